What follows belongs to an exercise in optimizing a design on an open flow for a short achievable clock period and few clock cycles; a production flow would make more cautious choices.
Only simulation tests tie the RTL to the original design; equivalence was not proved.
The runs stand in the order in which they began. Some may have run side by side, so a run need not build on the results above it, and the first need not be the original design.
The series may have gaps, and a smaller design here may also do less where the tests do not look.
No activity file was given, so power comes from the tool's default toggle rates.

<file path="design/flow/run.sh">
#!/bin/bash
# synth_recipe.tcl (not shown) runs the flow's synth.tcl, then flattens the netlist and writes it again
# the make line also repeats each setting of config.mk as NAME=value (left out here)
make -C /OpenROAD-flow-scripts/flow DESIGN_CONFIG=/design/flow/config.mk WORK_HOME=/design/flow/orfs CLKGATE_MAP_FILE= SYNTH_SCRIPT=/design/flow/synth_recipe.tcl finish
</file>
<file path="design/flow/design.v">
`timescale 1ns / 1ps
module Mux2to1(Output, Sel, Input_0, Input_1);
	input wire Input_0, Input_1, Sel; 	 
	output wire Output;						 
	wire Sel_bar, F1, F2;					 
	not NG(Sel_bar, Sel); 				 
	and AG1(F1, Sel_bar, Input_0);	 
	and AG2(F2, Sel, Input_1);			 
	or OG(Output, F1, F2);				 
endmodule
`timescale 1ns / 1ps
module Mux2to1Width32 ( out , in0 , in1 , sel ) ;
    input wire sel ;
    input wire [31:0] in0 ;
    input wire [31:0] in1 ;
    output reg [31:0] out ;
    always @ ( * ) begin
        case ( sel )     
            1'b0 : out = in0 ;
            1'b1 : out = in1 ;
            default : out = in0 ;    
        endcase
    end
endmodule
`timescale 1ns / 1ps
module Mux3to1Width32 ( out , in0 , in1 , in2 , sel ) ;
    input wire [1:0] sel ;
    input wire [31:0] in0 ;
    input wire [31:0] in1 ;
    input wire [31:0] in2 ;
    output reg signed [31:0] out ;
    always @ ( * ) begin
        case ( sel )     
            2'b00 : out = in0 ;
            2'b01 : out = in1 ;
            2'b10 : out = in2 ;
            default : out = in0 ;    
        endcase
    end
endmodule
`timescale 1ns / 1ps
module Mux3to1Width5 ( out , in0 , in1 , in2 , sel ) ;
    input wire [1:0] sel ;
    input wire [4:0] in0 ;
    input wire [4:0] in1 ;
    input wire [4:0] in2 ;
    output reg [4:0] out ;
    always @ ( * ) begin
        case ( sel )     
            2'b00 : out = in0 ;
            2'b01 : out = in1 ;
            2'b10 : out = in2 ;
            default : out = in0 ;    
        endcase
    end
endmodule
`timescale 1ns / 1ps
module Mux5to1Width32 ( out , in0 , in1 , in2 , in3 , in4 , sel ) ;
    input wire [2:0] sel ;
    input wire [31:0] in0 ;
    input wire [31:0] in1 ;
    input wire [31:0] in2 ;
    input wire [31:0] in3 ;
    input wire [31:0] in4 ;
    output reg [31:0] out ;
    always @ ( * ) begin
        case ( sel )     
            3'b000 : out = in0 ;
            3'b001 : out = in1 ;
            3'b010 : out = in2 ;
            3'b011 : out = in3 ;
            3'b100 : out = in4 ;
            default : out = in0 ;    
        endcase
    end
endmodule
`timescale 1ns / 1ps
module CLA_4_bit( PP , GG , s , a , b , c_in ) ;
	input [3:0] a, b ;		 
	input c_in ;			 
	output [3:0] s ;		 
	output PP, GG ;			 
	wire [3:0] P, G ;		 
	wire C1, C2, C3 ;		 
	assign P[0] = a[0] ^ b[0] ,	 
		   P[1] = a[1] ^ b[1] ,
		   P[2] = a[2] ^ b[2] ,
		   P[3] = a[3] ^ b[3] ;
	assign G[0] = a[0] & b[0] ,	 
		   G[1] = a[1] & b[1] ,
		   G[2] = a[2] & b[2] ,
		   G[3] = a[3] & b[3] ;
	assign PP = P[3] & P[2] & P[1] & P[0] ;  
	assign GG = G[3] | (P[3] & (G[2] | (P[2] & (G[1] | (P[1] & G[0]))))) ;	 
	assign C1 = G[0] | (P[0] & c_in) ;	 
	assign C2 = G[1] | (P[1] & C1) ;	 
	assign C3 = G[2] | (P[2] & (G[1] | (P[1] & C1))) ;	 
	assign s[0] = P[0] ^ c_in ;	 
	assign s[1] = P[1] ^ C1 ;	 
	assign s[2] = P[2] ^ C2 ;	 
	assign s[3] = P[3] ^ C3 ;	 
endmodule
`timescale 1ns / 1ps
module LookAhead_Carry_Unit_Level_1( C , BP , BG , P , G , c_in ) ;
	input [3:0] P, G ;	 
	input c_in ;		 
	output [3:0] C ;	 
	output BP, BG ;		 
	assign C[0] = G[0] | (P[0] & c_in) ;	 
	assign C[1] = G[1] | (P[1] & (G[0] | (P[0] & c_in))) ;	 
	assign C[2] = G[2] | (P[2] & (G[1] | (P[1] & (G[0] | (P[0] & c_in))))) ;	 
	assign C[3] = G[3] | (P[3] & (G[2] | (P[2] & (G[1] | (P[1] & (G[0] | (P[0] & c_in))))))) ;	 
	assign BP = P[0] & P[1] & P[2] & P[3] ;	 
	assign BG = G[3] | (P[3] & G[2]) | (P[3] & P[2] & G[1]) | (P[3] & P[2] & P[1] & G[0]) ;	 
endmodule
`timescale 1ns / 1ps
module LookAhead_Carry_Unit_Level_2 ( C , P , G , c_in ) ;
	input [1:0] P, G ;	 
	input c_in ;		 
	output [1:0] C ;	 
	assign C[0] = G[0] | (P[0] & c_in) ;	 
	assign C[1] = G[1] | (P[1] & (G[0] | (P[0] & c_in))) ;	 
endmodule
`timescale 1ns / 1ps
module CLA_16_bit ( s , BP , BG , a , b , c_in ) ;
	input [15:0] a, b ;		 
	input c_in ;			 
	output [15:0] s ;		 
	output BP, BG ;			 
	wire [3:0] P, G, C ;
	CLA_4_bit C0 (.PP(P[0]), .GG(G[0]), .s(s[3:0]), .a(a[3:0]), .b(b[3:0]), .c_in(c_in)) ;
	CLA_4_bit C1 (.PP(P[1]), .GG(G[1]), .s(s[7:4]), .a(a[7:4]), .b(b[7:4]), .c_in(C[0])) ;
	CLA_4_bit C2 (.PP(P[2]), .GG(G[2]), .s(s[11:8]), .a(a[11:8]), .b(b[11:8]), .c_in(C[1])) ;
	CLA_4_bit C3 (.PP(P[3]), .GG(G[3]), .s(s[15:12]), .a(a[15:12]), .b(b[15:12]), .c_in(C[2])) ;
	LookAhead_Carry_Unit_Level_1 LAC (.C(C), .BP(BP), .BG(BG), .P(P), .G(G), .c_in(c_in)) ;
endmodule
`timescale 1ns / 1ps
module CLA_32_bit ( s , c_out, a , b , c_in ) ;
	input [31:0] a, b ;		 
	input c_in ;			 
	output [31:0] s ;		 
	output c_out ;			 
	wire [1:0] P, G, C ;
	assign c_out = C[1] ;  
	CLA_16_bit C0 (.BP(P[0]), .BG(G[0]), .s(s[15:0]), .a(a[15:0]), .b(b[15:0]), .c_in(c_in)) ;
	CLA_16_bit C1 (.BP(P[1]), .BG(G[1]), .s(s[31:16]), .a(a[31:16]), .b(b[31:16]), .c_in(C[0])) ;
	LookAhead_Carry_Unit_Level_2 LAC (.C(C), .P(P), .G(G), .c_in(c_in)) ;
endmodule
`timescale 1ns / 1ps
module CLA32BitNoCarry ( s, a , b ) ;
	input [31:0] a, b ;		 
	output [31:0] s ;		 
	wire [1:0] P, G, C ;
	CLA_16_bit C0 (.BP(P[0]), .BG(G[0]), .s(s[15:0]), .a(a[15:0]), .b(b[15:0]), .c_in(1'b0)) ;	 
	CLA_16_bit C1 (.BP(P[1]), .BG(G[1]), .s(s[31:16]), .a(a[31:16]), .b(b[31:16]), .c_in(C[0])) ;
	LookAhead_Carry_Unit_Level_2 LAC (.C(C), .P(P), .G(G), .c_in(1'b0)) ;	 
endmodule
`timescale 1ns / 1ps
module Barrel_Shifter(in, shamt, fill_bit, dir, out);
	input wire signed [31:0] in;			 
	input wire [5:0] shamt;		 
	input wire dir;				 
	input wire fill_bit;			 
	output wire signed [31:0] out;		 
	wire [31:0] w0, w1, w2, w3, w4, w5, w6;  
	Mux2to1 dir_Level_0_Mux_0(.Output(w0[31]), .Sel(dir), .Input_0(in[31]), .Input_1(in[0]));
	Mux2to1 dir_Level_0_Mux_1(.Output(w0[30]), .Sel(dir), .Input_0(in[30]), .Input_1(in[1]));
	Mux2to1 dir_Level_0_Mux_2(.Output(w0[29]), .Sel(dir), .Input_0(in[29]), .Input_1(in[2]));
	Mux2to1 dir_Level_0_Mux_3(.Output(w0[28]), .Sel(dir), .Input_0(in[28]), .Input_1(in[3]));
	Mux2to1 dir_Level_0_Mux_4(.Output(w0[27]), .Sel(dir), .Input_0(in[27]), .Input_1(in[4]));
	Mux2to1 dir_Level_0_Mux_5(.Output(w0[26]), .Sel(dir), .Input_0(in[26]), .Input_1(in[5]));
	Mux2to1 dir_Level_0_Mux_6(.Output(w0[25]), .Sel(dir), .Input_0(in[25]), .Input_1(in[6]));
	Mux2to1 dir_Level_0_Mux_7(.Output(w0[24]), .Sel(dir), .Input_0(in[24]), .Input_1(in[7]));
	Mux2to1 dir_Level_0_Mux_8(.Output(w0[23]), .Sel(dir), .Input_0(in[23]), .Input_1(in[8]));
	Mux2to1 dir_Level_0_Mux_9(.Output(w0[22]), .Sel(dir), .Input_0(in[22]), .Input_1(in[9]));
	Mux2to1 dir_Level_0_Mux_10(.Output(w0[21]), .Sel(dir), .Input_0(in[21]), .Input_1(in[10]));
	Mux2to1 dir_Level_0_Mux_11(.Output(w0[20]), .Sel(dir), .Input_0(in[20]), .Input_1(in[11]));
	Mux2to1 dir_Level_0_Mux_12(.Output(w0[19]), .Sel(dir), .Input_0(in[19]), .Input_1(in[12]));
	Mux2to1 dir_Level_0_Mux_13(.Output(w0[18]), .Sel(dir), .Input_0(in[18]), .Input_1(in[13]));
	Mux2to1 dir_Level_0_Mux_14(.Output(w0[17]), .Sel(dir), .Input_0(in[17]), .Input_1(in[14]));
	Mux2to1 dir_Level_0_Mux_15(.Output(w0[16]), .Sel(dir), .Input_0(in[16]), .Input_1(in[15]));
	Mux2to1 dir_Level_0_Mux_16(.Output(w0[15]), .Sel(dir), .Input_0(in[15]), .Input_1(in[16]));
	Mux2to1 dir_Level_0_Mux_17(.Output(w0[14]), .Sel(dir), .Input_0(in[14]), .Input_1(in[17]));
	Mux2to1 dir_Level_0_Mux_18(.Output(w0[13]), .Sel(dir), .Input_0(in[13]), .Input_1(in[18]));
	Mux2to1 dir_Level_0_Mux_19(.Output(w0[12]), .Sel(dir), .Input_0(in[12]), .Input_1(in[19]));
	Mux2to1 dir_Level_0_Mux_20(.Output(w0[11]), .Sel(dir), .Input_0(in[11]), .Input_1(in[20]));
	Mux2to1 dir_Level_0_Mux_21(.Output(w0[10]), .Sel(dir), .Input_0(in[10]), .Input_1(in[21]));
	Mux2to1 dir_Level_0_Mux_22(.Output(w0[9]), .Sel(dir), .Input_0(in[9]), .Input_1(in[22]));
	Mux2to1 dir_Level_0_Mux_23(.Output(w0[8]), .Sel(dir), .Input_0(in[8]), .Input_1(in[23]));
	Mux2to1 dir_Level_0_Mux_24(.Output(w0[7]), .Sel(dir), .Input_0(in[7]), .Input_1(in[24]));
	Mux2to1 dir_Level_0_Mux_25(.Output(w0[6]), .Sel(dir), .Input_0(in[6]), .Input_1(in[25]));
	Mux2to1 dir_Level_0_Mux_26(.Output(w0[5]), .Sel(dir), .Input_0(in[5]), .Input_1(in[26]));
	Mux2to1 dir_Level_0_Mux_27(.Output(w0[4]), .Sel(dir), .Input_0(in[4]), .Input_1(in[27]));
	Mux2to1 dir_Level_0_Mux_28(.Output(w0[3]), .Sel(dir), .Input_0(in[3]), .Input_1(in[28]));
	Mux2to1 dir_Level_0_Mux_29(.Output(w0[2]), .Sel(dir), .Input_0(in[2]), .Input_1(in[29]));
	Mux2to1 dir_Level_0_Mux_30(.Output(w0[1]), .Sel(dir), .Input_0(in[1]), .Input_1(in[30]));
	Mux2to1 dir_Level_0_Mux_31(.Output(w0[0]), .Sel(dir), .Input_0(in[0]), .Input_1(in[31]));
	Mux2to1 shift_Level_1_Mux_0(.Output(w1[31]), .Sel(shamt[5]), .Input_0(w0[31]), .Input_1(fill_bit));
	Mux2to1 shift_Level_1_Mux_1(.Output(w1[30]), .Sel(shamt[5]), .Input_0(w0[30]), .Input_1(fill_bit));
	Mux2to1 shift_Level_1_Mux_2(.Output(w1[29]), .Sel(shamt[5]), .Input_0(w0[29]), .Input_1(fill_bit));
	Mux2to1 shift_Level_1_Mux_3(.Output(w1[28]), .Sel(shamt[5]), .Input_0(w0[28]), .Input_1(fill_bit));
	Mux2to1 shift_Level_1_Mux_4(.Output(w1[27]), .Sel(shamt[5]), .Input_0(w0[27]), .Input_1(fill_bit));
	Mux2to1 shift_Level_1_Mux_5(.Output(w1[26]), .Sel(shamt[5]), .Input_0(w0[26]), .Input_1(fill_bit));
	Mux2to1 shift_Level_1_Mux_6(.Output(w1[25]), .Sel(shamt[5]), .Input_0(w0[25]), .Input_1(fill_bit));
	Mux2to1 shift_Level_1_Mux_7(.Output(w1[24]), .Sel(shamt[5]), .Input_0(w0[24]), .Input_1(fill_bit));
	Mux2to1 shift_Level_1_Mux_8(.Output(w1[23]), .Sel(shamt[5]), .Input_0(w0[23]), .Input_1(fill_bit));
	Mux2to1 shift_Level_1_Mux_9(.Output(w1[22]), .Sel(shamt[5]), .Input_0(w0[22]), .Input_1(fill_bit));
	Mux2to1 shift_Level_1_Mux_10(.Output(w1[21]), .Sel(shamt[5]), .Input_0(w0[21]), .Input_1(fill_bit));
	Mux2to1 shift_Level_1_Mux_11(.Output(w1[20]), .Sel(shamt[5]), .Input_0(w0[20]), .Input_1(fill_bit));
	Mux2to1 shift_Level_1_Mux_12(.Output(w1[19]), .Sel(shamt[5]), .Input_0(w0[19]), .Input_1(fill_bit));
	Mux2to1 shift_Level_1_Mux_13(.Output(w1[18]), .Sel(shamt[5]), .Input_0(w0[18]), .Input_1(fill_bit));
	Mux2to1 shift_Level_1_Mux_14(.Output(w1[17]), .Sel(shamt[5]), .Input_0(w0[17]), .Input_1(fill_bit));
	Mux2to1 shift_Level_1_Mux_15(.Output(w1[16]), .Sel(shamt[5]), .Input_0(w0[16]), .Input_1(fill_bit));
	Mux2to1 shift_Level_1_Mux_16(.Output(w1[15]), .Sel(shamt[5]), .Input_0(w0[15]), .Input_1(fill_bit));
	Mux2to1 shift_Level_1_Mux_17(.Output(w1[14]), .Sel(shamt[5]), .Input_0(w0[14]), .Input_1(fill_bit));
	Mux2to1 shift_Level_1_Mux_18(.Output(w1[13]), .Sel(shamt[5]), .Input_0(w0[13]), .Input_1(fill_bit));
	Mux2to1 shift_Level_1_Mux_19(.Output(w1[12]), .Sel(shamt[5]), .Input_0(w0[12]), .Input_1(fill_bit));
	Mux2to1 shift_Level_1_Mux_20(.Output(w1[11]), .Sel(shamt[5]), .Input_0(w0[11]), .Input_1(fill_bit));
	Mux2to1 shift_Level_1_Mux_21(.Output(w1[10]), .Sel(shamt[5]), .Input_0(w0[10]), .Input_1(fill_bit));
	Mux2to1 shift_Level_1_Mux_22(.Output(w1[9]), .Sel(shamt[5]), .Input_0(w0[9]), .Input_1(fill_bit));
	Mux2to1 shift_Level_1_Mux_23(.Output(w1[8]), .Sel(shamt[5]), .Input_0(w0[8]), .Input_1(fill_bit));
	Mux2to1 shift_Level_1_Mux_24(.Output(w1[7]), .Sel(shamt[5]), .Input_0(w0[7]), .Input_1(fill_bit));
	Mux2to1 shift_Level_1_Mux_25(.Output(w1[6]), .Sel(shamt[5]), .Input_0(w0[6]), .Input_1(fill_bit));
	Mux2to1 shift_Level_1_Mux_26(.Output(w1[5]), .Sel(shamt[5]), .Input_0(w0[5]), .Input_1(fill_bit));
	Mux2to1 shift_Level_1_Mux_27(.Output(w1[4]), .Sel(shamt[5]), .Input_0(w0[4]), .Input_1(fill_bit));
	Mux2to1 shift_Level_1_Mux_28(.Output(w1[3]), .Sel(shamt[5]), .Input_0(w0[3]), .Input_1(fill_bit));
	Mux2to1 shift_Level_1_Mux_29(.Output(w1[2]), .Sel(shamt[5]), .Input_0(w0[2]), .Input_1(fill_bit));
	Mux2to1 shift_Level_1_Mux_30(.Output(w1[1]), .Sel(shamt[5]), .Input_0(w0[1]), .Input_1(fill_bit));
	Mux2to1 shift_Level_1_Mux_31(.Output(w1[0]), .Sel(shamt[5]), .Input_0(w0[0]), .Input_1(fill_bit));
	Mux2to1 shift_Level_2_Mux_0(.Output(w2[31]), .Sel(shamt[4]), .Input_0(w1[31]), .Input_1(fill_bit));
	Mux2to1 shift_Level_2_Mux_1(.Output(w2[30]), .Sel(shamt[4]), .Input_0(w1[30]), .Input_1(fill_bit));
	Mux2to1 shift_Level_2_Mux_2(.Output(w2[29]), .Sel(shamt[4]), .Input_0(w1[29]), .Input_1(fill_bit));
	Mux2to1 shift_Level_2_Mux_3(.Output(w2[28]), .Sel(shamt[4]), .Input_0(w1[28]), .Input_1(fill_bit));
	Mux2to1 shift_Level_2_Mux_4(.Output(w2[27]), .Sel(shamt[4]), .Input_0(w1[27]), .Input_1(fill_bit));
	Mux2to1 shift_Level_2_Mux_5(.Output(w2[26]), .Sel(shamt[4]), .Input_0(w1[26]), .Input_1(fill_bit));
	Mux2to1 shift_Level_2_Mux_6(.Output(w2[25]), .Sel(shamt[4]), .Input_0(w1[25]), .Input_1(fill_bit));
	Mux2to1 shift_Level_2_Mux_7(.Output(w2[24]), .Sel(shamt[4]), .Input_0(w1[24]), .Input_1(fill_bit));
	Mux2to1 shift_Level_2_Mux_8(.Output(w2[23]), .Sel(shamt[4]), .Input_0(w1[23]), .Input_1(fill_bit));
	Mux2to1 shift_Level_2_Mux_9(.Output(w2[22]), .Sel(shamt[4]), .Input_0(w1[22]), .Input_1(fill_bit));
	Mux2to1 shift_Level_2_Mux_10(.Output(w2[21]), .Sel(shamt[4]), .Input_0(w1[21]), .Input_1(fill_bit));
	Mux2to1 shift_Level_2_Mux_11(.Output(w2[20]), .Sel(shamt[4]), .Input_0(w1[20]), .Input_1(fill_bit));
	Mux2to1 shift_Level_2_Mux_12(.Output(w2[19]), .Sel(shamt[4]), .Input_0(w1[19]), .Input_1(fill_bit));
	Mux2to1 shift_Level_2_Mux_13(.Output(w2[18]), .Sel(shamt[4]), .Input_0(w1[18]), .Input_1(fill_bit));
	Mux2to1 shift_Level_2_Mux_14(.Output(w2[17]), .Sel(shamt[4]), .Input_0(w1[17]), .Input_1(fill_bit));
	Mux2to1 shift_Level_2_Mux_15(.Output(w2[16]), .Sel(shamt[4]), .Input_0(w1[16]), .Input_1(fill_bit));
	Mux2to1 shift_Level_2_Mux_16(.Output(w2[15]), .Sel(shamt[4]), .Input_0(w1[15]), .Input_1(w1[31]));
	Mux2to1 shift_Level_2_Mux_17(.Output(w2[14]), .Sel(shamt[4]), .Input_0(w1[14]), .Input_1(w1[30]));
	Mux2to1 shift_Level_2_Mux_18(.Output(w2[13]), .Sel(shamt[4]), .Input_0(w1[13]), .Input_1(w1[29]));
	Mux2to1 shift_Level_2_Mux_19(.Output(w2[12]), .Sel(shamt[4]), .Input_0(w1[12]), .Input_1(w1[28]));
	Mux2to1 shift_Level_2_Mux_20(.Output(w2[11]), .Sel(shamt[4]), .Input_0(w1[11]), .Input_1(w1[27]));
	Mux2to1 shift_Level_2_Mux_21(.Output(w2[10]), .Sel(shamt[4]), .Input_0(w1[10]), .Input_1(w1[26]));
	Mux2to1 shift_Level_2_Mux_22(.Output(w2[9]), .Sel(shamt[4]), .Input_0(w1[9]), .Input_1(w1[25]));
	Mux2to1 shift_Level_2_Mux_23(.Output(w2[8]), .Sel(shamt[4]), .Input_0(w1[8]), .Input_1(w1[24]));
	Mux2to1 shift_Level_2_Mux_24(.Output(w2[7]), .Sel(shamt[4]), .Input_0(w1[7]), .Input_1(w1[23]));
	Mux2to1 shift_Level_2_Mux_25(.Output(w2[6]), .Sel(shamt[4]), .Input_0(w1[6]), .Input_1(w1[22]));
	Mux2to1 shift_Level_2_Mux_26(.Output(w2[5]), .Sel(shamt[4]), .Input_0(w1[5]), .Input_1(w1[21]));
	Mux2to1 shift_Level_2_Mux_27(.Output(w2[4]), .Sel(shamt[4]), .Input_0(w1[4]), .Input_1(w1[20]));
	Mux2to1 shift_Level_2_Mux_28(.Output(w2[3]), .Sel(shamt[4]), .Input_0(w1[3]), .Input_1(w1[19]));
	Mux2to1 shift_Level_2_Mux_29(.Output(w2[2]), .Sel(shamt[4]), .Input_0(w1[2]), .Input_1(w1[18]));
	Mux2to1 shift_Level_2_Mux_30(.Output(w2[1]), .Sel(shamt[4]), .Input_0(w1[1]), .Input_1(w1[17]));
	Mux2to1 shift_Level_2_Mux_31(.Output(w2[0]), .Sel(shamt[4]), .Input_0(w1[0]), .Input_1(w1[16]));
	Mux2to1 shift_Level_3_Mux_0(.Output(w3[31]), .Sel(shamt[3]), .Input_0(w2[31]), .Input_1(fill_bit));
	Mux2to1 shift_Level_3_Mux_1(.Output(w3[30]), .Sel(shamt[3]), .Input_0(w2[30]), .Input_1(fill_bit));
	Mux2to1 shift_Level_3_Mux_2(.Output(w3[29]), .Sel(shamt[3]), .Input_0(w2[29]), .Input_1(fill_bit));
	Mux2to1 shift_Level_3_Mux_3(.Output(w3[28]), .Sel(shamt[3]), .Input_0(w2[28]), .Input_1(fill_bit));
	Mux2to1 shift_Level_3_Mux_4(.Output(w3[27]), .Sel(shamt[3]), .Input_0(w2[27]), .Input_1(fill_bit));
	Mux2to1 shift_Level_3_Mux_5(.Output(w3[26]), .Sel(shamt[3]), .Input_0(w2[26]), .Input_1(fill_bit));
	Mux2to1 shift_Level_3_Mux_6(.Output(w3[25]), .Sel(shamt[3]), .Input_0(w2[25]), .Input_1(fill_bit));
	Mux2to1 shift_Level_3_Mux_7(.Output(w3[24]), .Sel(shamt[3]), .Input_0(w2[24]), .Input_1(fill_bit));
	Mux2to1 shift_Level_3_Mux_8(.Output(w3[23]), .Sel(shamt[3]), .Input_0(w2[23]), .Input_1(w2[31]));
	Mux2to1 shift_Level_3_Mux_9(.Output(w3[22]), .Sel(shamt[3]), .Input_0(w2[22]), .Input_1(w2[30]));
	Mux2to1 shift_Level_3_Mux_10(.Output(w3[21]), .Sel(shamt[3]), .Input_0(w2[21]), .Input_1(w2[29]));
	Mux2to1 shift_Level_3_Mux_11(.Output(w3[20]), .Sel(shamt[3]), .Input_0(w2[20]), .Input_1(w2[28]));
	Mux2to1 shift_Level_3_Mux_12(.Output(w3[19]), .Sel(shamt[3]), .Input_0(w2[19]), .Input_1(w2[27]));
	Mux2to1 shift_Level_3_Mux_13(.Output(w3[18]), .Sel(shamt[3]), .Input_0(w2[18]), .Input_1(w2[26]));
	Mux2to1 shift_Level_3_Mux_14(.Output(w3[17]), .Sel(shamt[3]), .Input_0(w2[17]), .Input_1(w2[25]));
	Mux2to1 shift_Level_3_Mux_15(.Output(w3[16]), .Sel(shamt[3]), .Input_0(w2[16]), .Input_1(w2[24]));
	Mux2to1 shift_Level_3_Mux_16(.Output(w3[15]), .Sel(shamt[3]), .Input_0(w2[15]), .Input_1(w2[23]));
	Mux2to1 shift_Level_3_Mux_17(.Output(w3[14]), .Sel(shamt[3]), .Input_0(w2[14]), .Input_1(w2[22]));
	Mux2to1 shift_Level_3_Mux_18(.Output(w3[13]), .Sel(shamt[3]), .Input_0(w2[13]), .Input_1(w2[21]));
	Mux2to1 shift_Level_3_Mux_19(.Output(w3[12]), .Sel(shamt[3]), .Input_0(w2[12]), .Input_1(w2[20]));
	Mux2to1 shift_Level_3_Mux_20(.Output(w3[11]), .Sel(shamt[3]), .Input_0(w2[11]), .Input_1(w2[19]));
	Mux2to1 shift_Level_3_Mux_21(.Output(w3[10]), .Sel(shamt[3]), .Input_0(w2[10]), .Input_1(w2[18]));
	Mux2to1 shift_Level_3_Mux_22(.Output(w3[9]), .Sel(shamt[3]), .Input_0(w2[9]), .Input_1(w2[17]));
	Mux2to1 shift_Level_3_Mux_23(.Output(w3[8]), .Sel(shamt[3]), .Input_0(w2[8]), .Input_1(w2[16]));
	Mux2to1 shift_Level_3_Mux_24(.Output(w3[7]), .Sel(shamt[3]), .Input_0(w2[7]), .Input_1(w2[15]));
	Mux2to1 shift_Level_3_Mux_25(.Output(w3[6]), .Sel(shamt[3]), .Input_0(w2[6]), .Input_1(w2[14]));
	Mux2to1 shift_Level_3_Mux_26(.Output(w3[5]), .Sel(shamt[3]), .Input_0(w2[5]), .Input_1(w2[13]));
	Mux2to1 shift_Level_3_Mux_27(.Output(w3[4]), .Sel(shamt[3]), .Input_0(w2[4]), .Input_1(w2[12]));
	Mux2to1 shift_Level_3_Mux_28(.Output(w3[3]), .Sel(shamt[3]), .Input_0(w2[3]), .Input_1(w2[11]));
	Mux2to1 shift_Level_3_Mux_29(.Output(w3[2]), .Sel(shamt[3]), .Input_0(w2[2]), .Input_1(w2[10]));
	Mux2to1 shift_Level_3_Mux_30(.Output(w3[1]), .Sel(shamt[3]), .Input_0(w2[1]), .Input_1(w2[9]));
	Mux2to1 shift_Level_3_Mux_31(.Output(w3[0]), .Sel(shamt[3]), .Input_0(w2[0]), .Input_1(w2[8]));
	Mux2to1 shift_Level_4_Mux_0(.Output(w4[31]), .Sel(shamt[2]), .Input_0(w3[31]), .Input_1(fill_bit));
	Mux2to1 shift_Level_4_Mux_1(.Output(w4[30]), .Sel(shamt[2]), .Input_0(w3[30]), .Input_1(fill_bit));
	Mux2to1 shift_Level_4_Mux_2(.Output(w4[29]), .Sel(shamt[2]), .Input_0(w3[29]), .Input_1(fill_bit));
	Mux2to1 shift_Level_4_Mux_3(.Output(w4[28]), .Sel(shamt[2]), .Input_0(w3[28]), .Input_1(fill_bit));
	Mux2to1 shift_Level_4_Mux_4(.Output(w4[27]), .Sel(shamt[2]), .Input_0(w3[27]), .Input_1(w3[31]));
	Mux2to1 shift_Level_4_Mux_5(.Output(w4[26]), .Sel(shamt[2]), .Input_0(w3[26]), .Input_1(w3[30]));
	Mux2to1 shift_Level_4_Mux_6(.Output(w4[25]), .Sel(shamt[2]), .Input_0(w3[25]), .Input_1(w3[29]));
	Mux2to1 shift_Level_4_Mux_7(.Output(w4[24]), .Sel(shamt[2]), .Input_0(w3[24]), .Input_1(w3[28]));
	Mux2to1 shift_Level_4_Mux_8(.Output(w4[23]), .Sel(shamt[2]), .Input_0(w3[23]), .Input_1(w3[27]));
	Mux2to1 shift_Level_4_Mux_9(.Output(w4[22]), .Sel(shamt[2]), .Input_0(w3[22]), .Input_1(w3[26]));
	Mux2to1 shift_Level_4_Mux_10(.Output(w4[21]), .Sel(shamt[2]), .Input_0(w3[21]), .Input_1(w3[25]));
	Mux2to1 shift_Level_4_Mux_11(.Output(w4[20]), .Sel(shamt[2]), .Input_0(w3[20]), .Input_1(w3[24]));
	Mux2to1 shift_Level_4_Mux_12(.Output(w4[19]), .Sel(shamt[2]), .Input_0(w3[19]), .Input_1(w3[23]));
	Mux2to1 shift_Level_4_Mux_13(.Output(w4[18]), .Sel(shamt[2]), .Input_0(w3[18]), .Input_1(w3[22]));
	Mux2to1 shift_Level_4_Mux_14(.Output(w4[17]), .Sel(shamt[2]), .Input_0(w3[17]), .Input_1(w3[21]));
	Mux2to1 shift_Level_4_Mux_15(.Output(w4[16]), .Sel(shamt[2]), .Input_0(w3[16]), .Input_1(w3[20]));
	Mux2to1 shift_Level_4_Mux_16(.Output(w4[15]), .Sel(shamt[2]), .Input_0(w3[15]), .Input_1(w3[19]));
	Mux2to1 shift_Level_4_Mux_17(.Output(w4[14]), .Sel(shamt[2]), .Input_0(w3[14]), .Input_1(w3[18]));
	Mux2to1 shift_Level_4_Mux_18(.Output(w4[13]), .Sel(shamt[2]), .Input_0(w3[13]), .Input_1(w3[17]));
	Mux2to1 shift_Level_4_Mux_19(.Output(w4[12]), .Sel(shamt[2]), .Input_0(w3[12]), .Input_1(w3[16]));
	Mux2to1 shift_Level_4_Mux_20(.Output(w4[11]), .Sel(shamt[2]), .Input_0(w3[11]), .Input_1(w3[15]));
	Mux2to1 shift_Level_4_Mux_21(.Output(w4[10]), .Sel(shamt[2]), .Input_0(w3[10]), .Input_1(w3[14]));
	Mux2to1 shift_Level_4_Mux_22(.Output(w4[9]), .Sel(shamt[2]), .Input_0(w3[9]), .Input_1(w3[13]));
	Mux2to1 shift_Level_4_Mux_23(.Output(w4[8]), .Sel(shamt[2]), .Input_0(w3[8]), .Input_1(w3[12]));
	Mux2to1 shift_Level_4_Mux_24(.Output(w4[7]), .Sel(shamt[2]), .Input_0(w3[7]), .Input_1(w3[11]));
	Mux2to1 shift_Level_4_Mux_25(.Output(w4[6]), .Sel(shamt[2]), .Input_0(w3[6]), .Input_1(w3[10]));
	Mux2to1 shift_Level_4_Mux_26(.Output(w4[5]), .Sel(shamt[2]), .Input_0(w3[5]), .Input_1(w3[9]));
	Mux2to1 shift_Level_4_Mux_27(.Output(w4[4]), .Sel(shamt[2]), .Input_0(w3[4]), .Input_1(w3[8]));
	Mux2to1 shift_Level_4_Mux_28(.Output(w4[3]), .Sel(shamt[2]), .Input_0(w3[3]), .Input_1(w3[7]));
	Mux2to1 shift_Level_4_Mux_29(.Output(w4[2]), .Sel(shamt[2]), .Input_0(w3[2]), .Input_1(w3[6]));
	Mux2to1 shift_Level_4_Mux_30(.Output(w4[1]), .Sel(shamt[2]), .Input_0(w3[1]), .Input_1(w3[5]));
	Mux2to1 shift_Level_4_Mux_31(.Output(w4[0]), .Sel(shamt[2]), .Input_0(w3[0]), .Input_1(w3[4]));
	Mux2to1 shift_Level_5_Mux_0(.Output(w5[31]), .Sel(shamt[1]), .Input_0(w4[31]), .Input_1(fill_bit));
	Mux2to1 shift_Level_5_Mux_1(.Output(w5[30]), .Sel(shamt[1]), .Input_0(w4[30]), .Input_1(fill_bit));
	Mux2to1 shift_Level_5_Mux_2(.Output(w5[29]), .Sel(shamt[1]), .Input_0(w4[29]), .Input_1(w4[31]));
	Mux2to1 shift_Level_5_Mux_3(.Output(w5[28]), .Sel(shamt[1]), .Input_0(w4[28]), .Input_1(w4[30]));
	Mux2to1 shift_Level_5_Mux_4(.Output(w5[27]), .Sel(shamt[1]), .Input_0(w4[27]), .Input_1(w4[29]));
	Mux2to1 shift_Level_5_Mux_5(.Output(w5[26]), .Sel(shamt[1]), .Input_0(w4[26]), .Input_1(w4[28]));
	Mux2to1 shift_Level_5_Mux_6(.Output(w5[25]), .Sel(shamt[1]), .Input_0(w4[25]), .Input_1(w4[27]));
	Mux2to1 shift_Level_5_Mux_7(.Output(w5[24]), .Sel(shamt[1]), .Input_0(w4[24]), .Input_1(w4[26]));
	Mux2to1 shift_Level_5_Mux_8(.Output(w5[23]), .Sel(shamt[1]), .Input_0(w4[23]), .Input_1(w4[25]));
	Mux2to1 shift_Level_5_Mux_9(.Output(w5[22]), .Sel(shamt[1]), .Input_0(w4[22]), .Input_1(w4[24]));
	Mux2to1 shift_Level_5_Mux_10(.Output(w5[21]), .Sel(shamt[1]), .Input_0(w4[21]), .Input_1(w4[23]));
	Mux2to1 shift_Level_5_Mux_11(.Output(w5[20]), .Sel(shamt[1]), .Input_0(w4[20]), .Input_1(w4[22]));
	Mux2to1 shift_Level_5_Mux_12(.Output(w5[19]), .Sel(shamt[1]), .Input_0(w4[19]), .Input_1(w4[21]));
	Mux2to1 shift_Level_5_Mux_13(.Output(w5[18]), .Sel(shamt[1]), .Input_0(w4[18]), .Input_1(w4[20]));
	Mux2to1 shift_Level_5_Mux_14(.Output(w5[17]), .Sel(shamt[1]), .Input_0(w4[17]), .Input_1(w4[19]));
	Mux2to1 shift_Level_5_Mux_15(.Output(w5[16]), .Sel(shamt[1]), .Input_0(w4[16]), .Input_1(w4[18]));
	Mux2to1 shift_Level_5_Mux_16(.Output(w5[15]), .Sel(shamt[1]), .Input_0(w4[15]), .Input_1(w4[17]));
	Mux2to1 shift_Level_5_Mux_17(.Output(w5[14]), .Sel(shamt[1]), .Input_0(w4[14]), .Input_1(w4[16]));
	Mux2to1 shift_Level_5_Mux_18(.Output(w5[13]), .Sel(shamt[1]), .Input_0(w4[13]), .Input_1(w4[15]));
	Mux2to1 shift_Level_5_Mux_19(.Output(w5[12]), .Sel(shamt[1]), .Input_0(w4[12]), .Input_1(w4[14]));
	Mux2to1 shift_Level_5_Mux_20(.Output(w5[11]), .Sel(shamt[1]), .Input_0(w4[11]), .Input_1(w4[13]));
	Mux2to1 shift_Level_5_Mux_21(.Output(w5[10]), .Sel(shamt[1]), .Input_0(w4[10]), .Input_1(w4[12]));
	Mux2to1 shift_Level_5_Mux_22(.Output(w5[9]), .Sel(shamt[1]), .Input_0(w4[9]), .Input_1(w4[11]));
	Mux2to1 shift_Level_5_Mux_23(.Output(w5[8]), .Sel(shamt[1]), .Input_0(w4[8]), .Input_1(w4[10]));
	Mux2to1 shift_Level_5_Mux_24(.Output(w5[7]), .Sel(shamt[1]), .Input_0(w4[7]), .Input_1(w4[9]));
	Mux2to1 shift_Level_5_Mux_25(.Output(w5[6]), .Sel(shamt[1]), .Input_0(w4[6]), .Input_1(w4[8]));
	Mux2to1 shift_Level_5_Mux_26(.Output(w5[5]), .Sel(shamt[1]), .Input_0(w4[5]), .Input_1(w4[7]));
	Mux2to1 shift_Level_5_Mux_27(.Output(w5[4]), .Sel(shamt[1]), .Input_0(w4[4]), .Input_1(w4[6]));
	Mux2to1 shift_Level_5_Mux_28(.Output(w5[3]), .Sel(shamt[1]), .Input_0(w4[3]), .Input_1(w4[5]));
	Mux2to1 shift_Level_5_Mux_29(.Output(w5[2]), .Sel(shamt[1]), .Input_0(w4[2]), .Input_1(w4[4]));
	Mux2to1 shift_Level_5_Mux_30(.Output(w5[1]), .Sel(shamt[1]), .Input_0(w4[1]), .Input_1(w4[3]));
	Mux2to1 shift_Level_5_Mux_31(.Output(w5[0]), .Sel(shamt[1]), .Input_0(w4[0]), .Input_1(w4[2]));
	Mux2to1 shift_Level_6_Mux_0(.Output(w6[31]), .Sel(shamt[0]), .Input_0(w5[31]), .Input_1(fill_bit));
	Mux2to1 shift_Level_6_Mux_1(.Output(w6[30]), .Sel(shamt[0]), .Input_0(w5[30]), .Input_1(w5[31]));
	Mux2to1 shift_Level_6_Mux_2(.Output(w6[29]), .Sel(shamt[0]), .Input_0(w5[29]), .Input_1(w5[30]));
	Mux2to1 shift_Level_6_Mux_3(.Output(w6[28]), .Sel(shamt[0]), .Input_0(w5[28]), .Input_1(w5[29]));
	Mux2to1 shift_Level_6_Mux_4(.Output(w6[27]), .Sel(shamt[0]), .Input_0(w5[27]), .Input_1(w5[28]));
	Mux2to1 shift_Level_6_Mux_5(.Output(w6[26]), .Sel(shamt[0]), .Input_0(w5[26]), .Input_1(w5[27]));
	Mux2to1 shift_Level_6_Mux_6(.Output(w6[25]), .Sel(shamt[0]), .Input_0(w5[25]), .Input_1(w5[26]));
	Mux2to1 shift_Level_6_Mux_7(.Output(w6[24]), .Sel(shamt[0]), .Input_0(w5[24]), .Input_1(w5[25]));
	Mux2to1 shift_Level_6_Mux_8(.Output(w6[23]), .Sel(shamt[0]), .Input_0(w5[23]), .Input_1(w5[24]));
	Mux2to1 shift_Level_6_Mux_9(.Output(w6[22]), .Sel(shamt[0]), .Input_0(w5[22]), .Input_1(w5[23]));
	Mux2to1 shift_Level_6_Mux_10(.Output(w6[21]), .Sel(shamt[0]), .Input_0(w5[21]), .Input_1(w5[22]));
	Mux2to1 shift_Level_6_Mux_11(.Output(w6[20]), .Sel(shamt[0]), .Input_0(w5[20]), .Input_1(w5[21]));
	Mux2to1 shift_Level_6_Mux_12(.Output(w6[19]), .Sel(shamt[0]), .Input_0(w5[19]), .Input_1(w5[20]));
	Mux2to1 shift_Level_6_Mux_13(.Output(w6[18]), .Sel(shamt[0]), .Input_0(w5[18]), .Input_1(w5[19]));
	Mux2to1 shift_Level_6_Mux_14(.Output(w6[17]), .Sel(shamt[0]), .Input_0(w5[17]), .Input_1(w5[18]));
	Mux2to1 shift_Level_6_Mux_15(.Output(w6[16]), .Sel(shamt[0]), .Input_0(w5[16]), .Input_1(w5[17]));
	Mux2to1 shift_Level_6_Mux_16(.Output(w6[15]), .Sel(shamt[0]), .Input_0(w5[15]), .Input_1(w5[16]));
	Mux2to1 shift_Level_6_Mux_17(.Output(w6[14]), .Sel(shamt[0]), .Input_0(w5[14]), .Input_1(w5[15]));
	Mux2to1 shift_Level_6_Mux_18(.Output(w6[13]), .Sel(shamt[0]), .Input_0(w5[13]), .Input_1(w5[14]));
	Mux2to1 shift_Level_6_Mux_19(.Output(w6[12]), .Sel(shamt[0]), .Input_0(w5[12]), .Input_1(w5[13]));
	Mux2to1 shift_Level_6_Mux_20(.Output(w6[11]), .Sel(shamt[0]), .Input_0(w5[11]), .Input_1(w5[12]));
	Mux2to1 shift_Level_6_Mux_21(.Output(w6[10]), .Sel(shamt[0]), .Input_0(w5[10]), .Input_1(w5[11]));
	Mux2to1 shift_Level_6_Mux_22(.Output(w6[9]), .Sel(shamt[0]), .Input_0(w5[9]), .Input_1(w5[10]));
	Mux2to1 shift_Level_6_Mux_23(.Output(w6[8]), .Sel(shamt[0]), .Input_0(w5[8]), .Input_1(w5[9]));
	Mux2to1 shift_Level_6_Mux_24(.Output(w6[7]), .Sel(shamt[0]), .Input_0(w5[7]), .Input_1(w5[8]));
	Mux2to1 shift_Level_6_Mux_25(.Output(w6[6]), .Sel(shamt[0]), .Input_0(w5[6]), .Input_1(w5[7]));
	Mux2to1 shift_Level_6_Mux_26(.Output(w6[5]), .Sel(shamt[0]), .Input_0(w5[5]), .Input_1(w5[6]));
	Mux2to1 shift_Level_6_Mux_27(.Output(w6[4]), .Sel(shamt[0]), .Input_0(w5[4]), .Input_1(w5[5]));
	Mux2to1 shift_Level_6_Mux_28(.Output(w6[3]), .Sel(shamt[0]), .Input_0(w5[3]), .Input_1(w5[4]));
	Mux2to1 shift_Level_6_Mux_29(.Output(w6[2]), .Sel(shamt[0]), .Input_0(w5[2]), .Input_1(w5[3]));
	Mux2to1 shift_Level_6_Mux_30(.Output(w6[1]), .Sel(shamt[0]), .Input_0(w5[1]), .Input_1(w5[2]));
	Mux2to1 shift_Level_6_Mux_31(.Output(w6[0]), .Sel(shamt[0]), .Input_0(w5[0]), .Input_1(w5[1]));
	Mux2to1 dir_Level_7_Mux_0(.Output(out[31]), .Sel(dir), .Input_0(w6[31]), .Input_1(w6[0]));
	Mux2to1 dir_Level_7_Mux_1(.Output(out[30]), .Sel(dir), .Input_0(w6[30]), .Input_1(w6[1]));
	Mux2to1 dir_Level_7_Mux_2(.Output(out[29]), .Sel(dir), .Input_0(w6[29]), .Input_1(w6[2]));
	Mux2to1 dir_Level_7_Mux_3(.Output(out[28]), .Sel(dir), .Input_0(w6[28]), .Input_1(w6[3]));
	Mux2to1 dir_Level_7_Mux_4(.Output(out[27]), .Sel(dir), .Input_0(w6[27]), .Input_1(w6[4]));
	Mux2to1 dir_Level_7_Mux_5(.Output(out[26]), .Sel(dir), .Input_0(w6[26]), .Input_1(w6[5]));
	Mux2to1 dir_Level_7_Mux_6(.Output(out[25]), .Sel(dir), .Input_0(w6[25]), .Input_1(w6[6]));
	Mux2to1 dir_Level_7_Mux_7(.Output(out[24]), .Sel(dir), .Input_0(w6[24]), .Input_1(w6[7]));
	Mux2to1 dir_Level_7_Mux_8(.Output(out[23]), .Sel(dir), .Input_0(w6[23]), .Input_1(w6[8]));
	Mux2to1 dir_Level_7_Mux_9(.Output(out[22]), .Sel(dir), .Input_0(w6[22]), .Input_1(w6[9]));
	Mux2to1 dir_Level_7_Mux_10(.Output(out[21]), .Sel(dir), .Input_0(w6[21]), .Input_1(w6[10]));
	Mux2to1 dir_Level_7_Mux_11(.Output(out[20]), .Sel(dir), .Input_0(w6[20]), .Input_1(w6[11]));
	Mux2to1 dir_Level_7_Mux_12(.Output(out[19]), .Sel(dir), .Input_0(w6[19]), .Input_1(w6[12]));
	Mux2to1 dir_Level_7_Mux_13(.Output(out[18]), .Sel(dir), .Input_0(w6[18]), .Input_1(w6[13]));
	Mux2to1 dir_Level_7_Mux_14(.Output(out[17]), .Sel(dir), .Input_0(w6[17]), .Input_1(w6[14]));
	Mux2to1 dir_Level_7_Mux_15(.Output(out[16]), .Sel(dir), .Input_0(w6[16]), .Input_1(w6[15]));
	Mux2to1 dir_Level_7_Mux_16(.Output(out[15]), .Sel(dir), .Input_0(w6[15]), .Input_1(w6[16]));
	Mux2to1 dir_Level_7_Mux_17(.Output(out[14]), .Sel(dir), .Input_0(w6[14]), .Input_1(w6[17]));
	Mux2to1 dir_Level_7_Mux_18(.Output(out[13]), .Sel(dir), .Input_0(w6[13]), .Input_1(w6[18]));
	Mux2to1 dir_Level_7_Mux_19(.Output(out[12]), .Sel(dir), .Input_0(w6[12]), .Input_1(w6[19]));
	Mux2to1 dir_Level_7_Mux_20(.Output(out[11]), .Sel(dir), .Input_0(w6[11]), .Input_1(w6[20]));
	Mux2to1 dir_Level_7_Mux_21(.Output(out[10]), .Sel(dir), .Input_0(w6[10]), .Input_1(w6[21]));
	Mux2to1 dir_Level_7_Mux_22(.Output(out[9]), .Sel(dir), .Input_0(w6[9]), .Input_1(w6[22]));
	Mux2to1 dir_Level_7_Mux_23(.Output(out[8]), .Sel(dir), .Input_0(w6[8]), .Input_1(w6[23]));
	Mux2to1 dir_Level_7_Mux_24(.Output(out[7]), .Sel(dir), .Input_0(w6[7]), .Input_1(w6[24]));
	Mux2to1 dir_Level_7_Mux_25(.Output(out[6]), .Sel(dir), .Input_0(w6[6]), .Input_1(w6[25]));
	Mux2to1 dir_Level_7_Mux_26(.Output(out[5]), .Sel(dir), .Input_0(w6[5]), .Input_1(w6[26]));
	Mux2to1 dir_Level_7_Mux_27(.Output(out[4]), .Sel(dir), .Input_0(w6[4]), .Input_1(w6[27]));
	Mux2to1 dir_Level_7_Mux_28(.Output(out[3]), .Sel(dir), .Input_0(w6[3]), .Input_1(w6[28]));
	Mux2to1 dir_Level_7_Mux_29(.Output(out[2]), .Sel(dir), .Input_0(w6[2]), .Input_1(w6[29]));
	Mux2to1 dir_Level_7_Mux_30(.Output(out[1]), .Sel(dir), .Input_0(w6[1]), .Input_1(w6[30]));
	Mux2to1 dir_Level_7_Mux_31(.Output(out[0]), .Sel(dir), .Input_0(w6[0]), .Input_1(w6[31]));
endmodule
`timescale 1ns / 1ps
module D_Flip_Flop(clk, rst, D, Q);
	input wire clk, rst, D;  
	output reg Q; 	 
	always @(posedge clk)	 
	begin
		if(rst)
			begin
				Q <= 1'b0;
			end
		else
			begin
				Q <= D;
			end
	end
endmodule
`timescale 1ns / 1ps
module ALU(clk, rst, a, b, control_signal, result, carry_out, zero);
	input clk, rst;					 
	input signed [31:0] a, b; 				 
	input [6:0] control_signal;	 
	output reg signed [31:0] result;		 
	output carry_out;					 
	output zero;						 
	reg [31:0] adder_input1, adder_input2;		 
	reg fill_bit;						 
	wire c_in, c_out, direction;	 
	wire [31:0] adder_result, shift_result;	 
	assign direction = control_signal[4];	 
	assign c_in = control_signal[3];			 
	assign zero = ~(|result);					 
	Mux2to1 Carry_Out(.Output(new_c_out), .Sel(control_signal[6]), .Input_0(carry_out), .Input_1(c_out));	
	CLA_32_bit Adder(.s(adder_result) , .c_out(c_out), .a(adder_input1) , .b(adder_input2) , .c_in(c_in));
	Barrel_Shifter BS(.in(a), .shamt(b[5:0]), .fill_bit(fill_bit), .dir(direction), .out(shift_result));
	D_Flip_Flop DFF_(.clk(clk), .rst(rst), .D(new_c_out), .Q(carry_out));
	always @(*)
	begin
		case(control_signal[3])
			1'b0:			 
				begin
					adder_input1 = a;
					adder_input2 = b;
				end
			1'b1:			 
				begin
					adder_input1 = 0;
					adder_input2 = ~b;
				end
		endcase
		case(control_signal[5])
			1'b0: 		 
				begin
					fill_bit = 1'b0;
				end
			1'b1:			 
				begin
					fill_bit = a[31];
				end
		endcase
		case(control_signal[2:0])
			3'b000:	 	 
				begin
					result = adder_result;
				end
			3'b001: 		 
				begin
					result = a & b;
				end
			3'b010: 		 
				begin
					result = a ^ b;
				end
			3'b011: 		 
				begin
					result = shift_result;
				end
			default:		 
				begin
					result = 32'b0;
				end
		endcase
	end
endmodule
`timescale 1ns / 1ps
module ALU_Control(control_signal, ALUOp, function_code);
	input [2:0] ALUOp;				 
	input [9:0] function_code;		 
	output reg [6:0] control_signal;	 
	always @(*)
		begin
			case(ALUOp)
				3'b001:								 
					begin
						case(function_code)
							10'b0000000000:		 
								begin
									control_signal = 7'b1000000;
								end
							10'b0000000001:		 
								begin
									control_signal = 7'b0000001;
								end
							10'b0000000010:		 
								begin
									control_signal = 7'b0000010;
								end
							10'b0000000011:		 
								begin
									control_signal = 7'b0001000;
								end
							default:					 
								begin
									control_signal = 7'b0111111;
								end
						endcase
					end
				3'b010:								 
					begin
						case(function_code)
							10'b0000000000:		 
								begin
									control_signal = 7'b0010011;
								end
							10'b0000000001:		 
								begin
									control_signal = 7'b0000011;
								end
							10'b0000000010:		 
								begin
									control_signal = 7'b0100011;
								end
							default:					 
								begin
									control_signal = 7'b0111111;
								end
						endcase
					end
				3'b011:								 
					begin
						case(function_code)
							10'b0000000000:		 
								begin
									control_signal = 7'b0010011;
								end
							10'b0000000001:		 
								begin
									control_signal = 7'b0000011;
								end
							10'b0000000010:		 
								begin
									control_signal = 7'b0100011;
								end
							default:					 
								begin
									control_signal = 7'b0111111;
								end
						endcase
					end
				3'b100:		 
					begin
						control_signal = 7'b1000000;
					end
				3'b101:		 
					begin
						control_signal = 7'b0001000;
					end
				3'b110:		 
					begin
						control_signal = 7'b0000000;
					end
				3'b000:		 
					begin
						control_signal = 7'b0111111;
					end
				default:		 
					begin
						control_signal = 7'b0111111;
					end
			endcase
		end
endmodule
`timescale 1ns / 1ps
module Controller ( opcode , aluOp , memWrite , aluSrc , regWrite , branchCompType , 
                    regDest , branchReg , branchCarryType , branchCarryDep , 
                    branchNoRegNoCond , branchComp , mem2RegData ) ;
    output wire memWrite, regWrite, branchReg, branchCarryType, 
                branchCarryDep, branchNoRegNoCond, branchComp ;
    output wire [2:0] aluOp, aluSrc ;
    output wire [1:0] branchCompType, regDest, mem2RegData ;
    input wire [5:0] opcode ;
    wire [5:0] neg_opcode ;    
    not NOT0 (neg_opcode[0], opcode[0]) ;
    not NOT1 (neg_opcode[1], opcode[1]) ;
    not NOT2 (neg_opcode[2], opcode[2]) ;
    not NOT3 (neg_opcode[3], opcode[3]) ;
    not NOT4 (neg_opcode[4], opcode[4]) ;
    not NOT5 (neg_opcode[5], opcode[5]) ;
    and AND0 (memWrite, neg_opcode[5], neg_opcode[4], neg_opcode[3], opcode[2], opcode[1], neg_opcode[0]) ;
    wire wire0, wire1, wire2, wire3, wire4, wire5, wire6, wire7, wire8, wire9,
         wire13, wire15, wire16, wire19, wire20, wire21,
         wire23, wire24, wire25, wire26, wire27 ;
    and AND1 (wire0, opcode[2], neg_opcode[1]) ;
    or OR0 (wire1, wire0, neg_opcode[2]) ;
    and AND2 (wire2, neg_opcode[3], wire1) ;
    and AND3 (wire3, opcode[3], neg_opcode[2], neg_opcode[1], neg_opcode[0]) ;
    or OR1 (wire4, wire2, wire3) ;
    and AND4 (regWrite, neg_opcode[5], neg_opcode[4], wire4) ;
    and AND5 (branchReg, neg_opcode[5], neg_opcode[4], opcode[3], neg_opcode[2], opcode[1], opcode[0]) ;
    and AND6 (branchCarryType, neg_opcode[5], neg_opcode[4], opcode[3], neg_opcode[2], neg_opcode[1], opcode[0]) ;
    xor XOR0 (wire5, opcode[1], opcode[0]) ;
    and AND7 (branchCarryDep, neg_opcode[5], neg_opcode[4], opcode[3], neg_opcode[2], wire5) ;
    and AND8 (wire6, neg_opcode[3], opcode[2], opcode[1], opcode[0]) ;
    and AND9 (wire7, opcode[3], neg_opcode[2], neg_opcode[1], neg_opcode[0]) ;
    or OR2 (wire8, wire6, wire7) ;
    and AND10 (branchNoRegNoCond, neg_opcode[5], neg_opcode[4], wire8) ;
    nand NAND0 (wire9, opcode[1], opcode[0]) ;
    and AND11 (branchComp, neg_opcode[5], neg_opcode[4], opcode[3], opcode[2], wire9) ;
    nand NAND1 (wire13, opcode[1], opcode[2]) ;
    and AND26 (wire23, neg_opcode[2], opcode[1], opcode[0]) ;
    and AND27 (wire24, opcode[2], wire9) ;
    or OR8 (wire25, wire23, wire24) ;
    and AND28 (wire26, neg_opcode[5], neg_opcode[4], neg_opcode[3], wire25) ;
    or OR9 (aluOp[2], wire26, branchComp) ;
    and AND29 (wire27, neg_opcode[5], neg_opcode[4], neg_opcode[3], wire5) ;
    or OR10 (aluOp[1], wire27, branchComp) ;
    and AND20 (aluOp[0], neg_opcode[5], neg_opcode[4], neg_opcode[3], neg_opcode[0], wire13) ;
    xnor XNOR0 (wire15, opcode[1], opcode[0]) ;
    xor XOR1 (wire16, opcode[2], opcode[1]) ;
    and AND18 (aluSrc[2], neg_opcode[5], neg_opcode[4], neg_opcode[3], wire15, wire16) ;
    and AND19 (wire19, neg_opcode[5], neg_opcode[4], neg_opcode[3], neg_opcode[2], neg_opcode[1], opcode[0]) ;
    or OR5 (aluSrc[1], wire19, branchComp) ;
    and AND30 (wire20, neg_opcode[5], neg_opcode[4], neg_opcode[3], opcode[2], wire5) ;
    or OR6 (aluSrc[0], wire20, branchComp) ;
    and AND21 (wire21, neg_opcode[5], neg_opcode[4], opcode[3], opcode[2], neg_opcode[0]) ;
    and AND22 (branchCompType[1], wire21, opcode[1]) ;
    and AND23 (branchCompType[0], wire21, neg_opcode[1]) ;
    and AND24 (regDest[1], neg_opcode[5], neg_opcode[4], neg_opcode[3], opcode[2], neg_opcode[1], opcode[0]) ;
    and AND25 (regDest[0], neg_opcode[5], neg_opcode[4], opcode[3], neg_opcode[2], neg_opcode[1], neg_opcode[0]) ;
    assign mem2RegData[1] = regDest[0] ;
    assign mem2RegData[0] = regDest[1] ;
endmodule
`timescale 1ns / 1ps
module BranchComparisonSuccess ( zero , leadBitResult , ctrl , isSuccess ) ;
    input wire zero ;
    input wire [1:0] ctrl ;
    input wire leadBitResult ;
    output reg isSuccess ;
    always @ ( * ) begin     
        case ({ctrl, zero, leadBitResult})
            4'b00_1_0 : isSuccess = 1'b1 ;
            4'b00_1_1 : isSuccess = 1'b1 ;
            4'b00_0_0 : isSuccess = 1'b0 ;
            4'b00_0_1 : isSuccess = 1'b0 ;
            4'b01_1_0 : isSuccess = 1'b0 ;
            4'b01_0_0 : isSuccess = 1'b0 ;
            4'b01_1_1 : isSuccess = 1'b1 ;
            4'b01_0_1 : isSuccess = 1'b1 ;
            4'b10_1_0 : isSuccess = 1'b0 ;
            4'b10_1_1 : isSuccess = 1'b0 ;
            4'b10_0_0 : isSuccess = 1'b1 ;
            4'b10_0_1 : isSuccess = 1'b1 ;
            default : isSuccess = 1'b0 ;     
        endcase
    end
endmodule
`timescale 1ns / 1ps
module DFF ( writeEnable , writeData , data , clk , rst ) ;
    input wire writeEnable, writeData, clk , rst ;
    output reg data ;
    always @ ( posedge clk ) begin   
        if ( rst )  data <= 1'b0 ;   
        else if ( writeEnable )	data <= writeData ;  
    end
endmodule
`timescale 1ns / 1ps
module Register ( writeEnable , writeData , data , clk , rst ) ;
    input wire writeEnable, clk, rst ;
    input wire [31:0] writeData ;
    output wire [31:0] data ;
    DFF F00 (writeEnable, writeData[0], data[0], clk, rst) ;
    DFF F01 (writeEnable, writeData[1], data[1], clk, rst) ;
    DFF F02 (writeEnable, writeData[2], data[2], clk, rst) ;
    DFF F03 (writeEnable, writeData[3], data[3], clk, rst) ;
    DFF F04 (writeEnable, writeData[4], data[4], clk, rst) ;
    DFF F05 (writeEnable, writeData[5], data[5], clk, rst) ;
    DFF F06 (writeEnable, writeData[6], data[6], clk, rst) ;
    DFF F07 (writeEnable, writeData[7], data[7], clk, rst) ;
    DFF F08 (writeEnable, writeData[8], data[8], clk, rst) ;
    DFF F09 (writeEnable, writeData[9], data[9], clk, rst) ;
    DFF F10 (writeEnable, writeData[10], data[10], clk, rst) ;
    DFF F11 (writeEnable, writeData[11], data[11], clk, rst) ;
    DFF F12 (writeEnable, writeData[12], data[12], clk, rst) ;
    DFF F13 (writeEnable, writeData[13], data[13], clk, rst) ;
    DFF F14 (writeEnable, writeData[14], data[14], clk, rst) ;
    DFF F15 (writeEnable, writeData[15], data[15], clk, rst) ;
    DFF F16 (writeEnable, writeData[16], data[16], clk, rst) ;
    DFF F17 (writeEnable, writeData[17], data[17], clk, rst) ;
    DFF F18 (writeEnable, writeData[18], data[18], clk, rst) ;
    DFF F19 (writeEnable, writeData[19], data[19], clk, rst) ;
    DFF F20 (writeEnable, writeData[20], data[20], clk, rst) ;
    DFF F21 (writeEnable, writeData[21], data[21], clk, rst) ;
    DFF F22 (writeEnable, writeData[22], data[22], clk, rst) ;
    DFF F23 (writeEnable, writeData[23], data[23], clk, rst) ;
    DFF F24 (writeEnable, writeData[24], data[24], clk, rst) ;
    DFF F25 (writeEnable, writeData[25], data[25], clk, rst) ;
    DFF F26 (writeEnable, writeData[26], data[26], clk, rst) ;
    DFF F27 (writeEnable, writeData[27], data[27], clk, rst) ;
    DFF F28 (writeEnable, writeData[28], data[28], clk, rst) ;
    DFF F29 (writeEnable, writeData[29], data[29], clk, rst) ;
    DFF F30 (writeEnable, writeData[30], data[30], clk, rst) ;
    DFF F31 (writeEnable, writeData[31], data[31], clk, rst) ;
endmodule
`timescale 1ns / 1ps
module RegisterFile ( rs, rt , rd , regWrite , writeData , rsReadData , rtReadData , clk , rst ) ;
    input wire [4:0] rs, rt, rd ;    
    input wire regWrite, clk, rst ;  
    input wire signed [31:0] writeData ;     
    output reg signed [31:0] rsReadData, rtReadData ;    
    wire signed [1023:32] data ;     
    reg [31:1] writeEnable ;     
    Register R01 (writeEnable[1], writeData, data[63:32], clk, rst) ;
    Register R02 (writeEnable[2], writeData, data[95:64], clk, rst) ;
    Register R03 (writeEnable[3], writeData, data[127:96], clk, rst) ;
    Register R04 (writeEnable[4], writeData, data[159:128], clk, rst) ;
    Register R05 (writeEnable[5], writeData, data[191:160], clk, rst) ;
    Register R06 (writeEnable[6], writeData, data[223:192], clk, rst) ;
    Register R07 (writeEnable[7], writeData, data[255:224], clk, rst) ;
    Register R08 (writeEnable[8], writeData, data[287:256], clk, rst) ;
    Register R09 (writeEnable[9], writeData, data[319:288], clk, rst) ;
    Register R10 (writeEnable[10], writeData, data[351:320], clk, rst) ;
    Register R11 (writeEnable[11], writeData, data[383:352], clk, rst) ;
    Register R12 (writeEnable[12], writeData, data[415:384], clk, rst) ;
    Register R13 (writeEnable[13], writeData, data[447:416], clk, rst) ;
    Register R14 (writeEnable[14], writeData, data[479:448], clk, rst) ;
    Register R15 (writeEnable[15], writeData, data[511:480], clk, rst) ;
    Register R16 (writeEnable[16], writeData, data[543:512], clk, rst) ;
    Register R17 (writeEnable[17], writeData, data[575:544], clk, rst) ;
    Register R18 (writeEnable[18], writeData, data[607:576], clk, rst) ;
    Register R19 (writeEnable[19], writeData, data[639:608], clk, rst) ;
    Register R20 (writeEnable[20], writeData, data[671:640], clk, rst) ;
    Register R21 (writeEnable[21], writeData, data[703:672], clk, rst) ;
    Register R22 (writeEnable[22], writeData, data[735:704], clk, rst) ;
    Register R23 (writeEnable[23], writeData, data[767:736], clk, rst) ;
    Register R24 (writeEnable[24], writeData, data[799:768], clk, rst) ;
    Register R25 (writeEnable[25], writeData, data[831:800], clk, rst) ;
    Register R26 (writeEnable[26], writeData, data[863:832], clk, rst) ;
    Register R27 (writeEnable[27], writeData, data[895:864], clk, rst) ;
    Register R28 (writeEnable[28], writeData, data[927:896], clk, rst) ;
    Register R29 (writeEnable[29], writeData, data[959:928], clk, rst) ;
    Register R30 (writeEnable[30], writeData, data[991:960], clk, rst) ;
    Register R31 (writeEnable[31], writeData, data[1023:992], clk, rst) ;
    always @ ( * ) begin
        if ( ~ regWrite )
            writeEnable = 32'b0 ;
        else begin   
            writeEnable = 32'b0 ;
            case ( rd )  
                5'b00001: writeEnable[1] = 1'b1 ;
                5'b00010: writeEnable[2] = 1'b1 ;
                5'b00011: writeEnable[3] = 1'b1 ;
                5'b00100: writeEnable[4] = 1'b1 ;
                5'b00101: writeEnable[5] = 1'b1 ;
                5'b00110: writeEnable[6] = 1'b1 ;
                5'b00111: writeEnable[7] = 1'b1 ;
                5'b01000: writeEnable[8] = 1'b1 ;
                5'b01001: writeEnable[9] = 1'b1 ;
                5'b01010: writeEnable[10] = 1'b1 ;
                5'b01011: writeEnable[11] = 1'b1 ;
                5'b01100: writeEnable[12] = 1'b1 ;
                5'b01101: writeEnable[13] = 1'b1 ;
                5'b01110: writeEnable[14] = 1'b1 ;
                5'b01111: writeEnable[15] = 1'b1 ;
                5'b10000: writeEnable[16] = 1'b1 ;
                5'b10001: writeEnable[17] = 1'b1 ;
                5'b10010: writeEnable[18] = 1'b1 ;
                5'b10011: writeEnable[19] = 1'b1 ;
                5'b10100: writeEnable[20] = 1'b1 ;
                5'b10101: writeEnable[21] = 1'b1 ;
                5'b10110: writeEnable[22] = 1'b1 ;
                5'b10111: writeEnable[23] = 1'b1 ;
                5'b11000: writeEnable[24] = 1'b1 ;
                5'b11001: writeEnable[25] = 1'b1 ;
                5'b11010: writeEnable[26] = 1'b1 ;
                5'b11011: writeEnable[27] = 1'b1 ;
                5'b11100: writeEnable[28] = 1'b1 ;
                5'b11101: writeEnable[29] = 1'b1 ;
                5'b11110: writeEnable[30] = 1'b1 ;
                5'b11111: writeEnable[31] = 1'b1 ;
                default: ;   
            endcase
        end
        case ( rs )  
            5'b00000: rsReadData = 32'd0 ;      
            5'b00001: rsReadData = data[63:32] ;
            5'b00010: rsReadData = data[95:64] ;
            5'b00011: rsReadData = data[127:96] ;
            5'b00100: rsReadData = data[159:128] ;
            5'b00101: rsReadData = data[191:160] ;
            5'b00110: rsReadData = data[223:192] ;
            5'b00111: rsReadData = data[255:224] ;
            5'b01000: rsReadData = data[287:256] ;
            5'b01001: rsReadData = data[319:288] ;
            5'b01010: rsReadData = data[351:320] ;
            5'b01011: rsReadData = data[383:352] ;
            5'b01100: rsReadData = data[415:384] ;
            5'b01101: rsReadData = data[447:416] ;
            5'b01110: rsReadData = data[479:448] ;
            5'b01111: rsReadData = data[511:480] ;
            5'b10000: rsReadData = data[543:512] ;
            5'b10001: rsReadData = data[575:544] ;
            5'b10010: rsReadData = data[607:576] ;
            5'b10011: rsReadData = data[639:608] ;
            5'b10100: rsReadData = data[671:640] ;
            5'b10101: rsReadData = data[703:672] ;
            5'b10110: rsReadData = data[735:704] ;
            5'b10111: rsReadData = data[767:736] ;
            5'b11000: rsReadData = data[799:768] ;
            5'b11001: rsReadData = data[831:800] ;
            5'b11010: rsReadData = data[863:832] ;
            5'b11011: rsReadData = data[895:864] ;
            5'b11100: rsReadData = data[927:896] ;
            5'b11101: rsReadData = data[959:928] ;
            5'b11110: rsReadData = data[991:960] ;
            default: rsReadData = data[1023:992] ;   
        endcase
        case ( rt )  
            5'b00000: rtReadData = 32'd0 ;      
            5'b00001: rtReadData = data[63:32] ;
            5'b00010: rtReadData = data[95:64] ;
            5'b00011: rtReadData = data[127:96] ;
            5'b00100: rtReadData = data[159:128] ;
            5'b00101: rtReadData = data[191:160] ;
            5'b00110: rtReadData = data[223:192] ;
            5'b00111: rtReadData = data[255:224] ;
            5'b01000: rtReadData = data[287:256] ;
            5'b01001: rtReadData = data[319:288] ;
            5'b01010: rtReadData = data[351:320] ;
            5'b01011: rtReadData = data[383:352] ;
            5'b01100: rtReadData = data[415:384] ;
            5'b01101: rtReadData = data[447:416] ;
            5'b01110: rtReadData = data[479:448] ;
            5'b01111: rtReadData = data[511:480] ;
            5'b10000: rtReadData = data[543:512] ;
            5'b10001: rtReadData = data[575:544] ;
            5'b10010: rtReadData = data[607:576] ;
            5'b10011: rtReadData = data[639:608] ;
            5'b10100: rtReadData = data[671:640] ;
            5'b10101: rtReadData = data[703:672] ;
            5'b10110: rtReadData = data[735:704] ;
            5'b10111: rtReadData = data[767:736] ;
            5'b11000: rtReadData = data[799:768] ;
            5'b11001: rtReadData = data[831:800] ;
            5'b11010: rtReadData = data[863:832] ;
            5'b11011: rtReadData = data[895:864] ;
            5'b11100: rtReadData = data[927:896] ;
            5'b11101: rtReadData = data[959:928] ;
            5'b11110: rtReadData = data[991:960] ;
            default: rtReadData = data[1023:992] ;   
        endcase
    end
endmodule
`timescale 1ns / 1ps
module ProgramCounter ( clk , rst , next , add ) ;
	input wire clk, rst ;
	input wire [31:0] next ;
	output reg [31:0] add ;
	always @ ( posedge clk ) begin	 
		if ( rst )	add <= 32'b0 ;	 
		else			add <= next ;
	end
endmodule
`timescale 1ns / 1ps
module SignExtension16to32 ( in , out ) ;
    input wire [15:0] in ;
    output reg signed [31:0] out ;
    always @ ( * ) begin
        case ( in[15] )
            1'b0 : out = {16'b0, in} ;    
            1'b1 : out = {16'b1111111111111111, in} ;    
            default : out = {16'b0, in} ;    
        endcase
    end
endmodule
`timescale 1ns / 1ps
module SignExtension21to32 ( in , out ) ;
    input wire [20:0] in ;
    output reg signed [31:0] out ;
    always @ ( * ) begin
        case ( in[20] )
            1'b0 : out = {11'b0, in} ;    
            1'b1 : out = {11'b11111111111, in} ;    
            default : out = {11'b0, in} ;    
        endcase
    end
endmodule
`timescale 1ns / 1ps
module SignExtension23to32 ( in , out ) ;
    input wire [22:0] in ;
    output reg signed [31:0] out ;
    always @ ( * ) begin
        case ( in[22] )
            1'b0 : out = {9'b0, in} ;    
            1'b1 : out = {9'b111111111, in} ;    
            default : out = {9'b0, in} ;    
        endcase
    end
endmodule
`timescale 1ns / 1ps
module PadLeadingZeros6to32 ( in , out ) ;
    input wire [5:0] in ;
    output wire [31:0] out ;
    assign out = {26'b0, in} ;   
endmodule
`timescale 1ns / 1ps
module LeftShiftTwoPlacesWidth21 ( in , out ) ;
    input wire [20:0] in ;
    output wire [22:0] out ;
    assign out = {in, 2'b0} ;    
endmodule
`timescale 1ns / 1ps
module LeftShiftTwoPlacesWidth26 ( in , out ) ;
    input wire [25:0] in ;
    output wire [27:0] out ;
    assign out = {in, 2'b0} ;    
endmodule
`timescale 1ns / 1ps
module ConcatenateHigh4Low28 ( high , low , out ) ;
    input wire [3:0] high ;
    input wire [27:0] low ;
    output wire [31:0] out ;
    assign out = {high, low} ;   
endmodule
`timescale 1ns / 1ps
module Datapath ( clk , rst , imem_addr , imem_rdata , dmem_addr , dmem_wdata , dmem_we , dmem_rdata ) ;
    input wire clk, rst ;
    output wire [31:0] imem_addr ;       
    input wire [31:0] imem_rdata ;       
    output wire [31:0] dmem_addr ;       
    output wire [31:0] dmem_wdata ;      
    output wire dmem_we ;                
    input wire [31:0] dmem_rdata ;       
    wire [2:0] aluOp;
	wire memWrite;
	wire [2:0] aluSrc;
	wire regWrite;
	wire [1:0] branchCompType;
	wire [1:0] regDest;
	wire branchReg;
	wire branchCarryType;
	wire branchCarryDep;
	wire branchNoRegNoCond;
	wire branchComp;
	wire [1:0] mem2RegData;
    wire [31:0] nextInstrAdd ;
    wire [31:0] instrAdd ;
    wire [31:0] instr ;
    wire [4:0] destReg ;
	wire signed [31:0] rsReadData;
	wire signed [31:0] rtReadData;
    wire signed [31:0] writeData ;
    Controller CNT (
		.opcode(instr[31:26]),
		.aluOp(aluOp), 
		.memWrite(memWrite), 
		.aluSrc(aluSrc), 
		.regWrite(regWrite), 
		.branchCompType(branchCompType), 
		.regDest(regDest), 
		.branchReg(branchReg), 
		.branchCarryType(branchCarryType), 
		.branchCarryDep(branchCarryDep), 
		.branchNoRegNoCond(branchNoRegNoCond), 
		.branchComp(branchComp),
		.mem2RegData(mem2RegData)
	);
    ProgramCounter PC (.clk(clk), .rst(rst), .next(nextInstrAdd), .add(instrAdd)) ;
    assign imem_addr = instrAdd ;
    assign instr = imem_rdata ;
    RegisterFile RF (
		.rs(instr[25:21]), 
		.rt(instr[20:16]), 
		.rd(destReg), 
		.regWrite(regWrite), 
		.writeData(writeData), 
		.rsReadData(rsReadData), 
		.rtReadData(rtReadData), 
		.clk(clk), 
		.rst(rst)
	) ;
    Mux3to1Width5 DESTREG (.out(destReg), .in0(instr[25:21]), .in1(5'b11111), .in2(instr[20:16]), .sel(regDest)) ;
    wire signed [31:0] immedExt ;
    wire signed [31:0] offsetExt ;
    wire [31:0] shamtPadded ;
    SignExtension16to32 SIGNEXTD16 (.in(instr[15:0]), .out(immedExt)) ;
    SignExtension21to32 SIGNEXTD21 (.in(instr[20:0]), .out(offsetExt)) ;
    PadLeadingZeros6to32 ZEROPADDER (.in(instr[15:10]), .out(shamtPadded)) ;
    wire signed [31:0] aluSecOperand ;
    Mux5to1Width32 ALUSECOP (.out(aluSecOperand), .in0(rtReadData), .in1(immedExt), 
                             .in2(shamtPadded), .in3(32'b0), .in4(offsetExt), .sel(aluSrc)) ;
    wire [6:0] aluControlSig ;
    ALU_Control ALUCNT (.control_signal(aluControlSig), .ALUOp(aluOp), .function_code(instr[9:0])) ;
    wire [31:0] aluResult ;
    wire aluCarryOut ;
    wire aluZero ;
    ALU ALU32BIT (.clk(clk), .rst(rst), .a(rsReadData), .b(aluSecOperand), .control_signal(aluControlSig),
                  .result(aluResult), .carry_out(aluCarryOut), .zero(aluZero)) ;
    wire signed [31:0] memReadData ;
    assign dmem_addr = aluResult ;
    assign dmem_wdata = rtReadData ;
    assign dmem_we = memWrite ;
    assign memReadData = dmem_rdata ;
    wire [31:0] pcPlus4 ;
    Mux3to1Width32 REGWRITEDATA (.out(writeData), .in0(aluResult), .in1(memReadData), .in2(pcPlus4), .sel(mem2RegData)) ;
    CLA32BitNoCarry ADDER1 (.a(instrAdd), .b(32'b100), .s(pcPlus4)) ;
    wire [27:0] addrShifted ;
    wire [31:0] pseudoDirAdd ;
    LeftShiftTwoPlacesWidth26 LSH1 (.in(instr[25:0]), .out(addrShifted)) ;
    ConcatenateHigh4Low28 CONCAT (.high(pcPlus4[31:28]), .low(addrShifted), .out(pseudoDirAdd)) ;
    wire [22:0] offsetShifted ;
    wire [31:0] pcRelAdd ;
	 wire signed [31:0] offsetShiftedExtd ; 
    LeftShiftTwoPlacesWidth21 LSH2 (.in(instr[20:0]), .out(offsetShifted)) ;
	 SignExtension23to32 SIGNEXTD23 (.in(offsetShifted), .out(offsetShiftedExtd)) ;
    CLA32BitNoCarry ADDER2 (.a(offsetShiftedExtd), .b(pcPlus4), .s(pcRelAdd)) ;
    wire branchSuccess, branchPermit ;
    BranchComparisonSuccess BCS (.zero(aluZero), .leadBitResult(aluResult[31]), .ctrl(branchCompType), .isSuccess(branchSuccess)) ;
    and BP1 (branchPermit, branchSuccess, branchComp) ;
    wire [31:0] nextInstrAdd1 ;
    wire [31:0] nextInstrAdd2 ;
    wire [31:0] nextInstrAdd3 ;
    Mux2to1Width32 CHK1 (.out(nextInstrAdd1), .in0(pcPlus4), .in1(pcRelAdd), .sel(branchPermit)) ;
    Mux2to1Width32 CHK2 (.out(nextInstrAdd2), .in0(nextInstrAdd1), .in1(pseudoDirAdd), .sel(branchNoRegNoCond)) ;
    wire carryBrPermit ;
    wire carryBrPossible ;
    xnor CARRYBRSUC (carryBrPossible, aluCarryOut, branchCarryType) ;
    and BP2 (carryBrPermit, carryBrPossible, branchCarryDep) ;
    Mux2to1Width32 CHK3 (.out(nextInstrAdd3), .in0(nextInstrAdd2), .in1(pseudoDirAdd), .sel(carryBrPermit)) ;
    Mux2to1Width32 CHK4 (.out(nextInstrAdd), .in0(nextInstrAdd3), .in1(rsReadData), .sel(branchReg)) ;
endmodule
`timescale 1ns / 1ps
module KGPRISC(clk, rst, imem_addr, imem_rdata, dmem_addr, dmem_wdata, dmem_we, dmem_rdata);
	input wire clk, rst; 		 
	output wire [31:0] imem_addr;
	input wire [31:0] imem_rdata;
	output wire [31:0] dmem_addr;
	output wire [31:0] dmem_wdata;
	output wire dmem_we;
	input wire [31:0] dmem_rdata;
	Datapath DP( .clk(clk) , .rst(rst) , .imem_addr(imem_addr) , .imem_rdata(imem_rdata) ,
	             .dmem_addr(dmem_addr) , .dmem_wdata(dmem_wdata) , .dmem_we(dmem_we) ,
	             .dmem_rdata(dmem_rdata) ) ; 	 
endmodule
</file>
<file path="design/flow/constraint.sdc">
create_clock -name core_clock -period 14.0 [get_ports {clk}]
set_input_delay 2.8000 -clock core_clock [delete_from_list [all_inputs] [get_ports {clk}]]
set_output_delay 2.8000 -clock core_clock [all_outputs]
set_load 0.01 [all_outputs]
</file>
<file path="design/flow/config.mk">
export PLATFORM = sky130hd
export DESIGN_NAME = KGPRISC
export DESIGN_NICKNAME = KGPRISC
export VERILOG_FILES = /design/flow/design.v
export SDC_FILE = /design/flow/constraint.sdc
export NUM_CORES = 4
export LEC_CHECK = 0
export CAP_MARGIN = 20
export CORE_MARGIN = 2
export CORE_UTILIZATION = 40
export SLEW_MARGIN = 20
</file>
==> run summary, run 1 <==
Placed design
The count of buffers added on input and output ports is 162. At the end of routability-driven placement, the weighted congestion stood at 1.026. The HPWL reported at the end of detailed placement is 235300 um. In this run, placement finished with an instance count of 8848.

STA
After layout, the minimum clock period comes to 13.75 ns. The worst clock skew on the final layout is 0.05605 ns. The transition time at the pin with the least slew margin is 1.322 ns.

The total count of hold-check failures in the final report is 0. For this run, the top clock speed supported by timing is 72.71 MHz. In this run the tightest slew margin relative to its limit is 0.1188. Setup repair after global routing left no endpoint under its margin. The final sum of negative setup slack is 0 ns.

In the finished design, the share of the clock period the worst path needs comes to 0.9824. The final-report setup violation count is 0. The hold slack is 0.5052 ns.

The number of max-slew violations in the final report came to 0.

Final layout
After the last flow step, the layout net total stands at 7288. The area growth from synthesis to layout is 16.11%. The area occupied by multi-input gates is 34600 um^2. Leaving out fill and tap cells, the most frequent cells in the layout are 1213 x sky130_fd_sc_hd__nor2_1, 1025 x sky130_fd_sc_hd__dfxtp_1, 1022 x sky130_fd_sc_hd__a211oi_1. The combined flip-flop and latch cell area is 20520 um^2. The fraction of the core area covered by cells at the end of the flow is 0.4663. After filler insertion, the fill cell instance count of the layout stands at 14140. The share of final-layout standard cells stronger than drive strength 1 is 0.1167. The count of cells in the finished layout, fillers not included, comes to 9075. Ranked by flip-flop count, first place goes to DP.PC.add. The library cell used most frequently in the layout, excluding fill and tap cells, is sky130_fd_sc_hd__nor2_1.

The number of flip-flops under the largest register name is 32.

GRT
The first global-routing pass estimated 486700 um of wire. Entering global routing, the biggest net connects 206 pins. The remaining global-route overflow is 0. For this run, the total global-route usage over all layers was measured as 0.4687.

The number of global-route vias before repair was 59150. The initial antenna violation count is 30.

Setup path
Among all stages on the critical path, the largest delay is contributed by sky130_fd_sc_hd__or3b_2. The nature of the critical path startpoint is a primary input. The capturing element type of the critical path is a primary output. The largest fanout on the critical path is 27. The critical path ends at dmem_addr[31]. The worst reg-to-reg path cell count is 37.

The arrival time at the worst endpoint is 10.95 ns. The startpoint identified for the worst register-to-register timing path is DP.RF.R21.F03.data. The critical path is of the primary input to primary output type. The worst setup slack for register-to-register paths is 4.60 ns. The required arrival time at the worst endpoint is 11.20 ns.

On the worst path, the slowest cell contributes a delay of 0.65 ns. In this run the worst setup path begins at imem_rdata[23]. The reg-to-reg critical path endpoint is DP.PC.add[24].

Min path
The path class of the tightest hold or removal check is flop to flop. Counting instances, the worst hold path has a depth of 2.

Detailed routing
The first routing iteration left 12540 violations. The total iterations of the first detailed-routing run is 12. The detailed router placed 65940 vias in this run.

In this run the remaining antenna-violating nets after routing total 0. The routed wire length per instance is 39.52 um. For this run, design rule violations remaining after detail routing come to 0. The routed wire length is 358600 um. Using the TritonRoute via totals, the vias-per-cell ratio works out to 7.266.

Logic synthesis
The cell area that synthesis handed to floorplanning was 57490 um^2. sky130_fd_sc_hd__dfxtp_1 takes more of the synthesized area than any other cell. Of the synthesized area, sequential elements account for 0.3569. In this run, synthesis produced a sequential element count of 1025. The post-synthesis cell count is 7140. After synthesis, the cell types taking the most area are sky130_fd_sc_hd__dfxtp_1 36%, sky130_fd_sc_hd__a211oi_1 13%, sky130_fd_sc_hd__nor2_1 8.6%. The number of nets in the synthesized netlist is 7365. A synthesized cell averages 8.052 um^2.

In this run, synthesis inferred 0 flip-flops with an integrated enable. Of all flip-flops after synthesis, the portion carrying an async set or reset was 0. The netlist uses 102 different library cells. The most instantiated flip-flop cell in the synthesis netlist is sky130_fd_sc_hd__dfxtp_1.

The synthesis warning total is 16. The share of synthesized area in the top cell type comes to 0.3569.

Die
The core region is 143100 um^2. The die width is 383.1 um. The die is 383.1 um tall. The number of primary I/O pins is 163. The floorplan step defined a die boundary enclosing 146800 um^2.

The floorplan row count is 139. For this configuration, the core starts out at a cell density of 0.4017.

Clock tree
The number of buffers between clock root and the deepest sink is 3. The clock edge transition at the registers on the reported setup and hold paths is 0.07 ns. The tree is rooted in a sky130_fd_sc_hd__clkbuf_16. Clock tree synthesis inserted a total of 110 buffers. Hold repair after CTS inserted 0 buffers. In this run the number of H-tree levels came out at 3. The CTS tree is done. The clock net sink count is 1025.

The clock latency on the worst-skew pair is 0.80 ns.

Power and ir drop
Summing internal, switching and leakage power gives 0.006865 W. The cell leakage power is 23.62 nW. The power per cell area is 102.8 nW/um^2. IR analysis of the VDD net gives a maximum drop of 106.6 uV.

Job
The number of max-capacitance violations reported is 0.

Run status
The flow ran to the end and the layout has no timing, DRC or antenna violations.
-- Yosys cell counts, types with 19 or more instances --
master,number
sky130_fd_sc_hd__nand3_1,230
sky130_fd_sc_hd__inv_1,142
sky130_fd_sc_hd__xnor2_1,40
sky130_fd_sc_hd__a2bb2oi_1,23
sky130_fd_sc_hd__a2111oi_0,75
sky130_fd_sc_hd__and3_1,317
sky130_fd_sc_hd__nand4_1,140
sky130_fd_sc_hd__nor4_1,39
sky130_fd_sc_hd__a22oi_1,609
sky130_fd_sc_hd__buf_2,47
sky130_fd_sc_hd__ha_1,114
sky130_fd_sc_hd__o21a_1,19
sky130_fd_sc_hd__nand2_1,209
sky130_fd_sc_hd__a2111o_1,28
sky130_fd_sc_hd__nand3b_1,21
sky130_fd_sc_hd__or4_1,20
sky130_fd_sc_hd__a221oi_1,72
sky130_fd_sc_hd__a211oi_1,1023
sky130_fd_sc_hd__a21oi_1,146
sky130_fd_sc_hd__o211ai_1,22
sky130_fd_sc_hd__nor2_1,1313
sky130_fd_sc_hd__dfxtp_1,1025
sky130_fd_sc_hd__fa_1,45
sky130_fd_sc_hd__clkbuf_1,687
sky130_fd_sc_hd__a31oi_1,35
sky130_fd_sc_hd__a22o_1,42
sky130_fd_sc_hd__and2_1,32
sky130_fd_sc_hd__nand2b_1,19
sky130_fd_sc_hd__mux2i_1,48
sky130_fd_sc_hd__o22ai_1,23
sky130_fd_sc_hd__a32oi_1,22
sky130_fd_sc_hd__nor3_1,63
sky130_fd_sc_hd__nor2b_1,19
sky130_fd_sc_hd__o21ai_0,107
sky130_fd_sc_hd__a21o_1,20
-- per-layer routing --
metal | GRT usage | wire length [um]
met1 | 0.5858 | 131100
met5 | 0.01422 | 529
met3 | 0.1922 | 54930
met2 | 0.6497 | 139000
met4 | 0.3211 | 33080
-- stage by stage --
step                      area (um^2)  setup slack (ns)
after global placement          62770           0.08683
after detailed placement        62810            0.1650
final                           66750            0.2463
after CTS                       66530            0.1012
after global routing            66710           0.01279
after floorplan                 57490             1.515
-- worst min-delay path by stage --
stage,from,end,slack (ns)
floorplan,DP.RF.R26.F02.data,DP.RF.R26.F02.data,0.48
global placement,DP.PC.add[1],DP.PC.add[1],0.48
detailed placement,DP.PC.add[1],DP.PC.add[1],0.49
CTS,DP.PC.add[1],DP.PC.add[1],0.50
global route,DP.RF.R26.F02.data,DP.RF.R26.F02.data,0.52
finish,DP.RF.R26.F02.data,DP.RF.R26.F02.data,0.51
-- timing repair --
item,in CTS,in global routing
setup buffers,0,4
endpoints found under the setup margin,0,3
gates resized for setup,0,19
-- where the power goes --
group          leakage (nW)  switching [W]  internal [W]  total, W
Sequential             8.26      0.0000181       0.00293   0.00295
Clock                  1.85        0.00135       0.00171   0.00307
Combinational          13.5       0.000614      0.000231  0.000846
-- layout make-up --
cell class                 instances  area share
antenna                           17   0.0006373
clock buffer                     152     0.04735
clock inverter                    52    0.008398
inverter                         144    0.008098
multi-input combinational       5208      0.5183
sequential                      1025      0.3074
tap                             1903     0.03567
timing repair buffer             574     0.07412
-- critical path: cells and delay by family --
| kind | cells | cell delay (ns) |
|---|---|---|
| and+or+nand+nor | 9 | 2.82 |
| AOI/OAI and AO/OA | 13 | 2.36 |
| adders and majority gates | 4 | 1.41 |
| buffers and inverters | 5 | 1.35 |
| xor gates and xnor gates | 1 | 0.15 |
-- logic make-up after synthesis --
logic type,synth area share
flops,0.3569
simple gates,0.2083
fa+ha+maj,0.04048
mux,0.009728
buf+inv,0.06103
compound gates,0.3150
xor+xnor,0.008531
Testbench counts, summed over its fixed seeds: cycles 26,791.
==> run 2: changes to the inputs <==
==> design/flow/design.v (replaced) <==
`timescale 1ns / 1ps
module KGPRISC(clk, rst, imem_addr, imem_rdata, dmem_addr, dmem_wdata, dmem_we, dmem_rdata);
	input wire clk, rst;
	output wire [31:0] imem_addr;
	input wire [31:0] imem_rdata;
	output wire [31:0] dmem_addr;
	output wire [31:0] dmem_wdata;
	output wire dmem_we;
	input wire [31:0] dmem_rdata;
	reg  [31:0] pc_f;
	reg         v_d, ptk_d;
	reg  [31:0] ir_d, pc4_d;
	reg         v_e, we_e, ld_e, st_e, setc_e, useimm_e;
	reg  [4:0]  rd_e;
	reg  [31:0] a_e, t_e, imm_e, pv_e;
	reg         fa_m, fa_w, ft_m, ft_w;
	reg         r_add, r_and, r_xor, r_neg, r_shl, r_shr, r_sra, r_pass;
	reg         we_m, st_m;
	reg         ld_m;
	reg  [4:0]  rd_m;
	reg  [31:0] res_m, sd_m;
	reg         we_w;
	reg  [4:0]  rd_w;
	reg  [31:0] wv_w;
	reg         carry;
	reg         rst_q;    
	reg  [31:1] wsel_w;
	reg         wz_w;
	reg  [31:1] rs_oh, rt_oh;
	reg         se_a, sm_a, sw_a, se_t, sm_t, sw_t;
	wire [31:0] rfq [1:31];
	wire [31:1] rfz;
	genvar g;
	generate for (g = 1; g < 32; g = g + 1) begin : RF
		reg [31:0] q;
		reg        z;
		always @(posedge clk)
			if (rst_q) begin
				q <= 32'd0;
				z <= 1'b1;
			end else if (wsel_w[g]) begin
				q <= wv_w;
				z <= wz_w;
			end
		assign rfq[g] = q;
		assign rfz[g] = z;
	end endgenerate
	reg  [31:0] ra, rb;
	integer k;
	always @(*) begin
		ra = 32'd0;
		rb = 32'd0;
		for (k = 1; k < 32; k = k + 1) begin
			ra = ra | ({32{rs_oh[k]}} & rfq[k]);
			rb = rb | ({32{rt_oh[k]}} & rfq[k]);
		end
	end
	wire ra_z = ~|(rs_oh & ~rfz);
	wire [31:0] a_fw = fa_m ? res_m : (fa_w ? wv_w : a_e);
	wire [31:0] t_fw = ft_m ? res_m : (ft_w ? wv_w : t_e);
	wire [31:0] b_op = useimm_e ? imm_e : t_fw;
	wire [32:0] sum  = {1'b0, a_fw} + {1'b0, b_op};
	wire [31:0] neg  = 32'd0 - t_fw;
	wire [5:0]  amt  = b_op[5:0];
	wire [63:0] sra_x = {{32{a_fw[31]}}, a_fw} >> amt[4:0];
	wire [31:0] shl  = amt[5] ? 32'd0 : (a_fw << amt[4:0]);
	wire [31:0] shr  = amt[5] ? 32'd0 : (a_fw >> amt[4:0]);
	wire [31:0] sra  = amt[5] ? {32{a_fw[31]}} : sra_x[31:0];
	wire [31:0] res_e = ({32{r_add}} & sum[31:0]) | ({32{r_and}} & (a_fw & b_op)) |
	                    ({32{r_xor}} & (a_fw ^ b_op)) | ({32{r_neg}} & neg) |
	                    ({32{r_shl}} & shl) | ({32{r_shr}} & shr) | ({32{r_sra}} & sra) |
	                    ({32{r_pass}} & pv_e);
	wire [31:0] s_p = a_fw ^ b_op;
	wire [31:0] s_g = a_fw | b_op;
	wire sum_zero = &(s_p ~^ {s_g[30:0], 1'b0});    
	wire [5:0] op = ir_d[31:26];
	wire [4:0] rs = ir_d[25:21];
	wire [4:0] rt = ir_d[20:16];
	wire [9:0] fn = ir_d[9:0];
	wire fn0 = (fn == 10'd0), fn1 = (fn == 10'd1), fn2 = (fn == 10'd2), fn3 = (fn == 10'd3);
	wire o_alu = (op == 6'd0), o_shi = (op == 6'd1), o_shv = (op == 6'd2), o_addi = (op == 6'd3);
	wire o_compi = (op == 6'd4), o_lw = (op == 6'd5), o_sw = (op == 6'd6), o_b = (op == 6'd7);
	wire o_bl = (op == 6'd8), o_bcy = (op == 6'd9), o_bncy = (op == 6'd10), o_br = (op == 6'd11);
	wire o_bltz = (op == 6'd12), o_bz = (op == 6'd13), o_bnz = (op == 6'd14);
	wire o_sh = o_shi | o_shv;
	wire sh_ok = fn0 | fn1 | fn2;
	wire o_rel = o_bltz | o_bz | o_bnz;
	wire o_pd = o_b | o_bl | o_bcy | o_bncy;
	wire [31:0] imm21 = {{11{ir_d[20]}}, ir_d[20:0]};
	wire [31:0] imm16 = {{16{ir_d[15]}}, ir_d[15:0]};
	wire [31:0] rel_tgt = pc4_d + {imm21[29:0], 2'b00};
	wire [31:0] pd_tgt  = {pc4_d[31:28], ir_d[25:0], 2'b00};
	wire seq_d = (o_pd & (ir_d[25:0] == pc4_d[27:2])) | (o_rel & (ir_d[20:0] == 21'd0));
	wire uses_a = (o_alu & (fn0 | fn1 | fn2)) | o_shi | o_shv | o_addi | o_lw | o_sw | o_br | o_rel;
	wire uses_t = (o_alu & (fn0 | fn1 | fn2 | fn3)) | o_shv | o_sw;
	wire writes = o_alu | o_sh | o_addi | o_compi;    
	wire [4:0] rd_d = o_lw ? rt : (o_bl ? 5'd31 : rs);
	wire we_d = ((writes | o_lw) & (rd_d != 5'd0)) | o_bl;
	wire [31:0] a_d = sw_a ? wv_w : ra;
	wire [31:0] t_d = sw_t ? wv_w : rb;
	wire a_d_z = sw_a ? wz_w : ra_z;
	wire m_z = (res_m == 32'd0);
	wire hit_e = se_a;
	wire hit_m = sm_a;
	wire hitt_e = se_t;
	wire hitt_m = sm_t;
	wire o_regbr = o_rel | o_br;
	wire [31:0] bv = hit_e ? sum[31:0] : (hit_m ? res_m : a_d);
	wire b_zero = hit_e ? sum_zero : (hit_m ? m_z : a_d_z);
	wire cy = setc_e ? sum[32] : carry;
	wire stall_d = v_d & ((ld_e & ((uses_a & hit_e) | (uses_t & hitt_e))) |
	                      (o_regbr & ((hit_e & ~setc_e) | (hit_m & ld_m))));
	wire adv_d = v_d & ~stall_d;
	wire taken_d = (o_bz & b_zero) | (o_bnz & ~b_zero) | (o_bltz & bv[31]) | o_br |
	               o_b | o_bl | (o_bcy & cy) | (o_bncy & ~cy);
	wire redir_d = adv_d & (taken_d ^ ptk_d) & ~seq_d;
	wire [31:0] rtgt_d = taken_d ? (o_br ? bv : (o_rel ? rel_tgt : pd_tgt)) : pc4_d;
	wire [31:0] fi = imem_rdata;
	wire [5:0] f_op = fi[31:26];
	wire f_pd = (f_op == 6'd7) | (f_op == 6'd8);
	wire f_rel = (f_op == 6'd12) | (f_op == 6'd13) | (f_op == 6'd14);
	wire [31:0] pc4_f = pc_f + 32'd4;
	wire [31:0] f_rel_tgt = pc4_f + {{9{fi[20]}}, fi[20:0], 2'b00};
	wire [31:0] f_pd_tgt = {pc4_f[31:28], fi[25:0], 2'b00};
	wire f_bcy = (f_op == 6'd9), f_bncy = (f_op == 6'd10);
	wire f_cknow = ~(v_d & ((o_alu & fn0) | o_addi)) & ~setc_e;
	wire f_ctk = f_cknow & ((f_bcy & carry) | (f_bncy & ~carry));
	wire f_ptk = f_pd | f_ctk | (f_rel & fi[20]);
	wire [31:0] f_npc = f_ptk ? (f_rel ? f_rel_tgt : f_pd_tgt) : pc4_f;
	wire [31:0] npc = redir_d ? rtgt_d : (stall_d ? pc_f : f_npc);
	wire [4:0] rs_n = stall_d ? rs : fi[25:21];
	wire [4:0] rt_n = stall_d ? rt : fi[20:16];
	assign imem_addr  = pc_f;
	assign dmem_addr  = res_m;
	assign dmem_wdata = sd_m;
	assign dmem_we    = st_m;
	always @(posedge clk) begin
		rst_q <= rst;
		if (rst) begin
			pc_f <= 32'd0;
			carry <= 1'b0;
			v_d <= 1'b0;
			v_e <= 1'b0; we_e <= 1'b0; ld_e <= 1'b0; st_e <= 1'b0; setc_e <= 1'b0;
			we_m <= 1'b0; st_m <= 1'b0; ld_m <= 1'b0;
			we_w <= 1'b0;
			wsel_w <= 31'd0;
		end else begin
			pc_f <= npc;
			if (v_e & setc_e) carry <= sum[32];
			v_d <= ~redir_d;
			if (!stall_d) begin
				ir_d <= fi;
				pc4_d <= pc4_f;
				ptk_d <= f_ptk;
				for (k = 1; k < 32; k = k + 1) begin
					rs_oh[k] <= (fi[25:21] == k);
					rt_oh[k] <= (fi[20:16] == k);
				end
			end
			v_e    <= adv_d;
			we_e   <= adv_d & we_d;
			ld_e   <= adv_d & o_lw;
			st_e   <= adv_d & o_sw;
			setc_e <= adv_d & ((o_alu & fn0) | o_addi);
			we_m  <= we_e;
			ld_m  <= ld_e;
			st_m  <= st_e;
			we_w <= we_m;
			for (k = 1; k < 32; k = k + 1) wsel_w[k] <= we_m & (rd_m == k);
		end
	end
	always @(posedge clk) begin
		rd_e   <= rd_d;
		a_e    <= a_d;
		t_e    <= t_d;
		fa_m   <= hit_e;
		fa_w   <= hit_m;
		ft_m   <= hitt_e;
		ft_w   <= hitt_m;
		se_a   <= adv_d & we_d & (rd_d == rs_n);
		sm_a   <= we_e & (rd_e == rs_n);
		sw_a   <= we_m & (rd_m == rs_n);
		se_t   <= adv_d & we_d & (rd_d == rt_n);
		sm_t   <= we_e & (rd_e == rt_n);
		sw_t   <= we_m & (rd_m == rt_n);
		useimm_e <= o_addi | o_lw | o_sw | o_shi;
		imm_e  <= o_shi ? {26'd0, ir_d[15:10]} : (o_addi ? imm21 : imm16);
		pv_e   <= o_compi ? (32'd0 - imm21) : (o_bl ? pc4_d : 32'd0);
		r_add  <= (o_alu & fn0) | o_addi | o_lw | o_sw;
		r_and  <= o_alu & fn1;
		r_xor  <= o_alu & fn2;
		r_neg  <= o_alu & fn3;
		r_shl  <= o_sh & fn0;
		r_shr  <= o_sh & fn1;
		r_sra  <= o_sh & fn2;
		r_pass <= o_compi | o_bl | (o_alu & ~(fn0 | fn1 | fn2 | fn3)) | (o_sh & ~sh_ok);
		rd_m  <= rd_e;
		res_m <= res_e;
		sd_m  <= t_fw;
		rd_w <= rd_m;
		wv_w <= ld_m ? dmem_rdata : res_m;
		wz_w <= ld_m ? (dmem_rdata == 32'd0) : m_z;
	end
endmodule
==> design/flow/flow/run.sh (new file) <==
#!/bin/bash
# Own layout flow: the standard ORFS flow (standard.sh, unchanged synthesis), with
# - the port buffers made buf_4 cells (buffer_ports otherwise picks a slow delay cell);
# - gate sizing not limited to the same footprint.
set -euo pipefail
MARGIN=${MARGIN:-9.8}
sed "s|\"\${@:-finish}\"|SETUP_SLACK_MARGIN=$MARGIN MATCH_CELL_FOOTPRINT=0 'BUFFER_PORTS_ARGS=-buffer_cell sky130_fd_sc_hd__buf_4' \"\${@:-finish}\"|" standard.sh > standard_margin.sh
grep -q "SETUP_SLACK_MARGIN=$MARGIN" standard_margin.sh
bash standard_margin.sh > standard_margin.log 2>&1
==> design/flow/standard.sh (new file) <==
#!/bin/bash
# synth_recipe.tcl (not shown) runs the flow's synth.tcl, then flattens the netlist and writes it again
# the make line also repeats each setting of config.mk as NAME=value (left out here)
make -C /OpenROAD-flow-scripts/flow DESIGN_CONFIG=/design/flow/config.mk WORK_HOME=/design/flow/orfs CLKGATE_MAP_FILE= SYNTH_SCRIPT=/design/flow/synth_recipe.tcl "${@:-finish}"
removed: design/flow/run.sh
==> run 2 against run 1 <==
Against the previous run:
- hold slack lost 0.12 ns
- core utilization is 0.34 points higher
- clock power up about 50%
- still clean on timing, DRC and antenna
- largest cell class unchanged
==> run summary, run 2 <==
Logic synthesis
The async set or reset register ratio after synthesis is 0 (unchanged). The cell taking the most area after synthesis is sky130_fd_sc_hd__dfxtp_1. sky130_fd_sc_hd__dfxtp_1 is the most common cell in the netlist.

The register area share after synthesis is 0.4014 (+0.04445). The post-synthesis cell count was 8465 (+19%). The flop and latch count out of synthesis came to 1467 (+43%).

The mean post-synth cell area was 9.018 um^2 (+12%). The post-synth net total was 8662 (+18%). The number of distinct library cell variants in the gate-level netlist after synthesis is 93 (-8.8%). Ranked by total cell area, the synthesized netlist is headed by sky130_fd_sc_hd__dfxtp_1 35%, sky130_fd_sc_hd__mux2i_1 16%, sky130_fd_sc_hd__nor2_1 6.3%. The summed instance area of the synthesized netlist was 76340 um^2 (+33%). The number of enable flip-flop cells after synthesis is 127 (+127). The most instantiated flip-flop cell in the synthesis netlist is sky130_fd_sc_hd__dfxtp_1. The synthesis warning total came to 1 (-15). By count the netlist is led by 1340 x sky130_fd_sc_hd__dfxtp_1, 1285 x sky130_fd_sc_hd__nor2_1, 1196 x sky130_fd_sc_hd__mux2i_1. The top-area cell type share of the netlist area is 0.3514 (-0.005507).

STA
The headroom to the max-slew limit is 0.1279 (+0.009061). The minimum period implied by the final worst setup slack is 5.407 ns (-8.346 ns). The hold slack was 0.3864 ns (-0.1188 ns). The total count of hold-check failures in the final report was 0 (unchanged). The highest clock frequency the design can meet is 184.9 MHz (+150%). The final-report setup violation count was 0 (unchanged).

The share of the clock period used by the worst path was 0.3862 (-0.5962). The number of max-slew violations in the final report is 0 (unchanged). Setup repair after global routing could not meet its margin everywhere. The worst clock skew on the final layout is 0.05228 ns (-0.003764 ns).

The transition time at the pin with the least slew margin came to 1.295 ns (-0.02727 ns). The final sum of negative setup slack is 0 ns (unchanged).

Clock tree
The number of buffers between clock root and the deepest sink is 3 (unchanged). The clock edge transition at the registers on the reported setup and hold paths was 0.06 ns (about the same). The clock net sink count was 1467 (+43%). The total number of H-tree levels is 4 (+1). The clock latency on the worst-skew pair is 0.89 ns (+0.09 ns). The number of buffers created by CTS is 165 (+50%).

The root buffer cell chosen for the clock tree is sky130_fd_sc_hd__clkbuf_16. The CTS tree is done.

Final layout
The library cells used most frequently in the layout, excluding fill and tap cells, are 1276 x sky130_fd_sc_hd__nor2_1, 1218 x sky130_fd_sc_hd__dfxtp_1, 1172 x sky130_fd_sc_hd__mux2i_1. The final-stage net count is 8599 (+18%). The register containing the most flip-flops in the final layout is RF.q.

The share of final-layout standard cells stronger than drive strength 1 is 0.1565 (+0.03979). The post-route non-filler standard cell count is 11070 (+22%). The fraction of the core area covered by cells at the end of the flow is 0.4698 (+0.003443). The number of fillers in the final layout is 18060 (+28%). The library cell used most frequently in the layout, excluding fill and tap cells, is sky130_fd_sc_hd__nor2_1. The number of flip-flops under the largest register name is 992 (+3000%). Relative to the synthesized area, the layout overhead comes to 16.92%.

Placed design
The number of placed instances with taps included is 10630 (+20%). The quantity of I/O buffers inserted on ports came to 162 (unchanged). The HPWL reported at the end of detailed placement is 278800 um (+18%). The placer's final routability congestion estimate is 1.017 (-0.93%).

Job
The number of max-capacitance violations reported is 0 (unchanged).

Detailed routing
The total via count after detailed routing is 77110 (+17%). The routed wire length came to 437300 um (+22%). The total iterations of the first detailed-routing run is 9 (-3). The per-cell via count in the routed design is 6.968 (-4.1%).

The routed wire length per instance was 39.52 um (about the same). The count of nets left with antenna violations after detail routing came to 0 (unchanged). The DRC violations left was 0 (unchanged). The detailed router's first-iteration violation count is 13750 (+9.7%).

GRT
The global-route wire length before repair is 589200 um (+21%). The initial antenna violation count is 32 (+6.7%). The remaining global-route overflow is 0 (unchanged). The number of global-route vias before repair is 71090 (+20%). The overall global routing resource usage is 0.4319 (-0.03689). The pin count of the biggest net entering global routing is 218 (+5.8%).

Min path
The depth of the worst hold-timing path is 0 (-2). The worst hold path belongs to the class flop to flop.

Die
The die width came to 440.9 um (+15%). The height of the chip is 440.9 um (+15%). The number of primary I/O pins is 163 (unchanged).

The area inside the core boundary is 190000 um^2 (+33%). The total die area came to 194300 um^2 (+32%). The floorplan row count was 160 (+15%). The initial standard-cell utilization of the core came to 0.4018 (about the same).

Setup path
The capturing element type of the critical path is a flop. The worst setup path is launched from a flop. The type of the setup path with the least slack is flop to flop. The arrival time at the worst endpoint is 6.20 ns (-4.75 ns).

The largest fanout on the critical path is 26 (-3.7%). The worst setup slack for register-to-register paths is 8.59 ns (+3.99 ns). The required arrival time at the worst endpoint is 14.79 ns (+3.59 ns). The worst reg-to-reg path cell count is 10 (-73%).

Power and ir drop
The cell leakage power is 31.91 nW (+35%). The worst vdd rail ir drop came to 138.6 uV (+30%). The power per cell area is 106.3 nW/um^2 (+3.4%).

Run status
The run finished with no timing, DRC or antenna violations.
## run 2: changes by cell type after synthesis, moves of 259 or more
| cell | before | now |
|---|---|---|
| sky130_fd_sc_hd__mux2i_1 | 48 | 1196 |
| sky130_fd_sc_hd__a211oi_1 | 1023 | 55 |
| sky130_fd_sc_hd__and3_1 | 317 | 30 |
| sky130_fd_sc_hd__dfxtp_1 | 1025 | 1340 |
| sky130_fd_sc_hd__a22o_1 | 42 | 326 |
| sky130_fd_sc_hd__a22oi_1 | 609 | 345 |
| sky130_fd_sc_hd__a221oi_1 | 72 | 331 |
## run 2: through the flow
stage / power, W / setup WS [ns] / cell area, um^2
2_1_floorplan: 0.004699 / 8.783 / 76780
4_1_cts: 0.009446 / 9.074 / 88300
3_5_place_dp: 0.004917 / 6.917 / 80240
5_1_grt: 0.009662 / 9.014 / 89210
6_report: 0.009489 / 8.593 / 89250
3_3_place_gp: 0.004919 / 7.073 / 80200
## run 2: kinds of logic after synthesis
group | Yosys count | share of synthesized area
muxes | 1295 | 0.1719
DFF | 1467 | 0.4014
buffers and inverters | 970 | 0.04901
xor gates and xnor gates | 201 | 0.02306
AOI/OAI and AO/OA | 2010 | 0.1950
adders and majority gates | 131 | 0.02177
and+or+nand+nor | 2391 | 0.1379
## run 2: repair_timing
action,CTS,global route
setup buffers,79,25
hold buffers,0,0
endpoints found under the setup margin,272,185
pin swaps,25,36
gates cloned,11,2
resized for setup,439,138
## run 2: where the power goes
part | switching [W] | total, W | internal [W]
Clock | 0.00197 | 0.00461 | 0.00264
Sequential | 0.0000601 | 0.00431 | 0.00425
Combinational | 0.000393 | 0.000571 | 0.000178
## run 2: cell type report
class / count / area (um^2) / share of cell area
Antenna cell: 18 / 45.04 / 0.0005047
Clock buffer: 233 / 4790 / 0.05366
Clock inverter: 69 / 869.6 / 0.009743
Inverter: 181 / 706.9 / 0.007921
Multi-Input combinational cell: 6029 / 43740 / 0.4900
Sequential cell: 1467 / 31050 / 0.3479
Tap cell: 2511 / 3142 / 0.03520
Timing Repair Buffer: 558 / 4915 / 0.05507
## run 2: routing by layer
layer,up-vias,GRT usage,share of wire
li1,31040,-,-
met1,37570,0.5771,0.39
met2,6593,0.5838,0.39
met3,1891,0.1524,0.14
met4,22,0.2748,0.081
met5,-,0.0007444,0.00047
## run 2: worst max-delay path, stage by stage (launching register included)
cell and delay [ns]:
sky130_fd_sc_hd__edfxtp_1 0.90, sky130_fd_sc_hd__buf_4 0.84, sky130_fd_sc_hd__a22oi_1 0.22, sky130_fd_sc_hd__nand3_1 0.14
sky130_fd_sc_hd__nor3_1 0.08, sky130_fd_sc_hd__a21oi_1 0.65, sky130_fd_sc_hd__mux2i_1 0.43, sky130_fd_sc_hd__o21ai_0 1.00
sky130_fd_sc_hd__o21ai_0 0.48, sky130_fd_sc_hd__a31oi_1 0.31, sky130_fd_sc_hd__a32o_1 0.20
## run 2: final timing paths
path,startpoint,endpoint
hold reg to reg,sm_t,ft_w
setup / recovery,rs_oh[22],pc_f[4]
hold / removal,sm_t,ft_w
setup reg to reg,rs_oh[22],pc_f[4]
Testbench counts for the RTL of run 2, summed over its fixed seeds: cycles 28,386.
==> run 3: changes to the inputs <==
--- a/design/flow/design.v
+++ b/design/flow/design.v
@@ -20,3 +20,3 @@
 	reg  [4:0]  rd_m;
-	reg  [31:0] res_m, sd_m;
+	reg  [31:0] res_m, sd_m, da_m;    
 	reg         we_w;
@@ -27,3 +27,3 @@
 	reg  [31:1] wsel_w;
-	reg         wz_w;
+	reg         wz_w, wo_w;
 	reg  [31:1] rs_oh, rt_oh;
@@ -31,3 +31,3 @@
 	wire [31:0] rfq [1:31];
-	wire [31:1] rfz;
+	wire [31:1] rfz, rfo;
 	genvar g;
@@ -35,3 +35,3 @@
 		reg [31:0] q;
-		reg        z;
+		reg        z, o;
 		always @(posedge clk)
@@ -40,2 +40,3 @@
 				z <= 1'b1;
+				o <= 1'b0;
 			end else if (wsel_w[g]) begin
@@ -43,2 +44,3 @@
 				z <= wz_w;
+				o <= wo_w;
 			end
@@ -46,2 +48,3 @@
 		assign rfz[g] = z;
+		assign rfo[g] = o;
 	end endgenerate
@@ -58,2 +61,3 @@
 	wire ra_z = ~|(rs_oh & ~rfz);
+	wire ra_o = |(rs_oh & rfo);
 	wire [31:0] a_fw = fa_m ? res_m : (fa_w ? wv_w : a_e);
@@ -102,2 +106,3 @@
 	wire m_z = (res_m == 32'd0);
+	wire m_o = (res_m == 32'd1);
 	wire hit_e = se_a;
@@ -115,4 +120,11 @@
 	               o_b | o_bl | (o_bcy & cy) | (o_bncy & ~cy);
-	wire redir_d = adv_d & (taken_d ^ ptk_d) & ~seq_d;
-	wire [31:0] rtgt_d = taken_d ? (o_br ? bv : (o_rel ? rel_tgt : pd_tgt)) : pc4_d;
+	wire c_t = adv_d & ~seq_d & ~ptk_d;
+	wire c_n = adv_d & ~seq_d & ptk_d;
+	wire s_bv = c_t & o_br;
+	wire s_tg = c_t & ~o_br & taken_d;
+	wire s_p4 = c_n & ~taken_d;
+	wire redir_d = s_bv | s_tg | s_p4;
+	wire [31:0] tgt_d = o_rel ? rel_tgt : pd_tgt;
+	wire d_dec = v_d & o_addi & (ir_d[20:0] == 21'h1FFFFF) & ~hit_e & ~(hit_m & ld_m);
+	wire d_one = hit_m ? m_o : (sw_a ? wo_w : ra_o);
 	wire [31:0] fi = imem_rdata;
@@ -120,5 +132,13 @@
 	wire f_pd = (f_op == 6'd7) | (f_op == 6'd8);
-	wire f_rel = (f_op == 6'd12) | (f_op == 6'd13) | (f_op == 6'd14);
+	wire f_bz = (f_op == 6'd13), f_bnz = (f_op == 6'd14);
+	wire f_rel = (f_op == 6'd12) | f_bz | f_bnz;
+	wire f_know = d_dec & (f_bz | f_bnz) & (fi[25:21] == rs);
 	wire [31:0] pc4_f = pc_f + 32'd4;
-	wire [31:0] f_rel_tgt = pc4_f + {{9{fi[20]}}, fi[20:0], 2'b00};
+	wire f_short = (fi[20:9] == 12'd0) | (fi[20:9] == 12'hFFF);
+	wire [9:0]  f_lo = {1'b0, pc4_f[10:2]} + {1'b0, fi[8:0]};
+	wire [20:0] f_hi = pc4_f[31:11];
+	wire [20:0] f_hi_p1 = f_hi + 21'd1;
+	wire [20:0] f_hi_m1 = f_hi - 21'd1;
+	wire [20:0] f_hi_t = fi[20] ? (f_lo[9] ? f_hi : f_hi_m1) : (f_lo[9] ? f_hi_p1 : f_hi);
+	wire [31:0] f_rel_tgt = {f_hi_t, f_lo[8:0], pc4_f[1:0]};
 	wire [31:0] f_pd_tgt = {pc4_f[31:28], fi[25:0], 2'b00};
@@ -127,5 +147,9 @@
 	wire f_ctk = f_cknow & ((f_bcy & carry) | (f_bncy & ~carry));
-	wire f_ptk = f_pd | f_ctk | (f_rel & fi[20]);
-	wire [31:0] f_npc = f_ptk ? (f_rel ? f_rel_tgt : f_pd_tgt) : pc4_f;
-	wire [31:0] npc = redir_d ? rtgt_d : (stall_d ? pc_f : f_npc);
+	wire f_ptk = f_pd | f_ctk | (f_rel & f_short & (f_know ? (f_bnz ^ d_one) : fi[20]));
+	wire [31:0] f_tgt = f_rel ? f_rel_tgt : f_pd_tgt;
+	wire s_keep = ~redir_d & stall_d;
+	wire s_ft = ~redir_d & ~stall_d & f_ptk;
+	wire s_f4 = ~redir_d & ~stall_d & ~f_ptk;
+	wire [31:0] npc = ({32{s_bv}} & bv) | ({32{s_tg}} & tgt_d) | ({32{s_p4}} & pc4_d) |
+	                  ({32{s_keep}} & pc_f) | ({32{s_ft}} & f_tgt) | ({32{s_f4}} & pc4_f);
 	wire [4:0] rs_n = stall_d ? rs : fi[25:21];
@@ -133,3 +157,3 @@
 	assign imem_addr  = pc_f;
-	assign dmem_addr  = res_m;
+	assign dmem_addr  = da_m;
 	assign dmem_wdata = sd_m;
@@ -198,2 +222,3 @@
 		res_m <= res_e;
+		da_m  <= sum[31:0];
 		sd_m  <= t_fw;
@@ -202,2 +227,3 @@
 		wz_w <= ld_m ? (dmem_rdata == 32'd0) : m_z;
+		wo_w <= ld_m ? (dmem_rdata == 32'd1) : m_o;
 	end
==> run 3 against run 2 <==
Against the previous run:
- largest power group unchanged
- design area is 0.94% higher
- highest routed layer unchanged
- via count up 0.79%
- fmax rose by 9.8%
- die area rose by 2.4%
- first-iteration DRC count grew 0.73%
- critical endpoint is now pc_f[20]
- sequential power grew 4.9%
- non-clock buffer count shrank 30
==> run summary, run 3 <==
Run status
The run finished with no timing, DRC or antenna violations.

Final layout
The most common cell after layout, fill and taps aside is sky130_fd_sc_hd__nor2_1. The area growth from synthesis to layout is 15.21%. The share of final-layout standard cells stronger than drive strength 1 is 0.1335 (-0.02297). The register containing the most flip-flops in the final layout is RF.q. The post-route standard cell area excluding fillers is 90090 um^2 (+0.94%).

The post-route non-filler standard cell count is 11240 (+1.6%). In the layout the commonest cells are 1351 x sky130_fd_sc_hd__nor2_1, 1314 x sky130_fd_sc_hd__dfxtp_1, 1256 x sky130_fd_sc_hd__mux2i_1. The final-stage net count came to 8717 (+1.4%).

The number of flip-flops under the largest register name is 992 (unchanged). The fraction of the core area covered by cells at the end of the flow came to 0.4630 (-0.006808).

Die
The floorplan row count is 162 (+1.3%). The height of the chip was 446.2 um (+1.2%). The number of primary I/O pins is 163 (unchanged). The area inside the core boundary is 194600 um^2 (+2.4%). The initial standard-cell utilization of the core is 0.4019 (about the same). The total die area was 199100 um^2 (+2.4%). The die width is 446.2 um (+1.2%).

Detailed routing
The total via count after detailed routing is 77720 (+0.79%). The DRC violations left is 0 (unchanged). The detailed router's first-iteration violation count is 13850 (+0.73%). The count of nets left with antenna violations after detail routing was 0 (unchanged).

The total iterations of the first detailed-routing run is 10 (+1). The routed wire length came to 418700 um (-4.2%). The routed wire length per instance came to 37.24 um (-5.8%). The per-cell via count in the routed design is 6.913 (-0.80%).

Setup path
The largest delay contributor family on the critical path is buffers and inverters. The peak per-stage delay on the critical path is 0.51 ns (-0.49 ns). The number of cells on the critical path was 22 (+12). The capturing element type of the critical path is a flop.

The largest fanout on the critical path is 34 (+31%). The worst reg-to-reg path cell count is 22 (+12). The combined buffer and inverter count along the critical path was 7 (+6). The arrival time at the worst endpoint is 5.61 ns (-0.59 ns). The setup path with the least slack is of type flop to flop. The largest individual stage delay along the critical path comes from the cell sky130_fd_sc_hd__ha_1. By instance count, the cell type seen most on the critical path is sky130_fd_sc_hd__buf_4.

The worst setup path is launched from a flop. The critical path goes through buf_4, mux2i_1, o21ai_0, buf_4, mux2i_1, ha_1, xor2_1, nand4_1, nor4_1, a32o_2, a21oi_1, mux2_2, nand4b_1, buf_4, nor4_4, clkbuf_16, nor4_4, buf_6, buf_12, buf_6, o221ai_2, a41oi_2. The required arrival time at the worst endpoint was 14.69 ns (-0.10 ns).

Placed design
The HPWL reported at the end of detailed placement came to 256500 um (-8.0%). The placer's final routability congestion estimate is 1.055 (+3.8%). The post-detailed-placement cell area is 81750 um^2 (+1.9%). The number of placed instances with taps included was 10800 (+1.6%).

The quantity of I/O buffers inserted on ports is 162 (unchanged).

Power and ir drop
The relative contribution of combinational cells to total power was 0.078 (+0.018). The cell leakage power came to 32.17 nW (+0.80%). The clock share of power is 0.477 (-0.009). The worst vdd rail ir drop is 117.3 uV (-15%). The switching power summed over all nets is 0.002692 W (+11%).

The power per cell area is 112.6 nW/um^2 (+5.9%). The fraction of power spent switching nets was 0.2654 (+0.009499). The internal power consumption was 0.007451 W (+5.5%). The sequential group share of total power is 0.445 (-0.009).

Clock tree
The number of buffers created by CTS is 169 (+2.4%). The number of buffers between clock root and the deepest sink is 3 (unchanged). The clock edge transition at the registers on the reported setup and hold paths is 0.06 ns (about the same).

The total number of H-tree levels came to 4 (unchanged). The hold-fix buffer count after cts was 0 (unchanged). The clock net sink count is 1531 (+4.4%). The tree is rooted in a sky130_fd_sc_hd__clkbuf_16.

The CTS tree is done. The clock latency on the worst-skew pair was 0.87 ns (-0.02 ns).

GRT
The remaining global-route overflow is 0 (unchanged). The met1 usage in global routing is 0.5360 (-0.04116). The global routing stage identified its most utilized layer as met2.

The number of global-route vias before repair was 71220 (+0.18%). The met2 global-route usage came to 0.5477 (-0.03611). The global routing usage on met3 is 0.1475 (-0.004852). The global-route wire length before repair is 569200 um (-3.4%). The pin count of the biggest net entering global routing came to 228 (+4.6%). The initial antenna violation count was 25 (-22%). The overall global routing resource usage was 0.4027 (-0.02913).

STA
The total count of hold-check failures in the final report came to 0 (unchanged). The highest clock frequency the design can meet is 203.0 MHz (+9.8%). The transition time at the pin with the least slew margin is 1.360 ns (+0.06578 ns). The share of the clock period used by the worst path was 0.3519 (-0.03431). The minimum period implied by the final worst setup slack was 4.927 ns (-0.4804 ns).

Setup repair after global routing could not meet its margin everywhere. The final sum of negative setup slack was 0 ns (unchanged). The number of max-slew violations in the final report came to 0 (unchanged). The headroom to the max-slew limit came to 0.09312 (-0.03473). The final-report setup violation count is 0 (unchanged). The worst clock skew on the final layout came to 0.06465 ns (+0.01237 ns). The hold slack came to 0.3456 ns (-0.04086 ns).

Min path
The depth of the worst hold-timing path is 0 (unchanged). The worst hold path class is flop to flop.

Logic synthesis
The flop and latch count out of synthesis was 1531 (+4.4%). The top-area cell type share of the netlist area is 0.3594 (+0.008012). The post-synth net total is 8871 (+2.4%). The most common cell in the synthesized netlist is sky130_fd_sc_hd__dfxtp_1.

The number of enable flip-flop cells after synthesis is 127 (unchanged). The post-synthesis cell count came to 8692 (+2.7%). After synthesis, the most frequently instantiated cells are 1404 x sky130_fd_sc_hd__dfxtp_1, 1357 x sky130_fd_sc_hd__nor2_1, 1265 x sky130_fd_sc_hd__mux2i_1.

Of all cell types, the one taking the most synthesized area is sky130_fd_sc_hd__dfxtp_1. The number of distinct library cell variants in the gate-level netlist after synthesis is 88 (-5.4%). After synthesis, the cell types taking the most area are sky130_fd_sc_hd__dfxtp_1 36%, sky130_fd_sc_hd__mux2i_1 16%, sky130_fd_sc_hd__nor2_1 6.5%. The register area share after synthesis was 0.4082 (+0.006822).

The synthesis warning total is 1 (unchanged). Among all flip-flop cells after synthesis, the most frequent one is sky130_fd_sc_hd__dfxtp_1. The mean post-synth cell area is 8.997 um^2 (-0.23%). The summed instance area of the synthesized netlist is 78200 um^2 (+2.4%). The async set or reset register ratio after synthesis is 0 (unchanged).

Job
The number of max-capacitance violations reported is 0 (unchanged).
==> run 3: changes by cell type after synthesis, sizes merged, moves of 29 or more <==
cell / previous run / this run
clkbuf: 640 / 734
nor2: 1287 / 1357
mux2i: 1198 / 1265
dfxtp: 1340 / 1404
o21ai: 225 / 185
mux2: 96 / 58
buf: 149 / 120
==> run 3: timing repair <==
item	CTS	global route
hold endpoints to repair	0	0
cloned	15	0
setup endpoints to repair	206	269
gates resized for setup	254	70
setup buffers	74	18
pin swaps	36	23
==> run 3: final timing paths <==
check | startpoint | slack, ns | end
worst max-delay path | wv_w[8] | 9.07 | pc_f[20]
worst max register to register | wv_w[8] | 9.07 | pc_f[20]
worst min register to register | sm_t | 0.35 | ft_w
worst min-delay path | sm_t | 0.35 | ft_w
==> run 3: per-stage QoR <==
stage               setup slack, ns  power (W)
floorplan                     8.680   0.004954
global placement              7.175   0.005300
detailed placement            7.151   0.005300
CTS                           9.306    0.01006
global route                  8.997    0.01030
finish                        9.073    0.01014
==> run 3: cells by family (layout without fill, tap and decap cells) <==
logic type / after synthesis / in the layout / share of synthesized area
xor gates and xnor gates: 207 / 207 / 0.02328
other: 0 / 21 / 0
adders and majority gates: 113 / 113 / 0.01837
and+or+nand+nor: 2455 / 2455 / 0.1385
buffers and inverters: 1050 / 1037 / 0.05114
DFF: 1531 / 1531 / 0.4082
muxes: 1323 / 1323 / 0.1703
AOI/OAI and AO/OA: 2013 / 2014 / 0.1903
==> run 3: routing by layer <==
metal	share of wire	up-vias
li1	-	31480
met3	0.15	1813
met5	0.00059	-
met2	0.39	6719
met4	0.080	26
met1	0.38	37690
==> run 3: layout make-up <==
| class | instances | area, um^2 |
|---|---|---|
| Sequential cell | 1531 | 32210 |
| Fill cell | 18560 | 104500 |
| Clock inverter | 71 | 1033 |
| Antenna cell | 21 | 52.55 |
| Tap cell | 2542 | 3181 |
| Clock buffer | 242 | 4943 |
| Timing Repair Buffer | 528 | 4544 |
| Inverter | 196 | 777.0 |
| Multi-Input combinational cell | 6112 | 43350 |
==> run 3: power by group through the flow <==
stage | Combinational (W) | Sequential [W] | Clock (W)
floorplan | 0.000374 | 0.00458 | 0
global placement | 0.000682 | 0.00462 | 0
detailed placement | 0.000682 | 0.00462 | 0
CTS | 0.000719 | 0.00451 | 0.00483
global route | 0.000776 | 0.00452 | 0.00501
finish | 0.000789 | 0.00452 | 0.00484
Testbench counts for the RTL of run 3, summed over its fixed seeds: cycles 27,624.
==> run 4: changes to the inputs <==
--- a/design/flow/design.v
+++ b/design/flow/design.v
@@ -76,5 +76,2 @@
 	                    ({32{r_pass}} & pv_e);
-	wire [31:0] s_p = a_fw ^ b_op;
-	wire [31:0] s_g = a_fw | b_op;
-	wire sum_zero = &(s_p ~^ {s_g[30:0], 1'b0});    
 	wire [5:0] op = ir_d[31:26];
@@ -112,12 +109,17 @@
 	wire o_regbr = o_rel | o_br;
-	wire [31:0] bv = hit_e ? sum[31:0] : (hit_m ? res_m : a_d);
-	wire b_zero = hit_e ? sum_zero : (hit_m ? m_z : a_d_z);
-	wire cy = setc_e ? sum[32] : carry;
+	reg         brw;
+	reg  [31:0] brv;
+	wire br_slow = o_br & ~hit_e & ~hit_m & ~brw;
+	reg         pex_d;    
+	wire [31:0] bv = hit_m ? res_m : brv;
+	wire b_neg = hit_m ? res_m[31] : a_d[31];
+	wire b_zero = hit_m ? m_z : a_d_z;
 	wire stall_d = v_d & ((ld_e & ((uses_a & hit_e) | (uses_t & hitt_e))) |
-	                      (o_regbr & ((hit_e & ~setc_e) | (hit_m & ld_m))));
+	                      (~pex_d & ((o_regbr & (hit_e | (hit_m & ld_m))) |
+	                                 ((o_bcy | o_bncy) & setc_e) | br_slow)));
 	wire adv_d = v_d & ~stall_d;
-	wire taken_d = (o_bz & b_zero) | (o_bnz & ~b_zero) | (o_bltz & bv[31]) | o_br |
-	               o_b | o_bl | (o_bcy & cy) | (o_bncy & ~cy);
-	wire c_t = adv_d & ~seq_d & ~ptk_d;
-	wire c_n = adv_d & ~seq_d & ptk_d;
+	wire taken_d = (o_bz & b_zero) | (o_bnz & ~b_zero) | (o_bltz & b_neg) | o_br |
+	               o_b | o_bl | (o_bcy & carry) | (o_bncy & ~carry);
+	wire c_t = adv_d & ~seq_d & ~pex_d & ~ptk_d;
+	wire c_n = adv_d & ~seq_d & ~pex_d & ptk_d;
 	wire s_bv = c_t & o_br;
@@ -127,4 +129,6 @@
 	wire [31:0] tgt_d = o_rel ? rel_tgt : pd_tgt;
-	wire d_dec = v_d & o_addi & (ir_d[20:0] == 21'h1FFFFF) & ~hit_e & ~(hit_m & ld_m);
+	wire d_dec = v_d & o_addi & (rs != 5'd0) & (ir_d[20:0] == 21'h1FFFFF) & ~hit_e & ~(hit_m & ld_m);
 	wire d_one = hit_m ? m_o : (sw_a ? wo_w : ra_o);
+	wire d_brk = v_d & o_addi & (rs != 5'd0) & ((hit_e & r_pass) | (~hit_e & hit_m & ~ld_m));
+	wire [31:0] d_bsum = (hit_e ? pv_e : res_m) + imm21;
 	wire [31:0] fi = imem_rdata;
@@ -135,2 +139,3 @@
 	wire f_know = d_dec & (f_bz | f_bnz) & (fi[25:21] == rs);
+	wire f_brk = d_brk & (f_op == 6'd11) & (fi[25:21] == rs);
 	wire [31:0] pc4_f = pc_f + 32'd4;
@@ -151,5 +156,7 @@
 	wire s_ft = ~redir_d & ~stall_d & f_ptk;
-	wire s_f4 = ~redir_d & ~stall_d & ~f_ptk;
+	wire s_fb = ~redir_d & ~stall_d & f_brk;
+	wire s_f4 = ~redir_d & ~stall_d & ~f_ptk & ~f_brk;
 	wire [31:0] npc = ({32{s_bv}} & bv) | ({32{s_tg}} & tgt_d) | ({32{s_p4}} & pc4_d) |
-	                  ({32{s_keep}} & pc_f) | ({32{s_ft}} & f_tgt) | ({32{s_f4}} & pc4_f);
+	                  ({32{s_keep}} & pc_f) | ({32{s_ft}} & f_tgt) | ({32{s_fb}} & d_bsum) |
+	                  ({32{s_f4}} & pc4_f);
 	wire [4:0] rs_n = stall_d ? rs : fi[25:21];
@@ -170,2 +177,3 @@
 			wsel_w <= 31'd0;
+			brw <= 1'b0;
 		end else begin
@@ -174,2 +182,3 @@
 			v_d <= ~redir_d;
+			brw <= v_d & br_slow;
 			if (!stall_d) begin
@@ -178,2 +187,3 @@
 				ptk_d <= f_ptk;
+				pex_d <= f_brk | (f_know & f_short);
 				for (k = 1; k < 32; k = k + 1) begin
@@ -196,2 +206,3 @@
 	always @(posedge clk) begin
+		brv <= a_d;
 		rd_e   <= rd_d;
--- a/design/flow/flow/run.sh
+++ b/design/flow/flow/run.sh
@@ -5,3 +5,3 @@
 set -euo pipefail
-MARGIN=${MARGIN:-9.8}
+MARGIN=${MARGIN:-9.5}
 sed "s|\"\${@:-finish}\"|SETUP_SLACK_MARGIN=$MARGIN MATCH_CELL_FOOTPRINT=0 'BUFFER_PORTS_ARGS=-buffer_cell sky130_fd_sc_hd__buf_4' \"\${@:-finish}\"|" standard.sh > standard_margin.sh
==> run 4 against run 3 <==
Against the previous run:
- core utilization down 0.43 points
- clock skew down 0.011 ns
- fmax up 4.0%
- non-clock buffer count down 69
- total power down 0.67%
- hold slack better by 0.045 ns
- sequential power about the same
- clock power about the same
- routed wire length up 0.68%
- combinational power down 8.7%
- first-iteration DRC count up 1.3%
- clock-buffer cell count up 1
- highest routed layer unchanged
==> run summary, run 4 <==
Final layout
The number of flip-flops under the largest register name came to 992 (unchanged). The area growth from synthesis to layout is 14.17%. The library cells used most frequently in the layout, excluding fill and tap cells, are 1379 x sky130_fd_sc_hd__nor2_1, 1353 x sky130_fd_sc_hd__dfxtp_1, 1222 x sky130_fd_sc_hd__mux2i_1. The post-route non-filler standard cell count is 11410 (+1.4%).

The fraction of the core area covered by cells at the end of the flow was 0.4586 (-0.004328). The share of final-layout standard cells stronger than drive strength 1 is 0.1224 (-0.01117). The library cell used most frequently in the layout, excluding fill and tap cells, is sky130_fd_sc_hd__nor2_1.

RF.q holds more flip-flops than any other register. The final-stage net count is 8777 (+0.69%).

Logic synthesis
Counting instances in the post-synthesis netlist gives the leading cell types as 1405 x sky130_fd_sc_hd__dfxtp_1, 1387 x sky130_fd_sc_hd__nor2_1, 1225 x sky130_fd_sc_hd__mux2i_1. The synthesis warning total was 1 (unchanged). The register area share after synthesis is 0.4044 (-0.003812).

The top-area cell type share of the netlist area came to 0.3558 (-0.003660). The post-synth net total came to 8975 (+1.2%). The async set or reset register ratio after synthesis came to 0 (unchanged). The mean post-synth cell area is 8.989 um^2 (about the same). The post-synthesis cell count was 8795 (+1.2%). The number of distinct library cell variants in the gate-level netlist after synthesis is 98 (+11%). The summed instance area of the synthesized netlist is 79060 um^2 (+1.1%). The most common cell in the synthesized netlist is sky130_fd_sc_hd__dfxtp_1. In the synthesized netlist the dominant register cell turns out to be sky130_fd_sc_hd__dfxtp_1. The cell taking the most area after synthesis is sky130_fd_sc_hd__dfxtp_1.

The flop and latch count out of synthesis came to 1533 (+0.13%). By area the synthesized netlist is led by sky130_fd_sc_hd__dfxtp_1 36%, sky130_fd_sc_hd__mux2i_1 16%, sky130_fd_sc_hd__nor2_1 6.6%. The number of enable flip-flop cells after synthesis is 128 (+0.79%).

STA
The minimum period implied by the final worst setup slack is 4.739 ns (-0.1880 ns). The total count of hold-check failures in the final report is 0 (unchanged). The final sum of negative setup slack is 0 ns (unchanged). The final-report setup violation count is 0 (unchanged). The transition time at the pin with the least slew margin is 1.373 ns (+0.01285 ns). The share of the clock period used by the worst path is 0.3385 (-0.01343).

The number of max-slew violations in the final report is 0 (unchanged). The hold slack came to 0.3901 ns (+0.04455 ns). The headroom to the max-slew limit is 0.08455 (-0.008570). Setup repair after global routing could not meet its margin everywhere. The highest clock frequency the design can meet is 211.0 MHz (+4.0%). The worst clock skew on the final layout is 0.05403 ns (-0.01062 ns).

Placed design
The placer's final routability congestion estimate is 1.019 (-3.5%). The HPWL reported at the end of detailed placement is 259900 um (+1.3%). The quantity of I/O buffers inserted on ports is 162 (unchanged).

The number of placed instances with taps included is 11000 (+1.9%).

GRT
The remaining global-route overflow is 0 (unchanged). The pin count of the biggest net entering global routing is 226 (-0.88%). The initial antenna violation count is 38 (+52%). The number of global-route vias before repair was 71990 (+1.1%). The overall global routing resource usage is 0.3971 (-0.005662).

The global-route wire length before repair came to 572900 um (+0.65%).

Die
The area inside the core boundary came to 196800 um^2 (+1.1%). The number of primary I/O pins was 163 (unchanged). The die width was 448.6 um (+0.54%). The floorplan row count was 163 (+0.62%). The height of the chip came to 448.6 um (+0.54%). The total die area is 201200 um^2 (+1.1%). The initial standard-cell utilization of the core is 0.4017 (about the same).

Power and ir drop
The relative contribution of combinational cells to total power is 0.071 (-0.007). The fraction of power spent switching nets is 0.2593 (-0.006070). The power after layout is 0.01007 W (-0.67%). The internal power consumption came to 0.007462 W (+0.15%).

The sequential group share of total power is 0.448 (+0.003). The switching power summed over all nets was 0.002612 W (-2.9%). The clock share of power was 0.481 (+0.004). The cell leakage power is 32.24 nW (+0.23%). The worst vdd rail ir drop came to 135.0 uV (+15%).

The power per cell area is 111.6 nW/um^2 (-0.87%).

Job
The number of max-capacitance violations reported was 0 (unchanged).

Setup path
STA classifies the critical path endpoint as a flop. The arrival time at the worst endpoint is 5.50 ns (-0.11 ns). The type of the setup path with the least slack is primary input to flop. The nature of the critical path startpoint is a primary input.

The largest fanout on the critical path is 8 (-76%). The required arrival time at the worst endpoint is 14.77 ns (+0.08 ns).

Run status
The flow ran to the end and the layout has no timing, DRC or antenna violations.

Clock tree
The number of buffers created by CTS is 170 (+0.59%). The hold-fix buffer count after cts came to 0 (unchanged). CTS placed an instance of sky130_fd_sc_hd__clkbuf_16 at the clock tree root. The clock edge transition at the registers on the reported setup and hold paths is 0.06 ns (about the same). The clock net sink count was 1533 (+0.13%). The clock latency on the worst-skew pair is 0.87 ns (about the same). The number of buffers between clock root and the deepest sink came to 3 (unchanged). TritonCTS built the clock tree. The total number of H-tree levels is 4 (unchanged).

Detailed routing
The total via count after detailed routing is 78550 (+1.1%). The routed wire length per instance is 36.96 um (-0.76%). The routed wire length is 421500 um (+0.68%). The DRC violations left is 0 (unchanged). The detailed router's first-iteration violation count is 14030 (+1.3%).

The count of nets left with antenna violations after detail routing is 0 (unchanged). The per-cell via count in the routed design is 6.887 (-0.38%). The total iterations of the first detailed-routing run came to 12 (+2).

Min path
The min-delay analysis places its worst path in the category flop to flop.
## run 4: cell count changes after synthesis, sizes merged, moves of 14 or more
cell / change
a21oi: +45
a222oi: +14
mux2: +65
mux2i: -40
nor2: +30
o21ai: +31
xnor2: +27
xor2: -21
## run 4: layout make-up
type	instances	area (um^2)
fill	18800	106500
multi-input combinational	6246	44110
sequential	1533	32140
clock buffer	243	4892
timing repair buffer	459	3973
tap	2640	3303
clock inverter	69	1028
inverter	186	738.2
antenna	29	72.57
timing repair inverter	1	11.26
## run 4: cell families after synthesis
logic type	synth area share
fa+ha+maj	0.01842
mux	0.1729
flops	0.4044
compound gates	0.1915
simple gates	0.1398
xor+xnor	0.02402
buf+inv	0.04898
## run 4: metrics by stage
stage	worst slack [ns]	area, um^2
2_1_floorplan	8.658	79320
3_3_place_gp	7.672	82510
3_5_place_dp	7.642	82550
4_1_cts	9.318	89490
5_1_grt	9.152	90190
6_report	9.261	90270
## run 4: path summary, 6_finish.rpt
path / from / slack, ns / end / depth (start not counted)
setup / recovery: imem_rdata[20] / 9.26 / pc_f[0] / 13
hold reg to reg: rd_e[4] / 0.39 / rd_m[4] / 0
setup reg to reg: ir_d[7] / 9.36 / pc_f[31] / 12
hold / removal: rd_e[4] / 0.39 / rd_m[4] / 0
## run 4: repair_timing
item | 4_1_cts | 5_1_grt
pin swaps | 31 | 29
gates resized for setup | 136 | 87
cloned | 7 | 5
setup endpoints to repair | 153 | 124
setup buffers | 29 | 23
## run 4: layer usage
metal | up-vias | share of wire | GRT usage
li1 | 31820 | - | -
met1 | 38010 | 0.39 | 0.5363
met2 | 6915 | 0.38 | 0.5333
met3 | 1787 | 0.15 | 0.1503
met4 | 26 | 0.073 | 0.2284
met5 | - | 0.00042 | 0.0007102
## run 4: worst max-delay path, stage by stage
cell and delay (ns):
sky130_fd_sc_hd__buf_16 0.11, sky130_fd_sc_hd__or3_4 0.41, sky130_fd_sc_hd__or4_4 0.44, sky130_fd_sc_hd__nor3_4 0.23, sky130_fd_sc_hd__o21ai_2 0.12, sky130_fd_sc_hd__nor2_2 0.18, sky130_fd_sc_hd__a221oi_4 0.10, sky130_fd_sc_hd__or3_4 0.45
sky130_fd_sc_hd__buf_12 0.18, sky130_fd_sc_hd__buf_12 0.12, sky130_fd_sc_hd__o221ai_4 0.16, sky130_fd_sc_hd__a221oi_2 0.08, sky130_fd_sc_hd__nor2_1 0.11
## run 4: power groups by stage
stage / sequential (W) / clock, W / combinational (W)
after floorplan: 0.00458 / 0 / 0.000357
after global placement: 0.00460 / 0 / 0.000633
after detailed placement: 0.00460 / 0 / 0.000631
after CTS: 0.00451 / 0.00484 / 0.000654
after global routing: 0.00451 / 0.00500 / 0.000718
final: 0.00451 / 0.00485 / 0.000720
Testbench counts for the RTL of run 4, summed over its fixed seeds: cycles 27,326.
==> run 5: changes to the inputs <==
==> design/flow/flow/run.sh (replaced) <==
#!/bin/bash
# Own layout flow: the standard ORFS flow (standard.sh, unchanged synthesis), with
# - the port buffers made buf_4 cells (buffer_ports otherwise picks a slow delay cell);
# - gate sizing not limited to the same footprint;
# - the repair after global routing sees wires 25% more resistive and capacitive than the
#   platform's estimate (flow/grt_rc.tcl), to leave room for the detailed route.
set -euo pipefail
MARGIN=${MARGIN:-9.5}
export PRE_GLOBAL_ROUTE_TCL=$PWD/flow/grt_rc.tcl
sed "s|\"\${@:-finish}\"|SETUP_SLACK_MARGIN=$MARGIN MATCH_CELL_FOOTPRINT=0 'BUFFER_PORTS_ARGS=-buffer_cell sky130_fd_sc_hd__buf_4' PRE_GLOBAL_ROUTE_TCL=$PRE_GLOBAL_ROUTE_TCL \"\${@:-finish}\"|" standard.sh > standard_margin.sh
grep -q "SETUP_SLACK_MARGIN=$MARGIN" standard_margin.sh
bash standard_margin.sh > standard_margin.log 2>&1
==> design/flow/flow/grt_rc.tcl (new file) <==
# Sourced before global routing: the platform's wire RC (platforms/sky130hd/setRC.tcl)
# scaled by 1.25 for the estimates the repair after global routing works from.
set k 1.25
foreach {layer c r} {
  li1  1.499e-04   7.176e-02
  met1 1.72375E-04 8.929e-04
  met2 1.36233E-04 8.929e-04
  met3 2.14962E-04 1.567e-04
  met4 1.48128E-04 1.567e-04
  met5 1.54087E-04 1.781e-05
} {
  set_layer_rc -layer $layer -capacitance [expr {$c * $k}] -resistance [expr {$r * $k}]
}
puts "grt_rc.tcl: wire RC scaled by $k"
==> run 5 against run 4 <==
Against the previous run:
- largest power group unchanged
- via count grew 0.45%
- critical path type unchanged
- critical path depth is the same
- first-iteration DRC count grew 2.2%
==> run summary, run 5 <==
Setup path
The peak per-stage delay on the critical path is 0.44 ns (about the same). The cell repeated most along the worst path is sky130_fd_sc_hd__or3_4. The combined buffer and inverter count along the critical path is 3 (unchanged). The launch instance of the worst register-to-register path is rs_oh[18]. The worst setup slack for register-to-register paths was 9.57 ns (+0.21 ns).

The capturing element type of the critical path is a flop. The nature of the critical path startpoint is a primary input. The largest fanout on the critical path is 8 (unchanged).

The type of the setup path with the least slack is primary input to flop. Walking the worst path, the cells encountered are buf_16, or3_4, or4_4, nor3_4, o21ai_4, nor2_4, a221oi_4, or3_4, buf_12, clkbuf_16, nor2_1, o21ai_0, a31oi_1. The library cell contributing the largest single delay on the critical path is sky130_fd_sc_hd__or4_4. The worst reg-to-reg path cell count is 14 (+2). The required arrival time at the worst endpoint came to 14.75 ns (-0.02 ns). The largest delay contributor family on the critical path is simple AND/OR/NAND/NOR gates. The arrival time at the worst endpoint is 5.51 ns (about the same). The reg-to-reg critical path endpoint is pc_f[31].

Clock tree
The clock edge transition at the registers on the reported setup and hold paths is 0.06 ns (about the same). The total number of H-tree levels is 4 (unchanged). The number of buffers created by CTS is 170 (unchanged). The number of buffers between clock root and the deepest sink was 3 (unchanged).

TritonCTS built the clock tree. The hold-fix buffer count after cts is 0 (unchanged). The buffer cell driving the clock tree root is sky130_fd_sc_hd__clkbuf_16. The clock latency on the worst-skew pair was 0.87 ns (about the same).

The clock net sink count was 1533 (unchanged).

STA
Setup repair after global routing could not meet its margin everywhere. The worst clock skew on the final layout came to 0.04872 ns (-0.005313 ns). The final-report setup violation count is 0 (unchanged).

The highest clock frequency the design can meet came to 210.0 MHz (-0.49%). The hold slack is 0.3908 ns (+0.0006300 ns). The number of max-slew violations in the final report is 0 (unchanged). The total count of hold-check failures in the final report was 0 (unchanged). The headroom to the max-slew limit is 0.1635 (+0.07893).

The share of the clock period used by the worst path came to 0.3402 (+0.001651). The final sum of negative setup slack came to 0 ns (unchanged). The transition time at the pin with the least slew margin came to 1.255 ns (-0.1184 ns). The minimum period implied by the final worst setup slack is 4.762 ns (+0.02311 ns).

Placed design
The HPWL reported at the end of detailed placement is 259900 um (unchanged). The post-detailed-placement cell area is 82550 um^2 (unchanged). The placer's final routability congestion estimate is 1.019 (unchanged). The number of placed instances with taps included was 11000 (unchanged). The quantity of I/O buffers inserted on ports is 162 (unchanged).

Die
The area inside the core boundary came to 196800 um^2 (unchanged). The number of primary I/O pins was 163 (unchanged). The height of the chip is 448.6 um (unchanged). The die width is 448.6 um (unchanged).

The floorplan row count came to 163 (unchanged). The total die area is 201200 um^2 (unchanged). The initial standard-cell utilization of the core is 0.4017 (unchanged).

Power and ir drop
The clock share of power was 0.480 (about the same). The cell leakage power is 32.66 nW (+1.3%). The relative contribution of combinational cells to total power came to 0.073 (+0.002). The power per cell area is 110.6 nW/um^2 (-0.92%). The sequential group share of total power came to 0.447 (about the same).

The power after layout was 0.01009 W (+0.20%). The internal power consumption is 0.007472 W (+0.15%). The worst vdd rail ir drop is 135.7 uV (+0.50%).

The fraction of power spent switching nets is 0.2597 (+0.0003970). The switching power summed over all nets is 0.002622 W (+0.35%).

Logic synthesis
The post-synthesis cell count is 8795 (unchanged). By area the synthesized netlist is led by sky130_fd_sc_hd__dfxtp_1 36%, sky130_fd_sc_hd__mux2i_1 16%, sky130_fd_sc_hd__nor2_1 6.6%. The async set or reset register ratio after synthesis is 0 (unchanged). The summed instance area of the synthesized netlist is 79060 um^2 (unchanged). The post-synth net total is 8975 (unchanged).

The number of distinct library cell variants in the gate-level netlist after synthesis is 98 (unchanged). The most common cell in the synthesized netlist is sky130_fd_sc_hd__dfxtp_1. The number of enable flip-flop cells after synthesis is 128 (unchanged). The synthesis warning total is 1 (unchanged).

The cell taking the most area after synthesis is sky130_fd_sc_hd__dfxtp_1. The mean post-synth cell area was 8.989 um^2 (unchanged). By count the netlist is led by 1405 x sky130_fd_sc_hd__dfxtp_1, 1387 x sky130_fd_sc_hd__nor2_1, 1225 x sky130_fd_sc_hd__mux2i_1. The top-area cell type share of the netlist area is 0.3558 (unchanged). The register area share after synthesis is 0.4044 (unchanged). For this run, the leading register cell type out of synthesis is sky130_fd_sc_hd__dfxtp_1. The flop and latch count out of synthesis is 1533 (unchanged).

GRT
The remaining global-route overflow is 0 (unchanged). The pin count of the biggest net entering global routing is 226 (unchanged). The number of global-route vias before repair is 71970 (-0.028%). The overall global routing resource usage is 0.3970 (about the same).

The initial antenna violation count is 32 (-16%). The global-route wire length before repair is 572900 um (about the same).

Detailed routing
The met1 layer wirelength in the final routing is 164900 um (about the same). The total iterations of the first detailed-routing run was 10 (-2). The uppermost layer routed is met5. The routed wire length is 423400 um (+0.44%). The detailed router's first-iteration violation count is 14340 (+2.2%). The total via count after detailed routing is 78910 (+0.45%). The DRC violations left was 0 (unchanged). The count of nets left with antenna violations after detail routing came to 0 (unchanged). The per-cell via count in the routed design is 6.882 (about the same). The met2 wire length is 162700 um (+0.68%). The routed wire length per instance is 36.93 um (about the same).

The total met3 wirelength after detailed routing is 65080 um (+1.2%).

Run status
The run finished with no timing, DRC or antenna violations.

Final layout
In the layout the commonest cells are 1377 x sky130_fd_sc_hd__nor2_1, 1332 x sky130_fd_sc_hd__dfxtp_1, 1214 x sky130_fd_sc_hd__mux2i_1. The final-stage net count is 8840 (+0.72%). The post-route standard cell area excluding fillers is 91290 um^2 (+1.1%).

The post-route non-filler standard cell count was 11470 (+0.52%). The number of flip-flops under the largest register name is 992 (unchanged). The area growth from synthesis to layout is 15.46%. The register containing the most flip-flops in the final layout is RF.q. The share of final-layout standard cells stronger than drive strength 1 is 0.1385 (+0.01617). Leaving out fill and tap cells, the most frequent cell in the layout is sky130_fd_sc_hd__nor2_1.

Min path
The depth of the worst hold-timing path is 0 (unchanged). The worst hold path belongs to the class flop to flop. For hold timing, the worst endpoint is rd_m[4]. The startpoint identified for the worst hold timing path is rd_e[4].

Job
The number of max-capacitance violations reported is 0 (unchanged).
## run 5: final cells by class
class                           instances  area (um^2)
Antenna cell                           25        62.56
Clock buffer                          243         4892
Clock inverter                         69         1028
Fill cell                           18720       105500
Inverter                              186        740.7
Multi-Input combinational cell       6249        44520
Sequential cell                      1533        32170
Tap cell                             2640         3303
Timing Repair Buffer                  519         4561
Timing Repair inverter                  1        11.26
## run 5: metrics by stage
step                utilization  setup slack (ns)
floorplan                     -             8.658
global placement         0.4192             7.672
detailed placement       0.4194             7.642
CTS                      0.4547             9.318
global route             0.4635             9.083
finish                   0.4638             9.238
## run 5: cell families after synthesis
group                    count (synthesis)  synth area share
adder cells (fa/ha/maj)                114           0.01842
flip-flops                            1533            0.4044
multiplexers                          1349            0.1729
XOR/XNOR                               213           0.02402
buffers and inverters                 1016           0.04898
AND/OR/NAND/NOR                       2500            0.1398
AO/OA/AOI/OAI                         2070            0.1915
## run 5: power groups by stage
stage               Sequential [W]  Combinational, W  Clock [W]
floorplan                  0.00458          0.000357          0
global placement           0.00460          0.000633          0
detailed placement         0.00460          0.000631          0
CTS                        0.00451          0.000654    0.00484
global route               0.00451          0.000815    0.00526
finish                     0.00451          0.000738    0.00485
## run 5: layer usage
| layer | up-vias | GRT usage |
|---|---|---|
| li1 | 31970 | - |
| met1 | 38270 | 0.5363 |
| met2 | 6892 | 0.5333 |
| met3 | 1756 | 0.1502 |
| met4 | 22 | 0.2283 |
| met5 | - | 0.0007102 |
## run 5: worst max path at each step
| stage | startpoint | to | depth (start not counted) |
|---|---|---|---|
| 2_1_floorplan | rst | ir_d[0] | 3 |
| 5_1_grt | imem_rdata[1] | pc_f[29] | 14 |
| 3_3_place_gp | imem_rdata[1] | pc_f[31] | 13 |
| 3_5_place_dp | imem_rdata[1] | pc_f[31] | 13 |
| 4_1_cts | imem_rdata[17] | pc_f[31] | 12 |
| 6_report | imem_rdata[20] | pc_f[25] | 13 |
## run 5: repair_timing
item / in CTS / in global routing
setup buffers: 29 / 77
cloned: 7 / 10
gates resized for setup: 136 / 204
pin swaps: 31 / 40
setup endpoints to repair: 153 / 163
==> run 6: changes to the inputs <==
--- a/design/flow/design.v
+++ b/design/flow/design.v
@@ -122,3 +122,4 @@
 	               o_b | o_bl | (o_bcy & carry) | (o_bncy & ~carry);
-	wire c_t = adv_d & ~seq_d & ~pex_d & ~ptk_d;
+	wire long_d = o_rel & ~((ir_d[20:9] == 12'd0) | (ir_d[20:9] == 12'hFFF));
+	wire c_t = adv_d & ~seq_d & ~pex_d & (~ptk_d | long_d);
 	wire c_n = adv_d & ~seq_d & ~pex_d & ptk_d;
@@ -152,3 +153,3 @@
 	wire f_ctk = f_cknow & ((f_bcy & carry) | (f_bncy & ~carry));
-	wire f_ptk = f_pd | f_ctk | (f_rel & f_short & (f_know ? (f_bnz ^ d_one) : fi[20]));
+	wire f_ptk = f_pd | f_ctk | (f_rel & (f_know ? (f_bnz ^ d_one) : fi[20]));
 	wire [31:0] f_tgt = f_rel ? f_rel_tgt : f_pd_tgt;
==> design/flow/flow/run.sh (replaced) <==
#!/bin/bash
# Own layout flow: the standard ORFS flow (standard.sh, unchanged synthesis), with
# - the port buffers made buf_4 cells (buffer_ports otherwise picks a slow delay cell);
# - gate sizing not limited to the same footprint.
set -euo pipefail
MARGIN=${MARGIN:-9.5}
sed "s|\"\${@:-finish}\"|SETUP_SLACK_MARGIN=$MARGIN MATCH_CELL_FOOTPRINT=0 'BUFFER_PORTS_ARGS=-buffer_cell sky130_fd_sc_hd__buf_4' \"\${@:-finish}\"|" standard.sh > standard_margin.sh
grep -q "SETUP_SLACK_MARGIN=$MARGIN" standard_margin.sh
bash standard_margin.sh > standard_margin.log 2>&1
removed: design/flow/flow/grt_rc.tcl
==> run 6 against run 5 <==
Against the previous run:
- sequential power about the same
- synthesized cell count down 0.28%
- area after synthesis decreased by 0.20%
- critical path type unchanged
- routed wire length shrank 1.6%
- final cell count is 0.72% lower
==> run summary, run 6 <==
Setup path
The required arrival time at the worst endpoint is 14.68 ns (-0.07 ns). The capturing element type of the critical path is a flop. Traced cell by cell, the critical path runs through buf_8, ha_4, o21ai_2, o21a_1, o311ai_4, buf_4, nand3_4, or4_4, o32a_1, nand3_2, a21oi_2, nor3_2, a31oi_1.

The library cell contributing the largest single delay on the critical path is sky130_fd_sc_hd__or4_4. The arrival time at the worst endpoint is 5.37 ns (-0.14 ns). The nature of the critical path startpoint is a primary input. The worst register-to-register path begins at rs_oh[7]. The peak per-stage delay on the critical path was 0.43 ns (about the same). The largest delay contributor family on the critical path is compound AO/OA/AOI/OAI gates. The most critical setup path has its startpoint at imem_rdata[2]. The largest fanout on the critical path was 5 (-3).

The setup path with the least slack is of type primary input to flop. The combined buffer and inverter count along the critical path was 2 (-1).

Logic synthesis
The cell taking the most area after synthesis is sky130_fd_sc_hd__dfxtp_1. The async set or reset register ratio after synthesis is 0 (unchanged). The mean post-synth cell area is 8.997 um^2 (about the same). The number of distinct library cell variants in the gate-level netlist after synthesis is 93 (-5.1%). The post-synth net total is 8950 (-0.28%). The number of enable flip-flop cells after synthesis is 128 (unchanged). The register area share after synthesis is 0.4052 (+0.0008080). Sorting the synthesized cells by area gives the leading types as sky130_fd_sc_hd__dfxtp_1 36%, sky130_fd_sc_hd__mux2i_1 16%, sky130_fd_sc_hd__nor2_1 6.5%. The flop and latch count out of synthesis is 1533 (unchanged). The most instantiated flip-flop cell in the synthesis netlist is sky130_fd_sc_hd__dfxtp_1.

Counting instances in the post-synthesis netlist gives the leading cell types as 1405 x sky130_fd_sc_hd__dfxtp_1, 1371 x sky130_fd_sc_hd__nor2_1, 1251 x sky130_fd_sc_hd__mux2i_1. The synthesis warning total is 1 (unchanged). The most common cell in the synthesized netlist is sky130_fd_sc_hd__dfxtp_1.

The summed instance area of the synthesized netlist is 78900 um^2 (-0.20%). The top-area cell type share of the netlist area is 0.3565 (+0.0007109). The post-synthesis cell count is 8770 (-0.28%).

Placed design
The quantity of I/O buffers inserted on ports was 162 (unchanged). The placer's final routability congestion estimate is 1.005 (-1.4%). The HPWL reported at the end of detailed placement was 255600 um (-1.6%).

Die
The initial standard-cell utilization of the core is 0.4013 (about the same). The die width is 448.1 um (about the same). The total die area is 200800 um^2 (-0.20%).

The area inside the core boundary is 196600 um^2 (-0.10%). The number of primary I/O pins was 163 (unchanged). The height of the chip is 448.1 um (about the same). The floorplan row count is 163 (unchanged).

Final layout
The combined flip-flop and latch cell area is 32130 um^2 (-0.10%). The number of flip-flops under the largest register name is 992 (unchanged). The number of fillers in the final layout is 18980 (+1.4%).

The share of final-layout standard cells stronger than drive strength 1 was 0.1227 (-0.01580). The fraction of the core area covered by cells at the end of the flow is 0.4587 (-0.005132). The top cell types in the final layout, fill and taps aside, are 1366 x sky130_fd_sc_hd__nor2_1, 1350 x sky130_fd_sc_hd__dfxtp_1, 1244 x sky130_fd_sc_hd__mux2i_1.

RF.q holds more flip-flops than any other register. The most common cell after layout, fill and taps aside is sky130_fd_sc_hd__nor2_1. The final-stage net count is 8756 (-0.95%). The area growth from synthesis to layout is 14.30%. The area occupied by multi-input gates is 44060 um^2 (-1.0%).

Clock tree
The hold-fix buffer count after cts is 0 (unchanged). The buffer cell driving the clock tree root is sky130_fd_sc_hd__clkbuf_16. The number of buffers created by CTS is 171 (+0.59%).

The clock latency on the worst-skew pair is 0.88 ns (about the same). The number of buffers between clock root and the deepest sink was 3 (unchanged). The clock edge transition at the registers on the reported setup and hold paths was 0.06 ns (about the same). TritonCTS built the clock tree. The total number of H-tree levels is 4 (unchanged).

The clock net sink count was 1533 (unchanged).

Detailed routing
The total via count after detailed routing came to 78220 (-0.87%). The count of nets left with antenna violations after detail routing was 0 (unchanged). The routed wire length per instance was 36.59 um (-0.92%). The DRC violations left was 0 (unchanged). The per-cell via count in the routed design was 6.872 (-0.16%). The total iterations of the first detailed-routing run came to 9 (-1). The detailed router's first-iteration violation count is 12850 (-10%). The routed wire length is 416500 um (-1.6%).

Min path
The launch point of the worst hold path is sm_t. The worst hold path class is flop to flop.

STA
The final sum of negative setup slack came to 0 ns (unchanged). The worst clock skew on the final layout is 0.05626 ns (+0.007536 ns). The minimum period implied by the final worst setup slack is 4.689 ns (-0.07341 ns). The headroom to the max-slew limit is 0.1379 (-0.02558). The highest clock frequency the design can meet came to 213.3 MHz (+1.6%). Setup repair after global routing could not meet its margin everywhere. The total count of hold-check failures in the final report was 0 (unchanged).

The final-report setup violation count is 0 (unchanged). The number of max-slew violations in the final report is 0 (unchanged). The share of the clock period used by the worst path is 0.3349 (-0.005244). The transition time at the pin with the least slew margin is 1.293 ns (+0.03837 ns).

GRT
The number of global-route vias before repair was 71570 (-0.57%). The global-route wire length before repair was 568500 um (-0.76%). The remaining global-route overflow is 0 (unchanged). The overall global routing resource usage is 0.3972 (about the same). The initial antenna violation count came to 33 (+3.1%). The pin count of the biggest net entering global routing is 227 (+0.44%).

Power and ir drop
The worst vdd rail ir drop was 135.8 uV (+0.13%). The power per cell area is 114.1 nW/um^2 (+3.2%). The cell leakage power came to 32.30 nW (-1.1%).

Job
The number of max-capacitance violations reported is 0 (unchanged).

Run status
The run finished with no timing, DRC or antenna violations.
-- run 6: changes by cell type after synthesis, moves of 21 or more --
cell                       change
sky130_fd_sc_hd__inv_1        -26
sky130_fd_sc_hd__a21oi_1      -21
sky130_fd_sc_hd__nand2_1      +32
sky130_fd_sc_hd__clkbuf_1     -38
sky130_fd_sc_hd__buf_1        +34
sky130_fd_sc_hd__mux2i_1      +26
sky130_fd_sc_hd__mux2_2       -26
-- run 6: worst paths after layout --
| kind | to | slack, ns | cells past startpoint |
|---|---|---|---|
| worst max-delay path | pc_f[28] | 9.31 | 13 |
| worst min-delay path | ft_w | 0.37 | 0 |
| worst max register to register | pc_f[31] | 9.49 | 14 |
| worst min register to register | ft_w | 0.37 | 0 |
-- run 6: routing by layer --
layer	vias to the layer above	wire length (um)	track usage
met3	2061	56820	0.1259
li1	31820	-	-
met2	6801	170700	0.5808
met4	20	40500	0.3049
met5	-	200	0.0007215
met1	37520	148300	0.4842
-- run 6: where the power goes --
group / switching, W / internal [W]
Clock: 0.00208 / 0.00291
Sequential: 0.0000765 / 0.00445
Combinational: 0.000583 / 0.000195
Total: 0.00274 / 0.00755
-- run 6: area by class of cell --
class | count | share of cell area
tap | 2640 | 0.03663
clock buffer | 231 | 0.05416
antenna | 24 | 0.0006660
timing repair buffer | 459 | 0.04225
sequential | 1533 | 0.3563
multi-input combinational | 6252 | 0.4886
clock inverter | 85 | 0.01473
inverter | 159 | 0.006660
-- run 6: kinds of logic (layout without fill, tap and decap cells) --
group | Yosys count | after routing | share of synthesized area
AOI/OAI and AO/OA | 2056 | 2057 | 0.1911
xor gates and xnor gates | 210 | 210 | 0.02331
adders and majority gates | 114 | 114 | 0.01846
buffers and inverters | 987 | 934 | 0.04764
DFF | 1533 | 1533 | 0.4052
muxes | 1348 | 1348 | 0.1727
other | 0 | 24 | 0
and+or+nand+nor | 2522 | 2523 | 0.1416
-- run 6: through the flow --
| stage | instances | total power [W] | area, um^2 | hold WS [ns] | setup slack [ns] |
|---|---|---|---|---|---|
| finish | 11380 | 0.01029 | 90180 | 0.3687 | 9.311 |
| global route | 11370 | 0.01047 | 90140 | 0.3696 | 9.228 |
| CTS | 11330 | 0.01023 | 89380 | 0.3775 | 9.323 |
| detailed placement | 10980 | 0.005307 | 82510 | 0.3724 | 8.000 |
| global placement | 10980 | 0.005307 | 82500 | 0.3794 | 7.926 |
| floorplan | 8770 | 0.004960 | 79260 | 0.3096 | 8.659 |
-- run 6: timing repair --
item	in CTS	in global routing
pin swaps	14	40
setup endpoints to repair	161	126
buffers inserted	28	28
cloned	5	5
gates resized for setup	86	81
Testbench counts for the RTL of run 6, summed over its fixed seeds: cycles 27,326.
==> run 7: changes to the inputs <==
--- a/design/flow/design.v
+++ b/design/flow/design.v
@@ -139,4 +139,5 @@
 	wire f_rel = (f_op == 6'd12) | f_bz | f_bnz;
-	wire f_know = d_dec & (f_bz | f_bnz) & (fi[25:21] == rs);
-	wire f_brk = d_brk & (f_op == 6'd11) & (fi[25:21] == rs);
+	wire f_rsm = (fi[25:21] == rs);
+	wire f_know = d_dec & (f_bz | f_bnz);
+	wire f_brk = d_brk & (f_op == 6'd11);
 	wire [31:0] pc4_f = pc_f + 32'd4;
@@ -188,3 +189,3 @@
 				ptk_d <= f_ptk;
-				pex_d <= f_brk | (f_know & f_short);
+				pex_d <= f_rsm & (f_brk | (f_know & f_short));
 				for (k = 1; k < 32; k = k + 1) begin
==> run 7 against run 6 <==
Against the previous run:
- routed wire length grew 0.51%
- fmax decreased by 2.4%
- sequential cell count is the same
- critical path depth down 1
- combinational power grew 0.5%
- sequential share of layout area grew 0.29 points
- total power fell by 2.0%
- register-to-register slack lost 0.04 ns
- synthesized cell count is 0.99% lower
- clock power decreased by 4.2%
- highest routed layer unchanged
==> run summary, run 7 <==
Logic synthesis
The most instantiated flip-flop cell in the synthesis netlist is sky130_fd_sc_hd__dfxtp_1. The post-synth net total is 8863 (-0.97%). The number of distinct library cell variants in the gate-level netlist after synthesis is 97 (+4.3%). The post-synthesis cell count is 8683 (-0.99%). The mean post-synth cell area is 9.073 um^2 (+0.85%). Summed over all instances, the cell type with the most area after synthesis is sky130_fd_sc_hd__dfxtp_1. After synthesis, the most frequently instantiated cells are 1405 x sky130_fd_sc_hd__dfxtp_1, 1331 x sky130_fd_sc_hd__nor2_1, 1207 x sky130_fd_sc_hd__mux2i_1. The top-area cell type share of the netlist area came to 0.3570 (+0.0005492). After synthesis, the cell types taking the most area are sky130_fd_sc_hd__dfxtp_1 36%, sky130_fd_sc_hd__mux2i_1 15%, sky130_fd_sc_hd__nor2_1 6.3%. The number of enable flip-flop cells after synthesis was 128 (unchanged). The most common cell in the synthesized netlist is sky130_fd_sc_hd__dfxtp_1.

The synthesis warning total is 1 (unchanged). The flop and latch count out of synthesis is 1533 (unchanged). The async set or reset register ratio after synthesis is 0 (unchanged).

The summed instance area of the synthesized netlist is 78780 um^2 (-0.15%). The register area share after synthesis is 0.4058 (+0.0006242).

Min path
The depth of the worst hold-timing path is 0 (unchanged). The worst hold path class is flop to flop. The startpoint identified for the worst hold timing path is sm_t. The worst-case hold path end point is ft_w.

Detailed routing
The per-cell via count in the routed design is 6.871 (about the same). The count of nets left with antenna violations after detail routing is 0 (unchanged). The routed wire length per instance is 37.21 um (+1.7%). The DRC violations left came to 0 (unchanged). The routed wire length is 418600 um (+0.51%).

The total iterations of the first detailed-routing run was 11 (+2). The total via count after detailed routing is 77300 (-1.2%). The detailed router's first-iteration violation count was 13600 (+5.9%).

STA
The final-report setup violation count is 0 (unchanged). The minimum period implied by the final worst setup slack is 4.804 ns (+0.1149 ns). The final sum of negative setup slack is 0 ns (unchanged). The headroom to the max-slew limit is 0.1227 (-0.01516). The transition time at the pin with the least slew margin is 1.279 ns (-0.01386 ns).

The worst path setup slack after routing is 9.196 ns (-0.1149 ns). The worst clock skew on the final layout is 0.06823 ns (+0.01197 ns). The number of max-slew violations in the final report is 0 (unchanged). The share of the clock period used by the worst path came to 0.3431 (+0.008209). The highest clock frequency the design can meet is 208.2 MHz (-2.4%). Setup repair after global routing could not meet its margin everywhere. The total count of hold-check failures in the final report is 0 (unchanged).

Final layout
The number of flip-flops under the largest register name is 992 (unchanged). The share of final-layout standard cells stronger than drive strength 1 was 0.1223 (-0.0004634). The fraction of the core area covered by cells at the end of the flow is 0.4579 (-0.0008120). The final-stage net count is 8654 (-1.2%). The post-route non-filler standard cell count is 11250 (-1.2%).

The register containing the most flip-flops in the final layout is RF.q. In the layout the commonest cells are 1350 x sky130_fd_sc_hd__dfxtp_1, 1323 x sky130_fd_sc_hd__nor2_1, 1199 x sky130_fd_sc_hd__mux2i_1. Compared with the post-synthesis result, the final layout area differs by 13.57%. The number of fillers in the final layout came to 18800 (-0.91%). The most common cell after layout, fill and taps aside is sky130_fd_sc_hd__dfxtp_1.

Setup path
The largest fanout on the critical path is 4 (-1). The type of the setup path with the least slack is primary input to flop. The launch instance of the worst register-to-register path is se_a.

The worst reg-to-reg path cell count is 14 (unchanged). The required arrival time at the worst endpoint is 14.71 ns (+0.03 ns). The arrival time at the worst endpoint is 5.51 ns (+0.14 ns). The worst setup path is launched from a primary input.

The reg-to-reg critical path endpoint is pc_f[29]. STA classifies the critical path endpoint as a flop. The worst setup slack for register-to-register paths is 9.45 ns (-0.04 ns).

GRT
The initial antenna violation count is 27 (-18%). The remaining global-route overflow was 0 (unchanged). The met1 usage in global routing is 0.5360 (+0.05178). The global routing usage on met3 is 0.1527 (+0.02678). The number of global-route vias before repair is 70700 (-1.2%). The met2 global-route usage is 0.5309 (-0.04986). The global-route wire length before repair is 566700 um (-0.33%). The overall global routing resource usage is 0.3993 (+0.002054). The global-route layer with the greatest usage is met1. The pin count of the biggest net entering global routing was 226 (-0.44%).

Die
The area inside the core boundary is 195400 um^2 (-0.61%). The floorplan row count is 162 (-0.61%). The die width is 447.8 um (about the same). The initial standard-cell utilization of the core was 0.4032 (+0.001856). The total die area is 200500 um^2 (-0.15%). The number of primary I/O pins is 163 (unchanged). The height of the chip came to 447.8 um (about the same).

Placed design
The HPWL reported at the end of detailed placement is 253700 um (-0.74%). The post-placement worst setup slack is 8.150 ns (+0.1495 ns). The quantity of I/O buffers inserted on ports is 162 (unchanged). The placer's final routability congestion estimate is 1.011 (+0.66%).

The number of placed instances with taps included is 10870 (-0.94%).

Clock tree
The number of buffers between clock root and the deepest sink is 3 (unchanged). The CTS tree is done. The clock net sink count is 1533 (unchanged). The number of buffers created by CTS is 169 (-1.2%). The total number of H-tree levels is 4 (unchanged). Clock tree synthesis selected as its root buffer the cell sky130_fd_sc_hd__clkbuf_16. The clock latency on the worst-skew pair is 0.88 ns (about the same). The clock edge transition at the registers on the reported setup and hold paths is 0.06 ns (about the same).

Power and ir drop
The power after layout is 0.01009 W (-2.0%). The worst vdd rail ir drop is 140.9 uV (+3.7%). The power per cell area is 112.8 nW/um^2 (-1.2%). The cell leakage power was 31.76 nW (-1.7%).

Run status
The flow ran to the end and the layout has no timing, DRC or antenna violations.

Job
The number of max-capacitance violations reported is 0 (unchanged).
## run 7: changes by cell type in the layout (fill, tap and decap cells not counted), sizes merged, moves of 14 or more
cell     change
o2111ai     +14
a221oi      +16
a21oi       -23
buf         -30
o21ai       +23
clkbuf      +18
nand2       -38
mux2i       -42
a211oi      -20
a21o        +20
a211o       +20
nor2        -39
o211ai      -14
nand2b      +29
## run 7: logic make-up after synthesis
| group | synth area share |
|---|---|
| muxes | 0.1694 |
| AOI/OAI and AO/OA | 0.1957 |
| and+or+nand+nor | 0.1382 |
| DFF | 0.4058 |
| xor gates and xnor gates | 0.02400 |
| adders and majority gates | 0.01874 |
| buffers and inverters | 0.04814 |
## run 7: cell type report
class                   count  area (um^2)  area share
diodes                     14        35.03   0.0003916
inverters                 163        629.4    0.007034
well taps                2624         3283     0.03670
clock buffers             246         5055     0.05650
multi-input cells        6174        43790      0.4894
clock inverters            64        887.1    0.009915
flip-flops and latches   1533        32140      0.3592
repair buffers            432         3650     0.04079
repair inverters            1        5.005  0.00005594
## run 7: worst max-delay path: stages
cell and delay [ns]:
sky130_fd_sc_hd__buf_4 0.13, sky130_fd_sc_hd__ha_4 0.28, sky130_fd_sc_hd__o21ai_2 0.06, sky130_fd_sc_hd__o21a_1 0.23, sky130_fd_sc_hd__o31ai_4 0.38, sky130_fd_sc_hd__nand4_1 0.22, sky130_fd_sc_hd__or3_4 0.43, sky130_fd_sc_hd__o21a_1 0.22
sky130_fd_sc_hd__xnor2_1 0.13, sky130_fd_sc_hd__mux2_4 0.28, sky130_fd_sc_hd__a221oi_2 0.23, sky130_fd_sc_hd__a21oi_1 0.11
## run 7: routing by layer
metal | routed length [um] | vias to the layer above
met5 | 466 | -
met1 | 162800 | 37510
met3 | 63750 | 1712
met2 | 159100 | 6566
met4 | 32520 | 32
li1 | - | 31490
## run 7: how the worst max path moves through the flow
stage,end,slack (ns),start,depth (start not counted)
final,pc_f[27],9.20,imem_rdata[2],12
after global routing,pc_f[27],9.06,imem_rdata[1],13
after global placement,res_m[28],8.11,ft_w,18
after detailed placement,carry,8.15,ft_w,19
after floorplan,ir_d[0],8.66,rst,3
after CTS,pc_f[27],9.26,imem_rdata[1],13
## run 7: metrics by stage
stage	hold WS [ns]	instance area, um^2
global route	0.3816	89440
finish	0.3662	89470
detailed placement	0.3816	82270
floorplan	0.3096	79110
CTS	0.3732	88860
global placement	0.3820	82260
## run 7: repair_timing
item / CTS / global route
cloned: 8 / 4
hold buffers: 0 / 0
buffers inserted: 18 / 24
endpoints found under the setup margin: 141 / 40
pin swaps: 25 / 16
gates resized for setup: 97 / 68
## run 7: report_power, final
group          switching (W)  internal, W
Sequential         0.0000746      0.00445
Clock                0.00202      0.00276
Combinational       0.000595     0.000188
Testbench counts for the RTL of run 7, summed over its fixed seeds: cycles 27,326.
==> run 8: changes to the inputs <==
--- a/design/flow/design.v
+++ b/design/flow/design.v
@@ -122,3 +122,3 @@
 	               o_b | o_bl | (o_bcy & carry) | (o_bncy & ~carry);
-	wire long_d = o_rel & ~((ir_d[20:9] == 12'd0) | (ir_d[20:9] == 12'hFFF));
+	wire long_d = o_rel & ~((ir_d[20:6] == 15'd0) | (ir_d[20:6] == 15'h7FFF));
 	wire c_t = adv_d & ~seq_d & ~pex_d & (~ptk_d | long_d);
@@ -139,13 +139,12 @@
 	wire f_rel = (f_op == 6'd12) | f_bz | f_bnz;
-	wire f_rsm = (fi[25:21] == rs);
-	wire f_know = d_dec & (f_bz | f_bnz);
-	wire f_brk = d_brk & (f_op == 6'd11);
+	wire f_know = d_dec & (f_bz | f_bnz) & (fi[25:21] == rs);
+	wire f_brk = d_brk & (f_op == 6'd11) & (fi[25:21] == rs);
 	wire [31:0] pc4_f = pc_f + 32'd4;
-	wire f_short = (fi[20:9] == 12'd0) | (fi[20:9] == 12'hFFF);
-	wire [9:0]  f_lo = {1'b0, pc4_f[10:2]} + {1'b0, fi[8:0]};
-	wire [20:0] f_hi = pc4_f[31:11];
-	wire [20:0] f_hi_p1 = f_hi + 21'd1;
-	wire [20:0] f_hi_m1 = f_hi - 21'd1;
-	wire [20:0] f_hi_t = fi[20] ? (f_lo[9] ? f_hi : f_hi_m1) : (f_lo[9] ? f_hi_p1 : f_hi);
-	wire [31:0] f_rel_tgt = {f_hi_t, f_lo[8:0], pc4_f[1:0]};
+	wire f_short = (fi[20:6] == 15'd0) | (fi[20:6] == 15'h7FFF);
+	wire [6:0]  f_lo = {1'b0, pc4_f[7:2]} + {1'b0, fi[5:0]};
+	wire [23:0] f_hi = pc4_f[31:8];
+	wire [23:0] f_hi_p1 = f_hi + 24'd1;
+	wire [23:0] f_hi_m1 = f_hi - 24'd1;
+	wire [23:0] f_hi_t = fi[20] ? (f_lo[6] ? f_hi : f_hi_m1) : (f_lo[6] ? f_hi_p1 : f_hi);
+	wire [31:0] f_rel_tgt = {f_hi_t, f_lo[5:0], pc4_f[1:0]};
 	wire [31:0] f_pd_tgt = {pc4_f[31:28], fi[25:0], 2'b00};
@@ -189,3 +188,3 @@
 				ptk_d <= f_ptk;
-				pex_d <= f_rsm & (f_brk | (f_know & f_short));
+				pex_d <= f_brk | (f_know & f_short);
 				for (k = 1; k < 32; k = k + 1) begin
==> run 8 against run 7 <==
Against the previous run:
- critical path type unchanged
- sequential share of layout area is 0.11 points lower
- combinational power is 6.9% lower
- first-iteration DRC count is 5.5% lower
- core utilization is 0.24 points lower
- die area is 0.52% higher
- design area is 0.31% higher
- clock power is 3% lower
- sequential cell count stayed put
- sequential power hardly changed
- still clean
- critical path depth is 4 higher
- via count is 1.2% higher
==> run summary, run 8 <==
Final layout
The share of final-layout standard cells stronger than drive strength 1 is 0.1183 (-0.003973). The number of flip-flops under the largest register name is 992 (unchanged). Leaving out fill and tap cells, the most frequent cell in the layout is sky130_fd_sc_hd__dfxtp_1. The area growth from synthesis to layout is 13.32%.

The library cells used most frequently in the layout, excluding fill and tap cells, are 1348 x sky130_fd_sc_hd__dfxtp_1, 1328 x sky130_fd_sc_hd__nor2_1, 1233 x sky130_fd_sc_hd__mux2i_1. Counting flops per register, the top entry is RF.q. The final-stage net count came to 8803 (+1.7%).

STA
The share of the clock period used by the worst path is 0.3544 (+0.01133). The minimum period implied by the final worst setup slack is 4.962 ns (+0.1586 ns). The headroom to the max-slew limit is 0.1176 (-0.005168). The final-report setup violation count is 0 (unchanged). The final sum of negative setup slack is 0 ns (unchanged).

Setup repair after global routing could not meet its margin everywhere. The highest clock frequency the design can meet came to 201.5 MHz (-3.2%). The hold slack is 0.3522 ns (-0.01401 ns). The worst clock skew on the final layout is 0.04500 ns (-0.02323 ns).

The total count of hold-check failures in the final report is 0 (unchanged). The number of max-slew violations in the final report is 0 (unchanged). The transition time at the pin with the least slew margin was 1.324 ns (+0.04435 ns).

Die
The initial standard-cell utilization of the core is 0.4020 (-0.001195). The total die area came to 201600 um^2 (+0.52%). The die width is 449.0 um (+0.26%).

The number of primary I/O pins came to 163 (unchanged). The height of the chip came to 449.0 um (+0.26%). The area inside the core boundary is 197000 um^2 (+0.83%).

The floorplan row count is 163 (+0.62%).

Detailed routing
The total via count after detailed routing came to 78200 (+1.2%). The per-cell via count in the routed design was 6.846 (-0.36%). The total met3 wirelength after detailed routing is 57790 um (-9.3%). The routed wire length is 420800 um (+0.52%).

The count of nets left with antenna violations after detail routing came to 0 (unchanged). The detailed router's first-iteration violation count came to 12840 (-5.5%). The met2 wire length was 172100 um (+8.1%). The total iterations of the first detailed-routing run is 9 (-2). The met1 layer wirelength in the final routing is 149800 um (-8.0%). Routed signal wires occupy layers up through met5. The DRC violations left is 0 (unchanged). The routed wire length per instance is 36.84 um (-1.0%).

Setup path
The required arrival time at the worst endpoint is 14.69 ns (-0.02 ns). The peak per-stage delay on the critical path is 0.48 ns (+0.05 ns). The largest fanout on the critical path is 4 (unchanged). The nature of the critical path startpoint is a primary input.

The capturing element type of the critical path is a flop. By startpoint and endpoint, the worst setup path is classified as primary input to flop. Traced cell by cell, the critical path runs through buf_8, ha_4, inv_2, fa_2, nor2b_4, o31ai_4, a211oi_4, nand2_2, buf_6, or4_4, nor3_4, a31oi_1, xnor2_1, a21oi_2, a221oi_2, a21oi_1. The arrival time at the worst endpoint came to 5.65 ns (+0.14 ns).

The launch instance of the worst register-to-register path is se_a. The start point of the critical path is imem_rdata[0]. The library cell contributing the largest single delay on the critical path is sky130_fd_sc_hd__or4_4.

Logic synthesis
The flop and latch count out of synthesis is 1533 (unchanged). The post-synthesis cell count is 8824 (+1.6%). The async set or reset register ratio after synthesis is 0 (unchanged). By count the netlist is led by 1405 x sky130_fd_sc_hd__dfxtp_1, 1334 x sky130_fd_sc_hd__nor2_1, 1237 x sky130_fd_sc_hd__mux2i_1. The number of enable flip-flop cells after synthesis is 128 (unchanged). The post-synth net total is 9001 (+1.6%). The mean post-synth cell area is 8.975 um^2 (-1.1%).

The cell taking the most area after synthesis is sky130_fd_sc_hd__dfxtp_1. In the synthesized netlist the dominant register cell turns out to be sky130_fd_sc_hd__dfxtp_1. The summed instance area of the synthesized netlist is 79200 um^2 (+0.53%). The synthesis warning total is 1 (unchanged). The top-area cell type share of the netlist area came to 0.3552 (-0.001873).

The most common cell in the synthesized netlist is sky130_fd_sc_hd__dfxtp_1. In the post-synthesis netlist, the biggest area contributors are sky130_fd_sc_hd__dfxtp_1 36%, sky130_fd_sc_hd__mux2i_1 16%, sky130_fd_sc_hd__nor2_1 6.3%. The number of distinct library cell variants in the gate-level netlist after synthesis is 100 (+3.1%).

The register area share after synthesis was 0.4037 (-0.002129).

Clock tree
The clock latency on the worst-skew pair is 0.86 ns (-0.02 ns). TritonCTS built the clock tree. The hold-fix buffer count after cts is 0 (unchanged).

The clock edge transition at the registers on the reported setup and hold paths is 0.06 ns (about the same). The total number of H-tree levels came to 4 (unchanged). The clock net sink count is 1533 (unchanged). The number of buffers created by CTS was 166 (-1.8%). The buffer cell driving the clock tree root is sky130_fd_sc_hd__clkbuf_16. The number of buffers between clock root and the deepest sink is 3 (unchanged).

Placed design
The placer's final routability congestion estimate is 1.050 (+3.9%). The HPWL reported at the end of detailed placement is 265900 um (+4.8%). The quantity of I/O buffers inserted on ports is 162 (unchanged).

GRT
The number of global-route vias before repair is 72010 (+1.8%). The initial antenna violation count is 35 (+30%). The pin count of the biggest net entering global routing is 241 (+6.6%). The global-route wire length before repair is 573700 um (+1.2%).

The overall global routing resource usage came to 0.3955 (-0.003788). The remaining global-route overflow was 0 (unchanged).

Job
The number of max-capacitance violations reported is 0 (unchanged).

Power and ir drop
The power per cell area is 110.3 nW/um^2 (-2.2%). The worst vdd rail ir drop is 138.2 uV (-1.9%). The cell leakage power came to 31.98 nW (+0.68%).

Run status
The flow ran to the end and the layout has no timing, DRC or antenna violations.

Min path
The worst hold path begins at sm_t. In this run the worst hold path is classified as flop to flop.
==> run 8: cell count changes in the layout (fill, tap and decap cells not counted), moves of 23 or more <==
cell	before	now
sky130_fd_sc_hd__buf_4	396	446
sky130_fd_sc_hd__o21ai_0	186	218
sky130_fd_sc_hd__nand2b_1	58	30
sky130_fd_sc_hd__nand2_1	362	424
sky130_fd_sc_hd__a21o_1	79	56
sky130_fd_sc_hd__mux2i_1	1199	1233
sky130_fd_sc_hd__a211o_1	34	6
==> run 8: power by group <==
group / switching (W) / internal, W / leakage, nW
sequential: 0.0000777 / 0.00445 / 12.7
combinational: 0.000538 / 0.000190 / 16.5
clock: 0.00199 / 0.00265 / 2.78
==> run 8: per-layer routing <==
layer	track usage	up-vias
met5	0.001184	-
met4	0.3061	30
met3	0.1352	2063
met2	0.5780	6481
met1	0.4750	37590
li1	-	32030
==> run 8: timing repair <==
action,CTS,global route
pin swaps,22,43
resized for setup,96,55
endpoints found under the hold margin,0,0
buffers inserted,18,32
cloned,6,4
setup endpoints to repair,169,128
==> run 8: cells by family after synthesis <==
kind of cell / share of synthesized area
adder cells (fa/ha/maj): 0.01792
flip-flops: 0.4037
AO/OA/AOI/OAI: 0.1943
multiplexers: 0.1703
buffers and inverters: 0.04863
XOR/XNOR: 0.02300
AND/OR/NAND/NOR: 0.1421
==> run 8: stage by stage <==
| step | power [W] | util | cell area, um^2 | setup slack (ns) | instances |
|---|---|---|---|---|---|
| floorplan | 0.004956 | - | 79400 | 8.418 | 8824 |
| global placement | 0.005277 | 0.4201 | 82760 | 7.937 | 11040 |
| detailed placement | 0.005274 | 0.4201 | 82760 | 7.958 | 11040 |
| CTS | 0.009831 | 0.4522 | 89100 | 9.055 | 11370 |
| global route | 0.01008 | 0.4553 | 89710 | 8.922 | 11410 |
| finish | 0.009899 | 0.4555 | 89740 | 9.038 | 11420 |
==> run 8: final cells by class <==
type / count / area (um^2)
multi-input cells: 6285 / 44000
fillers: 19030 / 107300
clock buffers: 241 / 4871
well taps: 2640 / 3303
repair buffers: 479 / 3955
inverters: 161 / 608.1
diodes: 16 / 40.04
clock inverters: 68 / 827.0
flip-flops and latches: 1533 / 32140
==> run 8: path summary, 6_finish.rpt <==
| path | endpoint | slack [ns] | cells past startpoint |
|---|---|---|---|
| hold reg to reg | ft_w | 0.35 | 0 |
| setup reg to reg | pc_f[30] | 9.14 | 15 |
| setup / recovery | pc_f[24] | 9.04 | 16 |
| hold / removal | ft_w | 0.35 | 0 |
==> run 8: critical path, delay by kind of cell <==
| family | cells | cell delay, ns |
|---|---|---|
| buffers and inverters | 3 | 0.25 |
| xor gates and xnor gates | 1 | 0.26 |
| AOI/OAI and AO/OA | 6 | 0.94 |
| adders and majority gates | 2 | 0.50 |
| and+or+nand+nor | 4 | 0.90 |
Testbench counts for the RTL of run 8, summed over its fixed seeds: cycles 27,326.
==> run 9: changes to the inputs <==
--- a/design/flow/design.v
+++ b/design/flow/design.v
@@ -15,3 +15,3 @@
 	reg  [31:0] a_e, t_e, imm_e, pv_e;
-	reg         fa_m, fa_w, ft_m, ft_w;
+	reg         fa_m, ft_m;
 	reg         r_add, r_and, r_xor, r_neg, r_shl, r_shr, r_sra, r_pass;
@@ -62,4 +62,4 @@
 	wire ra_o = |(rs_oh & rfo);
-	wire [31:0] a_fw = fa_m ? res_m : (fa_w ? wv_w : a_e);
-	wire [31:0] t_fw = ft_m ? res_m : (ft_w ? wv_w : t_e);
+	wire [31:0] a_fw = fa_m ? res_m : a_e;
+	wire [31:0] t_fw = ft_m ? res_m : t_e;
 	wire [31:0] b_op = useimm_e ? imm_e : t_fw;
@@ -103,2 +103,3 @@
 	wire m_z = (res_m == 32'd0);
+	wire [31:0] m_val = ld_m ? dmem_rdata : res_m;    
 	wire m_o = (res_m == 32'd1);
@@ -209,8 +210,6 @@
 		rd_e   <= rd_d;
-		a_e    <= a_d;
-		t_e    <= t_d;
+		a_e    <= hit_m ? m_val : a_d;
+		t_e    <= hitt_m ? m_val : t_d;
 		fa_m   <= hit_e;
-		fa_w   <= hit_m;
 		ft_m   <= hitt_e;
-		ft_w   <= hitt_m;
 		se_a   <= adv_d & we_d & (rd_d == rs_n);
@@ -237,3 +236,3 @@
 		rd_w <= rd_m;
-		wv_w <= ld_m ? dmem_rdata : res_m;
+		wv_w <= m_val;
 		wz_w <= ld_m ? (dmem_rdata == 32'd0) : m_z;
==> run 9 against run 8 <==
Against the previous run:
- setup slack got worse by 0.14 ns
- clock power grew 7.5%
- core utilization increased by 0.36 points
==> run summary, run 9 <==
Run status
The flow ran to the end and the layout has no timing, DRC or antenna violations.

Setup path
The worst setup slack for register-to-register paths came to 9.31 ns (+0.17 ns). The arrival time at the worst endpoint is 5.79 ns (+0.14 ns). The worst reg-to-reg path cell count is 15 (unchanged).

The start point of the critical path is imem_rdata[0]. STA classifies the critical path startpoint as a primary input. The type of the setup path with the least slack is primary input to flop. The required arrival time at the worst endpoint came to 14.69 ns (about the same).

The launch instance of the worst register-to-register path is se_a. The largest fanout on the critical path is 6 (+2). The capturing element type of the critical path is a flop. In this run the critical register-to-register path is captured at pc_f[30].

STA
The transition time at the pin with the least slew margin is 1.258 ns (-0.06564 ns). The share of the clock period used by the worst path is 0.3644 (+0.009938). The total count of hold-check failures in the final report came to 0 (unchanged).

Setup repair after global routing could not meet its margin everywhere. The final-report setup violation count is 0 (unchanged). The highest clock frequency the design can meet came to 196.0 MHz (-2.7%).

The final sum of negative setup slack is 0 ns (unchanged). The worst clock skew on the final layout is 0.04668 ns (+0.001681 ns). The minimum period implied by the final worst setup slack is 5.101 ns (+0.1391 ns). The headroom to the max-slew limit is 0.1373 (+0.01977). The number of max-slew violations in the final report came to 0 (unchanged). The worst path setup slack after routing was 8.899 ns (-0.1391 ns).

Final layout
The register containing the most flip-flops in the final layout is RF.q. The number of flip-flops under the largest register name is 992 (unchanged). Leaving out fill and tap cells, the most frequent cell in the layout is sky130_fd_sc_hd__dfxtp_1. The area growth from synthesis to layout is 14.02%. The library cells used most frequently in the layout, excluding fill and tap cells, are 1363 x sky130_fd_sc_hd__dfxtp_1, 1346 x sky130_fd_sc_hd__nor2_1, 1151 x sky130_fd_sc_hd__mux2i_1. The fraction of the core area covered by cells at the end of the flow was 0.4591 (+0.003622).

The final-stage net count is 8690 (-1.3%). The number of fillers in the final layout is 18990 (-0.22%). The share of final-layout standard cells stronger than drive strength 1 came to 0.1354 (+0.01714).

Die
The die width is 449.8 um (+0.19%). The floorplan row count is 163 (unchanged). The total die area is 202300 um^2 (+0.38%).

The height of the chip is 449.8 um (+0.19%). The area inside the core boundary is 197400 um^2 (+0.21%). The number of primary I/O pins was 163 (unchanged). The initial standard-cell utilization of the core was 0.4027 (+0.0007032).

Logic synthesis
In the synthesized netlist, the cells that appear most often are 1435 x sky130_fd_sc_hd__dfxtp_1, 1356 x sky130_fd_sc_hd__nor2_1, 1160 x sky130_fd_sc_hd__mux2i_1. The post-synthesis cell count came to 8707 (-1.3%). The summed instance area of the synthesized netlist is 79500 um^2 (+0.38%). The number of enable flip-flop cells after synthesis was 128 (unchanged).

In the synthesized netlist the dominant register cell turns out to be sky130_fd_sc_hd__dfxtp_1. The number of distinct library cell variants in the gate-level netlist after synthesis is 92 (-8.0%). The mean post-synth cell area is 9.130 um^2 (+1.7%). The post-synth net total is 8884 (-1.3%). The synthesis warning total was 1 (unchanged). The async set or reset register ratio after synthesis was 0 (unchanged). In the post-synthesis netlist, the biggest area contributors are sky130_fd_sc_hd__dfxtp_1 36%, sky130_fd_sc_hd__mux2i_1 15%, sky130_fd_sc_hd__nor2_1 6.4%. The most common cell in the synthesized netlist is sky130_fd_sc_hd__dfxtp_1. The register area share after synthesis is 0.4097 (+0.006017).

sky130_fd_sc_hd__dfxtp_1 takes more of the synthesized area than any other cell. The flop and latch count out of synthesis is 1563 (+2.0%). The top-area cell type share of the netlist area came to 0.3614 (+0.006202).

Power and ir drop
The cell leakage power is 32.32 nW (+1.0%). The power per cell area is 117.4 nW/um^2 (+6.4%). The worst vdd rail ir drop came to 126.3 uV (-8.6%).

Clock tree
TritonCTS built the clock tree. The number of buffers between clock root and the deepest sink was 3 (unchanged). The number of buffers created by CTS was 171 (+3.0%). The clock net sink count is 1563 (+2.0%). The hold-fix buffer count after cts is 0 (unchanged).

The clock latency on the worst-skew pair came to 0.88 ns (+0.02 ns). The buffer cell driving the clock tree root is sky130_fd_sc_hd__clkbuf_16. The total number of H-tree levels was 4 (unchanged). The clock edge transition at the registers on the reported setup and hold paths came to 0.06 ns (about the same).

Min path
The depth of the worst hold-timing path is 0 (unchanged). The worst-case hold path end point is rd_m[3]. The launch point of the worst hold path is rd_e[3]. The worst hold path class is flop to flop.

Detailed routing
The per-cell via count in the routed design is 6.863 (+0.24%). The met1 layer wirelength in the final routing came to 151400 um (+1.1%). The DRC violations left is 0 (unchanged). The total via count after detailed routing is 77730 (-0.61%). The count of nets left with antenna violations after detail routing is 0 (unchanged). The routed wire length is 416900 um (-0.93%). The routed wire length per instance came to 36.81 um (about the same). The met2 wire length is 168900 um (-1.8%). The detailed router's first-iteration violation count is 12450 (-3.1%). The total met3 wirelength after detailed routing was 56110 um (-2.9%). The uppermost layer routed is met5. The total iterations of the first detailed-routing run is 9 (unchanged).

GRT
The number of global-route vias before repair is 71660 (-0.47%). The pin count of the biggest net entering global routing is 198 (-18%). The overall global routing resource usage was 0.3908 (-0.004732).

The initial antenna violation count is 33 (-5.7%). The global-route wire length before repair is 568400 um (-0.92%). The remaining global-route overflow is 0 (unchanged).

Placed design
The quantity of I/O buffers inserted on ports came to 162 (unchanged). The placer's final routability congestion estimate is 1.086 (+3.4%). The HPWL reported at the end of detailed placement came to 262100 um (-1.4%).

The post-placement worst setup slack came to 8.061 ns (+0.1034 ns).

Job
The number of max-capacitance violations reported is 0 (unchanged).
-- run 9: cell types whose count changed after synthesis, moves of 29 or more --
cell,change
sky130_fd_sc_hd__nor3_1,-49
sky130_fd_sc_hd__a21oi_1,-88
sky130_fd_sc_hd__clkbuf_1,+29
sky130_fd_sc_hd__o32a_1,+30
sky130_fd_sc_hd__nand2_1,-38
sky130_fd_sc_hd__mux2i_1,-77
sky130_fd_sc_hd__dfxtp_1,+30
sky130_fd_sc_hd__mux2_2,+84
sky130_fd_sc_hd__o32ai_1,+31
sky130_fd_sc_hd__inv_1,-80
-- run 9: worst max path at each step --
stage                          end  slack, ns
after CTS                 pc_f[25]       9.02
after detailed placement  pc_f[23]       8.06
after global routing      pc_f[27]       8.82
final                     pc_f[25]       8.90
after global placement    pc_f[25]       8.01
after floorplan           pc_f[23]       8.53
-- run 9: area by class of cell --
cell class / instances / area, um^2 / share of cell area
Clock buffer: 238 / 5010 / 0.05527
Inverter: 83 / 322.8 / 0.003561
Sequential cell: 1563 / 32750 / 0.3613
Multi-Input combinational cell: 6215 / 44140 / 0.4870
Antenna cell: 32 / 80.08 / 0.0008834
Clock inverter: 76 / 1160 / 0.01280
Timing Repair Buffer: 479 / 3879 / 0.04279
Tap cell: 2640 / 3303 / 0.03644
-- run 9: kinds of logic (layout without fill, tap and decap cells) --
family                     Yosys count  in the layout  synth area share
muxes                             1338           1338            0.1713
and+or+nand+nor                   2485           2485            0.1393
DFF                               1563           1563            0.4097
AOI/OAI and AO/OA                 2083           2083            0.1957
buffers and inverters              929            876           0.04441
xor gates and xnor gates           198            198           0.02181
adders and majority gates          111            111           0.01785
other                                0             32                 0
-- run 9: through the flow --
stage	hold slack (ns)	total power, W	cells	instance area, um^2
2_1_floorplan	0.3376	0.005170	8707	79720
3_3_place_gp	0.3889	0.005620	10900	83020
3_5_place_dp	0.3868	0.005620	10900	83040
4_1_cts	0.3983	0.01053	11260	89830
5_1_grt	0.4151	0.01081	11310	90600
6_report	0.4010	0.01064	11330	90640
-- run 9: critical path, cell delays in order --
cell and delay, ns:
sky130_fd_sc_hd__buf_8 0.10, sky130_fd_sc_hd__ha_4 0.15, sky130_fd_sc_hd__inv_2 0.05, sky130_fd_sc_hd__fa_2 0.21, sky130_fd_sc_hd__nor2b_2 0.05, sky130_fd_sc_hd__o31a_1 0.32, sky130_fd_sc_hd__o21ai_4 0.18, sky130_fd_sc_hd__buf_4 0.14
sky130_fd_sc_hd__buf_6 0.09, sky130_fd_sc_hd__o211ai_1 0.12, sky130_fd_sc_hd__or4_4 0.60, sky130_fd_sc_hd__nor4_1 0.35, sky130_fd_sc_hd__o21ai_2 0.11, sky130_fd_sc_hd__xnor2_2 0.17, sky130_fd_sc_hd__a221oi_2 0.25, sky130_fd_sc_hd__a21oi_1 0.09
-- run 9: power by group --
group | total (W) | switching, W | internal [W]
registers | 0.00465 | 0.000101 | 0.00455
logic | 0.000996 | 0.000747 | 0.000249
clock network | 0.00499 | 0.00208 | 0.00291
total | 0.0106 | 0.00293 | 0.00771
-- run 9: layer usage --
| layer | vias to the layer above | global-route usage |
|---|---|---|
| met4 | 18 | 0.3019 |
| met3 | 2048 | 0.1371 |
| met1 | 37390 | 0.4753 |
| met2 | 6455 | 0.5611 |
| met5 | - | 0 |
| li1 | 31820 | - |
-- run 9: repair_timing --
item                       4_1_cts  5_1_grt
gates resized for setup         79       78
pin swaps                       27       47
gates cloned                     3        4
buffers inserted                35       35
setup endpoints to repair       87       48
hold endpoints to repair         0        0
Testbench counts for the RTL of run 9, summed over its fixed seeds: cycles 27,326.
==> run 10: changes to the inputs <==
--- a/design/flow/design.v
+++ b/design/flow/design.v
@@ -123,3 +123,3 @@
 	               o_b | o_bl | (o_bcy & carry) | (o_bncy & ~carry);
-	wire long_d = o_rel & ~((ir_d[20:6] == 15'd0) | (ir_d[20:6] == 15'h7FFF));
+	wire long_d = o_rel & (rel_tgt[31:10] != pc4_d[31:10]);
 	wire c_t = adv_d & ~seq_d & ~pex_d & (~ptk_d | long_d);
@@ -143,9 +143,5 @@
 	wire [31:0] pc4_f = pc_f + 32'd4;
-	wire f_short = (fi[20:6] == 15'd0) | (fi[20:6] == 15'h7FFF);
-	wire [6:0]  f_lo = {1'b0, pc4_f[7:2]} + {1'b0, fi[5:0]};
-	wire [23:0] f_hi = pc4_f[31:8];
-	wire [23:0] f_hi_p1 = f_hi + 24'd1;
-	wire [23:0] f_hi_m1 = f_hi - 24'd1;
-	wire [23:0] f_hi_t = fi[20] ? (f_lo[6] ? f_hi : f_hi_m1) : (f_lo[6] ? f_hi_p1 : f_hi);
-	wire [31:0] f_rel_tgt = {f_hi_t, f_lo[5:0], pc4_f[1:0]};
+	wire [8:0]  f_lo = {1'b0, pc4_f[9:2]} + {1'b0, fi[7:0]};
+	wire [31:0] f_rel_tgt = {pc4_f[31:10], f_lo[7:0], pc4_f[1:0]};
+	wire f_ok = fi[20] ? ((fi[20:8] == 13'h1FFF) & f_lo[8]) : ((fi[20:8] == 13'd0) & ~f_lo[8]);
 	wire [31:0] f_pd_tgt = {pc4_f[31:28], fi[25:0], 2'b00};
@@ -189,3 +185,3 @@
 				ptk_d <= f_ptk;
-				pex_d <= f_brk | (f_know & f_short);
+				pex_d <= f_brk | (f_know & f_ok);
 				for (k = 1; k < 32; k = k + 1) begin
==> run 10 against run 9 <==
Against the previous run:
- clock skew increased by 0.0056 ns
- combinational power decreased by 18%
- sequential power decreased by 1%
- area after synthesis fell by 0.58%
- routed wire length increased by 3.0%
- clock power decreased by 2%
- sequential cell count did not move
- fmax up 10%
- synthesized cell count fell by 0.33%
- first-iteration DRC count increased by 9.4%
- still clean
- setup slack better by 0.47 ns
==> run summary, run 10 <==
Power and ir drop
The power per cell area is 113.5 nW/um^2 (-3.3%). The power after layout was 0.01029 W (-3.3%). The cell leakage power was 32.13 nW (-0.56%). The worst vdd rail ir drop is 132.7 uV (+5.1%).

Detailed routing
The count of nets left with antenna violations after detail routing is 0 (unchanged). The met2 wire length is 173600 um (+2.8%). The total met3 wirelength after detailed routing came to 58870 um (+4.9%). The total iterations of the first detailed-routing run was 11 (+2). The uppermost layer routed is met5. The routed wire length is 429300 um (+3.0%). The detailed router's first-iteration violation count was 13610 (+9.4%).

The total via count after detailed routing is 77730 (+0.010%). The per-cell via count in the routed design came to 6.854 (-0.13%). The DRC violations left is 0 (unchanged). The met1 layer wirelength in the final routing is 155100 um (+2.4%). The routed wire length per instance came to 37.85 um (+2.8%).

STA
The total count of hold-check failures in the final report came to 0 (unchanged). The transition time at the pin with the least slew margin is 1.288 ns (+0.03027 ns). The number of max-slew violations in the final report came to 0 (unchanged). The highest clock frequency the design can meet is 216.0 MHz (+10%).

The minimum period implied by the final worst setup slack came to 4.629 ns (-0.4723 ns). The final-report setup violation count is 0 (unchanged). The share of the clock period used by the worst path was 0.3306 (-0.03374). Setup repair after global routing could not meet its margin everywhere. The final sum of negative setup slack is 0 ns (unchanged). The hold slack came to 0.3825 ns (-0.01853 ns). The worst clock skew on the final layout was 0.05227 ns (+0.005586 ns). The headroom to the max-slew limit is 0.1385 (+0.001152).

The worst path setup slack after routing is 9.371 ns (+0.4723 ns).

Logic synthesis
By area the synthesized netlist is led by sky130_fd_sc_hd__dfxtp_1 36%, sky130_fd_sc_hd__mux2i_1 14%, sky130_fd_sc_hd__nor2_1 6.7%. The cell taking the most area after synthesis is sky130_fd_sc_hd__dfxtp_1. The summed instance area of the synthesized netlist was 79030 um^2 (-0.58%). The number of enable flip-flop cells after synthesis is 128 (unchanged).

The top-area cell type share of the netlist area is 0.3635 (+0.002122). The register area share after synthesis is 0.4121 (+0.002406). The number of distinct library cell variants in the gate-level netlist after synthesis came to 93 (+1.1%). The mean post-synth cell area is 9.107 um^2 (-0.25%). In the synthesized netlist the dominant register cell turns out to be sky130_fd_sc_hd__dfxtp_1. The post-synth net total is 8855 (-0.33%). Ranked by instance count, the synthesized netlist is headed by 1435 x sky130_fd_sc_hd__dfxtp_1, 1404 x sky130_fd_sc_hd__nor2_1, 1143 x sky130_fd_sc_hd__mux2i_1.

The post-synthesis cell count is 8678 (-0.33%). The flop and latch count out of synthesis is 1563 (unchanged). The synthesis warning total is 1 (unchanged). The most common cell in the synthesized netlist is sky130_fd_sc_hd__dfxtp_1.

The async set or reset register ratio after synthesis is 0 (unchanged).

GRT
The number of global-route vias before repair is 72130 (+0.65%). The overall global routing resource usage was 0.4055 (+0.01477). The initial antenna violation count is 29 (-12%). The remaining global-route overflow is 0 (unchanged).

The global-route wire length before repair is 583200 um (+2.6%). The pin count of the biggest net entering global routing is 241 (+22%).

Placed design
The HPWL reported at the end of detailed placement is 271700 um (+3.6%). The post-placement worst setup slack is 8.067 ns (+0.005460 ns). The placer's final routability congestion estimate is 1.040 (-4.2%). The quantity of I/O buffers inserted on ports was 162 (unchanged).

Die
The initial standard-cell utilization of the core is 0.4016 (-0.001107). The area inside the core boundary is 196800 um^2 (-0.31%). The height of the chip was 448.5 um (-0.29%). The die width is 448.5 um (-0.29%). The number of primary I/O pins is 163 (unchanged).

The floorplan row count is 163 (unchanged). The total die area is 201200 um^2 (-0.58%).

Clock tree
The clock latency on the worst-skew pair is 0.87 ns (about the same). The CTS tree is done. The hold-fix buffer count after cts was 0 (unchanged).

The buffer cell driving the clock tree root is sky130_fd_sc_hd__clkbuf_16. The clock edge transition at the registers on the reported setup and hold paths was 0.06 ns (about the same). The number of buffers between clock root and the deepest sink is 3 (unchanged). The number of buffers created by CTS is 170 (-0.58%). The clock net sink count is 1563 (unchanged).

The total number of H-tree levels is 4 (unchanged).

Final layout
In the layout the commonest cells are 1401 x sky130_fd_sc_hd__nor2_1, 1374 x sky130_fd_sc_hd__dfxtp_1, 1135 x sky130_fd_sc_hd__mux2i_1. The most common cell after layout, fill and taps aside is sky130_fd_sc_hd__nor2_1. The number of flip-flops under the largest register name is 992 (unchanged). The share of final-layout standard cells stronger than drive strength 1 was 0.1379 (+0.002475).

The final-stage net count is 8714 (+0.28%). The number of fillers in the final layout was 18800 (-1.0%). The area growth from synthesis to layout is 14.68%. Ranked by flip-flop count, first place goes to RF.q.

Setup path
The largest fanout on the critical path is 20 (+14). The capturing element type of the critical path is a flop. The type of the setup path with the least slack is flop to flop. The required arrival time at the worst endpoint came to 14.74 ns (+0.05 ns).

The combined buffer and inverter count along the critical path is 4 (unchanged). The largest delay contributor family on the critical path is compound AO/OA/AOI/OAI gates. The peak per-stage delay on the critical path is 0.58 ns (-0.02 ns). Traced cell by cell, the critical path runs through buf_4, buf_4, a22o_1, a221oi_1, and4_1, a21o_1, a32o_1, a2111oi_4, buf_4, nand4_1, or4_4, buf_6, a21oi_4, nand2_2, o211ai_1. The arrival time at the worst endpoint is 5.37 ns (-0.42 ns). The nature of the critical path startpoint is a flop. The cell that appears most often on the critical path is sky130_fd_sc_hd__buf_4. On the critical path, the stage with the largest delay is an instance of sky130_fd_sc_hd__buf_4.

Min path
The worst hold path class is flop to flop.

Job
The number of max-capacitance violations reported is 0 (unchanged).

Run status
The run finished with no timing, DRC or antenna violations.
run 10: changes by cell type in the layout (fill, tap and decap cells not counted), sizes merged, moves of 24 or more:
cell / change
nand2b: +24
nor2b: -31
inv: +31
nor3: +45
nand2: -53
nor2: +48
a31oi: -24
o32a: -33
a21oi: +65
run 10: cell type report:
class,count,area [um^2],area share
inverters,115,435.4,0.004804
flip-flops and latches,1563,32740,0.3612
clock inverters,74,1049,0.01157
clock buffers,241,4987,0.05503
repair buffers,499,4134,0.04561
diodes,22,55.05,0.0006074
multi-input cells,6188,43930,0.4847
well taps,2640,3303,0.03644
run 10: cell families (layout without fill, tap and decap cells):
family          Yosys count  count (layout)  share of synthesized area
flops                  1563            1563                     0.4121
xor+xnor                213             213                    0.02466
buf+inv                 929             929                    0.04487
fa+ha+maj               111             111                    0.01795
mux                    1314            1315                     0.1691
simple gates           2467            2468                     0.1374
compound gates         2081            2081                     0.1939
other cells               0              22                          0
run 10: power breakdown:
| group | switching, W | leakage (nW) | internal [W] | total [W] |
|---|---|---|---|---|
| Sequential | 0.0000593 | 12.9 | 0.00454 | 0.00460 |
| Combinational | 0.000596 | 16.2 | 0.000217 | 0.000814 |
| Clock | 0.00205 | 2.95 | 0.00283 | 0.00488 |
run 10: routing by layer:
| layer | global-route usage | up-vias |
|---|---|---|
| met5 | 0.001184 | - |
| met4 | 0.3092 | 26 |
| met3 | 0.1471 | 2198 |
| met2 | 0.5814 | 6565 |
| met1 | 0.4927 | 37270 |
| li1 | - | 31670 |
run 10: worst paths after layout:
path	startpoint	end	slack (ns)	cells after the start
setup / recovery	rs_oh[29]	pc_f[2]	9.37	15
hold / removal	rd_e[2]	rd_m[2]	0.38	0
setup reg to reg	rs_oh[29]	pc_f[2]	9.37	15
hold reg to reg	rd_e[2]	rd_m[2]	0.38	0
run 10: timing repair:
item / CTS / global route
resized for setup: 125 / 100
setup buffers: 56 / 35
setup endpoints to repair: 156 / 112
pin swaps: 23 / 35
gates cloned: 6 / 3
run 10: per-stage QoR:
stage / std cells / instance area, um^2 / utilization
after global placement: 10910 / 82580 / 0.4196
after CTS: 11280 / 89720 / 0.4559
after global routing: 11320 / 90590 / 0.4603
after floorplan: 8678 / 79220 / -
after detailed placement: 10910 / 82600 / 0.4197
final: 11340 / 90640 / 0.4605
Testbench counts for the RTL of run 10, summed over its fixed seeds: cycles 27,417.
==> run 11: changes to the inputs <==
--- a/design/flow/flow/run.sh
+++ b/design/flow/flow/run.sh
@@ -5,3 +5,3 @@
 set -euo pipefail
-MARGIN=${MARGIN:-9.5}
+MARGIN=${MARGIN:-9.7}
 sed "s|\"\${@:-finish}\"|SETUP_SLACK_MARGIN=$MARGIN MATCH_CELL_FOOTPRINT=0 'BUFFER_PORTS_ARGS=-buffer_cell sky130_fd_sc_hd__buf_4' \"\${@:-finish}\"|" standard.sh > standard_margin.sh
==> run 11 against run 10 <==
Against the previous run:
- fmax shrank 0.53%
- non-clock buffer count grew 47
- clock skew grew 0.013 ns
- global-route usage shrank 0.28 points
- largest cell class unchanged
- combinational power grew 1%
- still clean on timing, DRC and antenna
- die area is the same
==> run summary, run 11 <==
STA
The number of max-slew violations in the final report was 0 (unchanged). The highest clock frequency the design can meet is 214.9 MHz (-0.53%). The transition time at the pin with the least slew margin came to 1.310 ns (+0.02158 ns).

The minimum period implied by the final worst setup slack is 4.653 ns (+0.02447 ns). The share of the clock period used by the worst path was 0.3324 (+0.001748). The final sum of negative setup slack is 0 ns (unchanged). Setup repair after global routing could not meet its margin everywhere.

The headroom to the max-slew limit was 0.1241 (-0.01443). The final-report setup violation count was 0 (unchanged). The worst clock skew on the final layout is 0.06514 ns (+0.01287 ns). The total count of hold-check failures in the final report was 0 (unchanged).

GRT
The remaining global-route overflow is 0 (unchanged). The pin count of the biggest net entering global routing is 228 (-5.4%). The number of global-route vias before repair is 71910 (-0.31%). The initial antenna violation count came to 33 (+14%).

The overall global routing resource usage is 0.4028 (-0.002760). The global-route wire length before repair is 580400 um (-0.49%).

Die
The total die area is 201200 um^2 (unchanged). The floorplan row count came to 163 (unchanged). The initial standard-cell utilization of the core was 0.4016 (unchanged). The area inside the core boundary is 196800 um^2 (unchanged).

The height of the chip was 448.5 um (unchanged). The die width is 448.5 um (unchanged). The number of primary I/O pins was 163 (unchanged).

Placed design
The quantity of I/O buffers inserted on ports is 162 (unchanged). The HPWL reported at the end of detailed placement was 269800 um (-0.69%). The placer's final routability congestion estimate is 1.060 (+1.9%). The number of placed instances with taps included is 10910 (+0.0092%).

Setup path
The worst setup path is launched from a flop. The largest fanout on the critical path came to 20 (unchanged). The arrival time at the worst endpoint is 5.39 ns (+0.02 ns). STA classifies the critical path endpoint as a flop. The worst reg-to-reg path cell count is 15 (unchanged).

The endpoint identified for the worst register-to-register timing path is pc_f[9]. The worst setup slack for register-to-register paths came to 9.35 ns (-0.02 ns). The required arrival time at the worst endpoint is 14.74 ns (about the same). The launch instance of the worst register-to-register path is rs_oh[18]. The critical path is of the flop to flop type.

Detailed routing
The DRC violations left was 0 (unchanged). The routed wire length came to 427500 um (-0.41%). The detailed router's first-iteration violation count is 12980 (-4.6%). The routed wire length per instance came to 37.59 um (-0.69%). The total via count after detailed routing was 77960 (+0.29%). The per-cell via count in the routed design came to 6.855 (about the same).

The count of nets left with antenna violations after detail routing is 0 (unchanged). The total iterations of the first detailed-routing run came to 9 (-2).

Min path
The worst-case hold path end point is ft_m. The path class of the tightest hold or removal check is flop to flop. The startpoint identified for the worst hold timing path is se_t. The depth of the worst hold-timing path was 0 (unchanged).

Logic synthesis
The synthesis warning total came to 1 (unchanged). Summed over all instances, the cell type with the most area after synthesis is sky130_fd_sc_hd__dfxtp_1. The post-synth net total is 8855 (unchanged). The register area share after synthesis came to 0.4121 (unchanged).

The mean post-synth cell area is 9.107 um^2 (unchanged). The async set or reset register ratio after synthesis was 0 (unchanged). The number of distinct library cell variants in the gate-level netlist after synthesis is 93 (unchanged). The summed instance area of the synthesized netlist is 79030 um^2 (unchanged). Sorting the synthesized cells by area gives the leading types as sky130_fd_sc_hd__dfxtp_1 36%, sky130_fd_sc_hd__mux2i_1 14%, sky130_fd_sc_hd__nor2_1 6.7%. The most common cell in the synthesized netlist is sky130_fd_sc_hd__dfxtp_1.

The commonest cells after synthesis are 1435 x sky130_fd_sc_hd__dfxtp_1, 1404 x sky130_fd_sc_hd__nor2_1, 1143 x sky130_fd_sc_hd__mux2i_1. The most instantiated flip-flop cell in the synthesis netlist is sky130_fd_sc_hd__dfxtp_1. The flop and latch count out of synthesis came to 1563 (unchanged). The number of enable flip-flop cells after synthesis is 128 (unchanged). The top-area cell type share of the netlist area is 0.3635 (unchanged). The post-synthesis cell count is 8678 (unchanged).

Clock tree
The clock net sink count was 1563 (unchanged). The buffer cell driving the clock tree root is sky130_fd_sc_hd__clkbuf_16. The clock latency on the worst-skew pair is 0.87 ns (about the same).

TritonCTS built the clock tree. The number of buffers created by CTS is 169 (-0.59%). The clock edge transition at the registers on the reported setup and hold paths is 0.06 ns (about the same). The number of buffers between clock root and the deepest sink is 3 (unchanged). The total number of H-tree levels is 4 (unchanged).

Final layout
The number of flip-flops under the largest register name is 992 (unchanged). The final-stage net count is 8759 (+0.52%). The fraction of the core area covered by cells at the end of the flow is 0.4647 (+0.004126). The post-route non-filler standard cell count is 11370 (+0.27%).

The share of final-layout standard cells stronger than drive strength 1 came to 0.1502 (+0.01231). The most common cell after layout, fill and taps aside is sky130_fd_sc_hd__nor2_1. The register containing the most flip-flops in the final layout is RF.q. The area growth from synthesis to layout is 15.71%. The top cell types in the final layout, fill and taps aside, are 1401 x sky130_fd_sc_hd__nor2_1, 1351 x sky130_fd_sc_hd__dfxtp_1, 1126 x sky130_fd_sc_hd__mux2i_1.

Power and ir drop
The power after layout is 0.01017 W (-1.2%). The worst vdd rail ir drop is 132.0 uV (-0.56%). The cell leakage power is 32.39 nW (+0.80%). The power per cell area came to 111.2 nW/um^2 (-2.1%).

Job
The number of max-capacitance violations reported is 0 (unchanged).

Run status
The run finished with no timing, DRC or antenna violations.
run 11: worst max-delay path, cell delays in order, from the launching register on:
cell and delay [ns]:
sky130_fd_sc_hd__edfxtp_1 0.34, sky130_fd_sc_hd__buf_4 0.44, sky130_fd_sc_hd__buf_4 0.64, sky130_fd_sc_hd__a221oi_1 0.22, sky130_fd_sc_hd__and4_1 0.27, sky130_fd_sc_hd__a21o_1 0.19, sky130_fd_sc_hd__a32o_1 0.28, sky130_fd_sc_hd__a2111oi_4 0.35
sky130_fd_sc_hd__buf_4 0.21, sky130_fd_sc_hd__mux2i_1 0.34, sky130_fd_sc_hd__o21ai_4 0.15, sky130_fd_sc_hd__nor2_1 0.27, sky130_fd_sc_hd__buf_4 0.29, sky130_fd_sc_hd__a21oi_1 0.13, sky130_fd_sc_hd__a21o_1 0.23, sky130_fd_sc_hd__o211ai_1 0.11
run 11: timing repair:
| action | CTS | global route |
|---|---|---|
| cloned | 7 | 7 |
| gates resized for setup | 223 | 122 |
| endpoints found under the setup margin | 169 | 114 |
| hold endpoints to repair | 0 | 0 |
| setup buffers | 78 | 51 |
| hold buffers | 0 | 0 |
| pin swaps | 45 | 36 |
run 11: through the flow:
stage | setup WS (ns) | area [um^2] | hold slack [ns]
finish | 9.347 | 91450 | 0.3866
global route | 9.356 | 91420 | 0.3982
CTS | 9.541 | 90190 | 0.3951
detailed placement | 7.675 | 82680 | 0.3880
global placement | 7.641 | 82610 | 0.3893
floorplan | 8.528 | 79290 | 0.3311
run 11: final cells by class:
class | instances | area, um^2
Antenna cell | 12 | 30.03
Clock buffer | 242 | 4891
Clock inverter | 68 | 922.1
Fill cell | 18740 | 105400
Inverter | 115 | 446.7
Multi-Input combinational cell | 6186 | 44360
Sequential cell | 1563 | 32770
Tap cell | 2640 | 3303
Timing Repair Buffer | 546 | 4725
Timing Repair inverter | 1 | 5.005
run 11: per-layer routing:
layer,up-vias,global-route usage,share of wire
li1,31740,-,-
met1,37430,0.4902,0.36
met2,6575,0.5794,0.40
met3,2192,0.1519,0.14
met4,28,0.2912,0.096
met5,-,0,0.00041
run 11: logic make-up after synthesis:
logic type               count (synthesis)  synth area share
AO/OA/AOI/OAI                         2081            0.1939
XOR/XNOR                               213           0.02466
adder cells (fa/ha/maj)                111           0.01795
buffers and inverters                  929           0.04487
flip-flops                            1563            0.4121
multiplexers                          1314            0.1691
AND/OR/NAND/NOR                       2467            0.1374
run 11: worst max-delay path by stage:
stage,slack [ns],cells after the start,to,from
2_1_floorplan,8.53,6,pc_f[22],rst
3_3_place_gp,7.64,14,pc_f[9],ir_d[20]
3_5_place_dp,7.68,14,pc_f[8],ir_d[20]
4_1_cts,9.54,17,pc_f[25],pc4_d[2]
5_1_grt,9.36,18,pc_f[22],pc4_d[2]
6_report,9.35,15,pc_f[9],rs_oh[18]
run 11: where the power goes:
part | total (W) | internal, W | leakage (nW) | switching (W)
registers | 0.00460 | 0.00454 | 12.9 | 0.0000642
clock network | 0.00474 | 0.00268 | 2.85 | 0.00206
logic | 0.000826 | 0.000226 | 16.6 | 0.000600
==> run 12: changes to the inputs <==
--- a/design/flow/flow/run.sh
+++ b/design/flow/flow/run.sh
@@ -5,3 +5,3 @@
 set -euo pipefail
-MARGIN=${MARGIN:-9.7}
+MARGIN=${MARGIN:-9.5}
 sed "s|\"\${@:-finish}\"|SETUP_SLACK_MARGIN=$MARGIN MATCH_CELL_FOOTPRINT=0 'BUFFER_PORTS_ARGS=-buffer_cell sky130_fd_sc_hd__buf_4' \"\${@:-finish}\"|" standard.sh > standard_margin.sh
--- a/design/flow/config.mk
+++ b/design/flow/config.mk
@@ -9,3 +9,3 @@
 export CORE_MARGIN = 2
-export CORE_UTILIZATION = 40
+export CORE_UTILIZATION = 50
 export SLEW_MARGIN = 20
==> run 12 against run 11 <==
Against the previous run:
- still clean
- design area fell by 2.6%
- die area shrank 20%
- area after synthesis is the same
- final cell count decreased by 5.8%
- first-iteration DRC count is 6.6% higher
- total power down 0.49%
- critical path type unchanged
- largest power group unchanged
==> run summary, run 12 <==
Run status
The flow ran to the end and the layout has no timing, DRC or antenna violations.

Job
The number of max-capacitance violations reported is 0 (unchanged).

Logic synthesis
The number of enable flip-flop cells after synthesis was 128 (unchanged). The mean post-synth cell area is 9.107 um^2 (unchanged). The area fraction in compound gates after synthesis was 0.1939 (unchanged).

The area share of xor/xnor cells in the synthesized design came to 0.02466 (unchanged). The top-area cell type share of the netlist area is 0.3635 (unchanged). The adder-cell area share of the yosys netlist is 0.01795 (unchanged). The async set or reset register ratio after synthesis was 0 (unchanged). The summed instance area of the synthesized netlist is 79030 um^2 (unchanged).

The most common cell in the synthesized netlist is sky130_fd_sc_hd__dfxtp_1. The synthesis warning total is 1 (unchanged). The number of distinct library cell variants in the gate-level netlist after synthesis is 93 (unchanged). The post-synthesis cell count is 8678 (unchanged).

By area, the combinational part of the netlist is dominated by compound AO/OA/AOI/OAI gates. The post-synth net total is 8855 (unchanged). The share of synthesized cell area in and, or, nand and nor gates is 0.1374 (unchanged). The portion of netlist area occupied by mux cells came to 0.1691 (unchanged).

Among all flip-flop cells after synthesis, the most frequent one is sky130_fd_sc_hd__dfxtp_1. Sorting the synthesized cells by area gives the leading types as sky130_fd_sc_hd__dfxtp_1 36%, sky130_fd_sc_hd__mux2i_1 14%, sky130_fd_sc_hd__nor2_1 6.7%. The biggest area contributor in the post-synthesis netlist is sky130_fd_sc_hd__dfxtp_1. By count the netlist is led by 1435 x sky130_fd_sc_hd__dfxtp_1, 1404 x sky130_fd_sc_hd__nor2_1, 1143 x sky130_fd_sc_hd__mux2i_1.

The register area share after synthesis was 0.4121 (unchanged). The flop and latch count out of synthesis is 1563 (unchanged).

STA
The total count of hold-check failures in the final report is 0 (unchanged). The highest clock frequency the design can meet is 209.0 MHz (-2.7%). The transition time at the pin with the least slew margin is 1.314 ns (+0.004514 ns).

The share of the clock period used by the worst path came to 0.3418 (+0.009367). Setup repair after global routing could not meet its margin everywhere. The hold slack came to 0.4067 ns (+0.02011 ns). The final-report setup violation count was 0 (unchanged). The minimum period implied by the final worst setup slack was 4.785 ns (+0.1311 ns). The number of max-slew violations in the final report is 0 (unchanged). The worst clock skew on the final layout is 0.07351 ns (+0.008371 ns). The final sum of negative setup slack is 0 ns (unchanged). The headroom to the max-slew limit is 0.1145 (-0.009564).

Placed design
The post-detailed-placement cell area was 81880 um^2 (-0.96%). The quantity of I/O buffers inserted on ports was 162 (unchanged). The HPWL reported at the end of detailed placement was 261000 um (-3.2%). The placer's final routability congestion estimate is 1.082 (+2.1%).

Clock tree
TritonCTS built the clock tree. The clock latency on the worst-skew pair is 0.86 ns (about the same). The total number of H-tree levels is 4 (unchanged).

The clock net sink count came to 1563 (unchanged). The hold-fix buffer count after cts is 0 (unchanged). The number of buffers created by CTS was 168 (-0.59%). The number of buffers between clock root and the deepest sink came to 3 (unchanged).

The clock edge transition at the registers on the reported setup and hold paths was 0.06 ns (about the same). The root buffer cell chosen for the clock tree is sky130_fd_sc_hd__clkbuf_16.

Final layout
The post-route standard cell area excluding fillers is 89100 um^2 (-2.6%). The number of flip-flops under the largest register name is 992 (unchanged). Leaving out fill and tap cells, the most frequent cell in the layout is sky130_fd_sc_hd__nor2_1.

The area growth from synthesis to layout is 12.74%. The number of fillers in the final layout was 14090 (-25%). The top cell types in the final layout, fill and taps aside, are 1401 x sky130_fd_sc_hd__nor2_1, 1381 x sky130_fd_sc_hd__dfxtp_1, 1134 x sky130_fd_sc_hd__mux2i_1.

The register containing the most flip-flops in the final layout is RF.q. The share of final-layout standard cells stronger than drive strength 1 is 0.1298 (-0.02038). The final-stage net count is 8680 (-0.90%).

Detailed routing
The detailed router's first-iteration violation count is 13840 (+6.6%). The routed wire length per instance is 39.00 um (+3.8%). The total via count after detailed routing is 78270 (+0.39%). The routed wire length is 418000 um (-2.2%). The DRC violations left is 0 (unchanged). The per-cell via count in the routed design is 7.303 (+6.5%). The total iterations of the first detailed-routing run is 10 (+1). The count of nets left with antenna violations after detail routing came to 0 (unchanged).

Power and ir drop
The worst vdd rail ir drop is 149.1 uV (+13%). The power per cell area is 113.5 nW/um^2 (+2.1%). The power after layout is 0.01012 W (-0.49%). The cell leakage power is 31.84 nW (-1.7%).

Setup path
The required arrival time at the worst endpoint was 14.70 ns (-0.04 ns). The largest fanout on the critical path is 32 (+60%). The worst setup path is of the flop to flop kind.

The worst setup path is captured at a flop. The nature of the critical path startpoint is a flop. The arrival time at the worst endpoint was 5.48 ns (+0.09 ns).

Die
The area inside the core boundary is 156600 um^2 (-20%). The total die area is 161300 um^2 (-20%). The die width came to 401.6 um (-10%). The number of primary I/O pins came to 163 (unchanged). The floorplan row count is 145 (-11%). The height of the chip is 401.6 um (-10%). The initial standard-cell utilization of the core is 0.5048 (+0.1032).

GRT
The initial antenna violation count is 35 (+6.1%). The pin count of the biggest net entering global routing is 212 (-7.0%). The overall global routing resource usage is 0.4951 (+0.09238). The remaining global-route overflow is 0 (unchanged). The global-route wire length before repair is 569300 um (-1.9%). The number of global-route vias before repair was 71880 (-0.040%).

Min path
In this run the worst hold path is classified as flop to flop.
## run 12: cell counts after synthesis
No cell type changed its count.
## run 12: cell families after synthesis
group	Yosys count
adders and majority gates	111
and+or+nand+nor	2467
xor gates and xnor gates	213
buffers and inverters	929
muxes	1314
DFF	1563
AOI/OAI and AO/OA	2081
## run 12: critical path, cell delays in order, from the launching register on
cell,delay (ns)
sky130_fd_sc_hd__dfxtp_1,0.30
sky130_fd_sc_hd__buf_4,0.43
sky130_fd_sc_hd__mux2i_2,0.58
sky130_fd_sc_hd__inv_1,0.29
sky130_fd_sc_hd__ha_1,0.61
sky130_fd_sc_hd__nor2_1,0.08
sky130_fd_sc_hd__a21oi_1,0.15
sky130_fd_sc_hd__a21oi_1,0.08
sky130_fd_sc_hd__a221oi_1,0.95
sky130_fd_sc_hd__o2111ai_1,0.61
sky130_fd_sc_hd__a221oi_1,0.37
sky130_fd_sc_hd__o21ai_0,0.16
## run 12: worst paths after layout
kind / from / endpoint / slack (ns) / cells past startpoint
worst max-delay path: fa_m / res_m[30] / 9.22 / 11
worst min-delay path: rd_e[3] / rd_m[3] / 0.41 / 0
worst max register to register: fa_m / res_m[30] / 9.22 / 11
worst min register to register: rd_e[3] / rd_m[3] / 0.41 / 0
## run 12: per-stage QoR
stage / util / std cells / setup WS [ns]
floorplan: - / 8678 / 8.528
global placement: 0.5228 / 10320 / 8.250
detailed placement: 0.5230 / 10320 / 8.242
CTS: 0.5643 / 10670 / 9.425
global route: 0.5689 / 10700 / 9.335
finish: 0.5691 / 10720 / 9.215
## run 12: routing by layer
metal / share of wire / GRT usage / vias to the layer above
met3: 0.15 / 0.1963 / 2381
li1: - / - / 31570
met1: 0.35 / 0.5985 / 37130
met2: 0.39 / 0.6928 / 7158
met4: 0.10 / 0.3961 / 30
met5: 0.0017 / 0.01279 / -
## run 12: report_power, final
part / total, W / leakage [nW] / switching (W) / internal [W]
Combinational: 0.000776 / 16.1 / 0.000572 / 0.000204
Clock: 0.00474 / 2.85 / 0.00207 / 0.00267
Sequential: 0.00460 / 12.9 / 0.0000663 / 0.00454
Total: 0.0101 / 31.8 / 0.00271 / 0.00741
## run 12: repair_timing
item,4_1_cts,5_1_grt
setup buffers,34,26
cloned,2,5
endpoints found under the setup margin,164,132
gates resized for setup,88,76
pin swaps,9,24
endpoints found under the hold margin,0,0
## run 12: layout make-up
class | instances | area [um^2] | share of cell area
well taps | 2058 | 2575 | 0.02890
flip-flops and latches | 1563 | 32730 | 0.3673
inverters | 115 | 442.9 | 0.004971
repair buffers | 468 | 3772 | 0.04234
clock inverters | 79 | 925.9 | 0.01039
clock buffers | 230 | 4875 | 0.05471
multi-input cells | 6187 | 43740 | 0.4909
diodes | 17 | 42.54 | 0.0004774
==> run 13: changes to the inputs <==
--- a/design/flow/design.v
+++ b/design/flow/design.v
@@ -123,3 +123,4 @@
 	               o_b | o_bl | (o_bcy & carry) | (o_bncy & ~carry);
-	wire long_d = o_rel & (rel_tgt[31:10] != pc4_d[31:10]);
+	reg         fok_d;    
+	wire long_d = o_rel & ~fok_d;
 	wire c_t = adv_d & ~seq_d & ~pex_d & (~ptk_d | long_d);
@@ -186,2 +187,3 @@
 				pex_d <= f_brk | (f_know & f_ok);
+				fok_d <= f_ok;
 				for (k = 1; k < 32; k = k + 1) begin
--- a/design/flow/config.mk
+++ b/design/flow/config.mk
@@ -9,3 +9,3 @@
 export CORE_MARGIN = 2
-export CORE_UTILIZATION = 50
+export CORE_UTILIZATION = 40
 export SLEW_MARGIN = 20
==> run 13 against run 12 <==
Against the previous run:
- critical endpoint is now imem_addr[18]
- largest power group unchanged
- first-iteration DRC count decreased by 9.9%
- clock power grew 4%
- via count shrank 3.5%
- highest routed layer unchanged
- combinational power is 17% lower
- final cell count rose by 2.1%
- setup slack improved by 0.33 ns
- critical path depth decreased by 10
- still clean
==> run summary, run 13 <==
Power and ir drop
The power per cell area came to 115.3 nW/um^2 (+1.6%). The cell leakage power came to 31.42 nW (-1.3%). The power after layout is 0.01017 W (+0.54%). The worst vdd rail ir drop is 127.4 uV (-15%).

Die
The area inside the core boundary is 194400 um^2 (+24%). The initial standard-cell utilization of the core is 0.4015 (-0.1033). The floorplan row count is 162 (+12%). The total die area is 198700 um^2 (+23%). The die width is 445.7 um (+11%). The height of the chip is 445.7 um (+11%). The number of primary I/O pins is 163 (unchanged).

Detailed routing
The routed wire length per instance came to 37.19 um (-4.6%). The total iterations of the first detailed-routing run is 10 (unchanged). The routed wire length came to 407100 um (-2.6%). The count of nets left with antenna violations after detail routing is 0 (unchanged). The met2 wire length is 164400 um (+0.22%). The total via count after detailed routing came to 75570 (-3.5%). The met1 layer wirelength in the final routing is 144100 um (-2.2%). The per-cell via count in the routed design is 6.903 (-5.5%).

The uppermost layer routed is met5. The detailed router's first-iteration violation count came to 12470 (-9.9%). The DRC violations left came to 0 (unchanged). The total met3 wirelength after detailed routing is 57750 um (-7.5%).

Logic synthesis
Sorting the synthesized cells by how often they occur yields 1435 x sky130_fd_sc_hd__dfxtp_1, 1401 x sky130_fd_sc_hd__nor2_1, 1155 x sky130_fd_sc_hd__mux2i_1. The most used flip-flop cell after synthesis is sky130_fd_sc_hd__dfxtp_1. The top-area cell type share of the netlist area is 0.3681 (+0.004574). The summed instance area of the synthesized netlist is 78050 um^2 (-1.2%).

The synthesis warning total came to 1 (unchanged). The register area share after synthesis is 0.4177 (+0.005571). The mean post-synth cell area is 9.227 um^2 (+1.3%). The number of distinct library cell variants in the gate-level netlist after synthesis is 89 (-4.3%). The post-synthesis cell count is 8459 (-2.5%). The post-synth net total is 8636 (-2.5%). The async set or reset register ratio after synthesis was 0 (unchanged). sky130_fd_sc_hd__dfxtp_1 takes more of the synthesized area than any other cell.

The flop and latch count out of synthesis came to 1564 (+0.064%). The number of enable flip-flop cells after synthesis is 129 (+0.78%). The most common cell in the synthesized netlist is sky130_fd_sc_hd__dfxtp_1.

In the post-synthesis netlist, the biggest area contributors are sky130_fd_sc_hd__dfxtp_1 37%, sky130_fd_sc_hd__mux2i_1 15%, sky130_fd_sc_hd__nor2_1 6.7%.

Clock tree
The hold-fix buffer count after cts is 0 (unchanged). The CTS tree is done. The total number of H-tree levels is 4 (unchanged). The clock edge transition at the registers on the reported setup and hold paths came to 0.06 ns (about the same).

The clock net sink count is 1564 (+0.064%). The number of buffers created by CTS came to 172 (+2.4%). The number of buffers between clock root and the deepest sink came to 3 (unchanged).

The clock latency on the worst-skew pair was 0.88 ns (+0.02 ns). The tree is rooted in a sky130_fd_sc_hd__clkbuf_16.

Setup path
The arrival time at the worst endpoint is 1.66 ns (-3.82 ns). The library cell contributing the largest single delay on the critical path is sky130_fd_sc_hd__dfxtp_1. The required arrival time at the worst endpoint is 11.20 ns (-3.50 ns). The combined buffer and inverter count along the critical path came to 1 (-1). Traced cell by cell, the critical path runs through buf_4. The worst setup path is launched from a flop. The type of the setup path with the least slack is flop to primary output. The largest fanout on the critical path is 7 (-78%). The worst setup path is captured at a primary output. The largest delay contributor family on the critical path is flip-flops. The peak per-stage delay on the critical path was 0.59 ns (-0.36 ns).

GRT
The pin count of the biggest net entering global routing is 237 (+12%). The remaining global-route overflow was 0 (unchanged). The overall global routing resource usage is 0.3909 (-0.1042).

The global-route wire length before repair is 554000 um (-2.7%). The number of global-route vias before repair is 69660 (-3.1%). The initial antenna violation count is 39 (+11%).

STA
The minimum period implied by the final worst setup slack is 4.457 ns (-0.3272 ns). The total count of hold-check failures in the final report came to 0 (unchanged). The transition time at the pin with the least slew margin came to 1.304 ns (-0.009973 ns). The highest clock frequency the design can meet is 224.3 MHz (+7.3%). The headroom to the max-slew limit came to 0.1055 (-0.008967). Setup repair after global routing could not meet its margin everywhere.

The worst clock skew on the final layout is 0.05588 ns (-0.01763 ns). The hold slack is 0.3961 ns (-0.01063 ns). The final-report setup violation count is 0 (unchanged). The final sum of negative setup slack was 0 ns (unchanged).

The share of the clock period used by the worst path was 0.3184 (-0.02337). The number of max-slew violations in the final report is 0 (unchanged).

Placed design
The HPWL reported at the end of detailed placement is 251500 um (-3.7%). The post-detailed-placement cell area was 81440 um^2 (-0.54%). The placer's final routability congestion estimate came to 1.029 (-4.9%). The quantity of I/O buffers inserted on ports came to 162 (unchanged).

Min path
The path class of the tightest hold or removal check is flop to flop.

Final layout
The top cell types in the final layout, fill and taps aside, are 1396 x sky130_fd_sc_hd__nor2_1, 1372 x sky130_fd_sc_hd__dfxtp_1, 1144 x sky130_fd_sc_hd__mux2i_1. The post-route standard cell area excluding fillers is 88180 um^2 (-1.0%). The final-stage net count is 8419 (-3.0%). The number of flip-flops under the largest register name is 992 (unchanged). The library cell used most frequently in the layout, excluding fill and tap cells, is sky130_fd_sc_hd__nor2_1. The share of final-layout standard cells stronger than drive strength 1 is 0.1258 (-0.004056). From synthesis to final layout, the design area changed by 12.97%. The fraction of the core area covered by cells at the end of the flow is 0.4536 (-0.1155). The register containing the most flip-flops in the final layout is RF.q.

Run status
The flow ran to the end and the layout has no timing, DRC or antenna violations.

Job
The number of max-capacitance violations reported is 0 (unchanged).
-- run 13: cell types whose count changed in the layout (fill, tap and decap cells not counted), sizes merged, moves of 17 or more --
cell,delta
inv,-45
o21ai,-62
buf,-52
a21oi,-55
nor3,-60
nand2b,-17
nor2b,+30
o32a,+32
-- run 13: path summary, 6_finish.rpt --
check / depth (start not counted) / endpoint / start / slack (ns)
worst max-delay path: 1 / imem_addr[18] / pc_f[18] / 9.54
worst max register to register: 12 / res_m[31] / ft_m / 9.55
worst min register to register: 0 / rd_m[3] / rd_e[3] / 0.40
worst min-delay path: 0 / rd_m[3] / rd_e[3] / 0.40
-- run 13: what timing repair did --
item                       in CTS  in global routing
setup buffers                   7                 12
setup endpoints to repair     173                120
pin swaps                       5                  6
cloned                          4                  3
gates resized for setup        41                 29
-- run 13: kinds of logic (layout without fill, tap and decap cells) --
family	count (synthesis)	in the layout	share of synthesized area
xor gates and xnor gates	192	192	0.02154
adders and majority gates	111	111	0.01818
other	0	16	0
muxes	1335	1335	0.1741
AOI/OAI and AO/OA	1963	1963	0.1893
DFF	1564	1564	0.4177
buffers and inverters	880	808	0.04317
and+or+nand+nor	2414	2415	0.1360
-- run 13: final cells by class --
class | count | area (um^2)
Timing Repair Buffer | 416 | 3342
Inverter | 72 | 274.0
Fill cell | 18500 | 106200
Clock buffer | 239 | 4959
Sequential cell | 1564 | 32770
Multi-Input combinational cell | 6016 | 42510
Antenna cell | 16 | 40.04
Clock inverter | 81 | 1107
Tap cell | 2542 | 3181
-- run 13: metal layers --
layer	track usage	vias to the layer above
li1	-	30790
met1	0.4667	36120
met3	0.1450	2147
met5	0.005372	-
met2	0.5639	6481
met4	0.3061	24
-- run 13: power breakdown --
part / internal, W / switching, W / total (W)
combinational: 0.000156 / 0.000485 / 0.000641
sequential: 0.00454 / 0.0000699 / 0.00461
clock: 0.00285 / 0.00207 / 0.00492
total: 0.00754 / 0.00263 / 0.0102
-- run 13: stage by stage --
stage	cells	setup WS (ns)
3_3_place_gp	10580	8.313
6_report	10950	9.543
5_1_grt	10930	9.454
4_1_cts	10920	9.503
2_1_floorplan	8459	8.528
3_5_place_dp	10580	8.332
Testbench counts for the RTL of run 13, summed over its fixed seeds: cycles 27,417.

## what the ideal ports hide
Ports are ideal in the flow. The routed layouts listed here were re-timed in OpenROAD.
Step 1: set_driving_cell puts a clkbuf_16 on clk and a buf_2 on each other input, an assumption about the parent block.
Step 2 adds t to the input delays and takes it off the output delays; t is the mean of the earliest and latest rising clock arrival at the registers after step 1. Input paths then give back, and output paths get back, about the clock's delay inside the block.
a / b / c = ideal ports / drivers / drivers and shift; a / b = the first two.
run	t (ns)	setup WS [ns]	worst setup path at the end	cell pins on the clock port's net
run 1	0.847	0.246 / 0.146 / 0.146	input to output	1
run 2	0.942	8.593 / 8.593 / 8.221	input to register	1
run 3	0.933	9.073 / 9.073 / 8.308	input to register	1
run 4	0.930	9.261 / 9.277 / 8.347	input to register	1
run 5	0.930	9.238 / 9.255 / 8.325	input to register	1
run 6	0.930	9.311 / 9.351 / 8.421	input to register	1
run 7	0.936	9.196 / 9.261 / 8.325	input to register	1
run 8	0.921	9.038 / 9.069 / 8.148	input to register	1
run 9	0.952	8.899 / 8.951 / 7.999	input to register	1
run 10	0.936	9.371 / 9.371 / 8.698	input to register	1
run 11	0.929	9.347 / 9.347 / 8.784	input to register	1
run 12	0.908	9.215 / 9.215 / 8.749	input to register	1
run 13	0.936	9.543 / 9.452 / 8.816	input to register	1
After both steps setup and hold are still met in every run listed. The setup slack of run 4, which loses most, moves by +0.016 ns with the drivers and by -0.914 ns with both steps.
